This is an optimization exercise on Yosys and OpenROAD, whose aim is small area, not a production implementation. At most, simulation tests tie the RTL to the original design; equivalence was not proved. Runs are listed by start time; runs that overlapped did not see each other's results, and the first one shown may already differ from the original design. Some runs may be left out. An edit can pass the tests and still lose a function that they never use. Only the layout flow was run in runs 3 to 6 and 11; the RTL was not checked for function there.

[flow/design.v]
`timescale 1ns/10ps
module SpSram #(
  parameter SRAM_DEPTH = 10,
  parameter DATA_WIDTH = 16 ) (
  input                             iClk,      
  input                             iRsn,      
  input                             iCsn,      
  input                             iWrn,      
  input  [log_b2(SRAM_DEPTH-1)-1:0] iAddr,     
  input  [DATA_WIDTH-1:0]           iWrDt,     
  output [DATA_WIDTH-1:0]           oRdDt      
  );
  integer          i;
  reg  [DATA_WIDTH-1:0] rMem[0:SRAM_DEPTH-1];     
  reg  [DATA_WIDTH-1:0] rRdDt;
  function integer log_b2(input integer iDepth);
  begin
    log_b2 = 0;
    while (iDepth)
    begin
      log_b2 = log_b2  + 1;
      iDepth = iDepth >> 1;
    end
  end
  endfunction
  always @(posedge iClk)
  begin
    if (!iRsn)
    begin
      for (i=0 ; i<SRAM_DEPTH ; i=i+1)
      begin
        rMem[i] <= {DATA_WIDTH{1'b0}};
      end
    end
    else if (iCsn == 1'b0 && iWrn == 1'b0)
    begin
      rMem[iAddr] <= iWrDt[DATA_WIDTH-1:0];
    end
  end
  always @(posedge iClk)
  begin
    if (!iRsn)
    begin
      rRdDt <= {DATA_WIDTH{1'b0}};
    end
    else if (iCsn == 1'b0 && iWrn == 1'b1)
    begin
      rRdDt <= rMem[iAddr][DATA_WIDTH-1:0];
    end
  end
  assign oRdDt = rRdDt[DATA_WIDTH-1:0];
endmodule
`timescale 1ns/10ps
module AccessMux_Flex (
  input            iUpdateFlag,
  input  [1:0]     iCurState,
  input            iCsn,
  input            iWrn,
  input  [3:0]     iAddr,
  input            iCsn_Fsm,
  input            iWrn_Fsm,
  input  [3:0]     iAddr_Fsm,
  output            oCsn_Mux,
  output            oWrn_Mux,
  output  [3:0]     oAddr_Mux
  );
  localparam p_Idle   = 2'b00;
  localparam p_Update = 2'b01;
  localparam p_MemRd  = 2'b10;
  assign oCsn_Mux  = (iCurState == p_Update) ? iCsn : iCsn_Fsm;
  assign oWrn_Mux  = (iCurState == p_Update) ? iWrn : iWrn_Fsm;
  assign oAddr_Mux = (iCurState == p_Update) ? iAddr[3:0] : iAddr_Fsm[3:0];
endmodule
`timescale 1ns/10ps
module AddrDecoder_Flex  (
    input       [5:0]           iAddr,
    input                       iCsn,
    input                       iWrn,
    output  wire [3:0]          oAddr,
    output  reg                 oCsn_1,
    output  reg                 oCsn_2,
    output  reg                 oCsn_3,
    output  reg                 oCsn_4,
    output  reg                 oWrn_1,
    output  reg                 oWrn_2,
    output  reg                 oWrn_3,
    output  reg                 oWrn_4
);
always @(*)
begin
    if(iCsn==1)
    begin
            oCsn_1 <= 1'b1;
            oCsn_2 <= 1'b1;
            oCsn_3 <= 1'b1;
            oCsn_4 <= 1'b1;
            oWrn_1 <= 1'b1;
            oWrn_2 <= 1'b1;
            oWrn_3 <= 1'b1;
            oWrn_4 <= 1'b1;      
    end
    else
    begin
        if(iWrn==1)
        begin
            oCsn_1 <= 1'b1;
            oCsn_2 <= 1'b1;
            oCsn_3 <= 1'b1;
            oCsn_4 <= 1'b1;
            oWrn_1 <= 1'b1;
            oWrn_2 <= 1'b1;
            oWrn_3 <= 1'b1;
            oWrn_4 <= 1'b1; 
        end
        else
        begin
            case (iAddr[5:4])
                2'b00 : begin
                    oCsn_1 <= 1'b0;
                    oCsn_2 <= 1'b1;
                    oCsn_3 <= 1'b1;
                    oCsn_4 <= 1'b1;
                    oWrn_1 <= 1'b0;
                    oWrn_2 <= 1'b1;
                    oWrn_3 <= 1'b1;
                    oWrn_4 <= 1'b1;
                end
                2'b01 : begin
                    oCsn_1 <= 1'b1;
                    oCsn_2 <= 1'b0;
                    oCsn_3 <= 1'b1;
                    oCsn_4 <= 1'b1;
                    oWrn_1 <= 1'b1;
                    oWrn_2 <= 1'b0;
                    oWrn_3 <= 1'b1;
                    oWrn_4 <= 1'b1;
                end
                2'b10 : begin
                    oCsn_1 <= 1'b1;
                    oCsn_2 <= 1'b1;
                    oCsn_3 <= 1'b0;
                    oCsn_4 <= 1'b1;
                    oWrn_1 <= 1'b1;
                    oWrn_2 <= 1'b1;
                    oWrn_3 <= 1'b0;
                    oWrn_4 <= 1'b1;
                end
                2'b11 : begin
                    oCsn_1 <= 1'b1;
                    oCsn_2 <= 1'b1;
                    oCsn_3 <= 1'b1;
                    oCsn_4 <= 1'b0;
                    oWrn_1 <= 1'b1;
                    oWrn_2 <= 1'b1;
                    oWrn_3 <= 1'b1;
                    oWrn_4 <= 1'b0;
                end
            endcase
        end
    end
end
assign oAddr = iAddr[3:0];
endmodule
`timescale 1ns/10ps
module Fsm_Flex (
  input                 iClk_12M,       
  input                 iRsn,           
  input                 iEnSample600k,
  input                 iUpdateFlag,    
  output wire           oCsn_Fsm_1,
  output wire           oWrn_Fsm_1,
  output wire           oCsn_Fsm_2,
  output wire           oWrn_Fsm_2,
  output wire           oCsn_Fsm_3,
  output wire           oWrn_Fsm_3,
  output wire           oCsn_Fsm_4,
  output wire           oWrn_Fsm_4,
  output reg  [3:0]     oAddr_Fsm,
  output wire           oEnDelay, 
  output reg [3:0]      oInSel,
  output wire [1:0]     oCurState
  );
  parameter   p_Idle   = 2'b00,
              p_Update = 2'b01,
              p_MemRd  = 2'b10;
  reg    [1:0]     rCurState;      
  reg    [1:0]     rNxtState;      
  wire             wLastRd;
  always @(posedge iClk_12M)
    if (!iRsn)
        rCurState <= p_Idle;
    else if (iEnSample600k == 1'b1)
        rCurState <= rNxtState;
  assign oCurState = rCurState;
  always @(*)
  begin
    case (rCurState)
      p_Idle     :
        if (iUpdateFlag == 1'b1)
          rNxtState <= p_Update;
        else
          rNxtState <= p_Idle;
      p_Update   :
        if (iUpdateFlag == 1'b0)
          rNxtState <= p_MemRd;
        else
          rNxtState <= p_Update;
      p_MemRd  :
        if (iUpdateFlag==1)
          rNxtState <= p_Update;
        else
          rNxtState <= p_MemRd;
      default    :
        rNxtState <= p_Idle;
    endcase
  end
  assign oCsn_Fsm_1 = (rCurState == p_MemRd) ? 1'b0 : 1'b1;     
  assign oCsn_Fsm_2 = (rCurState == p_MemRd) ? 1'b0 : 1'b1;     
  assign oCsn_Fsm_3 = (rCurState == p_MemRd) ? 1'b0 : 1'b1;     
  assign oCsn_Fsm_4 = (rCurState == p_MemRd) ? 1'b0 : 1'b1;     
  assign oEnDelay = (iUpdateFlag == 0) ? iEnSample600k : 1'b0;
  assign oWrn_Fsm_1  = 1'b1;      
  assign oWrn_Fsm_2  = 1'b1;      
  assign oWrn_Fsm_3  = 1'b1;      
  assign oWrn_Fsm_4  = 1'b1;      
  always @(posedge iClk_12M)
  begin
    if (!iRsn)
    begin
      oAddr_Fsm <= 4'b0;
    end
    else if (oEnDelay)
    begin
      oAddr_Fsm <= 4'h0;
    end
    else if (oCsn_Fsm_1 == 1'b0 || oCsn_Fsm_2 == 1'b0 || oCsn_Fsm_3 == 1'b0 || oCsn_Fsm_4 == 1'b0 )
    begin
      if (oAddr_Fsm == 4'b1001)
        oAddr_Fsm <= oAddr_Fsm[3:0];
      else 
        oAddr_Fsm <= oAddr_Fsm[3:0] + 1'b1;
    end
  end
  always @(posedge iClk_12M)
  begin
    if (!iRsn)
      oInSel <= 4'h0;
    else if (oEnDelay == 1'b1)
      oInSel <= 4'h0;
    else
      oInSel <= oAddr_Fsm[3:0];
  end
endmodule
`timescale 1ns/10ps
module FSM_Top_Flex (
  input                         iClk_12M,
  input                         iRsn,
  input                         iEnSample600k,
  input                         iUpdateFlag,
  input         [5:0]           iAddr,
  input                         iCsn,
  input                         iWrn,
  output wire                   oEnDelay,
  output wire   [3:0]           oInSel,
  output wire                    oCsn_Mux_1,
  output wire                    oWrn_Mux_1,
  output wire                    oCsn_Mux_2,
  output wire                    oWrn_Mux_2,
  output wire                    oCsn_Mux_3,
  output wire                    oWrn_Mux_3,
  output wire                    oCsn_Mux_4,
  output wire                    oWrn_Mux_4,
  output wire [3:0]  oAddr_Mux
  );
  wire [3:0]       wAddr;
  wire             wCsn_1;
  wire             wCsn_2;
  wire             wCsn_3;
  wire             wCsn_4;
  wire             wWrn_1;
  wire             wWrn_2;
  wire             wWrn_3;
  wire             wWrn_4;
  wire             wCsn_Fsm_1;
  wire             wCsn_Fsm_2;
  wire             wCsn_Fsm_3;
  wire             wCsn_Fsm_4;
  wire             wWrn_Fsm_1;
  wire             wWrn_Fsm_2;
  wire             wWrn_Fsm_3;
  wire             wWrn_Fsm_4;
  wire [3:0]       wAddr_Fsm;
  wire [1:0]       wCurState;   
  Fsm_Flex inst_Fsm(
    .iClk_12M(iClk_12M),
    .iRsn(iRsn),
    .iEnSample600k(iEnSample600k),
    .iUpdateFlag(iUpdateFlag),
    .oCsn_Fsm_1(wCsn_Fsm_1),
    .oCsn_Fsm_2(wCsn_Fsm_2),
    .oCsn_Fsm_3(wCsn_Fsm_3),
    .oCsn_Fsm_4(wCsn_Fsm_4),
    .oWrn_Fsm_1(wWrn_Fsm_1),
    .oWrn_Fsm_2(wWrn_Fsm_2),
    .oWrn_Fsm_3(wWrn_Fsm_3),
    .oWrn_Fsm_4(wWrn_Fsm_4),
    .oAddr_Fsm(wAddr_Fsm),
    .oEnDelay(oEnDelay),
    .oInSel(oInSel),
    .oCurState(wCurState)
  );
 AddrDecoder_Flex inst_AddrDecoder (
    .iAddr(iAddr),
    .iCsn(iCsn),
    .iWrn(iWrn),
    .oAddr(wAddr),
    .oCsn_1(wCsn_1),
    .oCsn_2(wCsn_2),
    .oCsn_3(wCsn_3),
    .oCsn_4(wCsn_4),
    .oWrn_1(wWrn_1),
    .oWrn_2(wWrn_2),
    .oWrn_3(wWrn_3),
    .oWrn_4(wWrn_4)
 );
 AccessMux_Flex inst_AccessMux_Flex_1 (
    .iUpdateFlag(iUpdateFlag),
    .iCurState(wCurState),
    .iCsn(wCsn_1),
    .iWrn(wWrn_1),
    .iAddr(wAddr),
    .iCsn_Fsm(wCsn_Fsm_1),
    .iWrn_Fsm(wWrn_Fsm_1),
    .iAddr_Fsm(wAddr_Fsm),
    .oCsn_Mux(oCsn_Mux_1),
    .oWrn_Mux(oWrn_Mux_1),
    .oAddr_Mux(oAddr_Mux)
 );
 AccessMux_Flex inst_AccessMux_Flex_2 (
    .iUpdateFlag(iUpdateFlag),
    .iCurState(wCurState),
    .iCsn(wCsn_2),
    .iWrn(wWrn_2),
    .iAddr(wAddr),
    .iCsn_Fsm(wCsn_Fsm_2),
    .iWrn_Fsm(wWrn_Fsm_2),
    .iAddr_Fsm(wAddr_Fsm),
    .oCsn_Mux(oCsn_Mux_2),
    .oWrn_Mux(oWrn_Mux_2),
    .oAddr_Mux()              
 );
AccessMux_Flex inst_AccessMux_Flex_3 (
    .iUpdateFlag(iUpdateFlag),
    .iCurState(wCurState),
    .iCsn(wCsn_3),
    .iWrn(wWrn_3),
    .iAddr(wAddr),
    .iCsn_Fsm(wCsn_Fsm_3),
    .iWrn_Fsm(wWrn_Fsm_3),
    .iAddr_Fsm(wAddr_Fsm),
    .oCsn_Mux(oCsn_Mux_3),
    .oWrn_Mux(oWrn_Mux_3),
    .oAddr_Mux()              
 );
AccessMux_Flex inst_AccessMux_Flex_4 (
    .iUpdateFlag(iUpdateFlag),
    .iCurState(wCurState),
    .iCsn(wCsn_4),
    .iWrn(wWrn_4),
    .iAddr(wAddr),
    .iCsn_Fsm(wCsn_Fsm_4),
    .iWrn_Fsm(wWrn_Fsm_4),
    .iAddr_Fsm(wAddr_Fsm),
    .oCsn_Mux(oCsn_Mux_4),
    .oWrn_Mux(oWrn_Mux_4),
    .oAddr_Mux()              
 );
endmodule
`timescale 1ns/10ps
module DelayChain_Flex (
 input                            iClk,
 input                            iRsn,
 input                            iEnDelay,
 input         [2:0]              iFirIn,
 output reg    [2:0]              oTap_0,
 output reg    [2:0]              oTap_1,
 output reg    [2:0]              oTap_2,
 output reg    [2:0]              oTap_3,
 output reg    [2:0]              oTap_4,
 output reg    [2:0]              oTap_5,
 output reg    [2:0]              oTap_6,
 output reg    [2:0]              oTap_7,
 output reg    [2:0]              oTap_8,
 output reg    [2:0]              oTap_9,
 output wire   [2:0]              oTap
);
assign oTap = oTap_9;
always @(posedge iClk) begin
    if(!iRsn) begin
        oTap_0 <= 3'd0;
        oTap_1 <= 3'd0;
        oTap_2 <= 3'd0;
        oTap_3 <= 3'd0;
        oTap_4 <= 3'd0;
        oTap_5 <= 3'd0;
        oTap_6 <= 3'd0;
        oTap_7 <= 3'd0;
        oTap_8 <= 3'd0;
        oTap_9 <= 3'd0;
    end   
    else begin
        if (iEnDelay) begin 
        oTap_0 <= iFirIn;
        oTap_1 <= oTap_0;
        oTap_2 <= oTap_1;
        oTap_3 <= oTap_2;
        oTap_4 <= oTap_3;
        oTap_5 <= oTap_4;
        oTap_6 <= oTap_5;
        oTap_7 <= oTap_6;
        oTap_8 <= oTap_7;
        oTap_9 <= oTap_8;
        end
    end
end
endmodule
`timescale 1ns/10ps
module DelayMux_Flex (
  input   [3:0]    iInSel,
  input   [2:0]    iTap_0,
  input   [2:0]    iTap_1,
  input   [2:0]    iTap_2,
  input   [2:0]    iTap_3,
  input   [2:0]    iTap_4,
  input   [2:0]    iTap_5,
  input   [2:0]    iTap_6,
  input   [2:0]    iTap_7,
  input   [2:0]    iTap_8,
  input   [2:0]    iTap_9,
  output  [2:0]    oTap_Mux
  );
 assign oTap_Mux = (iInSel == 4'd0) ? iTap_0 :
                  (iInSel == 4'd1) ? iTap_1 :
                  (iInSel == 4'd2) ? iTap_2 :
                  (iInSel == 4'd3) ? iTap_3 :
                  (iInSel == 4'd4) ? iTap_4 :
                  (iInSel == 4'd5) ? iTap_5 :
                  (iInSel == 4'd6) ? iTap_6 :
                  (iInSel == 4'd7) ? iTap_7 :
                  (iInSel == 4'd8) ? iTap_8 :
                  (iInSel == 4'd9) ? iTap_9 :
                  3'b000;
endmodule
`timescale 1ns/10ps
module DelayChainTop_Flex (
  input                     iClk,
  input                     iRsn,
  input                     iEnDelay,
  input      [2:0]          iFirIn,
  input      [3:0]          iInSel,
  output wire [2:0]         oTap_Mux,
  output wire[2:0]          oChain
  );
  wire   [2:0]          wTap_0;
  wire   [2:0]          wTap_1;
  wire   [2:0]          wTap_2;
  wire   [2:0]          wTap_3;
  wire   [2:0]          wTap_4;
  wire   [2:0]          wTap_5;
  wire   [2:0]          wTap_6;
  wire   [2:0]          wTap_7;
  wire   [2:0]          wTap_8;
  wire   [2:0]          wTap_9;
  DelayChain_Flex inst_DelayChain (
    .iClk               (iClk),
    .iRsn               (iRsn),
    .iEnDelay           (iEnDelay),
    .iFirIn             (iFirIn),
    .oTap_0             (wTap_0),
    .oTap_1             (wTap_1),
    .oTap_2             (wTap_2),
    .oTap_3             (wTap_3),
    .oTap_4             (wTap_4),
    .oTap_5             (wTap_5),
    .oTap_6             (wTap_6),
    .oTap_7             (wTap_7),
    .oTap_8             (wTap_8),
    .oTap_9             (wTap_9),
    .oTap               (oChain)    
  );
  DelayMux_Flex inst_DelayMux (
    .iInSel             (iInSel),
    .iTap_0             (wTap_0),
    .iTap_1             (wTap_1),
    .iTap_2             (wTap_2),
    .iTap_3             (wTap_3),
    .iTap_4             (wTap_4),
    .iTap_5             (wTap_5),
    .iTap_6             (wTap_6),
    .iTap_7             (wTap_7),
    .iTap_8             (wTap_8),
    .iTap_9             (wTap_9),
    .oTap_Mux           (oTap_Mux)
  );
endmodule
`timescale 1ns/10ps
module  Multiplier_16x3_Flex (
    input                        iClk_12M,
    input                        iRsn,
    input       [3:0]            iInSel,   
    input       [15:0]           ia,
    input       [2:0]            ib,
    output reg  [15:0]           oMulOut,
    output reg  [3:0]            oInSel
);
wire              [15:0]         abs_a; 
wire              [2:0]          abs_b;
wire                             sBitSum;    
assign  abs_a = (ia[15]==1) ? ~ia + 1'b1 : ia;
assign  abs_b = (ib[2]==1) ? ~ib + 1'b1 : ib;
assign  sBitSum = (ia[15]==ib[2]) ? 1'b0 : 1'b1;
wire    signed    [15:0]         partial_0 = abs_b[0] ? abs_a : 16'b0 ;
wire    signed    [16:0]         partial_1 = abs_b[1] ? (abs_a << 1) : 17'b0;
wire    signed    [17:0]         partial_2 = abs_b[2] ? (abs_a << 2) : 18'b0;  
wire    signed    [18:0]         wSum = partial_0 + partial_1 + partial_2;
wire                             wSatCon;
wire     signed    [15:0]        wSatSum;
assign wSatCon =  (wSum >= 18'b00_0111_1111_1111_1111) ? 1'b1 : 1'b0;
assign wSatSum = (wSatCon == 1'b1 && sBitSum == 0) ? 16'h7FFF : 
                 (wSatCon == 1'b1 && sBitSum == 1) ? 16'h8000 :
                 (wSatCon == 1'b0 && sBitSum == 0) ? wSum : ~wSum + 1'b1;
always @(posedge iClk_12M)
begin
    if (!iRsn)begin
        oMulOut <= 16'h0;
        oInSel <= 4'h0;
    end
    else begin
        oMulOut <= wSatSum[15:0];
        oInSel <= iInSel;
    end
end
endmodule
`timescale 1ns/10ps
module Accumulator_Flex (
  input                 iClk,      
  input                 iRsn,      
  input       [15:0]    iRdDt,
  input       [3:0]     iInSel,
  input                 iEnDelay,    
  output reg  [15:0]    oAccOut
  );
  wire   [15:0]         wAccInA;
  wire   [15:0]         wAccInB;
  wire signed  [20:0]   wAccSum;
  wire                  wSatCon_1;
  wire                  wSatCon_2;
  wire   [15:0]         wAccSumSat;
  reg    [15:0]         rAccDt;
  assign wAccInA = (iInSel == 4'b0000) ? 16'h0 : rAccDt[15:0];
  assign wAccInB = iRdDt[15:0];
  assign wAccSum = {{5{wAccInA[15]}}, wAccInA[15:0]} + {{5{wAccInB[15]}}, wAccInB[15:0]};
  assign wSatCon_1 =  (iInSel==4'b1001) ? (( wAccSum > 20'sb0000_0111_1111_1111_1111 ) ?  1'b1 : 1'b0) : 1'b0;
  assign wSatCon_2 =  (iInSel==4'b1001) ? (( wAccSum < 20'sb1111_1000_0000_0000_0000 ) ?  1'b1 : 1'b0) : 1'b0;
  assign wAccSumSat = (wSatCon_1 == 1'b1) ? 16'h7FFF :
                      (wSatCon_2 == 1'b1) ? 16'h8000 : wAccSum[15:0];
  always @(posedge iClk)
  begin
    if (!iRsn)
      rAccDt <= 16'h0;
    else if (iInSel[3:0] != 4'b1001)
      rAccDt <= wAccSumSat[15:0];
  end
  always @(posedge iClk)
  begin
    if (!iRsn)
      oAccOut <= 16'h0;
    else if (iInSel[3:0]==4'b1001)
      oAccOut <= wAccSumSat[15:0];
  end
endmodule
`timescale 1ns/10ps
module MACTop_Flex (
  input                iClk_12M,       
  input                iRsn,           
  input  [15:0]        iCoeff,
  input  [2:0]         iFIRin,
  input  [3:0]         iInSel,
  input                iEnDelay,
  output wire [15:0]    oMac
  );
  wire   [15:0]        wMulOut;
  wire   [3:0]         wInSel;
  Multiplier_16x3_Flex inst_Multiplier_16x3 (
    .iClk_12M           (iClk_12M),
    .iRsn               (iRsn),
    .ia                 (iCoeff),
    .ib                 (iFIRin),
    .iInSel             (iInSel[3:0]),
    .oInSel             (wInSel[3:0]),
    .oMulOut            (wMulOut[15:0]) 
  );
  Accumulator_Flex inst_Accumulator (
    .iClk               (iClk_12M),
    .iRsn               (iRsn),
    .iRdDt              (wMulOut[15:0]),
    .iInSel             (wInSel[3:0]),
    .iEnDelay           (iEnDelay),
    .oAccOut            (oMac)
  );
endmodule
`timescale 1ns/10ps
module  MacFinalSum_Flex (
input                   iClk_12M,
input                   iRsn,
input                   iEnDelay,
input                   iEnSample_600k,
input       [15:0]      iMac_1,
input       [15:0]      iMac_2,
input       [15:0]      iMac_3,
input       [15:0]      iMac_4,
output  reg [15:0]      oFirOut
);
wire    signed  [17:0]    wMacSum;
wire                      wSatCon_1;
wire                      wSatCon_2;
wire        [15:0]        wMacSumSat;
assign wMacSum = {{2{iMac_1[15]}}, iMac_1} + {{2{iMac_2[15]}}, iMac_2} + {{2{iMac_3[15]}}, iMac_3} + {{2{iMac_4[15]}}, iMac_4};
  assign wSatCon_1 =  (wMacSum >= 18'sb00_0111_1111_1111_1111) ? 1'b1 : 1'b0;
  assign wSatCon_2 =  (wMacSum <= 18'sb11_1000_0000_0000_0000) ? 1'b1 : 1'b0;
  assign wMacSumSat = (wSatCon_1 == 1'b1) ? 16'h7FFF :
                      (wSatCon_2 == 1'b1) ? 16'h8000 : wMacSum[15:0];
always @(posedge iClk_12M)
begin
    if (!iRsn)
        oFirOut <= 16'h0;
    else if (iEnDelay == 1'b1)
        oFirOut <= wMacSumSat[15:0];
end
endmodule
`timescale 1ns/10ps
module Top_FirFilter_Flex (
    input  wire        iClk12M,
    input  wire        iRsn, 
    input  wire        iEnSample600k,
    input  wire        iCoeffUpdateFlag,  
    input  wire        iCsnRam,
    input  wire        iWrnRam,
    input  wire [5:0]  iAddrRam,
    input  wire [15:0] iWrDtRam,
    input  wire [2:0]  iFirIn,
    output wire [15:0] oFirOut
);
    wire        wCsnRam1;
    wire        wWrnRam1;
    wire [3:0]  wAddrRam1;
    wire [15:0] wWtDtRam1;
    wire [15:0] wRdDtRam1;  
    wire        wCsnRam2;
    wire        wWrnRam2;
    wire [3:0]  wAddrRam2;
    wire [15:0] wWtDtRam2;
    wire [15:0] wRdDtRam2;
    wire        wCsnRam3;
    wire        wWrnRam3;
    wire [3:0]  wAddrRam3;
    wire [15:0] wWtDtRam3;
    wire [15:0] wRdDtRam3;
    wire        wCsnRam4;
    wire        wWrnRam4;
    wire [3:0]  wAddrRam4;
    wire [15:0] wWtDtRam4;
    wire [15:0] wRdDtRam4;
    wire        wEnDelay;  
    wire [3:0]  wInSel;    
    wire [2:0]  wDelay1_10;   
    wire [2:0]  wDelay11_20;  
    wire [2:0]  wDelay21_30;  
    wire [2:0]  wDelay31_40;  
    wire [2:0]  wChain_1, wChain_2, wChain_3, wChain_4;
    wire [15:0] wCoeff1_10;
    wire [15:0] wCoeff11_20;
    wire [15:0] wCoeff21_30;
    wire [15:0] wCoeff31_40;
    assign wCoeff1_10  = wRdDtRam1;
    assign wCoeff11_20 = wRdDtRam2;
    assign wCoeff21_30 = wRdDtRam3;
    assign wCoeff31_40 = wRdDtRam4;
    wire [15:0] wMac1;
    wire [15:0] wMac2;
    wire [15:0] wMac3;
    wire [15:0] wMac4;
    assign wWtDtRam1 = iWrDtRam;
    assign wWtDtRam2 = iWrDtRam;
    assign wWtDtRam3 = iWrDtRam;
    assign wWtDtRam4 = iWrDtRam;
    wire [3:0] wAddr_Mux_Shared; 
    assign wAddrRam1 = wAddr_Mux_Shared;
    assign wAddrRam2 = wAddr_Mux_Shared;
    assign wAddrRam3 = wAddr_Mux_Shared;
    assign wAddrRam4 = wAddr_Mux_Shared;
    FSM_Top_Flex inst_FSM_Top (
        .iClk_12M       (iClk12M),
        .iRsn           (iRsn),
        .iEnSample600k  (iEnSample600k),
        .iUpdateFlag    (iCoeffUpdateFlag),
        .iAddr          (iAddrRam),
        .iCsn           (iCsnRam),
        .iWrn           (iWrnRam),
        .oEnDelay       (wEnDelay),
        .oInSel         (wInSel),
        .oAddr_Mux      (wAddr_Mux_Shared),  
        .oCsn_Mux_1(wCsnRam1), .oWrn_Mux_1(wWrnRam1),
        .oCsn_Mux_2(wCsnRam2), .oWrn_Mux_2(wWrnRam2),
        .oCsn_Mux_3(wCsnRam3), .oWrn_Mux_3(wWrnRam3),
        .oCsn_Mux_4(wCsnRam4), .oWrn_Mux_4(wWrnRam4)
    );
    SpSram #(.SRAM_DEPTH(16), .DATA_WIDTH(16)) inst_Sram_1 (
        .iClk(iClk12M), .iRsn(iRsn), 
        .iCsn(wCsnRam1), .iWrn(wWrnRam1), .iAddr(wAddrRam1), 
        .iWrDt(wWtDtRam1), .oRdDt(wRdDtRam1) 
    );
    SpSram #(.SRAM_DEPTH(16), .DATA_WIDTH(16)) inst_Sram_2 (
        .iClk(iClk12M), .iRsn(iRsn), 
        .iCsn(wCsnRam2), .iWrn(wWrnRam2), .iAddr(wAddrRam2), 
        .iWrDt(wWtDtRam2), .oRdDt(wRdDtRam2) 
    );
    SpSram #(.SRAM_DEPTH(16), .DATA_WIDTH(16)) inst_Sram_3 (
        .iClk(iClk12M), .iRsn(iRsn), 
        .iCsn(wCsnRam3), .iWrn(wWrnRam3), .iAddr(wAddrRam3), 
        .iWrDt(wWtDtRam3), .oRdDt(wRdDtRam3) 
    );
    SpSram #(.SRAM_DEPTH(16), .DATA_WIDTH(16)) inst_Sram_4 (
        .iClk(iClk12M), .iRsn(iRsn), 
        .iCsn(wCsnRam4), .iWrn(wWrnRam4), .iAddr(wAddrRam4), 
        .iWrDt(wWtDtRam4), .oRdDt(wRdDtRam4) 
    );
    DelayChainTop_Flex inst_Delay_1 (.iClk(iClk12M), .iRsn(iRsn), .iEnDelay(wEnDelay), .iFirIn(iFirIn),      .iInSel(wInSel), .oTap_Mux(wDelay1_10),  .oChain(wChain_1));
    DelayChainTop_Flex inst_Delay_2 (.iClk(iClk12M), .iRsn(iRsn), .iEnDelay(wEnDelay), .iFirIn(wChain_1),    .iInSel(wInSel), .oTap_Mux(wDelay11_20), .oChain(wChain_2));
    DelayChainTop_Flex inst_Delay_3 (.iClk(iClk12M), .iRsn(iRsn), .iEnDelay(wEnDelay), .iFirIn(wChain_2),    .iInSel(wInSel), .oTap_Mux(wDelay21_30), .oChain(wChain_3));
    DelayChainTop_Flex inst_Delay_4 (.iClk(iClk12M), .iRsn(iRsn), .iEnDelay(wEnDelay), .iFirIn(wChain_3),    .iInSel(wInSel), .oTap_Mux(wDelay31_40), .oChain(wChain_4));
    MACTop_Flex inst_MAC_1 (.iClk_12M(iClk12M), .iRsn(iRsn), .iCoeff(wCoeff1_10),  .iFIRin(wDelay1_10),  .iInSel(wInSel), .iEnDelay(wEnDelay), .oMac(wMac1));
    MACTop_Flex inst_MAC_2 (.iClk_12M(iClk12M), .iRsn(iRsn), .iCoeff(wCoeff11_20), .iFIRin(wDelay11_20), .iInSel(wInSel), .iEnDelay(wEnDelay), .oMac(wMac2));
    MACTop_Flex inst_MAC_3 (.iClk_12M(iClk12M), .iRsn(iRsn), .iCoeff(wCoeff21_30), .iFIRin(wDelay21_30), .iInSel(wInSel), .iEnDelay(wEnDelay), .oMac(wMac3));
    MACTop_Flex inst_MAC_4 (.iClk_12M(iClk12M), .iRsn(iRsn), .iCoeff(wCoeff31_40), .iFIRin(wDelay31_40), .iInSel(wInSel), .iEnDelay(wEnDelay), .oMac(wMac4));
    MacFinalSum_Flex inst_FinalSum (
        .iClk_12M(iClk12M), .iRsn(iRsn), 
        .iEnDelay(wEnDelay), .iEnSample_600k(iEnSample600k),
        .iMac_1(wMac1), .iMac_2(wMac2), .iMac_3(wMac3), .iMac_4(wMac4),
        .oFirOut(oFirOut)
    );
endmodule
[flow/run.sh]
#!/bin/bash
# synth_recipe.tcl (not shown) runs the flow's synth.tcl, then flattens the netlist and writes it again
# the make line also repeats each setting of config.mk as NAME=value (left out here)
make -C /OpenROAD-flow-scripts/flow DESIGN_CONFIG=/design/flow/config.mk WORK_HOME=/design/flow/orfs CLKGATE_MAP_FILE= SYNTH_SCRIPT=/design/flow/synth_recipe.tcl finish
[flow/config.mk]
export PLATFORM = sky130hd
export DESIGN_NAME = Top_FirFilter_Flex
export DESIGN_NICKNAME = Top_FirFilter_Flex
export VERILOG_FILES = /design/flow/design.v
export SDC_FILE = /design/flow/constraint.sdc
export NUM_CORES = 4
export LEC_CHECK = 0
export CAP_MARGIN = 20
export CORE_MARGIN = 2
export CORE_UTILIZATION = 40
export SLEW_MARGIN = 20
[flow/constraint.sdc]
create_clock -name core_clock -period 10.0 [get_ports {iClk12M}]
set_input_delay 2.0000 -clock core_clock [delete_from_list [all_inputs] [get_ports {iClk12M}]]
set_output_delay 2.0000 -clock core_clock [all_outputs]
set_load 0.01 [all_outputs]
==> tab_implementation.tex, run 1 <==
\begin{tabular}{lr}
\hline
Metric & Value \\
\hline
\multicolumn{2}{l}{\textbf{Setup path}} \\
\quad Arrival time reported for the critical path endpoint & 9080 ps \\
\quad R2R depth & 20 \\
\quad Crit path max fanout & 28 \\
\quad Critical Path RT & 10,610 ps \\
\quad Class of the most critical setup path & reg -> reg \\
\quad Kind of start point of the critical path & register \\
\quad Kind of end point of the critical path & register \\
\multicolumn{2}{l}{\textbf{Job}} \\
\quad Max-cap violations & 0 \\
\multicolumn{2}{l}{\textbf{Cells and area}} \\
\quad Number of nets in the final layout & 8,322 \\
\quad Leading cell types in the layout, fill and taps excluded & nand2\_1 (1,590), and2\_1 (1,068), edfxtp\_1 (1,024) \\
\quad Most common library cell in the layout ignoring fill and taps & nand2\_1 \\
\quad Post-synthesis to final-layout area growth & 9.992\% \\
\quad Fraction of layout cells with a size suffix above 1 & 0.05991 \\
\multicolumn{2}{l}{\textbf{Timing}} \\
\quad Ratio of final minimum period to clock period & 0.8474 \\
\quad Unrepaired setup endpoints after global routing & false \\
\quad Final hold viol count & 0 \\
\quad Min Tclk post-route & 8474 ps \\
\quad Largest clock skew in the final design & 65.27 ps \\
\quad Sum of negative setup slack & 0 ps \\
\quad Pins Over Slew Limit & 0 \\
\quad Pin slew with the least headroom to its limit & 1165 ps \\
\quad Fmax & 118.0 MHz \\
\quad Setup violations, final & 0 \\
\quad Worst max-slew margin expressed relative to the limit & 0.2202 \\
\multicolumn{2}{l}{\textbf{Clocking}} \\
\quad CTS tree & built \\
\quad Clock tree root driver cell & clkbuf\_16 \\
\quad Hold bufs inserted after CTS & 0 \\
\quad Cts bufs inserted & 161 \\
\quad Htree depth & 4 \\
\quad Clock slew at the register clock pins of the worst setup and hold paths & 60 ps \\
\quad Clock tree buffer depth & 3 \\
\quad Number of setup buffers added after CTS & 0 \\
\quad Worst skew pair latency & 830 ps \\
\quad Number of sinks handled by clock tree synthesis & 1,430 \\
\quad PostCTS Resize Cnt & 0 \\
\multicolumn{2}{l}{\textbf{Yosys}} \\
\quad Post-synthesis instance area & 78,000 sq um \\
\quad Mean cell area of the mapped netlist & 9.435 sq um \\
\quad Sequential share of the synthesized area & 0.4984 \\
\quad Count of warnings emitted by yosys & 7 \\
\quad Number of flops mapped to enable cells by yosys & 1,024 \\
\quad Seq cells post-synth & 1,430 \\
\quad Top FF cell, synth & edfxtp\_1 \\
\quad Total nets after synthesis & 8,576 \\
\quad Cells after Synth & 8,267 \\
\quad Share of flip-flops with an asynchronous set or reset after synthesis & 0 \\
\quad Yosys cell types & 106 \\
\multicolumn{2}{l}{\textbf{GRT}} \\
\quad Total routing resource utilization after global routing & 0.2154 \\
\quad First-pass GRT wire length & 336,500 microns \\
\quad Number of antenna violations at the first check in global routing & 4 \\
\quad Pin count of the biggest net entering global routing & 170 \\
\quad Via count of the first global-routing pass & 56,670 \\
\quad Overall overflow remaining after global route & 0 \\
\multicolumn{2}{l}{\textbf{Die}} \\
\quad Die Wd & 445.6 microns \\
\quad Effective utilization at floorplan & 0.4013 \\
\quad Number of placed I/O pins & 47 \\
\quad Die ar. & 198,500 sq um \\
\quad Area of the core & 194,400 sq um \\
\quad Die height & 445.6 microns \\
\quad Site Rows & 162 \\
\multicolumn{2}{l}{\textbf{Routing}} \\
\quad DRC marker count from the first detailed-route iteration & 5,379 \\
\quad Routed vias & 58,790 \\
\quad Remaining antenna violation count & 0 \\
\quad Average via count per standard cell & 5.500 \\
\quad Total length of routed wires & 217,100 microns \\
\quad DR DRC count & 0 \\
\quad Routed length per instance & 20.31 microns \\
\quad Drt first pass iters & 6 \\
\multicolumn{2}{l}{\textbf{Worst hold path}} \\
\quad HP Class & reg -> reg \\
\quad Number of cells on the worst hold path & 2 \\
\multicolumn{2}{l}{\textbf{Status}} \\
\quad Result of the run & finished clean \\
\multicolumn{2}{l}{\textbf{Place}} \\
\quad Number of buffers added on ports & 46 \\
\quad HPWL after DPL & 135,700 microns \\
\quad GPL Wtd Cong & 0.8665 \\
\hline
\end{tabular}
[worst max-delay path: stages (launching register included)]
cell	delay [ps]
dfxtp_1	830
nand2b_1	440
a221oi_1	330
o22ai_1	140
nand2_1	580
clkinv_1	460
ha_1	400
mux2i_1	560
nor2_1	160
fa_1	490
ha_1	250
fa_1	490
a21oi_1	270
o21a_1	200
o21a_1	140
nor2_1	60
o31ai_1	420
mux2i_1	280
nand4b_1	520
o211ai_1	960
o311ai_0	270
[layout make-up]
class	count	area (sq um)
Multi-Input combinational cell	6012	36150
Tap cell	2542	3181
Antenna cell	2	5.005
Timing Repair Buffer	180	1450
Fill cell	18250	108600
Sequential cell	1430	38880
Clock inverter	78	873.3
Clock buffer	217	4393
Inverter	228	863.3
[stage by stage]
stage               area (sq um)  hold slack (ps)  utilization  instances  worst slack (ps)
floorplan                  78000            427.3            -       8267              3610
global placement           80470            433.6       0.4140      10390              1574
detailed placement         80470            440.9       0.4140      10390              1488
CTS                        85740            448.8       0.4411      10690              1477
global route               85790            464.2       0.4413      10690             792.7
finish                     85790            446.3       0.4414      10690              1526
[kinds of logic after synthesis]
logic type / synth area share
AND/OR/NAND/NOR: 0.2680
buffers and inverters: 0.04070
XOR/XNOR: 0.02064
multiplexers: 0.01700
AO/OA/AOI/OAI: 0.1017
flip-flops: 0.4984
adder cells (fa/ha/maj): 0.05361
[sequential cells by signal, summed over array words and instances, names as in the netlist, 256 cells and up]
| register | count |
|---|---|
| inst_Sram_3.rMem | 256 |
| inst_Sram_2.rMem | 256 |
| inst_Sram_1.rMem | 256 |
| inst_Sram_4.rMem | 256 |
[cells in the mapped netlist (35+ instances only)]
cell type	instances	area [sq um]
nand2_1	1590	5968
and2_1	1068	6681
edfxtp_1	1024	30750
nand3_1	610	3053
clkbuf_1	519	1948
nor2_1	448	1682
dfxtp_1	406	8128
a21oi_1	313	1567
inv_1	222	833.3
ha_1	187	2340
o21ai_0	174	870.8
a311oi_1	135	1182
mux2i_1	110	1101
and3_1	108	675.7
xnor2_1	101	884.6
nor2b_1	98	613.1
fa_1	91	1822
nor3_1	85	425.4
a31oi_1	82	513.0
xor2_1	81	709.4
a211oi_1	46	345.3
o21a_1	45	337.8
buf_1	44	165.2
nor4_1	44	275.3
a21o_1	42	315.3
nand2b_1	42	262.8
o211ai_1	39	292.8
or3_1	35	219.0
[final timing paths]
check                                         from                                         end  slack (ps)
max                inst_FSM_Top.inst_Fsm.oInSel[2]  inst_MAC_4.inst_Multiplier_16x3.oMulOut[2]        1530
min          inst_MAC_4.inst_Accumulator.rAccDt[0]       inst_MAC_4.inst_Accumulator.rAccDt[0]         450
max reg2reg        inst_FSM_Top.inst_Fsm.oInSel[2]  inst_MAC_4.inst_Multiplier_16x3.oMulOut[2]        1530
min reg2reg  inst_MAC_4.inst_Accumulator.rAccDt[0]       inst_MAC_4.inst_Accumulator.rAccDt[0]         450
[layer usage]
layer  global-route usage  vias to the layer above  share of wire
li1                     -                    28240              -
met1               0.3040                    28580           0.45
met2               0.3476                     1679           0.47
met3              0.02757                      292          0.058
met4              0.05838                        4          0.022
met5                    0                        -        0.00011
Power of run 1 is not shown: the default activity estimate is doubtful for this run.
==> run 2: changes to the inputs <==
==> flow/design.v (replaced) <==
`timescale 1ns/10ps
module CoefRing (
  input             iClk,
  input      [9:0]  iWe,
  input      [15:0] iWrDt,
  output     [15:0] oC
);
  reg [15:0] rMem [0:9];
  integer p;
  always @(posedge iClk) begin
    for (p = 0; p < 10; p = p + 1)
      rMem[p] <= iWe[p] ? iWrDt : rMem[(p + 1) % 10];
  end
  assign oC = rMem[0];
endmodule
`timescale 1ns/10ps
module DelayLine (
  input            iClk,
  input            iRsn,
  input            iShift,
  input      [2:0] iX,
  input      [3:0] iPh,     
  output     [2:0] oTap0,
  output     [2:0] oTap1,
  output     [2:0] oTap2,
  output     [2:0] oTap3
);
  reg [2:0] rX [0:39];
  reg [5:0] rCnt;
  integer k;
  always @(posedge iClk) begin
    if (iShift) begin
      rX[0] <= iX;
      for (k = 1; k < 40; k = k + 1)
        rX[k] <= rX[k - 1];
    end
  end
  always @(posedge iClk) begin
    if (!iRsn)
      rCnt <= 6'd0;
    else if (iShift && rCnt != 6'd40)
      rCnt <= rCnt + 6'd1;
  end
  wire [3:0] wW = 4'd9 - iPh;
  reg [2:0] rTap [0:3];
  integer b;
  always @(*) begin
    for (b = 0; b < 4; b = b + 1) begin
      case (iPh)
        4'd9:    rTap[b] = rX[10 * b + 0];
        4'd8:    rTap[b] = rX[10 * b + 1];
        4'd7:    rTap[b] = rX[10 * b + 2];
        4'd6:    rTap[b] = rX[10 * b + 3];
        4'd5:    rTap[b] = rX[10 * b + 4];
        4'd4:    rTap[b] = rX[10 * b + 5];
        4'd3:    rTap[b] = rX[10 * b + 6];
        4'd2:    rTap[b] = rX[10 * b + 7];
        4'd1:    rTap[b] = rX[10 * b + 8];
        default: rTap[b] = rX[10 * b + 9];
      endcase
      if ({2'b00, wW} + 10 * b >= rCnt)
        rTap[b] = 3'd0;
    end
  end
  assign oTap0 = rTap[0];
  assign oTap1 = rTap[1];
  assign oTap2 = rTap[2];
  assign oTap3 = rTap[3];
endmodule
`timescale 1ns/10ps
module FirLane (
  input             iClk,
  input             iClr,      
  input             iProc,     
  input             iLast,     
  input      [15:0] iC,
  input      [2:0]  iX,
  output reg [15:0] oAcc
);
  wire wXp3 = (iX == 3'b011);
  wire wXp2 = (iX == 3'b010);
  wire wXp1 = (iX == 3'b001);
  wire wXm1 = (iX == 3'b111);
  wire wXm2 = (iX == 3'b110);
  wire wXm3 = (iX == 3'b101);
  wire wXm4 = (iX == 3'b100);
  wire wP14 = ~iC[15] &  iC[14];                        
  wire wN14 =  iC[15] & (~iC[14] | (iC[13:0] == 14'd0));  
  wire wP13 = ~iC[15] & (iC[14] | iC[13]);              
  wire wN13 =  iC[15] & (~(iC[14] & iC[13]) | (iC[12:0] == 13'd0));  
  wire wG3  = ~iC[15] & (iC[14:0] >= 15'd10923);        
  wire wL3  =  iC[15] & (~iC[14:0] >= 15'd10922);       
  wire wM1  =  iC[15] & (iC[14:1] == 14'd0);            
  wire wM0  =  wM1 & ~iC[0];                            
  wire wX1  = ~iC[15] & (&iC[14:0]);                    
  wire wOvP = (wXp2 & wP14) | (wXm2 & wN14) | (wXp3 & wG3) | (wXm3 & wL3) |
              (wXm4 & wN13) | (wXm1 & wM0);
  wire wOvN = (wXp1 & wM1) | (wXm1 & wX1) | (wXp2 & wN14) | (wXm2 & wP14) |
              (wXp3 & wL3) | (wXm3 & wG3) | (wXm4 & wP13);
  wire wOv  = wOvP | wOvN;
  wire wSel2 = wXp3 | wXp2 | wXm2;
  wire wSel4 = wXm3 | wXm4;
  wire wNegA = wXm2 | wXm3 | wXm4;
  wire wSelB = wXp3 | wXp1 | wXm3 | wXm1;
  wire wNegB = wXm1;
  wire [16:0] wC2 = {iC[15], iC, 1'b0};
  wire [16:0] wC4 = {iC, 2'b00};
  wire [16:0] wC1 = {iC[15], iC};
  wire [16:0] wK  = wOvP ? 17'h07FFF : 17'h18000;
  wire [16:0] wA = wOv ? wK :
                   (({17{wSel2}} & wC2) | ({17{wSel4}} & wC4)) ^ {17{wNegA}};
  wire [16:0] wB = wOv ? 17'd0 : (({17{wSelB}} & wC1) ^ {17{wNegB}});
  wire        wCin = ~wOv & (wNegA | wNegB);
  wire [16:0] wAcc = {oAcc[15], oAcc};
  wire [16:0] wS1 = wAcc ^ wA ^ wB;
  wire [17:0] wC1s = {(wAcc & wA) | (wAcc & wB) | (wA & wB), wCin};
  wire [17:0] wCy;
  wire [16:0] wSum;
  assign wCy[0] = 1'b0;
  genvar i;
  generate
    for (i = 0; i < 17; i = i + 1) begin : gAdd
      assign wSum[i]  = wS1[i] ^ wC1s[i] ^ wCy[i];
      assign wCy[i+1] = (wS1[i] & wC1s[i]) | (wS1[i] & wCy[i]) | (wC1s[i] & wCy[i]);
    end
  endgenerate
  wire        wSat = iLast & (wSum[16] ^ wSum[15]);
  wire [15:0] wNext = wSat ? {wSum[16], {15{~wSum[16]}}} : wSum[15:0];
  always @(posedge iClk) begin
    if (iClr)
      oAcc <= 16'd0;
    else if (iProc)
      oAcc <= wNext;
  end
endmodule
`timescale 1ns/10ps
module FinalSum (
  input  [15:0] iA0,
  input  [15:0] iA1,
  input  [15:0] iA2,
  input  [15:0] iA3,
  output [15:0] oR
);
  wire [17:0] wA0 = {{2{iA0[15]}}, iA0};
  wire [17:0] wA1 = {{2{iA1[15]}}, iA1};
  wire [17:0] wA2 = {{2{iA2[15]}}, iA2};
  wire [17:0] wA3 = {{2{iA3[15]}}, iA3};
  wire [17:0] wS1 = wA0 ^ wA1 ^ wA2;
  wire [17:0] wC1 = {(wA0[16:0] & wA1[16:0]) | (wA0[16:0] & wA2[16:0]) | (wA1[16:0] & wA2[16:0]), 1'b0};
  wire [17:0] wS2 = wS1 ^ wC1 ^ wA3;
  wire [17:0] wC2 = {(wS1[16:0] & wC1[16:0]) | (wS1[16:0] & wA3[16:0]) | (wC1[16:0] & wA3[16:0]), 1'b0};
  wire [18:0] wCy;
  wire [17:0] wSum;
  assign wCy[0] = 1'b0;
  genvar i;
  generate
    for (i = 0; i < 18; i = i + 1) begin : gAdd
      assign wSum[i]  = wS2[i] ^ wC2[i] ^ wCy[i];
      assign wCy[i+1] = (wS2[i] & wC2[i]) | (wS2[i] & wCy[i]) | (wC2[i] & wCy[i]);
    end
  endgenerate
  wire wOv = (wSum[17] != wSum[16]) | (wSum[16] != wSum[15]);
  assign oR = wOv ? {wSum[17], {15{~wSum[17]}}} : wSum[15:0];
endmodule
`timescale 1ns/10ps
module Top_FirFilter_Flex (
    input  wire        iClk12M,
    input  wire        iRsn,
    input  wire        iEnSample600k,
    input  wire        iCoeffUpdateFlag,
    input  wire        iCsnRam,
    input  wire        iWrnRam,
    input  wire [5:0]  iAddrRam,
    input  wire [15:0] iWrDtRam,
    input  wire [2:0]  iFirIn,
    output reg  [15:0] oFirOut
);
  reg        rUpd;
  reg        rRun;
  wire       wSample  = iEnSample600k & ~iCoeffUpdateFlag;
  wire       wRunTick = wSample & (rUpd | rRun);
  always @(posedge iClk12M) begin
    if (!iRsn) begin
      rUpd <= 1'b0;
      rRun <= 1'b0;
    end else if (iEnSample600k) begin
      rUpd <= iCoeffUpdateFlag;
      rRun <= ~iCoeffUpdateFlag & (rUpd | rRun);
    end
  end
  reg  [3:0] rPh;
  always @(posedge iClk12M) begin
    if (!iRsn)
      rPh <= 4'd9;
    else
      rPh <= (rPh == 4'd0) ? 4'd9 : rPh - 4'd1;
  end
  wire [3:0] wWord  = iAddrRam[3:0];
  wire       wWrite = rUpd & ~iCsnRam & ~iWrnRam & (wWord <= 4'd9);
  wire [4:0] wPosS  = {1'b0, wWord} + {1'b0, rPh};
  wire [3:0] wPos   = (wPosS >= 5'd10) ? wPosS[3:0] - 4'd10 : wPosS[3:0];
  wire [15:0] wWrDt = iWrDtRam & {16{iRsn}};
  reg [9:0] rWe [0:3];
  integer b, p;
  always @(*) begin
    for (b = 0; b < 4; b = b + 1)
      for (p = 0; p < 10; p = p + 1)
        rWe[b][p] = ~iRsn | (wWrite & (iAddrRam[5:4] == b) & (wPos == p));
  end
  wire [15:0] wC0, wC1, wC2, wC3;
  CoefRing inst_Ring0 (.iClk(iClk12M), .iWe(rWe[0]), .iWrDt(wWrDt), .oC(wC0));
  CoefRing inst_Ring1 (.iClk(iClk12M), .iWe(rWe[1]), .iWrDt(wWrDt), .oC(wC1));
  CoefRing inst_Ring2 (.iClk(iClk12M), .iWe(rWe[2]), .iWrDt(wWrDt), .oC(wC2));
  CoefRing inst_Ring3 (.iClk(iClk12M), .iWe(rWe[3]), .iWrDt(wWrDt), .oC(wC3));
  wire [2:0] wX0, wX1, wX2, wX3;
  DelayLine inst_Delay (.iClk(iClk12M), .iRsn(iRsn), .iShift(wSample), .iX(iFirIn),
                        .iPh(rPh), .oTap0(wX0), .oTap1(wX1), .oTap2(wX2), .oTap3(wX3));
  reg  rBusy;    
  reg  rAct;     
  wire wStart = (rPh == 4'd9);
  wire wLast  = (rPh == 4'd0);
  wire wProc  = rBusy & (rAct | wStart);
  wire wClr   = ~iRsn | wRunTick;
  always @(posedge iClk12M) begin
    if (!iRsn) begin
      rBusy <= 1'b0;
      rAct  <= 1'b0;
    end else if (wRunTick) begin
      rBusy <= 1'b1;
      rAct  <= 1'b0;
    end else if (wProc) begin
      rBusy <= ~wLast;
      rAct  <= ~wLast;
    end
  end
  wire [15:0] wAcc0, wAcc1, wAcc2, wAcc3;
  FirLane inst_Lane0 (.iClk(iClk12M), .iClr(wClr), .iProc(wProc), .iLast(wLast),
                      .iC(wC0), .iX(wX0), .oAcc(wAcc0));
  FirLane inst_Lane1 (.iClk(iClk12M), .iClr(wClr), .iProc(wProc), .iLast(wLast),
                      .iC(wC1), .iX(wX1), .oAcc(wAcc1));
  FirLane inst_Lane2 (.iClk(iClk12M), .iClr(wClr), .iProc(wProc), .iLast(wLast),
                      .iC(wC2), .iX(wX2), .oAcc(wAcc2));
  FirLane inst_Lane3 (.iClk(iClk12M), .iClr(wClr), .iProc(wProc), .iLast(wLast),
                      .iC(wC3), .iX(wX3), .oAcc(wAcc3));
  wire [15:0] wR;
  FinalSum inst_Sum (.iA0(wAcc0), .iA1(wAcc1), .iA2(wAcc2), .iA3(wAcc3), .oR(wR));
  always @(posedge iClk12M) begin
    if (!iRsn)
      oFirOut <= 16'd0;
    else if (wSample)
      oFirOut <= wR;
  end
endmodule
--- a/flow/config.mk
+++ b/flow/config.mk
@@ -5,6 +5,7 @@
 export SDC_FILE = /design/flow/constraint.sdc
 export NUM_CORES = 4
 export LEC_CHECK = 0
+export ABC_AREA = 1
 export CAP_MARGIN = 20
 export CORE_MARGIN = 2
 export CORE_UTILIZATION = 40
==> run 2 against run 1 <==
Against the previous run: still clean on timing, DRC and antenna; non-clock buffer count is 117 higher; final cell count is 44% lower; clock skew is 11 ps lower; critical path type unchanged; largest cell class is now multi-input combinational cells.
==> tab_implementation.tex, run 2 <==
\begin{tabular}{lr}
\hline
Metric & Value \\
\hline
\multicolumn{2}{l}{\textbf{Status}} \\
\quad Result of the run & finished clean \\
\multicolumn{2}{l}{\textbf{Setup path}} \\
\quad Kind of start point of the critical path & register \\
\quad Slowest stage cell on the critical path & fa\_1 \\
\quad Most used cell along the critical path & fa\_2 \\
\quad Delay of the slowest cell on the worst path & 510 ps \\
\quad Class of the most critical setup path & reg -> reg \\
\quad Cell type group with the largest total delay on the critical path & adder cells \\
\quad Critical Path RT & 10,530 ps \\
\quad Sum of buffers and inverters on the critical path & 11 \\
\quad Worst reg2reg setup slack & 130 ps \\
\quad Arrival time reported for the critical path endpoint & 10,400 ps \\
\quad Kind of end point of the critical path & register \\
\quad Crit path max fanout & 7 \\
\multicolumn{2}{l}{\textbf{Cells and area}} \\
\quad Post-synthesis to final-layout area growth & 18.73\% \\
\quad Final core area utilization & 0.4798 \\
\quad Leading cell types in the layout, fill and taps excluded & nand2\_1 (1,046), o21ai\_0 (783), dfxtp\_1 (731) \\
\quad Layout fillers & 9,085 \\
\quad Fraction of layout cells with a size suffix above 1 & 0.1612 \\
\quad Most common library cell in the layout ignoring fill and taps & nand2\_1 \\
\quad Total area of multi-input combinational cells & 18,420 sq um \\
\quad Area used by sequential logic in the layout & 18,300 sq um \\
\quad Number of nets in the final layout & 4,871 \\
\multicolumn{2}{l}{\textbf{Yosys}} \\
\quad Commonest cells in the netlist & nand2\_1 (1,088), o21ai\_0 (789), dfxtp\_1 (734), inv\_1 (387), clkbuf\_1 (220) \\
\quad Total nets after synthesis & 4,738 \\
\quad Cells taking the most area after synthesis & dfxtp\_1 (38\%), nand2\_1 (11\%), o21ai\_0 (10\%), edfxtp\_1 (9.4\%), fa\_1 (9.0\%) \\
\quad Yosys cell types & 50 \\
\quad Post-synthesis cell type with the largest combined area & dfxtp\_1 \\
\quad Mean cell area of the mapped netlist & 8.535 sq um \\
\quad Share of flip-flops with an asynchronous set or reset after synthesis & 0 \\
\quad Most instantiated library cell after synthesis & nand2\_1 \\
\quad Number of flops mapped to enable cells by yosys & 120 \\
\quad Cells after Synth & 4,498 \\
\quad Count of warnings emitted by yosys & 9 \\
\quad Sequential share of the synthesized area & 0.4766 \\
\quad Seq cells post-synth & 854 \\
\quad Post-synthesis instance area & 38,390 sq um \\
\quad Top FF cell, synth & dfxtp\_1 \\
\quad Synth top area share & 0.3827 \\
\multicolumn{2}{l}{\textbf{Routing}} \\
\quad DRC marker count from the first detailed-route iteration & 2,499 \\
\quad Remaining antenna violation count & 0 \\
\quad Average via count per standard cell & 5.077 \\
\quad DR DRC count & 0 \\
\quad Total length of routed wires & 106,800 microns \\
\quad Routed vias & 30,300 \\
\quad Drt first pass iters & 6 \\
\quad Routed length per instance & 17.90 microns \\
\multicolumn{2}{l}{\textbf{Clocking}} \\
\quad CTS tree & built \\
\quad Clock tree root driver cell & clkbuf\_16 \\
\quad Clock tree buffer depth & 3 \\
\quad Number of sinks handled by clock tree synthesis & 854 \\
\quad Worst skew pair latency & 700 ps \\
\quad Cts bufs inserted & 90 \\
\quad Htree depth & 3 \\
\quad Clock slew at the register clock pins of the worst setup and hold paths & 70 ps \\
\multicolumn{2}{l}{\textbf{Timing}} \\
\quad Final hold viol count & 0 \\
\quad Ratio of final minimum period to clock period & 0.9866 \\
\quad Worst max-slew margin expressed relative to the limit & 0.2463 \\
\quad Unrepaired setup endpoints after global routing & true \\
\quad Pins Over Slew Limit & 0 \\
\quad Min Tclk post-route & 9866 ps \\
\quad Pin slew with the least headroom to its limit & 1126 ps \\
\quad Fmax & 101.4 MHz \\
\quad Sum of negative setup slack & 0 ps \\
\quad Largest clock skew in the final design & 54.54 ps \\
\quad Setup violations, final & 0 \\
\multicolumn{2}{l}{\textbf{Worst hold path}} \\
\quad HP Class & reg -> reg \\
\multicolumn{2}{l}{\textbf{Die}} \\
\quad Area of the core & 95,010 sq um \\
\quad Effective utilization at floorplan & 0.4041 \\
\quad Site Rows & 113 \\
\quad Number of placed I/O pins & 47 \\
\quad Die Wd & 313.8 microns \\
\quad Die height & 313.8 microns \\
\quad Die ar. & 98,470 sq um \\
\multicolumn{2}{l}{\textbf{Place}} \\
\quad HPWL after DPL & 74,670 microns \\
\quad Number of buffers added on ports & 46 \\
\quad GPL Wtd Cong & 0.8982 \\
\multicolumn{2}{l}{\textbf{GRT}} \\
\quad Overall overflow remaining after global route & 0 \\
\quad Pin count of the biggest net entering global routing & 79 \\
\quad Total routing resource utilization after global routing & 0.2155 \\
\quad First-pass GRT wire length & 166,200 microns \\
\quad Number of antenna violations at the first check in global routing & 0 \\
\quad Via count of the first global-routing pass & 28,250 \\
\multicolumn{2}{l}{\textbf{Job}} \\
\quad Max-cap violations & 0 \\
\hline
\end{tabular}
==> run 2: cell types whose count changed in the layout (fill, tap and decap cells not counted), moves of 161 or more <==
cell,change
edfxtp_1,-904
ha_1,-161
and2_1,-1067
nand3_1,-474
dfxtp_1,+326
nand2_1,-544
nor2_1,-303
a21oi_1,-214
o21ai_0,+674
==> run 2: path summary, 6_finish.rpt <==
path	to	cells after the start	start
worst max-delay path	inst_Lane0.oAcc[12]	47	rPh[2]
worst min register to register	inst_Ring3.rMem[4][13]	2	inst_Ring3.rMem[5][13]
worst min-delay path	inst_Ring3.rMem[4][13]	2	inst_Ring3.rMem[5][13]
worst max register to register	inst_Lane0.oAcc[12]	47	rPh[2]
==> run 2: worst register-to-register path: cells and delay by family, from the launching register on <==
family / cells / cell delay, ps
flip-flops: 1 / 340
AO/OA/AOI/OAI: 3 / 280
AND/OR/NAND/NOR: 13 / 1250
buffers and inverters: 11 / 1170
adder cells (fa/ha/maj): 19 / 6520
XOR/XNOR: 1 / 160
==> run 2: what timing repair did <==
action                                  CTS  global route
buffers inserted                          4            12
hold endpoints to repair                  0             0
endpoints found under the setup margin   63            64
resized for setup                        36           111
hold buffers                              0             0
pin swaps                                 6            25
gates cloned                              3             0
==> run 2: logic make-up (layout without fill, tap and decap cells) <==
group / Yosys count / after routing / synth area share
other cells: 0 / 1 / 0
compound gates: 1106 / 1106 / 0.1557
flops: 854 / 854 / 0.4766
buf+inv: 667 / 871 / 0.06860
simple gates: 1591 / 1591 / 0.1812
fa+ha+maj: 209 / 209 / 0.1017
xor+xnor: 71 / 71 / 0.01620
==> run 2: area by class of cell <==
type                    count  area share
diodes                      1  0.00005490
clock buffers             117     0.05473
clock inverters            46     0.01375
inverters                 411     0.03456
multi-input cells        2977      0.4042
flip-flops and latches    854      0.4015
well taps                1265     0.03472
repair buffers            297     0.05652
==> run 2: routing by layer <==
metal  wire length [microns]  vias to the layer above  global-route usage
li1                        -                    15010                   -
met1                   51660                    14280              0.3187
met2                   44760                      856              0.3198
met3                    7110                      156             0.03952
met4                    3284                        0             0.06296
met5                       0                        -                   0
==> run 2: through the flow <==
step | area, sq um | cells | setup WS [ps] | hold WS, ps
global placement | 41560 | 5783 | -318.3 | 407.3
CTS | 44990 | 5954 | 12.79 | 422.8
floorplan | 38640 | 4498 | -16.14 | 405.6
global route | 45580 | 5967 | -264.5 | 437.9
finish | 45580 | 5968 | 133.5 | 416.5
detailed placement | 41620 | 5784 | -339.8 | 414.0
Power of run 2 is not shown: the default activity estimate is doubtful for this run.
==> run 3: changes to the inputs <==
--- a/flow/design.v
+++ b/flow/design.v
@@ -19,11 +19,11 @@
   input            iRsn,
   input            iShift,
   input      [2:0] iX,
-  input      [3:0] iPh,     
-  output     [2:0] oTap0,
-  output     [2:0] oTap1,
-  output     [2:0] oTap2,
-  output     [2:0] oTap3
+  input      [3:0] iPh,
+  output reg [2:0] oTap0,
+  output reg [2:0] oTap1,
+  output reg [2:0] oTap2,
+  output reg [2:0] oTap3
 );
   reg [2:0] rX [0:39];
   reg [5:0] rCnt;
@@ -41,31 +41,30 @@
     else if (iShift && rCnt != 6'd40)
       rCnt <= rCnt + 6'd1;
   end
-  wire [3:0] wW = 4'd9 - iPh;
+  wire [3:0] wWn = (iPh == 4'd0) ? 4'd0 : 4'd10 - iPh;
+  wire [3:0] wJ  = wWn + {3'd0, ~iShift};
   reg [2:0] rTap [0:3];
-  integer b;
+  integer b, j, vK;
   always @(*) begin
     for (b = 0; b < 4; b = b + 1) begin
-      case (iPh)
-        4'd9:    rTap[b] = rX[10 * b + 0];
-        4'd8:    rTap[b] = rX[10 * b + 1];
-        4'd7:    rTap[b] = rX[10 * b + 2];
-        4'd6:    rTap[b] = rX[10 * b + 3];
-        4'd5:    rTap[b] = rX[10 * b + 4];
-        4'd4:    rTap[b] = rX[10 * b + 5];
-        4'd3:    rTap[b] = rX[10 * b + 6];
-        4'd2:    rTap[b] = rX[10 * b + 7];
-        4'd1:    rTap[b] = rX[10 * b + 8];
-        default: rTap[b] = rX[10 * b + 9];
-      endcase
-      if ({2'b00, wW} + 10 * b >= rCnt)
-        rTap[b] = 3'd0;
-    end
-  end
-  assign oTap0 = rTap[0];
-  assign oTap1 = rTap[1];
-  assign oTap2 = rTap[2];
-  assign oTap3 = rTap[3];
+      rTap[b] = 3'd0;
+      for (j = 0; j < 11; j = j + 1) begin
+        vK = 10 * b + j - 1;
+        if (wJ == j) begin
+          if (vK < 0)
+            rTap[b] = iX;
+          else if (vK < rCnt)
+            rTap[b] = rX[vK];
+        end
+      end
+    end
+  end
+  always @(posedge iClk) begin
+    oTap0 <= rTap[0];
+    oTap1 <= rTap[1];
+    oTap2 <= rTap[2];
+    oTap3 <= rTap[3];
+  end
 endmodule
 `timescale 1ns/10ps
 module FirLane (
@@ -84,33 +83,32 @@
   wire wXm2 = (iX == 3'b110);
   wire wXm3 = (iX == 3'b101);
   wire wXm4 = (iX == 3'b100);
-  wire wP14 = ~iC[15] &  iC[14];                        
-  wire wN14 =  iC[15] & (~iC[14] | (iC[13:0] == 14'd0));  
-  wire wP13 = ~iC[15] & (iC[14] | iC[13]);              
-  wire wN13 =  iC[15] & (~(iC[14] & iC[13]) | (iC[12:0] == 13'd0));  
-  wire wG3  = ~iC[15] & (iC[14:0] >= 15'd10923);        
-  wire wL3  =  iC[15] & (~iC[14:0] >= 15'd10922);       
-  wire wM1  =  iC[15] & (iC[14:1] == 14'd0);            
-  wire wM0  =  wM1 & ~iC[0];                            
-  wire wX1  = ~iC[15] & (&iC[14:0]);                    
+  wire wP14 = ~iC[15] &  iC[14];                                       
+  wire wN14 =  iC[15] & (~iC[14] | (iC[13:0] == 14'd0));               
+  wire wP13 = ~iC[15] & (iC[14] | iC[13]);                             
+  wire wN13 =  iC[15] & (~(iC[14] & iC[13]) | (iC[12:0] == 13'd0));    
+  wire wG3  = ~iC[15] & (iC[14:0] >= 15'd10923);                       
+  wire wL3  =  iC[15] & (~iC[14:0] >= 15'd10922);                      
+  wire wM1  =  iC[15] & (iC[14:1] == 14'd0);                           
+  wire wM0  =  wM1 & ~iC[0];                                           
+  wire wX1  = ~iC[15] & (&iC[14:0]);                                   
   wire wOvP = (wXp2 & wP14) | (wXm2 & wN14) | (wXp3 & wG3) | (wXm3 & wL3) |
               (wXm4 & wN13) | (wXm1 & wM0);
   wire wOvN = (wXp1 & wM1) | (wXm1 & wX1) | (wXp2 & wN14) | (wXm2 & wP14) |
               (wXp3 & wL3) | (wXm3 & wG3) | (wXm4 & wP13);
   wire wOv  = wOvP | wOvN;
-  wire wSel2 = wXp3 | wXp2 | wXm2;
-  wire wSel4 = wXm3 | wXm4;
-  wire wNegA = wXm2 | wXm3 | wXm4;
-  wire wSelB = wXp3 | wXp1 | wXm3 | wXm1;
-  wire wNegB = wXm1;
-  wire [16:0] wC2 = {iC[15], iC, 1'b0};
-  wire [16:0] wC4 = {iC, 2'b00};
+  wire wSel2 = ~wOv & iX[1];
+  wire wSel4 = ~wOv & iX[2] & ~iX[1];
+  wire wSelB = ~wOv & iX[0];
+  wire wInvL = wOv ? wOvP : iX[2];     
+  wire wInvH = wOv ? wOvN : iX[2];     
+  wire wCin  = ~wOv & iX[2];
+  wire [16:0] wC2 = {iC, 1'b0};
+  wire [16:0] wC4 = {iC[14:0], 2'b00};
   wire [16:0] wC1 = {iC[15], iC};
-  wire [16:0] wK  = wOvP ? 17'h07FFF : 17'h18000;
-  wire [16:0] wA = wOv ? wK :
-                   (({17{wSel2}} & wC2) | ({17{wSel4}} & wC4)) ^ {17{wNegA}};
-  wire [16:0] wB = wOv ? 17'd0 : (({17{wSelB}} & wC1) ^ {17{wNegB}});
-  wire        wCin = ~wOv & (wNegA | wNegB);
+  wire [16:0] wInv = {{2{wInvH}}, {15{wInvL}}};
+  wire [16:0] wA = (({17{wSel2}} & wC2) | ({17{wSel4}} & wC4)) ^ wInv;
+  wire [16:0] wB = {17{wSelB}} & wC1;
   wire [16:0] wAcc = {oAcc[15], oAcc};
   wire [16:0] wS1 = wAcc ^ wA ^ wB;
   wire [17:0] wC1s = {(wAcc & wA) | (wAcc & wB) | (wA & wB), wCin};
--- a/flow/config.mk
+++ b/flow/config.mk
@@ -9,4 +9,5 @@
 export CAP_MARGIN = 20
 export CORE_MARGIN = 2
 export CORE_UTILIZATION = 40
+export GPL_TIMING_DRIVEN = 0
 export SLEW_MARGIN = 20
==> run 3 against run 2 <==
Against the previous run: flip-flop and latch count grew 12; count of clock-buffer cells in the layout grew 13; synthesized cell count shrank 3.6%; first-iteration DRC count grew 4.6%; cell area shrank 6.6%; largest cell class is now sequential cells; highest routed layer is now met5.
==> tab_implementation.tex, run 3 <==
\begin{tabular}{lr}
\hline
Metric & Value \\
\hline
\multicolumn{2}{l}{\textbf{Status}} \\
\quad Result of the run & finished clean \\
\multicolumn{2}{l}{\textbf{Yosys}} \\
\quad Cells after Synth & 4,334 \\
\quad Count of warnings emitted by yosys & 9 \\
\quad Sequential share of the synthesized area & 0.5018 \\
\quad Top FF cell, synth & dfxtp\_1 \\
\quad Post-synthesis instance area & 36,940 sq um \\
\quad Commonest cells in the netlist & nand2\_1 (1,112), dfxtp\_1 (746), o21ai\_0 (736), inv\_1 (322), nor2\_1 (276) \\
\quad Cells taking the most area after synthesis & dfxtp\_1 (40\%), nand2\_1 (11\%), o21ai\_0 (10\%), edfxtp\_1 (9.8\%), fa\_1 (9.3\%) \\
\quad Share of flip-flops with an asynchronous set or reset after synthesis & 0 \\
\quad Synth top area share & 0.4043 \\
\quad Yosys cell types & 50 \\
\quad Seq cells post-synth & 866 \\
\quad Total nets after synthesis & 4,555 \\
\quad Mean cell area of the mapped netlist & 8.523 sq um \\
\quad Number of flops mapped to enable cells by yosys & 120 \\
\quad Post-synthesis cell type with the largest combined area & dfxtp\_1 \\
\quad Most instantiated library cell after synthesis & nand2\_1 \\
\multicolumn{2}{l}{\textbf{Place}} \\
\quad Number of buffers added on ports & 45 \\
\quad Placed cell areas & 38,920 sq um \\
\quad GPL Wtd Cong & 0.9615 \\
\quad Setup WS pre-CTS & -369.1 ps \\
\quad HPWL after DPL & 83,920 microns \\
\multicolumn{2}{l}{\textbf{Worst hold path}} \\
\quad HP Class & reg -> reg \\
\quad Launch point of the worst hold path & inst\_Ring3.rMem[9][7] \\
\multicolumn{2}{l}{\textbf{Timing}} \\
\quad Pins Over Slew Limit & 0 \\
\quad Pin slew with the least headroom to its limit & 1199 ps \\
\quad Fmax & 104.1 MHz \\
\quad Largest clock skew in the final design & 64.78 ps \\
\quad Sum of negative setup slack & 0 ps \\
\quad Worst max-slew margin expressed relative to the limit & 0.1931 \\
\quad Final hold viol count & 0 \\
\quad Setup violations, final & 0 \\
\quad Min Tclk post-route & 9608 ps \\
\quad Min setup slack post-route & 391.6 ps \\
\quad Ratio of final minimum period to clock period & 0.9608 \\
\multicolumn{2}{l}{\textbf{Setup path}} \\
\quad Kind of start point of the critical path & register \\
\quad Most used cell along the critical path & fa\_1 \\
\quad Class of the most critical setup path & reg -> reg \\
\quad Slowest stage cell on the critical path & fa\_1 \\
\quad Startpoint of the worst-slack reg-to-reg timing path & inst\_Ring2.rMem[0][3] \\
\quad Crit path max fanout & 10 \\
\quad Start point of the critical path & inst\_Ring2.rMem[0][3] \\
\quad Kind of end point of the critical path & register \\
\quad Arrival time reported for the critical path endpoint & 10,130 ps \\
\quad Delay of the slowest cell on the worst path & 510 ps \\
\quad Critical Path RT & 10,520 ps \\
\multicolumn{2}{l}{\textbf{Routing}} \\
\quad Drt first pass iters & 8 \\
\quad DRC marker count from the first detailed-route iteration & 2,615 \\
\quad Routed vias & 29,720 \\
\quad Remaining antenna violation count & 0 \\
\quad Average via count per standard cell & 5.166 \\
\quad Total length of routed wires & 110,900 microns \\
\quad DR DRC count & 0 \\
\quad Routed length per instance & 19.28 microns \\
\multicolumn{2}{l}{\textbf{Clocking}} \\
\quad Hold bufs inserted after CTS & 0 \\
\quad Clock tree buffer depth & 3 \\
\quad Number of sinks handled by clock tree synthesis & 866 \\
\quad Cts bufs inserted & 91 \\
\quad Worst skew pair latency & 680 ps \\
\quad Clock slew at the register clock pins of the worst setup and hold paths & 60 ps \\
\quad Htree depth & 3 \\
\quad CTS tree & built \\
\quad Clock tree root driver cell & clkbuf\_16 \\
\multicolumn{2}{l}{\textbf{GRT}} \\
\quad Pin count of the biggest net entering global routing & 47 \\
\quad Overall overflow remaining after global route & 0 \\
\quad Number of antenna violations at the first check in global routing & 3 \\
\quad Via count of the first global-routing pass & 29,130 \\
\quad Total routing resource utilization after global routing & 0.2341 \\
\quad First-pass GRT wire length & 169,900 microns \\
\multicolumn{2}{l}{\textbf{Cells and area}} \\
\quad Total area of multi-input combinational cells & 16,380 sq um \\
\quad Post-synthesis to final-layout area growth & 15.30\% \\
\quad Number of nets in the final layout & 4,716 \\
\quad Fraction of layout cells with a size suffix above 1 & 0.09547 \\
\quad Layout fillers & 8,819 \\
\quad Most common library cell in the layout ignoring fill and taps & nand2\_1 \\
\quad Leading cell types in the layout, fill and taps excluded & nand2\_1 (1,100), o21ai\_0 (736), dfxtp\_1 (704) \\
\quad Diode count & 0 \\
\quad Final instance area & 42,590 sq um \\
\quad Area used by sequential logic in the layout & 18,610 sq um \\
\multicolumn{2}{l}{\textbf{Die}} \\
\quad Die Wd & 307.9 microns \\
\quad Die height & 307.9 microns \\
\quad Site Rows & 111 \\
\quad Die ar. & 94,800 sq um \\
\quad Area of the core & 91,520 sq um \\
\quad Effective utilization at floorplan & 0.4036 \\
\quad Number of placed I/O pins & 47 \\
\multicolumn{2}{l}{\textbf{Job}} \\
\quad Max-cap violations & 0 \\
\hline
\end{tabular}
[run 3: cell types whose count changed after synthesis, sizes merged, moves of 19 or more]
cell	change
o211ai	-56
buf	+44
nand3	-31
nand4	-35
nor2	+103
clkbuf	-66
o21ai	-46
inv	-80
ha	-19
[run 3: timing repair]
action,CTS,global route
setup endpoints to repair,42,64
gates resized for setup,31,156
pin swaps,2,22
setup buffers,10,18
[run 3: final timing paths]
| check | to | slack (ps) | cells after the start |
|---|---|---|---|
| setup / recovery | inst_Lane2.oAcc[6] | 390 | 42 |
| hold / removal | inst_Ring3.rMem[8][7] | 420 | 2 |
| setup reg to reg | inst_Lane2.oAcc[6] | 390 | 42 |
| hold reg to reg | inst_Ring3.rMem[8][7] | 420 | 2 |
[run 3: cell families (layout without fill, tap and decap cells)]
kind of cell             count (synthesis)  in the layout  share of synthesized area
AO/OA/AOI/OAI                         1021           1021                     0.1433
XOR/XNOR                                74             74                    0.01755
adder cells (fa/ha/maj)                190            190                    0.09931
buffers and inverters                  565            798                    0.06097
flip-flops                             866            866                     0.5018
multiplexers                             1              1                  0.0002710
AND/OR/NAND/NOR                       1617           1617                     0.1768
[run 3: area by class of cell]
class / instances / share of cell area
timing repair buffer: 75 / 0.01645
inverter: 331 / 0.02997
clock buffer: 130 / 0.06275
clock inverter: 35 / 0.009754
tap: 1186 / 0.03484
multi-input combinational: 2903 / 0.3846
buffer: 227 / 0.02471
sequential: 866 / 0.4369
[run 3: per-layer routing]
layer,share of wire,track usage,vias to the layer above
li1,-,-,14420
met1,0.44,0.3123,14220
met2,0.46,0.3832,882
met3,0.059,0.03704,190
met4,0.033,0.08667,4
met5,0.00024,0,-
[run 3: worst max-delay path, delay by kind of cell (launching register included)]
kind | cells | cell delay (ps)
fa+ha+maj | 17 | 6300
simple gates | 16 | 1710
buf+inv | 7 | 640
xor+xnor | 2 | 410
flops | 1 | 410
[run 3: stage by stage]
step / hold WS (ps) / instances / utilization
after floorplan: 405.6 / 4334 / -
after global placement: 410.1 / 5565 / 0.4247
after detailed placement: 414.0 / 5567 / 0.4252
after CTS: 422.7 / 5740 / 0.4603
after global routing: 438.1 / 5753 / 0.4653
final: 417.7 / 5753 / 0.4653
Power of run 3 is not shown: the default activity estimate is doubtful for this run.
==> run 4: changes to the inputs <==
--- a/flow/config.mk
+++ b/flow/config.mk
@@ -9,5 +9,4 @@
 export CAP_MARGIN = 20
 export CORE_MARGIN = 2
 export CORE_UTILIZATION = 40
-export GPL_TIMING_DRIVEN = 0
 export SLEW_MARGIN = 20
==> run 4 against run 3 <==
Against the previous run: final cell count decreased by 2.9%; area after synthesis unchanged; cell area decreased by 0.90%; synthesized cell count unchanged; register-to-register slack improved by 40 ps; highest routed layer unchanged.
==> tab_implementation.tex, run 4 <==
\begin{tabular}{lr}
\hline
Metric & Value \\
\hline
\multicolumn{2}{l}{\textbf{Place}} \\
\quad Number of buffers added on ports & 46 \\
\quad GPL Wtd Cong & 0.9703 \\
\quad HPWL after DPL & 72,890 microns \\
\multicolumn{2}{l}{\textbf{Timing}} \\
\quad Final hold viol count & 0 \\
\quad Fmax & 104.5 MHz \\
\quad Worst max-slew margin expressed relative to the limit & 0.2507 \\
\quad Hold slack final & 404.2 ps \\
\quad Pins Over Slew Limit & 0 \\
\quad Ratio of final minimum period to clock period & 0.9570 \\
\quad Pin slew with the least headroom to its limit & 1114 ps \\
\quad Setup violations, final & 0 \\
\quad Largest clock skew in the final design & 40.18 ps \\
\quad Min Tclk post-route & 9570 ps \\
\multicolumn{2}{l}{\textbf{GRT}} \\
\quad First-pass GRT wire length & 161,900 microns \\
\quad Pin count of the biggest net entering global routing & 89 \\
\quad Number of antenna violations at the first check in global routing & 5 \\
\quad Overall overflow remaining after global route & 0 \\
\quad Total routing resource utilization after global routing & 0.2192 \\
\quad Via count of the first global-routing pass & 27,620 \\
\multicolumn{2}{l}{\textbf{Clocking}} \\
\quad Cts bufs inserted & 92 \\
\quad Clock tree buffer depth & 3 \\
\quad Hold bufs inserted after CTS & 0 \\
\quad Number of sinks handled by clock tree synthesis & 866 \\
\quad Htree depth & 3 \\
\quad CTS tree & built \\
\quad Worst skew pair latency & 670 ps \\
\quad Clock tree root driver cell & clkbuf\_16 \\
\quad Clock slew at the register clock pins of the worst setup and hold paths & 60 ps \\
\multicolumn{2}{l}{\textbf{Setup path}} \\
\quad Crit path max fanout & 8 \\
\quad Critical Path RT & 10,590 ps \\
\quad Delay of the slowest cell on the worst path & 530 ps \\
\quad Slowest stage cell on the critical path & fa\_1 \\
\quad Arrival time reported for the critical path endpoint & 10,160 ps \\
\quad Kind of end point of the critical path & register \\
\quad Startpoint of the worst-slack reg-to-reg timing path & inst\_Delay.oTap3[2] \\
\quad Kind of start point of the critical path & register \\
\quad Most used cell along the critical path & fa\_1 \\
\quad Class of the most critical setup path & reg -> reg \\
\quad Worst reg2reg setup slack & 430 ps \\
\quad End of the worst register-to-register path & inst\_Lane3.oAcc[14] \\
\quad R2R depth & 40 \\
\multicolumn{2}{l}{\textbf{Routing}} \\
\quad Remaining antenna violation count & 0 \\
\quad Average via count per standard cell & 5.152 \\
\quad Drt first pass iters & 6 \\
\quad Routed length per instance & 18.62 microns \\
\quad Routed vias & 28,780 \\
\quad Total length of routed wires & 104,000 microns \\
\quad DRC marker count from the first detailed-route iteration & 2,715 \\
\quad DR DRC count & 0 \\
\multicolumn{2}{l}{\textbf{Cells and area}} \\
\quad Most common library cell in the layout ignoring fill and taps & nand2\_1 \\
\quad Diode count & 0 \\
\quad Post-synthesis to final-layout area growth & 14.26\% \\
\quad Number of nets in the final layout & 4,550 \\
\quad Final core area utilization & 0.4612 \\
\quad Fraction of layout cells with a size suffix above 1 & 0.09498 \\
\quad Leading cell types in the layout, fill and taps excluded & nand2\_1 (1,090), o21ai\_0 (735), dfxtp\_1 (712) \\
\multicolumn{2}{l}{\textbf{Yosys}} \\
\quad Post-synthesis instance area & 36,940 sq um \\
\quad Complex-gate fraction of the synthesized area & 0.1433 \\
\quad Synth top area share & 0.4043 \\
\quad Most instantiated library cell after synthesis & nand2\_1 \\
\quad Commonest cells in the netlist & nand2\_1 (1,112), dfxtp\_1 (746), o21ai\_0 (736), inv\_1 (322), nor2\_1 (276) \\
\quad Count of warnings emitted by yosys & 9 \\
\quad Adder-Cell Fraction of Synth Area & 0.09931 \\
\quad Yosys cell types & 50 \\
\quad Seq cells post-synth & 866 \\
\quad Area fraction in and, or, nand and nor cells after synthesis & 0.1768 \\
\quad Mean cell area of the mapped netlist & 8.523 sq um \\
\quad Cells after Synth & 4,334 \\
\quad Dominant combinational cell family by area after synthesis & simple AND/OR/NAND/NOR gates \\
\quad Share of synthesized area spent on multiplexers & 0.0002710 \\
\quad Total nets after synthesis & 4,555 \\
\quad Number of flops mapped to enable cells by yosys & 120 \\
\quad Xor/xnor cell area share of the yosys netlist & 0.01755 \\
\quad Cells taking the most area after synthesis & dfxtp\_1 (40\%), nand2\_1 (11\%), o21ai\_0 (10\%), edfxtp\_1 (9.8\%), fa\_1 (9.3\%) \\
\quad Share of flip-flops with an asynchronous set or reset after synthesis & 0 \\
\quad Top FF cell, synth & dfxtp\_1 \\
\quad Post-synthesis cell type with the largest combined area & dfxtp\_1 \\
\quad Sequential share of the synthesized area & 0.5018 \\
\multicolumn{2}{l}{\textbf{Worst hold path}} \\
\quad Worst Hold End & inst\_Ring0.rMem[0][1] \\
\quad Number of cells on the worst hold path & 2 \\
\quad HP Class & reg -> reg \\
\quad Launch point of the worst hold path & inst\_Ring0.rMem[1][1] \\
\multicolumn{2}{l}{\textbf{Die}} \\
\quad Die ar. & 94,800 sq um \\
\quad Effective utilization at floorplan & 0.4036 \\
\quad Die height & 307.9 microns \\
\quad Area of the core & 91,520 sq um \\
\quad Number of placed I/O pins & 47 \\
\quad Die Wd & 307.9 microns \\
\quad Site Rows & 111 \\
\multicolumn{2}{l}{\textbf{Job}} \\
\quad Max-cap violations & 0 \\
\multicolumn{2}{l}{\textbf{Status}} \\
\quad Result of the run & finished clean \\
\hline
\end{tabular}
-- run 4: cell counts after synthesis --
No cell type changed its count.
-- run 4: cells by family after synthesis --
logic type,after synthesis
flip-flops,866
XOR/XNOR,74
multiplexers,1
adder cells (fa/ha/maj),190
buffers and inverters,565
AO/OA/AOI/OAI,1021
AND/OR/NAND/NOR,1617
-- run 4: layer usage --
layer,part of all wire,vias up,wire length [microns],track usage
met5,0.00024,-,25,0
li1,-,14070,-,-
met1,0.45,13770,47260,0.2987
met4,0.030,4,3080,0.06693
met2,0.46,764,48010,0.3602
met3,0.054,184,5641,0.03175
-- run 4: area by class of cell --
class / count / area, sq um
fill: 8783 / 49320
timing repair buffer: 131 / 1122
sequential: 866 / 18590
timing repair inverter: 1 / 7.507
inverter: 331 / 1256
clock inverter: 42 / 578.1
multi-input combinational: 2906 / 16550
clock buffer: 124 / 2623
tap: 1186 / 1484
-- run 4: worst max path at each step --
stage / from / to / slack (ps) / cells after the start
5_1_grt: inst_Ring3.rMem[0][9] / inst_Lane3.oAcc[6] / -30 / 42
3_5_place_dp: inst_Ring3.rMem[0][6] / inst_Lane3.oAcc[8] / 100 / 43
2_1_floorplan: inst_Ring3.rMem[0][14] / inst_Lane3.oAcc[14] / 730 / 44
4_1_cts: inst_Ring3.rMem[0][6] / inst_Lane3.oAcc[8] / 90 / 43
6_report: inst_Delay.oTap3[2] / inst_Lane3.oAcc[14] / 430 / 40
3_3_place_gp: inst_Ring3.rMem[0][6] / inst_Lane3.oAcc[3] / 220 / 43
-- run 4: through the flow --
| stage | area [sq um] | instances | setup slack [ps] | setup TNS (ps) |
|---|---|---|---|---|
| after CTS | 41850 | 5573 | 91.74 | 0 |
| final | 42210 | 5587 | 429.9 | 0 |
| after detailed placement | 38650 | 5407 | 99.97 | 0 |
| after global placement | 38610 | 5407 | 224.2 | 0 |
| after floorplan | 36940 | 4334 | 733.2 | 0 |
| after global routing | 42210 | 5587 | -29.11 | -227.6 |
-- run 4: what timing repair did --
action | 4_1_cts | 5_1_grt
buffers inserted | 0 | 10
setup endpoints to repair | 0 | 63
resized for setup | 0 | 98
-- run 4: worst max-delay path, delay by kind of cell, from the launching register on --
| family | cells | cell delay, ps |
|---|---|---|
| AOI/OAI and AO/OA | 2 | 390 |
| xor gates and xnor gates | 2 | 350 |
| adders and majority gates | 17 | 6200 |
| buffers and inverters | 10 | 1020 |
| DFF | 1 | 440 |
| and+or+nand+nor | 9 | 1090 |
Power of run 4 is not shown: the default activity estimate is doubtful for this run.
==> run 5: changes to the inputs <==
--- a/flow/config.mk
+++ b/flow/config.mk
@@ -9,4 +9,6 @@
 export CAP_MARGIN = 20
 export CORE_MARGIN = 2
 export CORE_UTILIZATION = 40
+export CTS_CLUSTER_DIAMETER = 100
+export CTS_CLUSTER_SIZE = 30
 export SLEW_MARGIN = 20
==> run 5 against run 4 <==
Against the previous run: count of clock-buffer cells in the layout is 81 lower; non-clock buffer count grew 7; setup slack worse by 16 ps; still clean; critical endpoint unchanged; largest cell class unchanged; core utilization fell by 2.1 points.
==> tab_implementation.tex, run 5 <==
\begin{tabular}{lr}
\hline
Metric & Value \\
\hline
\multicolumn{2}{l}{\textbf{Status}} \\
\quad Result of the run & finished clean \\
\multicolumn{2}{l}{\textbf{Routing}} \\
\quad Total length of routed wires & 102,200 microns \\
\quad Remaining antenna violation count & 0 \\
\quad Drt first pass iters & 6 \\
\quad DR DRC count & 0 \\
\quad DRC marker count from the first detailed-route iteration & 2,703 \\
\quad Routed length per instance & 18.64 microns \\
\quad Average via count per standard cell & 5.166 \\
\quad Routed vias & 28,320 \\
\multicolumn{2}{l}{\textbf{Setup path}} \\
\quad Critical Path Sink & inst\_Lane3.oAcc[14] \\
\quad Startpoint of the worst-slack reg-to-reg timing path & inst\_Delay.oTap3[2] \\
\quad R2R depth & 40 \\
\quad Class of the most critical setup path & reg -> reg \\
\quad Start point of the critical path & inst\_Delay.oTap3[2] \\
\quad Kind of end point of the critical path & register \\
\quad Most used cell along the critical path & fa\_1 \\
\quad Delay of the slowest cell on the worst path & 530 ps \\
\quad Critical Path RT & 10,560 ps \\
\quad Worst reg2reg setup slack & 410 ps \\
\quad End of the worst register-to-register path & inst\_Lane3.oAcc[14] \\
\quad Crit path max fanout & 8 \\
\quad Slowest stage cell on the critical path & fa\_1 \\
\quad Kind of start point of the critical path & register \\
\quad Arrival time reported for the critical path endpoint & 10,150 ps \\
\multicolumn{2}{l}{\textbf{Yosys}} \\
\quad Share of flip-flops with an asynchronous set or reset after synthesis & 0 \\
\quad Dominant combinational cell family by area after synthesis & simple AND/OR/NAND/NOR gates \\
\quad Complex-gate fraction of the synthesized area & 0.1433 \\
\quad Count of warnings emitted by yosys & 9 \\
\quad Adder-Cell Fraction of Synth Area & 0.09931 \\
\quad Synth top area share & 0.4043 \\
\quad Number of flops mapped to enable cells by yosys & 120 \\
\quad Total nets after synthesis & 4,555 \\
\quad Yosys cell types & 50 \\
\quad Cells taking the most area after synthesis & dfxtp\_1 (40\%), nand2\_1 (11\%), o21ai\_0 (10\%), edfxtp\_1 (9.8\%), fa\_1 (9.3\%) \\
\quad Most instantiated library cell after synthesis & nand2\_1 \\
\quad Commonest cells in the netlist & nand2\_1 (1,112), dfxtp\_1 (746), o21ai\_0 (736), inv\_1 (322), nor2\_1 (276) \\
\quad Xor/xnor cell area share of the yosys netlist & 0.01755 \\
\quad Share of synthesized area spent on multiplexers & 0.0002710 \\
\quad Post-synthesis instance area & 36,940 sq um \\
\quad Sequential share of the synthesized area & 0.5018 \\
\quad Cells after Synth & 4,334 \\
\quad Area fraction in and, or, nand and nor cells after synthesis & 0.1768 \\
\quad Mean cell area of the mapped netlist & 8.523 sq um \\
\quad Top FF cell, synth & dfxtp\_1 \\
\quad Seq cells post-synth & 866 \\
\quad Post-synthesis cell type with the largest combined area & dfxtp\_1 \\
\multicolumn{2}{l}{\textbf{Clocking}} \\
\quad Clock tree buffer depth & 3 \\
\quad Htree depth & 2 \\
\quad Clock tree root driver cell & clkbuf\_16 \\
\quad Clock slew at the register clock pins of the worst setup and hold paths & 110 ps \\
\quad CTS tree & built \\
\quad Worst skew pair latency & 640 ps \\
\quad Cts bufs inserted & 38 \\
\quad Number of sinks handled by clock tree synthesis & 866 \\
\multicolumn{2}{l}{\textbf{Cells and area}} \\
\quad Most common library cell in the layout ignoring fill and taps & nand2\_1 \\
\quad Fraction of layout cells with a size suffix above 1 & 0.07682 \\
\quad Final core area utilization & 0.4401 \\
\quad Post-synthesis to final-layout area growth & 9.054\% \\
\quad Number of nets in the final layout & 4,503 \\
\quad Leading cell types in the layout, fill and taps excluded & nand2\_1 (1,090), o21ai\_0 (735), dfxtp\_1 (708) \\
\quad Number of standard cells in the layout, taps in and fillers out & 5,482 \\
\quad Diode count & 0 \\
\multicolumn{2}{l}{\textbf{Timing}} \\
\quad Largest clock skew in the final design & 47.59 ps \\
\quad Worst max-slew margin expressed relative to the limit & 0.2150 \\
\quad Final hold viol count & 0 \\
\quad Min setup slack post-route & 413.7 ps \\
\quad Fmax & 104.3 MHz \\
\quad Min Tclk post-route & 9586 ps \\
\quad Pins Over Slew Limit & 0 \\
\quad Pin slew with the least headroom to its limit & 1167 ps \\
\quad Setup violations, final & 0 \\
\quad Ratio of final minimum period to clock period & 0.9586 \\
\multicolumn{2}{l}{\textbf{Die}} \\
\quad Die ar. & 94,800 sq um \\
\quad Area of the core & 91,520 sq um \\
\quad Site Rows & 111 \\
\quad Die height & 307.9 microns \\
\quad Number of placed I/O pins & 47 \\
\quad Die Wd & 307.9 microns \\
\quad Effective utilization at floorplan & 0.4036 \\
\multicolumn{2}{l}{\textbf{GRT}} \\
\quad Pin count of the biggest net entering global routing & 89 \\
\quad Number of antenna violations at the first check in global routing & 3 \\
\quad Via count of the first global-routing pass & 26,910 \\
\quad Total routing resource utilization after global routing & 0.2152 \\
\quad Overall overflow remaining after global route & 0 \\
\quad First-pass GRT wire length & 159,300 microns \\
\multicolumn{2}{l}{\textbf{Worst hold path}} \\
\quad HP Class & reg -> reg \\
\quad Launch point of the worst hold path & inst\_Ring2.rMem[4][9] \\
\multicolumn{2}{l}{\textbf{Place}} \\
\quad Setup WS pre-CTS & 99.97 ps \\
\quad Placed cell count & 5,407 \\
\quad HPWL after DPL & 72,890 microns \\
\quad GPL Wtd Cong & 0.9703 \\
\quad Number of buffers added on ports & 46 \\
\multicolumn{2}{l}{\textbf{Job}} \\
\quad Max-cap violations & 0 \\
\hline
\end{tabular}
-- run 5: cell counts after synthesis --
No cell type changed its count.
-- run 5: final cells by class --
type                       instances  area [sq um]
timing repair buffer             138          1162
inverter                         331          1266
clock buffer                      43          1012
sequential                       866         18610
clock inverter                    11         181.4
multi-input combinational       2906         16560
tap                             1186          1484
fill                            8969         51240
timing repair inverter             1         7.507
-- run 5: timing repair --
| item | 4_1_cts | 5_1_grt |
|---|---|---|
| endpoints found under the setup margin | 0 | 63 |
| hold buffers | 0 | 0 |
| setup buffers | 0 | 17 |
| gates resized for setup | 0 | 112 |
-- run 5: kinds of logic (layout without fill, tap and decap cells) --
group	after synthesis	count (layout)
XOR/XNOR	74	74
buffers and inverters	565	524
AO/OA/AOI/OAI	1021	1021
flip-flops	866	866
AND/OR/NAND/NOR	1617	1620
adder cells (fa/ha/maj)	190	190
multiplexers	1	1
-- run 5: worst min path at each step --
stage	endpoint	slack [ps]	cells past startpoint
after floorplan	inst_Ring0.rMem[0][0]	410	2
after global placement	inst_Ring3.rMem[5][8]	410	2
after detailed placement	inst_Ring2.rMem[1][8]	410	2
after CTS	inst_Ring2.rMem[3][9]	420	2
after global routing	inst_Ring3.rMem[2][7]	450	2
final	inst_Ring2.rMem[3][9]	410	2
-- run 5: per-stage QoR --
stage	setup TNS, ps	cell area (sq um)	hold WS (ps)
after floorplan	0	36940	405.6
after global placement	0	38610	407.4
after detailed placement	0	38650	413.1
after CTS	0	39850	420.3
after global routing	-354.3	40280	448.4
final	0	40280	413.6
-- run 5: metal layers --
metal / part of all wire / GRT usage
met1: 0.46 / 0.3000
met2: 0.47 / 0.3572
met3: 0.051 / 0.02446
met4: 0.024 / 0.05139
met5: 0 / 0
-- run 5: worst max-delay path: cells and delay by family (launching register included) --
| family | cells | cell delay [ps] |
|---|---|---|
| AOI/OAI and AO/OA | 2 | 400 |
| xor gates and xnor gates | 2 | 350 |
| adders and majority gates | 17 | 6210 |
| buffers and inverters | 10 | 1020 |
| DFF | 1 | 460 |
| and+or+nand+nor | 9 | 1090 |
Power of run 5 is not shown: the default activity estimate is doubtful for this run.
==> run 6: changes to the inputs <==
--- a/flow/config.mk
+++ b/flow/config.mk
@@ -9,6 +9,6 @@
 export CAP_MARGIN = 20
 export CORE_MARGIN = 2
 export CORE_UTILIZATION = 40
-export CTS_CLUSTER_DIAMETER = 100
-export CTS_CLUSTER_SIZE = 30
+export CTS_CLUSTER_DIAMETER = 80
+export CTS_CLUSTER_SIZE = 25
 export SLEW_MARGIN = 20
==> run 6 against run 5 <==
Against the previous run: fmax increased by 0.15%; global-route usage barely moved; die area stayed put; setup slack better by 14 ps; register-to-register slack is essentially flat; core utilization is 0.20 points higher; count of clock-buffer cells in the layout up 8; clock skew down 11 ps; first-iteration DRC count down 7.1%; flip-flop and latch count is the same; hold slack worse by 5.7 ps; sequential share of layout area is 0.22 points lower; critical path type unchanged.
==> tab_implementation.tex, run 6 <==
\begin{tabular}{lr}
\hline
Metric & Value \\
\hline
\multicolumn{2}{l}{\textbf{Timing}} \\
\quad Pins Over Slew Limit & 0 \\
\quad Pin slew with the least headroom to its limit & 1035 ps \\
\quad Min Tclk post-route & 9572 ps \\
\quad Final hold viol count & 0 \\
\quad Sum of negative setup slack & 0 ps \\
\quad Largest clock skew in the final design & 36.49 ps \\
\quad Fmax & 104.5 MHz \\
\quad Hold slack final & 407.9 ps \\
\quad Worst max-slew margin expressed relative to the limit & 0.3047 \\
\quad Ratio of final minimum period to clock period & 0.9572 \\
\quad Setup violations, final & 0 \\
\multicolumn{2}{l}{\textbf{Routing}} \\
\quad Drt first pass iters & 6 \\
\quad Routed vias & 28,420 \\
\quad DR DRC count & 0 \\
\quad Remaining antenna violation count & 0 \\
\quad Total length of routed wires & 102,500 microns \\
\quad DRC marker count from the first detailed-route iteration & 2,512 \\
\quad Average via count per standard cell & 5.172 \\
\quad Routed length per instance & 18.66 microns \\
\multicolumn{2}{l}{\textbf{Setup path}} \\
\quad Kind of end point of the critical path & register \\
\quad Cell type group with the largest total delay on the critical path & adder cells \\
\quad Slowest stage cell on the critical path & fa\_1 \\
\quad Startpoint of the worst-slack reg-to-reg timing path & inst\_Delay.oTap3[2] \\
\quad Delay of the slowest cell on the worst path & 530 ps \\
\quad Most used cell along the critical path & fa\_1 \\
\quad Critical Path RT & 10,580 ps \\
\quad Kind of start point of the critical path & register \\
\quad Start point of the critical path & inst\_Delay.oTap3[2] \\
\quad Crit path max fanout & 8 \\
\quad Sum of buffers and inverters on the critical path & 10 \\
\quad Arrival time reported for the critical path endpoint & 10,150 ps \\
\quad Class of the most critical setup path & reg -> reg \\
\multicolumn{2}{l}{\textbf{Die}} \\
\quad Area of the core & 91,520 sq um \\
\quad Site Rows & 111 \\
\quad Die height & 307.9 microns \\
\quad Die ar. & 94,800 sq um \\
\quad Effective utilization at floorplan & 0.4036 \\
\quad Die Wd & 307.9 microns \\
\quad Number of placed I/O pins & 47 \\
\multicolumn{2}{l}{\textbf{Clocking}} \\
\quad Hold bufs inserted after CTS & 0 \\
\quad CTS tree & built \\
\quad Htree depth & 2 \\
\quad Number of sinks handled by clock tree synthesis & 866 \\
\quad Clock slew at the register clock pins of the worst setup and hold paths & 100 ps \\
\quad Clock tree root driver cell & clkbuf\_16 \\
\quad Clock tree buffer depth & 3 \\
\quad Cts bufs inserted & 46 \\
\quad Worst skew pair latency & 640 ps \\
\multicolumn{2}{l}{\textbf{Cells and area}} \\
\quad Number of nets in the final layout & 4,509 \\
\quad Number of standard cells in the layout, taps in and fillers out & 5,494 \\
\quad Diode count & 0 \\
\quad Most common library cell in the layout ignoring fill and taps & nand2\_1 \\
\quad Post-synthesis to final-layout area growth & 9.552\% \\
\quad Fraction of layout cells with a size suffix above 1 & 0.07799 \\
\quad Leading cell types in the layout, fill and taps excluded & nand2\_1 (1,090), o21ai\_0 (735), dfxtp\_1 (711) \\
\multicolumn{2}{l}{\textbf{GRT}} \\
\quad Overall overflow remaining after global route & 0 \\
\quad Total routing resource utilization after global routing & 0.2151 \\
\quad First-pass GRT wire length & 159,300 microns \\
\quad Number of antenna violations at the first check in global routing & 3 \\
\quad Via count of the first global-routing pass & 26,990 \\
\quad Pin count of the biggest net entering global routing & 89 \\
\multicolumn{2}{l}{\textbf{Place}} \\
\quad HPWL after DPL & 72,890 microns \\
\quad Placed cell count & 5,407 \\
\quad Number of buffers added on ports & 46 \\
\quad GPL Wtd Cong & 0.9703 \\
\multicolumn{2}{l}{\textbf{Status}} \\
\quad Result of the run & finished clean \\
\multicolumn{2}{l}{\textbf{Yosys}} \\
\quad Synth top area share & 0.4043 \\
\quad Yosys cell types & 50 \\
\quad Seq cells post-synth & 866 \\
\quad Sequential share of the synthesized area & 0.5018 \\
\quad Most instantiated library cell after synthesis & nand2\_1 \\
\quad Commonest cells in the netlist & nand2\_1 (1,112), dfxtp\_1 (746), o21ai\_0 (736), inv\_1 (322), nor2\_1 (276) \\
\quad Mean cell area of the mapped netlist & 8.523 sq um \\
\quad Share of flip-flops with an asynchronous set or reset after synthesis & 0 \\
\quad Post-synthesis cell type with the largest combined area & dfxtp\_1 \\
\quad Total nets after synthesis & 4,555 \\
\quad Cells after Synth & 4,334 \\
\quad Cells taking the most area after synthesis & dfxtp\_1 (40\%), nand2\_1 (11\%), o21ai\_0 (10\%), edfxtp\_1 (9.8\%), fa\_1 (9.3\%) \\
\quad Count of warnings emitted by yosys & 9 \\
\quad Post-synthesis instance area & 36,940 sq um \\
\quad Number of flops mapped to enable cells by yosys & 120 \\
\quad Top FF cell, synth & dfxtp\_1 \\
\multicolumn{2}{l}{\textbf{Worst hold path}} \\
\quad Launch point of the worst hold path & inst\_Ring2.rMem[6][1] \\
\quad HP Class & reg -> reg \\
\multicolumn{2}{l}{\textbf{Job}} \\
\quad Max-cap violations & 0 \\
\hline
\end{tabular}
[run 6: logic make-up after synthesis]
group,synth area share
AOI/OAI and AO/OA,0.1433
xor gates and xnor gates,0.01755
adders and majority gates,0.09931
buffers and inverters,0.06097
DFF,0.5018
muxes,0.0002710
and+or+nand+nor,0.1768
[run 6: worst reg2reg max path, delay by kind of cell, from the launching register on]
| kind | cells | cell delay (ps) |
|---|---|---|
| AOI/OAI and AO/OA | 2 | 390 |
| xor gates and xnor gates | 2 | 360 |
| adders and majority gates | 17 | 6210 |
| buffers and inverters | 10 | 1020 |
| DFF | 1 | 450 |
| and+or+nand+nor | 9 | 1080 |
[run 6: final cells by class]
type                    count  area (sq um)
flip-flops and latches    866         18600
repair inverters            1         7.507
fillers                  8958         51060
multi-input cells        2906         16560
clock inverters            17         232.7
well taps                1186          1484
repair buffers            136          1147
clock buffers              51          1170
inverters                 331          1264
[run 6: final timing paths]
check                               end  slack, ps  cells after the start
setup / recovery    inst_Lane3.oAcc[14]        430                     40
hold / removal    inst_Ring2.rMem[5][1]        410                      2
setup reg to reg    inst_Lane3.oAcc[14]        430                     40
hold reg to reg   inst_Ring2.rMem[5][1]        410                      2
[run 6: per-layer routing]
metal / share of wire / GRT usage
met1: 0.45 / 0.2974
met2: 0.47 / 0.3578
met3: 0.056 / 0.02467
met4: 0.024 / 0.05570
met5: 0 / 0
[run 6: what timing repair did]
action	CTS	global route
resized for setup	0	105
setup buffers	0	15
endpoints found under the setup margin	0	63
[run 6: stage by stage]
| stage | setup WS (ps) | util | cell area, sq um |
|---|---|---|---|
| final | 427.8 | 0.4422 | 40470 |
| after global routing | -40.76 | 0.4422 | 40470 |
| after CTS | 104.9 | 0.4376 | 40050 |
| after detailed placement | 99.97 | 0.4223 | 38650 |
| after global placement | 224.2 | 0.4219 | 38610 |
| after floorplan | 733.2 | - | 36940 |
Power of run 6 is not shown: the default activity estimate is doubtful for this run.
==> run 7: changes to the inputs <==
--- a/flow/design.v
+++ b/flow/design.v
@@ -26,7 +26,8 @@
   output reg [2:0] oTap3
 );
   reg [2:0] rX [0:39];
-  reg [5:0] rCnt;
+  reg [2:0] rQ;     
+  reg [3:0] rR;     
   integer k;
   always @(posedge iClk) begin
     if (iShift) begin
@@ -36,27 +37,40 @@
     end
   end
   always @(posedge iClk) begin
-    if (!iRsn)
-      rCnt <= 6'd0;
-    else if (iShift && rCnt != 6'd40)
-      rCnt <= rCnt + 6'd1;
+    if (!iRsn) begin
+      rQ <= 3'd0;
+      rR <= 4'd0;
+    end else if (iShift && rQ != 3'd4) begin
+      if (rR == 4'd9) begin
+        rQ <= rQ + 3'd1;
+        rR <= 4'd0;
+      end else
+        rR <= rR + 4'd1;
+    end
   end
   wire [3:0] wWn = (iPh == 4'd0) ? 4'd0 : 4'd10 - iPh;
   wire [3:0] wJ  = wWn + {3'd0, ~iShift};
+  reg [10:0] rOh;
+  integer j;
+  always @(*) begin
+    for (j = 0; j < 11; j = j + 1)
+      rOh[j] = (wJ == j);
+  end
+  wire wLt = (wJ <= rR);
   reg [2:0] rTap [0:3];
-  integer b, j, vK;
+  reg       rVal;
+  integer b;
   always @(*) begin
     for (b = 0; b < 4; b = b + 1) begin
-      rTap[b] = 3'd0;
-      for (j = 0; j < 11; j = j + 1) begin
-        vK = 10 * b + j - 1;
-        if (wJ == j) begin
-          if (vK < 0)
-            rTap[b] = iX;
-          else if (vK < rCnt)
-            rTap[b] = rX[vK];
-        end
-      end
+      rTap[b] = (b == 0) ? (iX & {3{rOh[0]}}) : (rX[10 * b - 1] & {3{rOh[0]}});
+      for (j = 1; j < 11; j = j + 1)
+        rTap[b] = rTap[b] | (rX[10 * b + j - 1] & {3{rOh[j]}});
+      if (rOh[0])
+        rVal = (b == 0) || (b <= rQ);
+      else
+        rVal = (b < rQ) || ((b == rQ) && wLt);
+      if (!rVal)
+        rTap[b] = 3'd0;
     end
   end
   always @(posedge iClk) begin
--- a/flow/config.mk
+++ b/flow/config.mk
@@ -9,6 +9,6 @@
 export CAP_MARGIN = 20
 export CORE_MARGIN = 2
 export CORE_UTILIZATION = 40
-export CTS_CLUSTER_DIAMETER = 80
-export CTS_CLUSTER_SIZE = 25
+export CTS_CLUSTER_DIAMETER = 100
+export CTS_CLUSTER_SIZE = 30
 export SLEW_MARGIN = 20
==> run 7 against run 6 <==
Against the previous run: via count decreased by 3.8%; synthesized cell count down 4.9%; global-route usage decreased by 0.79 points; die area down 1.3%; fmax grew 0.29%; hold slack lost 7.2 ps; still clean on timing, DRC and antenna; critical path depth up 5; clock skew increased by 51 ps.
==> tab_implementation.tex, run 7 <==
\begin{tabular}{lr}
\hline
Metric & Value \\
\hline
\multicolumn{2}{l}{\textbf{Setup path}} \\
\quad Slowest stage cell on the critical path & fa\_1 \\
\quad Worst reg2reg setup slack & 460 ps \\
\quad Most used cell along the critical path & fa\_2 \\
\quad Arrival time reported for the critical path endpoint & 10,090 ps \\
\quad Kind of start point of the critical path & register \\
\quad Startpoint of the worst-slack reg-to-reg timing path & inst\_Ring2.rMem[0][6] \\
\quad Critical Path RT & 10,550 ps \\
\quad Crit path max fanout & 15 \\
\quad Class of the most critical setup path & reg -> reg \\
\quad Kind of end point of the critical path & register \\
\quad R2R depth & 45 \\
\quad End of the worst register-to-register path & inst\_Lane2.oAcc[9] \\
\quad Delay of the slowest cell on the worst path & 500 ps \\
\multicolumn{2}{l}{\textbf{Clocking}} \\
\quad CTS tree & built \\
\quad Worst skew pair latency & 640 ps \\
\quad Number of sinks handled by clock tree synthesis & 867 \\
\quad Clock tree root driver cell & clkbuf\_16 \\
\quad Clock slew at the register clock pins of the worst setup and hold paths & 120 ps \\
\quad Cts bufs inserted & 41 \\
\quad Htree depth & 2 \\
\quad Clock tree buffer depth & 3 \\
\quad Hold bufs inserted after CTS & 0 \\
\multicolumn{2}{l}{\textbf{Cells and area}} \\
\quad Post-synthesis to final-layout area growth & 12.53\% \\
\quad Final instance area & 41,000 sq um \\
\quad Most common library cell in the layout ignoring fill and taps & nand2\_1 \\
\quad Layout fillers & 8,712 \\
\quad Final core area utilization & 0.4548 \\
\quad Leading cell types in the layout, fill and taps excluded & nand2\_1 (966), o21ai\_0 (731), dfxtp\_1 (715) \\
\quad Fraction of layout cells with a size suffix above 1 & 0.1284 \\
\quad Number of nets in the final layout & 4,440 \\
\multicolumn{2}{l}{\textbf{Timing}} \\
\quad Pin slew with the least headroom to its limit & 1097 ps \\
\quad Final hold viol count & 0 \\
\quad Hold slack final & 400.7 ps \\
\quad Ratio of final minimum period to clock period & 0.9545 \\
\quad Setup violations, final & 0 \\
\quad Unrepaired setup endpoints after global routing & false \\
\quad Largest clock skew in the final design & 87.07 ps \\
\quad Min setup slack post-route & 455.2 ps \\
\quad Min Tclk post-route & 9545 ps \\
\quad Pins Over Slew Limit & 0 \\
\quad Fmax & 104.8 MHz \\
\quad Worst max-slew margin expressed relative to the limit & 0.2686 \\
\multicolumn{2}{l}{\textbf{Routing}} \\
\quad Routed vias & 27,340 \\
\quad Average via count per standard cell & 5.057 \\
\quad Total length of routed wires & 97,910 microns \\
\quad Remaining antenna violation count & 0 \\
\quad DR DRC count & 0 \\
\quad DRC marker count from the first detailed-route iteration & 2,427 \\
\quad Routed length per instance & 18.11 microns \\
\quad Drt first pass iters & 6 \\
\multicolumn{2}{l}{\textbf{Place}} \\
\quad GPL Wtd Cong & 0.9071 \\
\quad HPWL after DPL & 68,050 microns \\
\quad Number of buffers added on ports & 46 \\
\quad Setup WS pre-CTS & -580.4 ps \\
\quad Placed cell areas & 39,320 sq um \\
\multicolumn{2}{l}{\textbf{Worst hold path}} \\
\quad HP Class & reg -> reg \\
\quad Worst Hold End & inst\_Ring0.rMem[4][10] \\
\quad Number of cells on the worst hold path & 2 \\
\quad Launch point of the worst hold path & inst\_Ring0.rMem[5][10] \\
\multicolumn{2}{l}{\textbf{Die}} \\
\quad Die Wd & 305.8 microns \\
\quad Site Rows & 110 \\
\quad Die height & 305.8 microns \\
\quad Area of the core & 90,150 sq um \\
\quad Die ar. & 93,520 sq um \\
\quad Number of placed I/O pins & 47 \\
\quad Effective utilization at floorplan & 0.4042 \\
\multicolumn{2}{l}{\textbf{Yosys}} \\
\quad Count of warnings emitted by yosys & 9 \\
\quad Seq cells post-synth & 867 \\
\quad Post-synthesis instance area & 36,430 sq um \\
\quad Top FF cell, synth & dfxtp\_1 \\
\quad Number of flops mapped to enable cells by yosys & 120 \\
\quad Post-synthesis cell type with the largest combined area & dfxtp\_1 \\
\quad Most instantiated library cell after synthesis & nand2\_1 \\
\quad Total nets after synthesis & 4,348 \\
\quad Share of flip-flops with an asynchronous set or reset after synthesis & 0 \\
\quad Sequential share of the synthesized area & 0.5093 \\
\quad Cells taking the most area after synthesis & dfxtp\_1 (41\%), nand2\_1 (10\%), o21ai\_0 (10\%), edfxtp\_1 (9.9\%), fa\_1 (9.5\%) \\
\quad Yosys cell types & 51 \\
\quad Commonest cells in the netlist & nand2\_1 (987), dfxtp\_1 (747), o21ai\_0 (734), inv\_1 (279), nor2\_1 (200) \\
\quad Mean cell area of the mapped netlist & 8.839 sq um \\
\quad Cells after Synth & 4,122 \\
\quad Synth top area share & 0.4104 \\
\multicolumn{2}{l}{\textbf{GRT}} \\
\quad Pin count of the biggest net entering global routing & 88 \\
\quad Overall overflow remaining after global route & 0 \\
\quad Number of antenna violations at the first check in global routing & 1 \\
\quad Via count of the first global-routing pass & 25,670 \\
\quad First-pass GRT wire length & 151,800 microns \\
\quad Total routing resource utilization after global routing & 0.2071 \\
\multicolumn{2}{l}{\textbf{Status}} \\
\quad Result of the run & finished clean \\
\multicolumn{2}{l}{\textbf{Job}} \\
\quad Max-cap violations & 0 \\
\hline
\end{tabular}
==> run 7: cell types whose count changed in the layout (fill, tap and decap cells not counted), moves of 14 or more <==
| cell | previous run | this run |
|---|---|---|
| inv_1 | 301 | 271 |
| xor2_1 | 65 | 50 |
| buf_4 | 88 | 237 |
| fa_2 | 1 | 43 |
| nand3_1 | 124 | 109 |
| a21oi_1 | 140 | 103 |
| nor2_1 | 269 | 191 |
| nand2_1 | 1090 | 966 |
| a221oi_1 | 0 | 23 |
| fa_1 | 171 | 129 |
| xnor2_1 | 7 | 21 |
==> run 7: per-stage QoR <==
step | setup TNS, ps | std cells
5_1_grt | 0 | 5406
6_report | 0 | 5407
3_5_place_dp | -21030 | 5339
2_1_floorplan | 0 | 4122
4_1_cts | 0 | 5402
3_3_place_gp | -14760 | 5339
==> run 7: worst max-delay path by stage <==
| stage | startpoint | endpoint | slack [ps] | cells after the start |
|---|---|---|---|---|
| floorplan | inst_Ring1.rMem[0][14] | inst_Lane1.oAcc[10] | 2 | 42 |
| global placement | inst_Ring2.rMem[0][4] | inst_Lane2.oAcc[9] | -410 | 41 |
| detailed placement | inst_Ring2.rMem[0][4] | inst_Lane2.oAcc[9] | -580 | 41 |
| CTS | inst_Ring3.rMem[0][7] | inst_Lane3.oAcc[2] | 4 | 41 |
| global route | inst_Ring2.rMem[0][6] | inst_Lane2.oAcc[9] | 5 | 44 |
| finish | inst_Ring2.rMem[0][6] | inst_Lane2.oAcc[9] | 460 | 45 |
==> run 7: cell type report <==
class | count | area [sq um] | area share
Inverter | 296 | 1111 | 0.02710
Antenna cell | 1 | 2.502 | 0.00006103
Sequential cell | 867 | 18600 | 0.4537
Multi-Input combinational cell | 2717 | 16120 | 0.3932
Timing Repair Buffer | 291 | 2395 | 0.05841
Clock buffer | 46 | 1065 | 0.02597
Clock inverter | 13 | 232.7 | 0.005676
Tap cell | 1176 | 1471 | 0.03589
==> run 7: logic make-up after synthesis <==
| family | share of synthesized area |
|---|---|
| AO/OA/AOI/OAI | 0.1502 |
| AND/OR/NAND/NOR | 0.1609 |
| adder cells (fa/ha/maj) | 0.1024 |
| multiplexers | 0.0006181 |
| XOR/XNOR | 0.01707 |
| buffers and inverters | 0.05948 |
| flip-flops | 0.5093 |
==> run 7: routing by layer <==
| metal | global-route usage | share of wire | routed length (microns) | vias up |
|---|---|---|---|---|
| li1 | - | - | - | 13650 |
| met5 | 0 | 0 | 0 | - |
| met1 | 0.3096 | 0.49 | 48260 | 12980 |
| met3 | 0.02524 | 0.051 | 4997 | 107 |
| met2 | 0.3151 | 0.43 | 42040 | 606 |
| met4 | 0.05636 | 0.027 | 2616 | 0 |
==> run 7: critical path, delay by kind of cell (launching register included) <==
family	cells	cell delay (ps)
adder cells (fa/ha/maj)	17	6450
AO/OA/AOI/OAI	1	150
AND/OR/NAND/NOR	17	1510
buffers and inverters	8	610
XOR/XNOR	2	330
flip-flops	1	350
==> run 7: repair_timing <==
item,4_1_cts,5_1_grt
setup endpoints to repair,63,64
cloned,1,0
resized for setup,53,61
pin swaps,7,26
endpoints found under the hold margin,0,0
buffers inserted,3,4
Power of run 7 is not shown: the default activity estimate is doubtful for this run.
==> run 8: changes to the inputs <==
--- a/flow/config.mk
+++ b/flow/config.mk
@@ -9,6 +9,7 @@
 export CAP_MARGIN = 20
 export CORE_MARGIN = 2
 export CORE_UTILIZATION = 40
-export CTS_CLUSTER_DIAMETER = 100
-export CTS_CLUSTER_SIZE = 30
+export CTS_CLUSTER_DIAMETER = 90
+export CTS_CLUSTER_SIZE = 28
+export GPL_TIMING_DRIVEN = 0
 export SLEW_MARGIN = 20
==> run 8 against run 7 <==
Against the previous run: still clean; global-route usage rose by 1.8 points; routed wire length rose by 9.1%; area after synthesis did not move; final cell count rose by 0.83%; clock skew fell by 28 ps; register-to-register slack got worse by 70 ps; critical path type unchanged.
==> tab_implementation.tex, run 8 <==
\begin{tabular}{lr}
\hline
Metric & Value \\
\hline
\multicolumn{2}{l}{\textbf{Status}} \\
\quad Result of the run & finished clean \\
\multicolumn{2}{l}{\textbf{Routing}} \\
\quad Average via count per standard cell & 5.209 \\
\quad Remaining antenna violation count & 0 \\
\quad Highest metal used & met5 \\
\quad Length of routed met3 wiring & 6799 microns \\
\quad DR DRC count & 0 \\
\quad Total routed wire length on the met1 layer & 50,270 microns \\
\quad DRC marker count from the first detailed-route iteration & 2,827 \\
\quad Drt first pass iters & 9 \\
\quad Total length of routed wires & 106,800 microns \\
\quad Routed length per instance & 19.60 microns \\
\quad Routed vias & 28,400 \\
\quad Amount of wire on met2 after detailed routing & 46,540 microns \\
\multicolumn{2}{l}{\textbf{Timing}} \\
\quad Min Tclk post-route & 9612 ps \\
\quad Sum of negative setup slack & 0 ps \\
\quad Fmax & 104.0 MHz \\
\quad Pin slew with the least headroom to its limit & 1000 ps \\
\quad Pins Over Slew Limit & 0 \\
\quad Ratio of final minimum period to clock period & 0.9612 \\
\quad Setup violations, final & 0 \\
\quad Worst max-slew margin expressed relative to the limit & 0.3280 \\
\quad Final hold viol count & 0 \\
\quad Largest clock skew in the final design & 58.72 ps \\
\multicolumn{2}{l}{\textbf{Die}} \\
\quad Die ar. & 93,520 sq um \\
\quad Number of placed I/O pins & 47 \\
\quad Area of the core & 90,150 sq um \\
\quad Die height & 305.8 microns \\
\quad Die Wd & 305.8 microns \\
\quad Effective utilization at floorplan & 0.4042 \\
\quad Site Rows & 110 \\
\multicolumn{2}{l}{\textbf{Cells and area}} \\
\quad Leading cell types in the layout, fill and taps excluded & nand2\_1 (966), o21ai\_0 (731), dfxtp\_1 (702) \\
\quad Fraction of layout cells with a size suffix above 1 & 0.1093 \\
\quad Post-synthesis to final-layout area growth & 11.62\% \\
\quad Final instance area & 40,670 sq um \\
\quad Most common library cell in the layout ignoring fill and taps & nand2\_1 \\
\quad Number of nets in the final layout & 4,481 \\
\multicolumn{2}{l}{\textbf{Place}} \\
\quad Number of buffers added on ports & 45 \\
\quad Placed cell areas & 38,450 sq um \\
\quad HPWL after DPL & 79,150 microns \\
\quad GPL Wtd Cong & 0.9384 \\
\multicolumn{2}{l}{\textbf{Clocking}} \\
\quad Hold bufs inserted after CTS & 0 \\
\quad Number of sinks handled by clock tree synthesis & 867 \\
\quad CTS tree & built \\
\quad Htree depth & 2 \\
\quad Cts bufs inserted & 42 \\
\quad Clock slew at the register clock pins of the worst setup and hold paths & 110 ps \\
\quad Worst skew pair latency & 630 ps \\
\quad Clock tree root driver cell & clkbuf\_16 \\
\quad Clock tree buffer depth & 3 \\
\multicolumn{2}{l}{\textbf{Setup path}} \\
\quad Arrival time reported for the critical path endpoint & 10,140 ps \\
\quad Class of the most critical setup path & reg -> reg \\
\quad Most used cell along the critical path & fa\_2 \\
\quad Critical Path RT & 10,530 ps \\
\quad Delay of the slowest cell on the worst path & 500 ps \\
\quad Kind of start point of the critical path & register \\
\quad Kind of end point of the critical path & register \\
\quad Slowest stage cell on the critical path & fa\_1 \\
\quad Crit path max fanout & 10 \\
\multicolumn{2}{l}{\textbf{Worst hold path}} \\
\quad HP Class & reg -> reg \\
\multicolumn{2}{l}{\textbf{Yosys}} \\
\quad Yosys cell types & 51 \\
\quad Total nets after synthesis & 4,348 \\
\quad Sequential share of the synthesized area & 0.5093 \\
\quad Commonest cells in the netlist & nand2\_1 (987), dfxtp\_1 (747), o21ai\_0 (734), inv\_1 (279), nor2\_1 (200) \\
\quad Cells after Synth & 4,122 \\
\quad Seq cells post-synth & 867 \\
\quad Most instantiated library cell after synthesis & nand2\_1 \\
\quad Post-synthesis instance area & 36,430 sq um \\
\quad Top FF cell, synth & dfxtp\_1 \\
\quad Mean cell area of the mapped netlist & 8.839 sq um \\
\quad Post-synthesis cell type with the largest combined area & dfxtp\_1 \\
\quad Count of warnings emitted by yosys & 9 \\
\quad Number of flops mapped to enable cells by yosys & 120 \\
\quad Synth top area share & 0.4104 \\
\quad Cells taking the most area after synthesis & dfxtp\_1 (41\%), nand2\_1 (10\%), o21ai\_0 (10\%), edfxtp\_1 (9.9\%), fa\_1 (9.5\%) \\
\quad Share of flip-flops with an asynchronous set or reset after synthesis & 0 \\
\multicolumn{2}{l}{\textbf{GRT}} \\
\quad Pin count of the biggest net entering global routing & 58 \\
\quad Number of antenna violations at the first check in global routing & 3 \\
\quad Total routing resource utilization after global routing & 0.2253 \\
\quad Overall overflow remaining after global route & 0 \\
\quad Via count of the first global-routing pass & 26,880 \\
\quad First-pass GRT wire length & 162,500 microns \\
\multicolumn{2}{l}{\textbf{Job}} \\
\quad Max-cap violations & 0 \\
\hline
\end{tabular}
## run 8: changes by cell type in the layout (fill, tap and decap cells not counted), moves of 7 or more
cell        change
a21oi_1        +20
a21oi_2        -16
buf_12          -7
buf_2          +47
buf_4         -189
buf_6           +7
clkbuf_1      +166
clkinvlp_4      +7
dfxtp_1        -13
dfxtp_4        +11
inv_1          -42
inv_2          +32
## run 8: cell type report
type	instances	area, sq um
Fill cell	8793	49480
Sequential cell	867	18650
Multi-Input combinational cell	2717	16110
Tap cell	1176	1471
Inverter	296	1145
Clock buffer	50	1112
Buffer	239	1100
Timing Repair Buffer	92	862.1
Clock inverter	13	215.2
Antenna cell	2	5.005
## run 8: repair_timing
| item | 4_1_cts | 5_1_grt |
|---|---|---|
| buffers inserted | 21 | 22 |
| endpoints found under the setup margin | 64 | 64 |
| pin swaps | 18 | 33 |
| cloned | 0 | 2 |
| resized for setup | 139 | 106 |
## run 8: per-layer routing
layer,global-route usage,up-vias
li1,-,13760
met1,0.3337,13560
met2,0.3439,928
met3,0.02579,152
met4,0.06977,2
met5,0,-
## run 8: worst max-delay path: cells and delay by family (launching register included)
| family | cells | cell delay [ps] |
|---|---|---|
| adder cells (fa/ha/maj) | 17 | 6260 |
| AND/OR/NAND/NOR | 14 | 1550 |
| buffers and inverters | 7 | 670 |
| XOR/XNOR | 2 | 400 |
| flip-flops | 1 | 360 |
| AO/OA/AOI/OAI | 2 | 260 |
## run 8: worst paths after layout
kind / from / end / slack (ps) / depth (start not counted)
max: inst_Ring2.rMem[0][14] / inst_Lane2.oAcc[14] / 390 / 42
min: inst_Ring1.rMem[2][11] / inst_Ring1.rMem[1][11] / 430 / 2
max reg2reg: inst_Ring2.rMem[0][14] / inst_Lane2.oAcc[14] / 390 / 42
min reg2reg: inst_Ring1.rMem[2][11] / inst_Ring1.rMem[1][11] / 430 / 2
## run 8: kinds of logic (layout without fill, tap and decap cells)
kind of cell,count (synthesis),in the layout,share of synthesized area
compound gates,1021,1021,0.1502
xor+xnor,71,71,0.01707
fa+ha+maj,195,195,0.1024
buf+inv,539,690,0.05948
flops,867,867,0.5093
mux,2,2,0.0006181
other cells,0,2,0
simple gates,1427,1428,0.1609
## run 8: per-stage QoR
stage | hold slack (ps) | setup WS (ps) | utilization | std cells
floorplan | 405.6 | 2.379 | - | 4122
global placement | 411.6 | -952.0 | 0.4257 | 5343
detailed placement | 414.5 | -992.7 | 0.4265 | 5345
CTS | 423.8 | 11.95 | 0.4461 | 5427
global route | 450.1 | -1.132 | 0.4511 | 5450
finish | 425.3 | 388.3 | 0.4511 | 5452
Power of run 8 is not shown: the default activity estimate is doubtful for this run.
==> run 9: changes to the inputs <==
--- a/flow/config.mk
+++ b/flow/config.mk
@@ -9,7 +9,7 @@
 export CAP_MARGIN = 20
 export CORE_MARGIN = 2
 export CORE_UTILIZATION = 40
-export CTS_CLUSTER_DIAMETER = 90
-export CTS_CLUSTER_SIZE = 28
+export CTS_CLUSTER_DIAMETER = 100
+export CTS_CLUSTER_SIZE = 30
 export GPL_TIMING_DRIVEN = 0
 export SLEW_MARGIN = 20
==> run 9 against run 8 <==
Against the previous run: still clean on timing, DRC and antenna; hold slack got worse by 8.3 ps; final cell count shrank 0.24%; core utilization down 0.22 points; clock skew fell by 17 ps; setup slack worse by 68 ps; global-route usage is essentially flat; via count increased by 0.35%; synthesized cell count stayed put; non-clock buffer count shrank 9.
==> tab_implementation.tex, run 9 <==
\begin{tabular}{lr}
\hline
Metric & Value \\
\hline
\multicolumn{2}{l}{\textbf{Cells and area}} \\
\quad Number of nets in the final layout & 4,469 \\
\quad Fraction of layout cells with a size suffix above 1 & 0.1044 \\
\quad Total area of multi-input combinational cells & 16,060 sq um \\
\quad Final instance area & 40,470 sq um \\
\quad Leading cell types in the layout, fill and taps excluded & nand2\_1 (975), o21ai\_0 (731), dfxtp\_1 (699) \\
\quad Layout fillers & 8,795 \\
\quad Area used by sequential logic in the layout & 18,640 sq um \\
\quad Most common library cell in the layout ignoring fill and taps & nand2\_1 \\
\quad Final core area utilization & 0.4490 \\
\quad Post-synthesis to final-layout area growth & 11.08\% \\
\multicolumn{2}{l}{\textbf{Place}} \\
\quad Number of buffers added on ports & 45 \\
\quad HPWL after DPL & 79,150 microns \\
\quad Placed cell areas & 38,450 sq um \\
\quad GPL Wtd Cong & 0.9384 \\
\multicolumn{2}{l}{\textbf{Yosys}} \\
\quad Most instantiated library cell after synthesis & nand2\_1 \\
\quad Top FF cell, synth & dfxtp\_1 \\
\quad Number of flops mapped to enable cells by yosys & 120 \\
\quad Share of flip-flops with an asynchronous set or reset after synthesis & 0 \\
\quad Synth top area share & 0.4104 \\
\quad Post-synthesis instance area & 36,430 sq um \\
\quad Sequential share of the synthesized area & 0.5093 \\
\quad Count of warnings emitted by yosys & 9 \\
\quad Total nets after synthesis & 4,348 \\
\quad Post-synthesis cell type with the largest combined area & dfxtp\_1 \\
\quad Cells taking the most area after synthesis & dfxtp\_1 (41\%), nand2\_1 (10\%), o21ai\_0 (10\%), edfxtp\_1 (9.9\%), fa\_1 (9.5\%) \\
\quad Mean cell area of the mapped netlist & 8.839 sq um \\
\quad Seq cells post-synth & 867 \\
\quad Yosys cell types & 51 \\
\quad Commonest cells in the netlist & nand2\_1 (987), dfxtp\_1 (747), o21ai\_0 (734), inv\_1 (279), nor2\_1 (200) \\
\quad Cells after Synth & 4,122 \\
\multicolumn{2}{l}{\textbf{Routing}} \\
\quad DR DRC count & 0 \\
\quad Drt first pass iters & 5 \\
\quad Routed vias & 28,500 \\
\quad Total length of routed wires & 106,600 microns \\
\quad Average via count per standard cell & 5.240 \\
\quad Length of routed met3 wiring & 7251 microns \\
\quad Highest metal used & met4 \\
\quad DRC marker count from the first detailed-route iteration & 2,843 \\
\quad Amount of wire on met2 after detailed routing & 46,180 microns \\
\quad Total routed wire length on the met1 layer & 49,810 microns \\
\quad Routed length per instance & 19.59 microns \\
\quad Remaining antenna violation count & 0 \\
\multicolumn{2}{l}{\textbf{Timing}} \\
\quad Min Tclk post-route & 9680 ps \\
\quad Final hold viol count & 0 \\
\quad Setup violations, final & 0 \\
\quad Largest clock skew in the final design & 42.07 ps \\
\quad Fmax & 103.3 MHz \\
\quad Pins Over Slew Limit & 0 \\
\quad Worst max-slew margin expressed relative to the limit & 0.2620 \\
\quad Ratio of final minimum period to clock period & 0.9680 \\
\quad Pin slew with the least headroom to its limit & 1099 ps \\
\multicolumn{2}{l}{\textbf{Die}} \\
\quad Area of the core & 90,150 sq um \\
\quad Number of placed I/O pins & 47 \\
\quad Effective utilization at floorplan & 0.4042 \\
\quad Die height & 305.8 microns \\
\quad Site Rows & 110 \\
\quad Die ar. & 93,520 sq um \\
\quad Die Wd & 305.8 microns \\
\multicolumn{2}{l}{\textbf{Setup path}} \\
\quad Kind of end point of the critical path & register \\
\quad Crit path max fanout & 10 \\
\quad Cell type group with the largest total delay on the critical path & adder cells \\
\quad Kind of start point of the critical path & register \\
\quad Arrival time reported for the critical path endpoint & 10,200 ps \\
\quad End of the worst register-to-register path & inst\_Lane2.oAcc[14] \\
\quad Startpoint of the worst-slack reg-to-reg timing path & inst\_Ring2.rMem[0][14] \\
\quad Sum of buffers and inverters on the critical path & 7 \\
\quad Slowest stage cell on the critical path & fa\_1 \\
\quad R2R depth & 42 \\
\quad Worst reg2reg setup slack & 320 ps \\
\quad Most used cell along the critical path & fa\_2 \\
\quad Delay of the slowest cell on the worst path & 500 ps \\
\quad Class of the most critical setup path & reg -> reg \\
\quad Critical Path RT & 10,520 ps \\
\multicolumn{2}{l}{\textbf{Clocking}} \\
\quad Htree depth & 2 \\
\quad Clock tree buffer depth & 3 \\
\quad Worst skew pair latency & 630 ps \\
\quad Clock tree root driver cell & clkbuf\_16 \\
\quad Number of sinks handled by clock tree synthesis & 867 \\
\quad Clock slew at the register clock pins of the worst setup and hold paths & 110 ps \\
\quad Cts bufs inserted & 39 \\
\quad CTS tree & built \\
\multicolumn{2}{l}{\textbf{Worst hold path}} \\
\quad Number of cells on the worst hold path & 2 \\
\quad HP Class & reg -> reg \\
\quad Launch point of the worst hold path & inst\_Ring1.rMem[5][5] \\
\quad Worst Hold End & inst\_Ring1.rMem[4][5] \\
\multicolumn{2}{l}{\textbf{GRT}} \\
\quad First-pass GRT wire length & 162,500 microns \\
\quad Total routing resource utilization after global routing & 0.2252 \\
\quad Pin count of the biggest net entering global routing & 58 \\
\quad Number of antenna violations at the first check in global routing & 3 \\
\quad Overall overflow remaining after global route & 0 \\
\quad Via count of the first global-routing pass & 26,880 \\
\multicolumn{2}{l}{\textbf{Status}} \\
\quad Result of the run & finished clean \\
\multicolumn{2}{l}{\textbf{Job}} \\
\quad Max-cap violations & 0 \\
\hline
\end{tabular}
==> run 9: cell counts after synthesis <==
Identical to the previous run, type by type.
==> run 9: layout make-up <==
cell class / instances / share of cell area
Antenna cell: 2 / 0.0001237
Buffer: 239 / 0.02742
Clock buffer: 47 / 0.02643
Clock inverter: 12 / 0.004854
Inverter: 296 / 0.02823
Multi-Input combinational cell: 2717 / 0.3967
Sequential cell: 867 / 0.4606
Tap cell: 1176 / 0.03636
Timing Repair Buffer: 83 / 0.01926
==> run 9: per-stage QoR <==
stage / hold slack, ps / cells / worst slack (ps) / setup TNS (ps)
6_report: 417.1 / 5439 / 319.8 / 0
5_1_grt: 447.6 / 5437 / -40.90 / -251.5
4_1_cts: 419.9 / 5424 / 7.969 / 0
3_5_place_dp: 414.5 / 5345 / -992.7 / -42470
3_3_place_gp: 411.6 / 5343 / -952.0 / -39170
2_1_floorplan: 405.6 / 4122 / 2.379 / 0
==> run 9: timing repair <==
| item | CTS | global route |
|---|---|---|
| pin swaps | 19 | 29 |
| cloned | 0 | 1 |
| setup buffers | 22 | 14 |
| resized for setup | 145 | 89 |
| hold buffers | 0 | 0 |
| endpoints found under the setup margin | 64 | 64 |
==> run 9: metal layers <==
layer  global-route usage  vias to the layer above
met5                    0                        -
met4              0.06931                        0
met3              0.02690                      159
met2               0.3444                     1011
met1               0.3324                    13580
li1                     -                    13750
==> run 9: logic make-up (layout without fill, tap and decap cells) <==
logic type / Yosys count / in the layout / share of synthesized area
flops: 867 / 867 / 0.5093
fa+ha+maj: 195 / 195 / 0.1024
buf+inv: 539 / 677 / 0.05948
simple gates: 1427 / 1428 / 0.1609
mux: 2 / 2 / 0.0006181
other cells: 0 / 2 / 0
xor+xnor: 71 / 71 / 0.01707
compound gates: 1021 / 1021 / 0.1502
==> run 9: worst max-delay path by stage <==
stage,start,to,slack [ps],cells after the start
2_1_floorplan,inst_Ring1.rMem[0][14],inst_Lane1.oAcc[10],2,42
3_3_place_gp,inst_Ring1.rMem[0][0],inst_Lane1.oAcc[5],-950,44
3_5_place_dp,inst_Ring1.rMem[0][0],inst_Lane1.oAcc[13],-990,42
4_1_cts,inst_Ring3.rMem[0][15],inst_Lane3.oAcc[5],8,43
5_1_grt,inst_Ring2.rMem[0][14],inst_Lane2.oAcc[14],-40,45
6_report,inst_Ring2.rMem[0][14],inst_Lane2.oAcc[14],320,42
==> run 9: worst min-delay path: stages (launching register included) <==
cell     delay [ps]
dfxtp_1         310
nand2_1          40
o21ai_0          50
Power of run 9 is not shown: the default activity estimate is doubtful for this run.
==> run 10: changes to the inputs <==
--- a/flow/config.mk
+++ b/flow/config.mk
@@ -8,7 +8,7 @@
 export ABC_AREA = 1
 export CAP_MARGIN = 20
 export CORE_MARGIN = 2
-export CORE_UTILIZATION = 40
+export CORE_UTILIZATION = 55
 export CTS_CLUSTER_DIAMETER = 100
 export CTS_CLUSTER_SIZE = 30
 export GPL_TIMING_DRIVEN = 0
==> run 10 against run 9 <==
Against the previous run: critical endpoint is now inst_Lane3.oAcc[12]; die area is 27% lower; hold slack worse by 1.2 ps; highest routed layer is now met5; routed wire length grew 0.37%; core utilization rose by 16 points; flip-flop and latch count is the same; count of clock-buffer cells in the layout down 4; area after synthesis unchanged; still clean; first-iteration DRC count shrank 6.4%.
==> tab_implementation.tex, run 10 <==
\begin{tabular}{lr}
\hline
Metric & Value \\
\hline
\multicolumn{2}{l}{\textbf{Yosys}} \\
\quad Yosys cell types & 51 \\
\quad Mean cell area of the mapped netlist & 8.839 sq um \\
\quad Top FF cell, synth & dfxtp\_1 \\
\quad Count of warnings emitted by yosys & 9 \\
\quad Most instantiated library cell after synthesis & nand2\_1 \\
\quad Synth top area share & 0.4104 \\
\quad Cells after Synth & 4,122 \\
\quad Commonest cells in the netlist & nand2\_1 (987), dfxtp\_1 (747), o21ai\_0 (734), inv\_1 (279), nor2\_1 (200) \\
\quad Post-synthesis cell type with the largest combined area & dfxtp\_1 \\
\quad Sequential share of the synthesized area & 0.5093 \\
\quad Share of flip-flops with an asynchronous set or reset after synthesis & 0 \\
\quad Seq cells post-synth & 867 \\
\quad Cells taking the most area after synthesis & dfxtp\_1 (41\%), nand2\_1 (10\%), o21ai\_0 (10\%), edfxtp\_1 (9.9\%), fa\_1 (9.5\%) \\
\quad Post-synthesis instance area & 36,430 sq um \\
\quad Total nets after synthesis & 4,348 \\
\quad Number of flops mapped to enable cells by yosys & 120 \\
\multicolumn{2}{l}{\textbf{GRT}} \\
\quad Met1 demand-to-capacity share in global routing & 0.4754 \\
\quad Grt met3 use & 0.05130 \\
\quad Via count of the first global-routing pass & 26,680 \\
\quad GRT Max-Usage Layer & met1 \\
\quad Number of antenna violations at the first check in global routing & 1 \\
\quad Overall overflow remaining after global route & 0 \\
\quad Total routing resource utilization after global routing & 0.3148 \\
\quad First-pass GRT wire length & 161,800 microns \\
\quad Pin count of the biggest net entering global routing & 47 \\
\quad Met2 Use GR & 0.4668 \\
\multicolumn{2}{l}{\textbf{Setup path}} \\
\quad Crit path max fanout & 10 \\
\quad Sum of buffers and inverters on the critical path & 7 \\
\quad Arrival time reported for the critical path endpoint & 10,030 ps \\
\quad Slowest stage cell on the critical path & fa\_1 \\
\quad Cell type group with the largest total delay on the critical path & adder cells \\
\quad Critical Path RT & 10,510 ps \\
\quad Kind of start point of the critical path & register \\
\quad Kind of end point of the critical path & register \\
\quad Delay of the slowest cell on the worst path & 520 ps \\
\quad Most used cell along the critical path & fa\_2 \\
\quad Class of the most critical setup path & reg -> reg \\
\multicolumn{2}{l}{\textbf{Place}} \\
\quad HPWL after DPL & 78,450 microns \\
\quad Placed cell count & 5,034 \\
\quad Number of buffers added on ports & 45 \\
\quad GPL Wtd Cong & 0.9433 \\
\quad Setup WS pre-CTS & -1018 ps \\
\multicolumn{2}{l}{\textbf{Routing}} \\
\quad Remaining antenna violation count & 0 \\
\quad Routed length per instance & 20.83 microns \\
\quad DRC marker count from the first detailed-route iteration & 2,661 \\
\quad Total length of routed wires & 107,000 microns \\
\quad Average via count per standard cell & 5.548 \\
\quad Drt first pass iters & 6 \\
\quad DR DRC count & 0 \\
\quad Routed vias & 28,490 \\
\multicolumn{2}{l}{\textbf{Timing}} \\
\quad Min Tclk post-route & 9513 ps \\
\quad Pins Over Slew Limit & 0 \\
\quad Setup violations, final & 0 \\
\quad Min setup slack post-route & 486.7 ps \\
\quad Worst max-slew margin expressed relative to the limit & 0.3293 \\
\quad Final hold viol count & 0 \\
\quad Pin slew with the least headroom to its limit & 1006 ps \\
\quad Ratio of final minimum period to clock period & 0.9513 \\
\quad Largest clock skew in the final design & 33.56 ps \\
\quad Fmax & 105.1 MHz \\
\multicolumn{2}{l}{\textbf{Cells and area}} \\
\quad Number of nets in the final layout & 4,480 \\
\quad Fraction of layout cells with a size suffix above 1 & 0.1043 \\
\quad Post-synthesis to final-layout area growth & 10.19\% \\
\quad Final core area utilization & 0.6117 \\
\quad Layout fillers & 5,832 \\
\quad Leading cell types in the layout, fill and taps excluded & nand2\_1 (979), o21ai\_0 (732), dfxtp\_1 (702) \\
\quad Number of standard cells in the layout, taps in and fillers out & 5,135 \\
\quad Most common library cell in the layout ignoring fill and taps & nand2\_1 \\
\multicolumn{2}{l}{\textbf{Die}} \\
\quad Number of placed I/O pins & 47 \\
\quad Effective utilization at floorplan & 0.5552 \\
\quad Site Rows & 94 \\
\quad Die height & 261.4 microns \\
\quad Die Wd & 261.4 microns \\
\quad Area of the core & 65,630 sq um \\
\quad Die ar. & 68,320 sq um \\
\multicolumn{2}{l}{\textbf{Clocking}} \\
\quad Htree depth & 2 \\
\quad Clock tree buffer depth & 3 \\
\quad Number of sinks handled by clock tree synthesis & 867 \\
\quad Clock tree root driver cell & clkbuf\_16 \\
\quad Cts bufs inserted & 38 \\
\quad Worst skew pair latency & 640 ps \\
\quad CTS tree & built \\
\quad Clock slew at the register clock pins of the worst setup and hold paths & 110 ps \\
\quad Hold bufs inserted after CTS & 0 \\
\multicolumn{2}{l}{\textbf{Job}} \\
\quad Max-cap violations & 0 \\
\multicolumn{2}{l}{\textbf{Worst hold path}} \\
\quad HP Class & reg -> reg \\
\multicolumn{2}{l}{\textbf{Status}} \\
\quad Result of the run & finished clean \\
\hline
\end{tabular}
## run 10: worst paths after layout
| check | cells past startpoint | start | slack, ps | to |
|---|---|---|---|---|
| max | 42 | inst_Delay.oTap3[2] | 490 | inst_Lane3.oAcc[12] |
| min | 2 | inst_Ring3.rMem[7][12] | 420 | inst_Ring3.rMem[6][12] |
| max reg2reg | 42 | inst_Delay.oTap3[2] | 490 | inst_Lane3.oAcc[12] |
| min reg2reg | 2 | inst_Ring3.rMem[7][12] | 420 | inst_Ring3.rMem[6][12] |
## run 10: logic make-up (layout without fill, tap and decap cells)
logic type               Yosys count  after routing  share of synthesized area
AND/OR/NAND/NOR                 1427           1427                     0.1609
AO/OA/AOI/OAI                   1021           1021                     0.1502
flip-flops                       867            867                     0.5093
buffers and inverters            539            685                    0.05948
adder cells (fa/ha/maj)          195            195                     0.1024
XOR/XNOR                          71             71                    0.01707
multiplexers                       2              2                  0.0006181
other                              0              3                          0
## run 10: cell type report
| cell class | instances | area (sq um) | area share |
|---|---|---|---|
| tap | 864 | 1081 | 0.02693 |
| clock inverter | 11 | 205.2 | 0.005111 |
| antenna | 3 | 7.507 | 0.0001870 |
| buffer | 242 | 1126 | 0.02805 |
| multi-input combinational | 2716 | 16080 | 0.4006 |
| sequential | 867 | 18640 | 0.4644 |
| clock buffer | 43 | 970.9 | 0.02418 |
| timing repair buffer | 93 | 857.1 | 0.02135 |
| inverter | 296 | 1174 | 0.02923 |
## run 10: repair_timing
item	CTS	global route
hold endpoints to repair	0	0
endpoints found under the setup margin	64	64
buffers inserted	33	9
cloned	1	2
pin swaps	23	29
resized for setup	157	72
## run 10: tightest hold or removal path, cell delays in order (launching register included)
cell	delay (ps)
dfxtp_1	310
nand2_1	40
o21ai_0	50
## run 10: per-stage QoR
step / hold WS [ps] / setup TNS [ps] / area (sq um)
detailed placement: 414.0 / -38910 / 38060
global placement: 408.9 / -36590 / 37990
finish: 415.9 / 0 / 40150
floorplan: 405.6 / 0 / 36460
CTS: 417.6 / 0 / 39850
global route: 435.3 / -152.9 / 40140
## run 10: layer usage
layer,wire [microns],part of all wire
met1,50210,0.47
met2,45090,0.42
met3,8593,0.080
met4,3051,0.029
met5,12,0.00011
Power of run 10 is not shown: the default activity estimate is doubtful for this run.
==> run 11: changes to the inputs <==
--- a/flow/design.v
+++ b/flow/design.v
@@ -20,21 +20,27 @@
   input            iShift,
   input      [2:0] iX,
   input      [3:0] iPh,
-  output reg [2:0] oTap0,
-  output reg [2:0] oTap1,
-  output reg [2:0] oTap2,
-  output reg [2:0] oTap3
-);
-  reg [2:0] rX [0:39];
+  output     [2:0] oTap0,
+  output     [2:0] oTap1,
+  output     [2:0] oTap2,
+  output     [2:0] oTap3
+);
+  reg [2:0] rX [0:3][0:9];
   reg [2:0] rQ;     
   reg [3:0] rR;     
-  integer k;
-  always @(posedge iClk) begin
-    if (iShift) begin
-      rX[0] <= iX;
-      for (k = 1; k < 40; k = k + 1)
-        rX[k] <= rX[k - 1];
-    end
+  reg [9:0] rIns;
+  integer p, b;
+  always @(*) begin
+    for (p = 0; p < 10; p = p + 1)
+      rIns[p] = iShift & (iPh == p);
+  end
+  wire       wRot  = ~iShift;
+  always @(posedge iClk) begin
+    for (b = 0; b < 4; b = b + 1)
+      for (p = 0; p < 10; p = p + 1)
+        rX[b][p] <= ({3{wRot}} & rX[b][(p + 1) % 10]) |
+                    ({3{iShift & ~rIns[p]}} & rX[b][p]) |
+                    ({3{rIns[p]}} & ((b == 0) ? iX : rX[(b + 3) % 4][p]));
   end
   always @(posedge iClk) begin
     if (!iRsn) begin
@@ -49,36 +55,16 @@
     end
   end
   wire [3:0] wWn = (iPh == 4'd0) ? 4'd0 : 4'd10 - iPh;
-  wire [3:0] wJ  = wWn + {3'd0, ~iShift};
-  reg [10:0] rOh;
-  integer j;
-  always @(*) begin
-    for (j = 0; j < 11; j = j + 1)
-      rOh[j] = (wJ == j);
-  end
-  wire wLt = (wJ <= rR);
-  reg [2:0] rTap [0:3];
-  reg       rVal;
-  integer b;
-  always @(*) begin
-    for (b = 0; b < 4; b = b + 1) begin
-      rTap[b] = (b == 0) ? (iX & {3{rOh[0]}}) : (rX[10 * b - 1] & {3{rOh[0]}});
-      for (j = 1; j < 11; j = j + 1)
-        rTap[b] = rTap[b] | (rX[10 * b + j - 1] & {3{rOh[j]}});
-      if (rOh[0])
-        rVal = (b == 0) || (b <= rQ);
-      else
-        rVal = (b < rQ) || ((b == rQ) && wLt);
-      if (!rVal)
-        rTap[b] = 3'd0;
-    end
-  end
-  always @(posedge iClk) begin
-    oTap0 <= rTap[0];
-    oTap1 <= rTap[1];
-    oTap2 <= rTap[2];
-    oTap3 <= rTap[3];
-  end
+  wire       wLt = ({1'b0, wWn} < ({1'b0, rR} + {4'd0, iShift}));
+  reg  [3:0] rValid;
+  always @(posedge iClk) begin
+    for (b = 0; b < 4; b = b + 1)
+      rValid[b] <= (b < rQ) || ((b == rQ) && wLt);
+  end
+  assign oTap0 = rX[0][0] & {3{rValid[0]}};
+  assign oTap1 = rX[1][0] & {3{rValid[1]}};
+  assign oTap2 = rX[2][0] & {3{rValid[2]}};
+  assign oTap3 = rX[3][0] & {3{rValid[3]}};
 endmodule
 `timescale 1ns/10ps
 module FirLane (
--- a/flow/config.mk
+++ b/flow/config.mk
@@ -8,7 +8,7 @@
 export ABC_AREA = 1
 export CAP_MARGIN = 20
 export CORE_MARGIN = 2
-export CORE_UTILIZATION = 55
+export CORE_UTILIZATION = 40
 export CTS_CLUSTER_DIAMETER = 100
 export CTS_CLUSTER_SIZE = 30
 export GPL_TIMING_DRIVEN = 0
==> run 11 against run 10 <==
Against the previous run: count of clock-buffer cells in the layout decreased by 2; still clean on timing, DRC and antenna; synthesized cell count is 7.3% higher; hold slack improved by 15 ps; via count is 5.0% higher; fmax is 1.1% lower; largest cell class is now multi-input combinational cells; core utilization down 16 points; area after synthesis about the same; setup slack got worse by 110 ps.
==> tab_implementation.tex, run 11 <==
\begin{tabular}{lr}
\hline
Metric & Value \\
\hline
\multicolumn{2}{l}{\textbf{Routing}} \\
\quad Routed vias & 29,930 \\
\quad Total length of routed wires & 112,600 microns \\
\quad Remaining antenna violation count & 0 \\
\quad Average via count per standard cell & 5.204 \\
\quad DRC marker count from the first detailed-route iteration & 2,987 \\
\quad Drt first pass iters & 6 \\
\quad Routed length per instance & 19.58 microns \\
\quad DR DRC count & 0 \\
\multicolumn{2}{l}{\textbf{Timing}} \\
\quad Sum of negative setup slack & 0 ps \\
\quad Hold slack final & 430.6 ps \\
\quad Pins Over Slew Limit & 0 \\
\quad Largest clock skew in the final design & 45.21 ps \\
\quad Final hold viol count & 0 \\
\quad Min Tclk post-route & 9623 ps \\
\quad Fmax & 103.9 MHz \\
\quad Pin slew with the least headroom to its limit & 1027 ps \\
\quad Setup violations, final & 0 \\
\quad Min setup slack post-route & 377.1 ps \\
\quad Ratio of final minimum period to clock period & 0.9623 \\
\quad Worst max-slew margin expressed relative to the limit & 0.3151 \\
\multicolumn{2}{l}{\textbf{Die}} \\
\quad Die Wd & 305.9 microns \\
\quad Effective utilization at floorplan & 0.4045 \\
\quad Die ar. & 93,590 sq um \\
\quad Area of the core & 90,150 sq um \\
\quad Die height & 305.9 microns \\
\quad Number of placed I/O pins & 47 \\
\quad Site Rows & 110 \\
\multicolumn{2}{l}{\textbf{Clocking}} \\
\quad Clock tree root driver cell & clkbuf\_16 \\
\quad CTS tree & built \\
\quad Clock tree buffer depth & 3 \\
\quad Clock slew at the register clock pins of the worst setup and hold paths & 110 ps \\
\quad Htree depth & 2 \\
\quad Cts bufs inserted & 38 \\
\quad Worst skew pair latency & 640 ps \\
\quad Number of sinks handled by clock tree synthesis & 859 \\
\multicolumn{2}{l}{\textbf{GRT}} \\
\quad Pin count of the biggest net entering global routing & 31 \\
\quad Overall overflow remaining after global route & 0 \\
\quad First-pass GRT wire length & 172,100 microns \\
\quad Total routing resource utilization after global routing & 0.2373 \\
\quad Via count of the first global-routing pass & 28,660 \\
\quad Number of antenna violations at the first check in global routing & 2 \\
\multicolumn{2}{l}{\textbf{Job}} \\
\quad Max-cap violations & 0 \\
\multicolumn{2}{l}{\textbf{Status}} \\
\quad Result of the run & finished clean \\
\multicolumn{2}{l}{\textbf{Setup path}} \\
\quad Delay of the slowest cell on the worst path & 510 ps \\
\quad Slowest stage cell on the critical path & fa\_1 \\
\quad Kind of end point of the critical path & register \\
\quad Kind of start point of the critical path & register \\
\quad Class of the most critical setup path & reg -> reg \\
\quad Arrival time reported for the critical path endpoint & 10,120 ps \\
\quad Crit path max fanout & 10 \\
\quad Critical Path RT & 10,500 ps \\
\quad R2R depth & 40 \\
\quad Most used cell along the critical path & fa\_2 \\
\multicolumn{2}{l}{\textbf{Yosys}} \\
\quad Most instantiated library cell after synthesis & nand2\_1 \\
\quad Sequential share of the synthesized area & 0.4716 \\
\quad Post-synthesis instance area & 36,460 sq um \\
\quad Cells taking the most area after synthesis & dfxtp\_1 (47\%), nand2\_1 (13\%), fa\_1 (9.4\%), o21ai\_0 (8.5\%), inv\_1 (2.8\%) \\
\quad Top FF cell, synth & dfxtp\_1 \\
\quad Post-synthesis cell type with the largest combined area & dfxtp\_1 \\
\quad Commonest cells in the netlist & nand2\_1 (1,246), dfxtp\_1 (859), o21ai\_0 (618), inv\_1 (274), nor2\_1 (229) \\
\quad Cells after Synth & 4,423 \\
\quad Yosys cell types & 48 \\
\quad Count of warnings emitted by yosys & 8 \\
\quad Number of flops mapped to enable cells by yosys & 0 \\
\quad Seq cells post-synth & 859 \\
\quad Total nets after synthesis & 4,649 \\
\quad Share of flip-flops with an asynchronous set or reset after synthesis & 0 \\
\quad Synth top area share & 0.4716 \\
\quad Mean cell area of the mapped netlist & 8.244 sq um \\
\multicolumn{2}{l}{\textbf{Worst hold path}} \\
\quad Number of cells on the worst hold path & 2 \\
\quad HP Class & reg -> reg \\
\multicolumn{2}{l}{\textbf{Cells and area}} \\
\quad Number of nets in the final layout & 4,785 \\
\quad Post-synthesis to final-layout area growth & 11.72\% \\
\quad Leading cell types in the layout, fill and taps excluded & nand2\_1 (1,221), dfxtp\_1 (810), o21ai\_0 (618) \\
\quad Fraction of layout cells with a size suffix above 1 & 0.1167 \\
\quad Most common library cell in the layout ignoring fill and taps & nand2\_1 \\
\quad Final core area utilization & 0.4519 \\
\multicolumn{2}{l}{\textbf{Place}} \\
\quad Number of buffers added on ports & 42 \\
\quad Setup WS pre-CTS & -1126 ps \\
\quad GPL Wtd Cong & 0.9506 \\
\quad HPWL after DPL & 82,890 microns \\
\hline
\end{tabular}
[run 11: cell count changes after synthesis, moves of 17 or more]
cell,previous run,this run
o21ai_1,24,136
a21oi_2,25,45
dfxtp_1,747,859
nand2_1,987,1246
nor3_1,32,9
a221oi_1,23,0
o211ai_1,4,57
nor2_1,200,229
o21ai_0,734,618
nand3_1,119,136
a21oi_1,127,85
a22oi_1,0,32
edfxtp_1,120,0
buf_2,55,77
[run 11: worst max-delay path: cells and delay by family (launching register included)]
family	cells	cell delay [ps]
AOI/OAI and AO/OA	2	180
adders and majority gates	17	6530
buffers and inverters	6	650
DFF	1	350
and+or+nand+nor	15	1760
[run 11: cell type report]
type,count,area [sq um]
diodes,1,2.502
plain buffers,254,1219
clock buffers,41,983.4
clock inverters,14,186.4
fillers,8989,49410
inverters,295,1151
multi-input cells,3009,17470
flip-flops and latches,859,17300
well taps,1176,1471
repair buffers,102,953.4
[run 11: per-layer routing]
layer / GRT usage / wire length (microns)
met1: 0.3456 / 52830
met5: 0 / 30
met3: 0.04244 / 8413
met4: 0.06782 / 3319
met2: 0.3590 / 48000
[run 11: cells by family after synthesis]
kind of cell               after synthesis  share of synthesized area
xor gates and xnor gates                72                    0.01750
adders and majority gates              195                     0.1023
and+or+nand+nor                       1690                     0.1875
DFF                                    859                     0.4716
buffers and inverters                  555                    0.06187
AOI/OAI and AO/OA                     1052                     0.1592
[run 11: path summary, 6_finish.rpt]
kind                                from                      to  slack (ps)
setup / recovery  inst_Ring2.rMem[0][14]      inst_Lane2.oAcc[5]         380
hold / removal    inst_Ring2.rMem[4][11]  inst_Ring2.rMem[3][11]         430
setup reg to reg  inst_Ring2.rMem[0][14]      inst_Lane2.oAcc[5]         380
hold reg to reg   inst_Ring2.rMem[4][11]  inst_Ring2.rMem[3][11]         430
[run 11: metrics by stage]
step                cells  instance area, sq um
finish               5751                 40740
global route         5750                 40740
CTS                  5727                 40300
detailed placement   5641                 38390
global placement     5641                 38380
floorplan            4423                 36490
[run 11: repair_timing]
action / CTS / global route
resized for setup: 187 / 96
setup buffers: 29 / 26
gates cloned: 4 / 1
pin swaps: 22 / 54
hold buffers: 0 / 0
setup endpoints to repair: 64 / 67
Power of run 11 is not shown: the default activity estimate is doubtful for this run.
==> run 12: changes to the inputs <==
--- a/flow/design.v
+++ b/flow/design.v
@@ -20,27 +20,21 @@
   input            iShift,
   input      [2:0] iX,
   input      [3:0] iPh,
-  output     [2:0] oTap0,
-  output     [2:0] oTap1,
-  output     [2:0] oTap2,
-  output     [2:0] oTap3
-);
-  reg [2:0] rX [0:3][0:9];
+  output reg [2:0] oTap0,
+  output reg [2:0] oTap1,
+  output reg [2:0] oTap2,
+  output reg [2:0] oTap3
+);
+  reg [2:0] rX [0:39];
   reg [2:0] rQ;     
   reg [3:0] rR;     
-  reg [9:0] rIns;
-  integer p, b;
-  always @(*) begin
-    for (p = 0; p < 10; p = p + 1)
-      rIns[p] = iShift & (iPh == p);
-  end
-  wire       wRot  = ~iShift;
-  always @(posedge iClk) begin
-    for (b = 0; b < 4; b = b + 1)
-      for (p = 0; p < 10; p = p + 1)
-        rX[b][p] <= ({3{wRot}} & rX[b][(p + 1) % 10]) |
-                    ({3{iShift & ~rIns[p]}} & rX[b][p]) |
-                    ({3{rIns[p]}} & ((b == 0) ? iX : rX[(b + 3) % 4][p]));
+  integer k;
+  always @(posedge iClk) begin
+    if (iShift) begin
+      rX[0] <= iX;
+      for (k = 1; k < 40; k = k + 1)
+        rX[k] <= rX[k - 1];
+    end
   end
   always @(posedge iClk) begin
     if (!iRsn) begin
@@ -55,16 +49,36 @@
     end
   end
   wire [3:0] wWn = (iPh == 4'd0) ? 4'd0 : 4'd10 - iPh;
-  wire       wLt = ({1'b0, wWn} < ({1'b0, rR} + {4'd0, iShift}));
-  reg  [3:0] rValid;
-  always @(posedge iClk) begin
-    for (b = 0; b < 4; b = b + 1)
-      rValid[b] <= (b < rQ) || ((b == rQ) && wLt);
-  end
-  assign oTap0 = rX[0][0] & {3{rValid[0]}};
-  assign oTap1 = rX[1][0] & {3{rValid[1]}};
-  assign oTap2 = rX[2][0] & {3{rValid[2]}};
-  assign oTap3 = rX[3][0] & {3{rValid[3]}};
+  wire [3:0] wJ  = wWn + {3'd0, ~iShift};
+  reg [10:0] rOh;
+  integer j;
+  always @(*) begin
+    for (j = 0; j < 11; j = j + 1)
+      rOh[j] = (wJ == j);
+  end
+  wire wLt = (wJ <= rR);
+  reg [2:0] rTap [0:3];
+  reg       rVal;
+  integer b;
+  always @(*) begin
+    for (b = 0; b < 4; b = b + 1) begin
+      rTap[b] = (b == 0) ? (iX & {3{rOh[0]}}) : (rX[10 * b - 1] & {3{rOh[0]}});
+      for (j = 1; j < 11; j = j + 1)
+        rTap[b] = rTap[b] | (rX[10 * b + j - 1] & {3{rOh[j]}});
+      if (rOh[0])
+        rVal = (b == 0) || (b <= rQ);
+      else
+        rVal = (b < rQ) || ((b == rQ) && wLt);
+      if (!rVal)
+        rTap[b] = 3'd0;
+    end
+  end
+  always @(posedge iClk) begin
+    oTap0 <= rTap[0];
+    oTap1 <= rTap[1];
+    oTap2 <= rTap[2];
+    oTap3 <= rTap[3];
+  end
 endmodule
 `timescale 1ns/10ps
 module FirLane (
--- a/flow/config.mk
+++ b/flow/config.mk
@@ -8,8 +8,9 @@
 export ABC_AREA = 1
 export CAP_MARGIN = 20
 export CORE_MARGIN = 2
-export CORE_UTILIZATION = 40
+export CORE_UTILIZATION = 55
 export CTS_CLUSTER_DIAMETER = 100
 export CTS_CLUSTER_SIZE = 30
 export GPL_TIMING_DRIVEN = 0
+export PLACE_DENSITY = 0.75
 export SLEW_MARGIN = 20
==> run 12 against run 11 <==
Against the previous run: hold slack got worse by 5.1 ps; critical path type unchanged; die area decreased by 27%; largest cell class is now sequential cells; register-to-register slack worse by 50 ps; synthesized cell count is 6.8% lower; cell area is 2.1% lower.
==> tab_implementation.tex, run 12 <==
\begin{tabular}{lr}
\hline
Metric & Value \\
\hline
\multicolumn{2}{l}{\textbf{Status}} \\
\quad Result of the run & finished clean \\
\multicolumn{2}{l}{\textbf{Setup path}} \\
\quad Critical Path RT & 10,490 ps \\
\quad Kind of end point of the critical path & register \\
\quad Crit path max fanout & 8 \\
\quad Class of the most critical setup path & reg -> reg \\
\quad Slowest stage cell on the critical path & fa\_1 \\
\quad Delay of the slowest cell on the worst path & 510 ps \\
\quad Most used cell along the critical path & fa\_2 \\
\quad Arrival time reported for the critical path endpoint & 10,170 ps \\
\quad Kind of start point of the critical path & register \\
\multicolumn{2}{l}{\textbf{Cells and area}} \\
\quad Post-synthesis to final-layout area growth & 9.475\% \\
\quad Number of standard cells in the layout, taps in and fillers out & 5,120 \\
\quad Final instance area & 39,890 sq um \\
\quad Most common library cell in the layout ignoring fill and taps & nand2\_1 \\
\quad Number of nets in the final layout & 4,471 \\
\quad Fraction of layout cells with a size suffix above 1 & 0.1013 \\
\quad Diode count & 0 \\
\quad Final core area utilization & 0.6078 \\
\quad Leading cell types in the layout, fill and taps excluded & nand2\_1 (975), o21ai\_0 (733), dfxtp\_1 (706) \\
\multicolumn{2}{l}{\textbf{Die}} \\
\quad Effective utilization at floorplan & 0.5552 \\
\quad Die Wd & 261.4 microns \\
\quad Site Rows & 94 \\
\quad Number of placed I/O pins & 47 \\
\quad Die ar. & 68,320 sq um \\
\quad Area of the core & 65,630 sq um \\
\quad Die height & 261.4 microns \\
\multicolumn{2}{l}{\textbf{Yosys}} \\
\quad Count of warnings emitted by yosys & 9 \\
\quad Number of flops mapped to enable cells by yosys & 120 \\
\quad Commonest cells in the netlist & nand2\_1 (987), dfxtp\_1 (747), o21ai\_0 (734), inv\_1 (279), nor2\_1 (200) \\
\quad Share of flip-flops with an asynchronous set or reset after synthesis & 0 \\
\quad Seq cells post-synth & 867 \\
\quad Top FF cell, synth & dfxtp\_1 \\
\quad Most instantiated library cell after synthesis & nand2\_1 \\
\quad Cells taking the most area after synthesis & dfxtp\_1 (41\%), nand2\_1 (10\%), o21ai\_0 (10\%), edfxtp\_1 (9.9\%), fa\_1 (9.5\%) \\
\quad Yosys cell types & 51 \\
\quad Sequential share of the synthesized area & 0.5093 \\
\quad Total nets after synthesis & 4,348 \\
\quad Cells after Synth & 4,122 \\
\quad Post-synthesis instance area & 36,430 sq um \\
\quad Post-synthesis cell type with the largest combined area & dfxtp\_1 \\
\quad Mean cell area of the mapped netlist & 8.839 sq um \\
\quad Synth top area share & 0.4104 \\
\multicolumn{2}{l}{\textbf{Job}} \\
\quad Max-cap violations & 0 \\
\multicolumn{2}{l}{\textbf{Timing}} \\
\quad Ratio of final minimum period to clock period & 0.9675 \\
\quad Pins Over Slew Limit & 0 \\
\quad Worst max-slew margin expressed relative to the limit & 0.3047 \\
\quad Setup violations, final & 0 \\
\quad Final hold viol count & 0 \\
\quad Pin slew with the least headroom to its limit & 1039 ps \\
\quad Min Tclk post-route & 9675 ps \\
\quad Largest clock skew in the final design & 23.44 ps \\
\quad Fmax & 103.4 MHz \\
\multicolumn{2}{l}{\textbf{GRT}} \\
\quad Overall overflow remaining after global route & 0 \\
\quad First-pass GRT wire length & 152,000 microns \\
\quad Pin count of the biggest net entering global routing & 50 \\
\quad Total routing resource utilization after global routing & 0.2908 \\
\quad Number of antenna violations at the first check in global routing & 0 \\
\quad Via count of the first global-routing pass & 26,510 \\
\multicolumn{2}{l}{\textbf{Routing}} \\
\quad Drt first pass iters & 6 \\
\quad DRC marker count from the first detailed-route iteration & 3,153 \\
\quad Remaining antenna violation count & 0 \\
\quad Average via count per standard cell & 5.630 \\
\quad DR DRC count & 0 \\
\quad Routed length per instance & 19.64 microns \\
\quad Total length of routed wires & 100,500 microns \\
\quad Routed vias & 28,830 \\
\multicolumn{2}{l}{\textbf{Clocking}} \\
\quad Clock tree root driver cell & clkbuf\_16 \\
\quad Worst skew pair latency & 620 ps \\
\quad Clock tree buffer depth & 3 \\
\quad Number of sinks handled by clock tree synthesis & 867 \\
\quad Cts bufs inserted & 36 \\
\quad Hold bufs inserted after CTS & 0 \\
\quad Htree depth & 2 \\
\quad Clock slew at the register clock pins of the worst setup and hold paths & 120 ps \\
\quad CTS tree & built \\
\multicolumn{2}{l}{\textbf{Place}} \\
\quad HPWL after DPL & 72,890 microns \\
\quad Number of buffers added on ports & 45 \\
\quad GPL Wtd Cong & 0.9889 \\
\quad Placed cell count & 5,035 \\
\quad Placed cell areas & 38,060 sq um \\
\multicolumn{2}{l}{\textbf{Worst hold path}} \\
\quad HP Class & reg -> reg \\
\hline
\end{tabular}
## run 12: final cells by class
type                            count  area, sq um
Clock buffer                       40        937.1
Tap cell                          864         1081
Fill cell                        5609        25740
Inverter                          296         1139
Buffer                            242         1135
Clock inverter                      9        101.3
Multi-Input combinational cell   2716        16060
Sequential cell                   867        18630
Timing Repair Buffer               86        804.5
## run 12: cell families after synthesis
logic type / after synthesis / synth area share
buffers and inverters: 539 / 0.05948
AO/OA/AOI/OAI: 1021 / 0.1502
multiplexers: 2 / 0.0006181
flip-flops: 867 / 0.5093
AND/OR/NAND/NOR: 1427 / 0.1609
adder cells (fa/ha/maj): 195 / 0.1024
XOR/XNOR: 71 / 0.01707
## run 12: worst max-delay path, delay by kind of cell (launching register included)
| kind | cells | cell delay [ps] |
|---|---|---|
| DFF | 1 | 340 |
| adders and majority gates | 17 | 6290 |
| buffers and inverters | 9 | 920 |
| AOI/OAI and AO/OA | 1 | 60 |
| xor gates and xnor gates | 2 | 410 |
| and+or+nand+nor | 14 | 1510 |
## run 12: final timing paths
path	slack, ps	start	endpoint	cells past startpoint
min reg2reg	430	inst_Ring3.rMem[2][0]	inst_Ring3.rMem[1][0]	2
min	430	inst_Ring3.rMem[2][0]	inst_Ring3.rMem[1][0]	2
max reg2reg	330	inst_Delay.oTap1[1]	inst_Lane1.oAcc[11]	43
max	330	inst_Delay.oTap1[1]	inst_Lane1.oAcc[11]	43
## run 12: through the flow
step                setup WS, ps  TNS, ps  hold WS (ps)
floorplan                  2.379        0         405.6
global placement          -921.6   -32540         409.4
detailed placement         -1069   -38400         414.0
CTS                        23.15        0         431.9
global route              -38.13   -332.1         443.9
finish                     325.2        0         425.5
## run 12: routing by layer
metal  GRT usage  vias up  part of all wire
li1            -    13710                 -
met1      0.4253    13520              0.44
met2      0.4354     1388              0.43
met3     0.05052      208             0.094
met4      0.1027        0             0.036
met5           0        -                 0
## run 12: repair_timing
action | CTS | global route
setup buffers | 13 | 21
cloned | 1 | 2
pin swaps | 22 | 36
endpoints found under the setup margin | 64 | 64
resized for setup | 137 | 85
Power of run 12 is not shown: the default activity estimate is doubtful for this run.

-- separate check: timing with driven ports --
Ports are ideal in the flow. The routed layouts listed here were re-timed in OpenROAD.
Step 1 (the two cells are an assumption about what drives the block):
set clk [get_ports {iClk12M}]
set_driving_cell -lib_cell sky130_fd_sc_hd__clkbuf_16 $clk
set_driving_cell -lib_cell sky130_fd_sc_hd__buf_2 [delete_from_list [all_inputs] $clk]
Step 2 adds t to the input delays and takes it off the output delays; t is the mean of the earliest and latest rising clock arrival at the registers after step 1. Input paths then give back, and output paths get back, about the clock's delay inside the block.
a / b / c = ideal / step 1 / step 2; a / b = the first two.
run | t (ns) | setup WS [ns] | latest minus earliest clock arrival (ns) | slew at the worst register clock pin (ns) | cell pins on the clock port's net
run 1 | 0.899 | 1.526 / 1.526 / 1.526 | 0.068 / 0.069 | 0.06 / 0.06 | 1
run 2 | 0.734 | 0.134 / 0.134 / 0.134 | 0.055 / 0.055 | 0.07 / 0.07 | 1
run 3 | 0.715 | 0.392 / 0.392 / 0.392 | 0.065 / 0.065 | 0.07 / 0.07 | 1
run 4 | 0.714 | 0.430 / 0.430 / 0.430 | 0.042 / 0.042 | 0.06 / 0.06 | 1
run 5 | 0.683 | 0.414 / 0.414 / 0.414 | 0.048 / 0.048 | 0.12 / 0.12 | 1
run 6 | 0.691 | 0.428 / 0.428 / 0.428 | 0.050 / 0.050 | 0.11 / 0.11 | 1
run 7 | 0.666 | 0.455 / 0.455 / 0.455 | 0.096 / 0.095 | 0.12 / 0.12 | 1
run 8 | 0.662 | 0.388 / 0.388 / 0.388 | 0.064 / 0.064 | 0.11 / 0.11 | 1
run 9 | 0.667 | 0.320 / 0.320 / 0.320 | 0.045 / 0.044 | 0.11 / 0.11 | 1
run 10 | 0.692 | 0.487 / 0.487 / 0.487 | 0.036 / 0.036 | 0.12 / 0.12 | 1
run 11 | 0.685 | 0.377 / 0.377 / 0.377 | 0.049 / 0.049 | 0.12 / 0.12 | 1
run 12 | 0.673 | 0.325 / 0.325 / 0.325 | 0.026 / 0.025 | 0.12 / 0.12 | 1
After both steps setup and hold are still met in every run listed.
